What follows belongs to an exercise in optimizing a design on an open flow for small area; a production flow would make more cautious choices. RTL that was checked went through simulation tests only; none was proved equivalent to the original. The runs stand in the order in which they began. Some may have run side by side, so a run need not build on the results above it, and the first need not be the original design. Some runs may be left out. An edit can pass the tests and still lose a function that they never use. For runs 3, 21 and 22, only the layout was checked, not whether the RTL still works. Power is estimated from default activity; no workload was simulated.

$ cat flow/design.v
module cic3
    #(parameter DECIMATION_FACTOR = 256,  
    parameter CLOCK_WIDTH = $clog2(DECIMATION_FACTOR),
    parameter NUMBITS = 3*CLOCK_WIDTH+1)
    (output logic [NUMBITS-1:0] out,  
    input logic in,  
    input logic clk,  
    input logic reset_n);  
logic [NUMBITS-1:0] in_coded;  
logic [NUMBITS-1:0] acc1;
logic [NUMBITS-1:0] acc2;
logic [NUMBITS-1:0] acc3;
logic [NUMBITS-1:0] acc3_next;
logic [NUMBITS-1:0] acc3_d;
logic [NUMBITS-1:0] diff1;
logic [NUMBITS-1:0] diff2;
logic [NUMBITS-1:0] diff3;
logic [NUMBITS-1:0] diff1_d;
logic [NUMBITS-1:0] diff2_d;
logic [CLOCK_WIDTH-1:0] clock_counter;  
logic diff_en;  
logic out_en;  
always_comb begin : coder
    if (in) 
        in_coded = 1;
    else
        in_coded = 0;
end  
always_comb begin : clock_assign
    diff_en = (clock_counter == {CLOCK_WIDTH{1'b1}});
    out_en = (clock_counter == {1'b0, {(CLOCK_WIDTH-1){1'b1}}});
    acc3_next = acc3 + acc2;
end  
always_ff @ (posedge clk or negedge reset_n) begin : integrators 
    if (!reset_n) begin 
        acc1 <= 'b0; 
        acc2 <= 'b0; 
        acc3 <= 'b0; 
    end 
    else begin
        acc1 <= acc1 + in_coded; 
        acc2 <= acc2 + acc1; 
        acc3 <= acc3_next;  
    end
end  
always_ff @ (posedge clk or negedge reset_n) begin : clk_divider
    if (!reset_n)
        clock_counter <= 'b0; 
    else 
        clock_counter <= clock_counter + 1'b1;
end  
always_ff @ (posedge clk or negedge reset_n) begin: differentiators
    if(!reset_n) begin
        acc3_d <= 'b0; 
        diff1_d <= 'b0; 
        diff2_d <= 'b0; 
        diff1 <= 'b0; 
        diff2 <= 'b0; 
        diff3 <= 'b0;
    end 
    else if (diff_en) begin 
        diff1 <= acc3_next - acc3_d; 
        diff2 <= diff1 - diff1_d; 
        diff3 <= diff2 - diff2_d; 
        acc3_d <= acc3_next; 
        diff1_d <= diff1; 
        diff2_d <= diff2; 
    end
end  
always_ff @ (posedge clk)  
    if (out_en)
        out <= diff3;
endmodule
$ cat flow/run.sh
#!/bin/bash
# synth_recipe.tcl (not shown) runs the flow's synth.tcl, then flattens the netlist and writes it again
# the make line also repeats each setting of config.mk as NAME=value (left out here)
make -C /OpenROAD-flow-scripts/flow DESIGN_CONFIG=/design/flow/config.mk WORK_HOME=/design/flow/orfs CLKGATE_MAP_FILE= SYNTH_SCRIPT=/design/flow/synth_recipe.tcl finish
$ cat flow/config.mk
export PLATFORM = sky130hd
export DESIGN_NAME = cic3
export DESIGN_NICKNAME = cic3
export VERILOG_FILES = /design/flow/design.v
export SDC_FILE = /design/flow/constraint.sdc
export NUM_CORES = 4
export LEC_CHECK = 0
export CAP_MARGIN = 20
export CORE_MARGIN = 2
export CORE_UTILIZATION = 40
export SLEW_MARGIN = 20
$ cat flow/constraint.sdc
create_clock -name core_clock -period 5.0 [get_ports {clk}]
set_input_delay 1.0000 -clock core_clock [delete_from_list [all_inputs] [get_ports {clk}]]
set_output_delay 1.0000 -clock core_clock [all_outputs]
set_load 0.01 [all_outputs]
==> results.txt, run 1 <==
* Max-cap viol count at 0
* Mapped Area at 14690 µm²
* Worst reg2reg endpoint: diff1[24]
* Die ar. at 38270 µm²
* Core Footprint at 36350 µm²
* Cells on Worst Hold Path at 0
* Commonest non-fill, non-tap cell in the layout: dfrtp_1
* Clock Tree Root: clkbuf_16
* GRT Overall Usage at 0.1324
* Critical path type: flop to flop
* CTS resizes at 0
* Vias in the first global route at 9533
* Dominant synthesized flop cell: dfrtp_1
* Worst R2R Setup Slack at 0.55 ns
* Critical path cell sequence: ha_1 -> a21o_1 -> a21oi_1 -> nand2b_1 -> a21oi_1 -> a21o_1 -> a21o_1 -> a21oi_1 -> xnor2_1 -> ha_1 -> a21oi_1 -> o21ai_0 -> a21oi_1 -> o21ai_1 -> a21oi_1 -> o21ai_1 -> a221oi_1 -> o21bai_1 -> xor3_1 -> o21ai_1
* Register area at 6581 µm²
* Drt pass-1 iters at 4
* GP Congestion at 0.7708
* Hold-fix buffers, CTS at 0
* Sequential-to-total area share from yosys stat at 0.4481
* Ant. Diodes at 0
* Crit-path most repeated cell: a21oi_1
* Worst r2r src: acc2[1]
* Critical Path Start Type: flop
* # setup viols final at 0
* CTS buffer count at 29
* 1st-iter DRT viols at 343
* H-tree lvl count at 1
* P per Cell Area at 562.8 nW/µm²
* IO Pins at 28
* Most Crowded Layer GR: met2
* Largest net degree at the start of global routing at 236
* Worst Hold Class: flop to flop
* Worst skew pair latency at 0.55 ns
* Worst-path clk slew at 0.06 ns
* Critical path data arrival time at 4.84 ns
* Dpl hpwl at 17.53 mm
* Synthesized instance count at 1430
* Initial Utilization at 0.4041
* Synth unique cells at 74
* Fin. max-slew vios at 0
* RSZ-0062 raised after global routing: false
* Actual slew at the worst max-slew pin at 1.138 ns
* CP bufs+invs at 0
* Die outline height at 195.6 µm
* Peak supply drop at 0.4205 mV
* Slowest stage delay, CP at 0.40 ns
* Max Freq at 224.8 MHz
* Final Hold Violating Endpoints at 0
* Critical path origin: acc2[1]
* Fraction of registers with async set/reset at 0.9031
* Syn Nets at 1561
* Fillcell total at 3452
* CP max-delay cell: dfrtp_1
* Relative slew slack at 0.2413
* Clk sinks at 258
* Port buffer count at 27
* Crit-path max FO at 8
* DIE WIDTH at 195.6 µm
* Met1 Use GR at 0.1813
* TNS Setup at 0 ns
* Number of synthesized flops with an enable pin at 25
* Per-cell routed wire length at 12.56 µm
* Via/cell ratio at 4.919
* Overflow after GRT at 0
* Initial antenna violation count at 0
* CP Capture Type: flop
* Number of cell rows at 70
* Final core occ at 0.4522
* ANT nets after route at 0
* Crit path max-delay family: compound AO/OA/AOI/OAI gates
* Final min period at 4.449 ns
* Layout area overhead at 11.91%
* Met3 usage at 0.01658
* Hold Startpoint: diff3[9]
* Final period utilization at 0.8898
* Multi-input gate area at 7562 µm²
* Detailed-route via count at 9588
* Clk_skew at 0.01014 ns
* # DRC at 0
* WHS Endpoint: out[9]
* Most frequent cells in the layout: dfrtp_1 (233), nand2_1 (141), ha_1 (123)
* Synth warn at 1
* Lkg Pwr at 7.731 nW
* First-pass GRT wire length at 43.58 mm
* Ratio of cells with drive above 1 in the final layout at 0.1006
* CP required at 5.39 ns
* Max clock buf depth at 3
* CTS tree: built
* Drt total wl at 24.48 mm
* Syn_area_per_cell at 10.27 µm²
* Run status: no timing/DRC/antenna violations
* Synth Register Bits at 258
* Setup Buffers After CTS at 0
* Final #Nets at 1590
* GR Util met2 at 0.2221
* R2R depth at 20
==> report_power, final <==
group	switching (mW)	internal, mW	leakage (nW)	total, mW
combinational	2.67	2.01	3.94	4.68
sequential	0.124	2.33	3.31	2.46
clock	0.829	1.29	0.478	2.11
==> worst reg2reg max path: stages, from the launching register on <==
cell	delay, ns
dfrtp_1	0.40
ha_1	0.30
a21o_1	0.18
a21oi_1	0.25
nand2b_1	0.17
a21oi_1	0.07
a21o_1	0.20
a21o_1	0.18
a21oi_1	0.17
xnor2_1	0.19
ha_1	0.35
a21oi_1	0.22
o21ai_0	0.12
a21oi_1	0.16
o21ai_1	0.09
a21oi_1	0.38
o21ai_1	0.20
a221oi_1	0.33
o21bai_1	0.10
xor3_1	0.19
o21ai_1	0.06
==> how the worst max path moves through the flow <==
stage                      to  slack (ns)  cells after the start
finish              diff1[24]        0.55                     20
floorplan           diff1[24]        1.20                     20
CTS                 diff1[24]        0.63                     20
global placement    diff1[24]        0.72                     20
global route        diff1[24]        0.32                     20
detailed placement  diff1[24]        0.65                     20
==> cell usage after synthesis, types with 3 or more instances <==
master	number	area [µm²]
a2111oi_0	3	26.28
a211o_1	5	43.79
a211oi_1	6	45.04
a21boi_0	3	22.52
a21o_1	65	488.0
a21oi_1	86	430.4
a221o_1	4	40.04
a221oi_2	4	60.06
a31oi_1	10	62.56
and2_1	5	31.28
and3_1	18	112.6
clkbuf_1	34	127.6
dfrtp_1	233	5831
edfxtp_1	25	750.7
fa_1	5	100.1
ha_1	123	1539
inv_1	111	416.7
mux2_2	70	788.3
mux2i_1	4	40.04
nand2_1	141	529.3
nand2b_1	16	100.1
nand3_1	29	145.1
nand4_1	16	100.1
nor2_1	47	176.4
nor2b_1	11	68.82
nor3_1	17	85.08
nor3b_1	7	52.55
o211ai_1	6	45.04
o21a_1	7	52.55
o21ai_0	109	545.5
o21ai_1	10	50.05
o21bai_1	7	52.55
o31ai_1	8	60.06
or2_2	6	37.54
xnor2_1	81	709.4
xor2_1	53	464.2
==> cell families after synthesis <==
logic type | Yosys count | synth area share
AO/OA/AOI/OAI | 362 | 0.1590
XOR/XNOR | 136 | 0.08263
adder cells (fa/ha/maj) | 128 | 0.1116
buffers and inverters | 146 | 0.03740
flip-flops | 258 | 0.4481
multiplexers | 74 | 0.05639
AND/OR/NAND/NOR | 326 | 0.1049
==> stage by stage <==
step / power [mW] / setup slack [ns] / area [µm²] / hold WS (ns) / cells
floorplan: 6.272 / 1.198 / 14690 / 0.4248 / 1430
global placement: 7.087 / 0.7202 / 15480 / 0.4315 / 1896
detailed placement: 7.140 / 0.6520 / 15480 / 0.4297 / 1896
CTS: 9.320 / 0.6288 / 16440 / 0.4383 / 1949
global route: 10.04 / 0.3193 / 16440 / 0.4467 / 1949
finish: 9.251 / 0.5509 / 16440 / 0.4407 / 1949
==> cell type report <==
cell class / instances / share of cell area
sequential: 258 / 0.4004
clock inverter: 14 / 0.008830
tap: 468 / 0.03562
timing repair buffer: 33 / 0.02025
multi-input combinational: 1026 / 0.4601
clock buffer: 39 / 0.04948
inverter: 111 / 0.02535
==> routing by layer <==
metal  vias to the layer above  wire [µm]  part of all wire
li1                       5115          -                 -
met1                      4326      12410              0.51
met2                       104      10830              0.44
met3                        43        578             0.024
met4                         0        662             0.027
met5                         -          0                 0
==> run 2, diff against run 1 <==
==> flow/design.v (replaced) <==
module cic3
    #(parameter DECIMATION_FACTOR = 256,  
    parameter CLOCK_WIDTH = $clog2(DECIMATION_FACTOR),
    parameter NUMBITS = 3*CLOCK_WIDTH+1)
    (output logic [NUMBITS-1:0] out,  
    input logic in,  
    input logic clk,  
    input logic reset_n);  
localparam int W = 25;    
localparam int L = 141;   
localparam int PB = 26;   
localparam int PC = 52;   
localparam int PO = 119;  
logic [7:0] cnt;           
logic [1:0] age;           
logic [W-1:0] acc1, acc2, acc3;
logic [L-1:0] ring;
logic cy1, cy2;            
logic blk_start, ser_first, ser_act, out_load;
logic sa, sb, sc, s1, s2, c1i, c2i;
always_comb begin
    blk_start = (cnt == 8'd0);
    ser_first = (cnt == 8'd1);
    ser_act   = (cnt >= 8'd1) && (cnt <= 8'd25);
    out_load  = (cnt == 8'd127) && age[1];
    sa  = ring[0]  & (age != 2'd0);
    sb  = ring[PB-1] & age[1] & !ser_first;
    sc  = ring[PC] & (age == 2'd3);
    c1i = ser_first ? 1'b0 : cy1;
    c2i = ser_first ? 1'b1 : cy2;
    s1  = sa ^ sc ^ c1i;
    s2  = s1 ^ ~sb ^ c2i;
end
always_ff @(posedge clk or negedge reset_n) begin
    if (!reset_n) begin
        cnt  <= '0;
        age  <= '0;
        acc1 <= '0;
        acc2 <= '0;
    end else begin
        cnt  <= cnt + 1'b1;
        if (cnt == 8'd255 && age != 2'd3) age <= age + 1'b1;
        acc1 <= acc1 + in;
        acc2 <= acc2 + acc1;
    end
end
always_ff @(posedge clk) begin
    acc3 <= (blk_start ? '0 : acc3) + acc2;
    cy1  <= (sa & sc) | (sa & c1i) | (sc & c1i);
    cy2  <= (s1 & ~sb) | (s1 & c2i) | (~sb & c2i);
    for (int i = 0; i < L; i++) begin
        if (i < W && blk_start)
            ring[i] <= acc3[i];
        else if (i == PC-1 && ser_act)
            ring[i] <= s2;
        else
            ring[i] <= ring[(i+1) % L];
    end
end
always_ff @(posedge clk or negedge reset_n) begin
    if (!reset_n)
        out <= '0;
    else if (out_load)
        for (int b = 0; b < W; b++)
            out[b] <= ring[(PO+b) % L];
end
endmodule
==> run 2 against run 1 <==
Net effect:
- clock skew shrank 0.0023 ns
- cell count shrank 41%
- non-clock buffer count shrank 3
- combinational power shrank 75%
- sequential power shrank 7%
- largest cell class is now registers
==> results.txt, run 2 <==
* Die outline height at 157.2 µm
* Synth top area share at 0.3581
* R2R depth at 14
* Top post-synthesis cells by area: dfxtp_1 (36%), dfrtp_1 (23%), ha_1 (7.3%)
* Clk sinks at 253
* Per-cell routed wire length at 13.15 µm
* Ant. Diodes at 0
* Critical path cell sequence: or3_1 -> nor2b_1 -> nand2_1 -> buf_4 -> and2_1 -> ha_1 -> a211oi_2 -> o211a_1 -> nor2_1 -> or3_1 -> a221oi_2 -> o31a_2 -> o21ai_0 -> and3_1
* DIE WIDTH at 157.2 µm
* CP max-delay cell: dfrtp_1
* Number of synthesized flops with an enable pin at 0
* Dominant synthesized flop cell: dfxtp_1
* Worst Hold Class: flop to flop
* CTS buffer count at 25
* CP Capture Type: flop
* WHS Endpoint: ring[43]
* Max Freq at 270.1 MHz
* Synthesized instance count at 777
* Fillcell total at 2121
* ANT nets after route at 0
* Die ar. at 24720 µm²
* Cells on Worst Hold Path at 0
* Synth unique cells at 53
* CTS tree: built
* Ratio of cells with drive above 1 in the final layout at 0.1310
* Synth top cells by count: dfxtp_1 (168), dfrtp_1 (85), ha_1 (55)
* Initial Utilization at 0.4038
* Hold Worst Slack at 0.3222 ns
* Most frequent cell after synthesis: dfxtp_1
* Initial antenna violation count at 0
* Drt pass-1 iters at 4
* Dominant cell type by area after synthesis: dfxtp_1
* Largest register FFs at 141
* Pre-CTS setup slack at 1.293 ns
* Crit-path most repeated cell: or3_1
* Final #Nets at 875
* Crit-path max FO at 48
* CP bufs+invs at 1
* Clock Tree Root: clkbuf_16
* Worst R2R Setup Slack at 1.30 ns
* Top reg by flops: ring
* TNS Setup at 0 ns
* Synth Register Bits at 253
* Worst-path clk slew at 0.06 ns
* IO Pins at 28
* 1st-iter DRT viols at 121
* Fin. max-slew vios at 0
* Relative slew slack at 0.5679
* Vias in the first global route at 5448
* Pwr Total at 5.270 mW
* First-pass GRT wire length at 26.01 mm
* Core Footprint at 23260 µm²
* Sequential-to-total area share from yosys stat at 0.5845
* RSZ-0062 raised after global routing: false
* Detailed-route via count at 5367
* GP Congestion at 0.8023
* Dpl hpwl at 10.17 mm
* Critical path type: flop to flop
* Final min period at 3.702 ns
* Syn_area_per_cell at 12.09 µm²
* # DRC at 0
* Via/cell ratio at 4.663
* Critical Path Start Type: flop
* Max clock buf depth at 3
* Max-cap viol count at 0
* Overflow after GRT at 0
* Crit path max-delay family: simple AND/OR/NAND/NOR gates
* Peak supply drop at 0.2362 mV
* Most frequent cells in the layout: dfxtp_1 (168), dfrtp_1 (85), ha_1 (55)
* CP required at 5.42 ns
* Drt total wl at 15.14 mm
* Mapped Area at 9393 µm²
* Worst reg2reg endpoint: acc3[24]
* Hold Startpoint: ring[44]
* Fraction of registers with async set/reset at 0.3360
* Final period utilization at 0.7404
* Worst setup margin at 1.298 ns
* Port buffer count at 27
* Run status: no timing/DRC/antenna violations
* Setup Buffers After CTS at 0
* Worst r2r src: cnt[6]
* Lkg Pwr at 5.029 nW
* Synth warn at 117
* Worst skew pair latency at 0.53 ns
* Slowest stage delay, CP at 0.41 ns
* Number of cell rows at 56
* Critical path data arrival time at 4.12 ns
* GRT Overall Usage at 0.1283
* Largest net degree at the start of global routing at 49
* # setup viols final at 0
* Commonest non-fill, non-tap cell in the layout: dfxtp_1
* Actual slew at the worst max-slew pin at 0.6481 ns
* Clk_skew at 0.007872 ns
* P per Cell Area at 486.5 nW/µm²
* Final Hold Violating Endpoints at 0
* Layout area overhead at 15.35%
* CTS resizes at 0
* Hold-fix buffers, CTS at 0
* H-tree lvl count at 1
* Syn Nets at 839
-- run 2: stage by stage --
stage            util  cell area (µm²)  cells
2_1_floorplan       -             9393    777
3_3_place_gp   0.4301            10010   1105
3_5_place_dp   0.4301            10010   1105
4_1_cts        0.4657            10830   1151
5_1_grt        0.4657            10830   1151
6_report       0.4657            10830   1151
-- run 2: cell families (layout without fill, tap and decap cells) --
family	after synthesis	after routing	share of synthesized area
flops	253	253	0.5845
simple gates	165	165	0.09111
compound gates	135	135	0.09605
xor+xnor	74	74	0.06900
fa+ha+maj	59	59	0.08179
mux	51	51	0.06114
buf+inv	40	95	0.01638
-- run 2: final cells by class --
cell class	instances	area, µm²	area share
Inverter	19	71.32	0.006583
Timing Repair Buffer	30	290.3	0.02679
Clock buffer	32	711.9	0.06571
Clock inverter	14	116.4	0.01074
Sequential cell	253	5490	0.5068
Tap cell	319	399.1	0.03684
Multi-Input combinational cell	484	3755	0.3466
-- run 2: how the worst max path moves through the flow --
stage               slack (ns)  cells past startpoint       end   start
finish                    1.30                     14  acc3[24]  cnt[6]
global route              1.05                     14  acc3[24]  cnt[6]
CTS                       1.26                     14  acc3[24]  cnt[6]
detailed placement        1.29                     14  acc3[24]  cnt[6]
global placement          1.31                     14  acc3[24]  cnt[6]
floorplan                 1.22                     16  acc3[24]  cnt[6]
-- run 2: routing by layer --
metal | GRT usage | routed length (µm) | vias up
li1 | - | - | 2780
met1 | 0.1772 | 7671 | 2496
met5 | 0 | 0 | -
met4 | 0.04675 | 439 | 0
met2 | 0.2021 | 6583 | 64
met3 | 0.02258 | 440 | 27
-- run 2: report_power, final --
group          internal (mW)  leakage (nW)  switching, mW
clock network           1.07         0.420          0.776
registers               2.18          2.50         0.0981
logic                  0.533          2.11          0.615
==> run 3, diff against run 2 <==
--- a/flow/design.v
+++ b/flow/design.v
@@ -18,2 +18,4 @@
 logic cy1, cy2;            
+logic [W-1:0] sum1, sum2, sum3, acc3g;
+logic [W:0] cr1, cr2, cr3;
 logic blk_start, ser_first, ser_act, out_load;
@@ -33,2 +35,16 @@
 end
+always_comb begin
+    acc3g = blk_start ? '0 : acc3;
+    cr1[0] = in;
+    cr2[0] = 1'b0;
+    cr3[0] = 1'b0;
+    for (int i = 0; i < W; i++) begin
+        sum1[i]  = acc1[i] ^ cr1[i];
+        cr1[i+1] = acc1[i] & cr1[i];
+        sum2[i]  = acc2[i] ^ acc1[i] ^ cr2[i];
+        cr2[i+1] = (acc2[i] & acc1[i]) | (acc2[i] & cr2[i]) | (acc1[i] & cr2[i]);
+        sum3[i]  = acc3g[i] ^ acc2[i] ^ cr3[i];
+        cr3[i+1] = (acc3g[i] & acc2[i]) | (acc3g[i] & cr3[i]) | (acc2[i] & cr3[i]);
+    end
+end
 always_ff @(posedge clk or negedge reset_n) begin
@@ -42,4 +58,4 @@
         if (cnt == 8'd255 && age != 2'd3) age <= age + 1'b1;
-        acc1 <= acc1 + in;
-        acc2 <= acc2 + acc1;
+        acc1 <= sum1;
+        acc2 <= sum2;
     end
@@ -47,3 +63,3 @@
 always_ff @(posedge clk) begin
-    acc3 <= (blk_start ? '0 : acc3) + acc2;
+    acc3 <= sum3;
     cy1  <= (sa & sc) | (sa & c1i) | (sc & c1i);
==> run 3 against run 2 <==
Net effect:
- sequential share of layout area up 4.6 points
- first-iteration DRC count down 4.1%
- largest power group unchanged
- highest routed layer unchanged
- count of clock-buffer cells in the layout up 3
- die area down 15%
- via count down 35%
- now fails the layout checks on negative setup slack
- cell count down 28%
- worst hold slack better by 0.0021 ns
- largest cell class unchanged
- clock skew up 0.0051 ns
- global-route usage down 1.5 points
- register-to-register slack worse by 5.7 ns
==> results.txt, run 3 <==
* Max clock buf depth at 3
* IO Pins at 28
* Ratio of cells with drive above 1 in the final layout at 0.3857
* Syn Nets at 543
* Initial antenna violation count at 0
* P per Cell Area at 467.5 nW/µm²
* Most frequent cells in the layout: dfxtp_1 (168), dfrtp_1 (83), mux2_2 (51)
* Detailed-route via count at 3510
* Die ar. at 20960 µm²
* Dominant cell type by area after synthesis: dfxtp_1
* Final Hold Violating Endpoints at 0
* Number of cell rows at 51
* Peak supply drop at 0.2512 mV
* Fin. max-slew vios at 0
* Largest net degree at the start of global routing at 52
* Worst Hold Class: flop to flop
* Mapped Area at 7928 µm²
* H-tree lvl count at 1
* Final min period at 9.430 ns
* Top post-synthesis cells by area: dfxtp_1 (42%), dfrtp_1 (27%), fa_1 (12%)
* R2R depth at 30
* Worst r2r src: cnt[0]
* Relative slew slack at 0.5570
* Worst setup margin at -4.430 ns
* TNS Setup at -59.20 ns
* RSZ-0062 raised after global routing: true
* CP max-delay cell: dfrtp_1
* Core Footprint at 19460 µm²
* Clock Tree Root: clkbuf_16
* 1st-iter DRT viols at 116
* # DRC at 0
* Top reg by flops: ring
* Synth top area share at 0.4242
* Fraction of registers with async set/reset at 0.3360
* # setup viols final at 26
* Critical path type: flop to flop
* Via/cell ratio at 4.255
* Cells on Worst Hold Path at 0
* WHS Endpoint: ring[72]
* Vias in the first global route at 3887
* CTS tree: built
* Layout area overhead at 25.46%
* DIE WIDTH at 144.8 µm
* Register area at 5493 µm²
* GR Util met2 at 0.1792
* Critical path data arrival time at 9.83 ns
* Per-cell routed wire length at 12.97 µm
* GRT Overall Usage at 0.1134
* Met3 usage at 0.02270
* Clk_skew at 0.01298 ns
* First-pass GRT wire length at 18.89 mm
* Die outline height at 144.8 µm
* Fillcell total at 1616
* Worst skew pair latency at 0.51 ns
* Dominant synthesized flop cell: dfxtp_1
* Crit-path max FO at 3
* Most frequent cell after synthesis: dfxtp_1
* Max-cap viol count at 0
* Dpl hpwl at 6.912 mm
* Most Crowded Layer GR: met2
* Final #Nets at 623
* Multi-input gate area at 2723 µm²
* Layout check faults: negative setup slack
* Ant. Diodes at 0
* Max Freq at 106.0 MHz
* Worst-path clk slew at 0.06 ns
* DP Area at 9012 µm²
* Synth Register Bits at 253
* Overflow after GRT at 0
* Syn_area_per_cell at 17.23 µm²
* Number of synthesized flops with an enable pin at 0
* Largest register FFs at 141
* Initial Utilization at 0.4073
* Drt total wl at 10.70 mm
* Crit-path most repeated cell: fa_2
* Run status: finished with violations
* Final Instance Area at 9946 µm²
* Port buffer count at 27
* CTS buffer count at 26
* Sequential-to-total area share from yosys stat at 0.6926
* Pre-CTS setup slack at -4.489 ns
* Slowest stage delay, CP at 0.39 ns
* ANT nets after route at 0
* Actual slew at the worst max-slew pin at 0.6644 ns
* Final period utilization at 1.886
* Synthesized instance count at 460
* Critical Path Start Type: flop
* Hold Startpoint: ring[73]
* Worst R2R Setup Slack at -4.43 ns
* Commonest non-fill, non-tap cell in the layout: dfxtp_1
* Drt pass-1 iters at 4
* Lkg Pwr at 4.302 nW
* Synth warn at 117
* Met1 Use GR at 0.1537
* CP Capture Type: flop
* CP required at 5.40 ns
* Worst reg2reg endpoint: acc3[24]
* Clk sinks at 253
* Synth top cells by count: dfxtp_1 (168), dfrtp_1 (85), mux2_2 (51)
* Synth unique cells at 25
* GP Congestion at 0.7433
[run 3: changes by cell type in the layout (fill, tap and decap cells not counted), moves of 13 or more]
cell	change
ha_1	-50
a21oi_1	-46
fa_2	+46
xnor2_1	-45
nand2_1	-33
buf_4	+29
a21o_1	-28
nor2_1	-25
xor2_1	-19
o21ai_0	-18
nand3_1	-15
ha_2	+14
ha_4	+13
inv_1	-13
[run 3: layout make-up]
type | instances | area share
clock buffers | 35 | 0.07825
clock inverters | 13 | 0.008429
inverters | 8 | 0.003019
multi-input cells | 192 | 0.2737
flip-flops and latches | 253 | 0.5523
well taps | 265 | 0.03334
repair buffers | 59 | 0.05095
[run 3: metal layers]
metal	wire length, µm	part of all wire
met1	5014	0.47
met2	5021	0.47
met3	306	0.029
met4	361	0.034
met5	0	0
[run 3: metrics by stage]
| stage | hold slack [ns] | util | power, mW | std cells |
|---|---|---|---|---|
| 2_1_floorplan | 0.3096 | - | 2.649 | 460 |
| 3_3_place_gp | 0.3109 | 0.4631 | 2.785 | 775 |
| 3_5_place_dp | 0.3121 | 0.4631 | 2.842 | 775 |
| 4_1_cts | 0.3239 | 0.5087 | 4.743 | 825 |
| 5_1_grt | 0.3319 | 0.5110 | 4.934 | 825 |
| 6_report | 0.3244 | 0.5110 | 4.649 | 825 |
[run 3: power by group]
part	switching, mW	leakage (nW)	internal, mW	total (mW)
clock	0.774	0.428	1.10	1.87
sequential	0.119	2.49	2.19	2.30
combinational	0.207	1.38	0.264	0.470
total	1.10	4.30	3.55	4.65
[run 3: critical path: cells and delay by family, from the launching register on]
kind                       cells  cell delay (ns)
DFF                            1             0.39
xor gates and xnor gates       2             0.26
buffers and inverters          1             0.07
and+or+nand+nor                2             0.27
adders and majority gates     25             8.32
[run 3: worst max path at each step]
stage | cells past startpoint | end | slack, ns | from
finish | 30 | acc3[24] | -4.43 | cnt[0]
floorplan | 30 | acc3[24] | -4.42 | cnt[4]
CTS | 29 | acc3[24] | -4.50 | cnt[6]
global placement | 29 | acc3[24] | -4.34 | cnt[6]
global route | 29 | acc3[24] | -4.70 | cnt[7]
detailed placement | 30 | acc3[24] | -4.49 | cnt[1]
[run 3: logic make-up after synthesis]
group | Yosys count | share of synthesized area
flip-flops | 253 | 0.6926
adder cells (fa/ha/maj) | 80 | 0.1717
multiplexers | 52 | 0.07386
AND/OR/NAND/NOR | 45 | 0.03598
buffers and inverters | 15 | 0.009469
XOR/XNOR | 12 | 0.01326
AO/OA/AOI/OAI | 3 | 0.003157
[run 3: repair_timing]
action	CTS	global route
hold buffers	0	0
gates resized for setup	6	6
pin swaps	0	2
setup buffers	2	0
endpoints found under the setup margin	29	28
==> run 4, diff against run 3 <==
--- a/flow/design.v
+++ b/flow/design.v
@@ -13,2 +13,10 @@
 localparam int PO = 119;  
+localparam int NSEG = 3;
+localparam int B1 = 9;    
+localparam int B2 = 17;   
+function automatic integer seg(input integer i);
+    if (i >= B2) seg = 2;
+    else if (i >= B1) seg = 1;
+    else seg = 0;
+endfunction
 logic [7:0] cnt;           
@@ -16,10 +24,34 @@
 logic [W-1:0] acc1, acc2, acc3;
+logic [NSEG-1:1] k1, k2, k3;   
 logic [L-1:0] ring;
 logic cy1, cy2;            
-logic [W-1:0] sum1, sum2, sum3, acc3g;
+logic [W-1:0] sum1, sum2, sum3, acc3g, wr;
 logic [W:0] cr1, cr2, cr3;
-logic blk_start, ser_first, ser_act, out_load;
+logic [NSEG-1:1] k1n, k2n, k3n;
+logic ser_first, ser_act, out_load;
 logic sa, sb, sc, s1, s2, c1i, c2i;
 always_comb begin
-    blk_start = (cnt == 8'd0);
+    for (int i = 0; i < W; i++) begin
+        wr[i]    = (cnt == seg(i));    
+        acc3g[i] = wr[i] ? 1'b0 : acc3[i];
+    end
+    for (int i = 0; i < W; i++) begin
+        if (i == 0) begin
+            cr1[i] = in; cr2[i] = 1'b0; cr3[i] = 1'b0;
+        end else if (i == B1) begin
+            k1n[1] = cr1[i]; k2n[1] = cr2[i]; k3n[1] = cr3[i];
+            cr1[i] = k1[1];  cr2[i] = k2[1];  cr3[i] = k3[1];
+        end else if (i == B2) begin
+            k1n[2] = cr1[i]; k2n[2] = cr2[i]; k3n[2] = cr3[i];
+            cr1[i] = k1[2];  cr2[i] = k2[2];  cr3[i] = k3[2];
+        end
+        sum1[i]  = acc1[i] ^ cr1[i];
+        cr1[i+1] = acc1[i] & cr1[i];
+        sum2[i]  = acc2[i] ^ acc1[i] ^ cr2[i];
+        cr2[i+1] = (acc2[i] & acc1[i]) | (acc2[i] & cr2[i]) | (acc1[i] & cr2[i]);
+        sum3[i]  = acc3g[i] ^ acc2[i] ^ cr3[i];
+        cr3[i+1] = (acc3g[i] & acc2[i]) | (acc3g[i] & cr3[i]) | (acc2[i] & cr3[i]);
+    end
+end
+always_comb begin
     ser_first = (cnt == 8'd1);
@@ -35,16 +67,2 @@
 end
-always_comb begin
-    acc3g = blk_start ? '0 : acc3;
-    cr1[0] = in;
-    cr2[0] = 1'b0;
-    cr3[0] = 1'b0;
-    for (int i = 0; i < W; i++) begin
-        sum1[i]  = acc1[i] ^ cr1[i];
-        cr1[i+1] = acc1[i] & cr1[i];
-        sum2[i]  = acc2[i] ^ acc1[i] ^ cr2[i];
-        cr2[i+1] = (acc2[i] & acc1[i]) | (acc2[i] & cr2[i]) | (acc1[i] & cr2[i]);
-        sum3[i]  = acc3g[i] ^ acc2[i] ^ cr3[i];
-        cr3[i+1] = (acc3g[i] & acc2[i]) | (acc3g[i] & cr3[i]) | (acc2[i] & cr3[i]);
-    end
-end
 always_ff @(posedge clk or negedge reset_n) begin
@@ -55,2 +73,4 @@
         acc2 <= '0;
+        k1   <= '0;
+        k2   <= '0;
     end else begin
@@ -60,2 +80,4 @@
         acc2 <= sum2;
+        k1   <= k1n;
+        k2   <= k2n;
     end
@@ -64,12 +86,12 @@
     acc3 <= sum3;
+    k3   <= k3n;
     cy1  <= (sa & sc) | (sa & c1i) | (sc & c1i);
     cy2  <= (s1 & ~sb) | (s1 & c2i) | (~sb & c2i);
-    for (int i = 0; i < L; i++) begin
-        if (i < W && blk_start)
-            ring[i] <= acc3[i];
-        else if (i == PC-1 && ser_act)
-            ring[i] <= s2;
-        else
-            ring[i] <= ring[(i+1) % L];
-    end
+    for (int i = 0; i < L; i++)
+        ring[i] <= ring[(i+1) % L];
+    for (int b = 0; b < W; b++)
+        if (wr[b])
+            ring[b - seg(b)] <= acc3[b];
+    if (ser_act)
+        ring[PC-1] <= s2;
 end
==> run 4 against run 3 <==
Net effect:
- design area decreased by 2.5%
- sequential share of layout area increased by 2.8 points
- the run now finishes clean
- critical endpoint is now acc3[16]
- register-to-register slack improved by 4.8 ns
- global-route usage decreased by 0.60 points
- largest cell class unchanged
==> results.txt, run 4 <==
* Run status: no timing/DRC/antenna violations
* Syn_area_per_cell at 16.47 µm²
* # setup viols final at 0
* Top post-synthesis cells by area: dfxtp_1 (41%), dfrtp_1 (27%), fa_1 (12%)
* CP bufs+invs at 3
* Dominant synthesized flop cell: dfxtp_1
* Initial Utilization at 0.4082
* Per-cell routed wire length at 12.50 µm
* Sw frac at 0.2327
* CTS tree: built
* GRT Overall Usage at 0.1074
* Syn Nets at 586
* DP Area at 8853 µm²
* Max clock buf depth at 3
* CP required at 5.46 ns
* Final period utilization at 0.9201
* Critical Path Start Type: flop
* ANT nets after route at 0
* Worst skew pair latency at 0.52 ns
* IO Pins at 28
* Final min period at 4.601 ns
* Most frequent cells in the layout: dfxtp_1 (170), dfrtp_1 (89), fa_1 (48)
* Synth Register Bits at 259
* CTS buffer count at 25
* Largest register FFs at 141
* GP Congestion at 0.7008
* Mapped Area at 8285 µm²
* Number of cell rows at 52
* Die ar. at 21880 µm²
* Dominant cell type by area after synthesis: dfxtp_1
* Layout area overhead at 17.03%
* Fin. max-slew vios at 0
* Crit-path most repeated cell: fa_1
* Clock Tree Root: clkbuf_16
* Max-cap viol count at 0
* Worst-path clk slew at 0.06 ns
* DIE WIDTH at 147.9 µm
* Synth warn at 1
* Clock share of power at 0.404
* CP max-delay cell: dfrtp_1
* Most frequent cell after synthesis: dfxtp_1
* Synth top area share at 0.4108
* First-pass GRT wire length at 19.26 mm
* Critical path data arrival time at 5.06 ns
* Setup Buffers After CTS at 0
* Overflow after GRT at 0
* Detailed-route via count at 3615
* P per Cell Area at 473.9 nW/µm²
* # DRC at 0
* Vias in the first global route at 4043
* Clk_skew at 0.01149 ns
* CTS resizes at 0
* Final Instance Area at 9697 µm²
* Synth top cells by count: dfxtp_1 (170), dfrtp_1 (89), fa_1 (48)
* Synthesized instance count at 503
* RSZ-0062 raised after global routing: false
* Critical path cell sequence: nor3_2 -> buf_4 -> nand3_2 -> and2_1 -> fa_1 -> fa_1 -> fa_1 -> fa_1 -> fa_1 -> fa_1 -> fa_1 -> inv_1 -> fa_1 -> inv_1
* Logic pwr share at 0.087
* Drt total wl at 10.54 mm
* Final Hold Violating Endpoints at 0
* Internal power at 3.526 mW
* Hold Worst Slack at 0.3241 ns
* Top reg by flops: ring
* Crit path max-delay family: adder cells
* Worst setup margin at 0.3993 ns
* 1st-iter DRT viols at 97
* Psw at 1.069 mW
* Sequential-to-total area share from yosys stat at 0.6796
* Synth unique cells at 35
* Ant. Diodes at 0
* Dpl hpwl at 6.976 mm
* Worst Hold Class: flop to flop
* Slowest stage delay, CP at 0.45 ns
* TNS Setup at 0 ns
* Lkg Pwr at 4.485 nW
* Initial antenna violation count at 0
* H-tree lvl count at 1
* Crit-path max FO at 11
* Drt pass-1 iters at 4
* Critical path type: flop to flop
* CP Capture Type: flop
* Relative slew slack at 0.5338
* Die outline height at 147.9 µm
* Largest net degree at the start of global routing at 55
* Hold-fix buffers, CTS at 0
* Seq pwr share at 0.510
* Peak supply drop at 0.2746 mV
* Core Footprint at 20300 µm²
* Commonest non-fill, non-tap cell in the layout: dfxtp_1
* Pre-CTS setup slack at 0.4069 ns
* Number of synthesized flops with an enable pin at 0
* Via/cell ratio at 4.288
* Ratio of cells with drive above 1 in the final layout at 0.1728
* Port buffer count at 27
* Max Freq at 217.4 MHz
* Clk sinks at 259
* Final #Nets at 637
* Fraction of registers with async set/reset at 0.3436
* Actual slew at the worst max-slew pin at 0.6993 ns
==> run 4: changes by cell type in the layout (fill, tap and decap cells not counted), sizes merged, moves of 3 or more <==
| cell | before | now |
|---|---|---|
| nand2 | 4 | 8 |
| buf | 33 | 7 |
| o211ai | 0 | 4 |
| mux2 | 52 | 47 |
| clkinv | 9 | 6 |
| inv | 10 | 38 |
| dfrtp | 85 | 89 |
==> run 4: power groups by stage <==
stage | combinational [mW] | sequential [mW] | clock [mW]
floorplan | 0.302 | 2.36 | 0
global placement | 0.367 | 2.39 | 0
detailed placement | 0.417 | 2.39 | 0
CTS | 0.419 | 2.35 | 1.91
global route | 0.515 | 2.37 | 2.00
finish | 0.399 | 2.34 | 1.85
==> run 4: through the flow <==
step	total power, mW	std cells	util
after global placement	2.754	797	0.4361
after detailed placement	2.808	797	0.4361
final	4.595	843	0.4777
after CTS	4.680	843	0.4777
after global routing	4.886	843	0.4777
after floorplan	2.662	503	-
==> run 4: routing by layer <==
layer  wire length (µm)  share of wire  GRT usage  up-vias
li1                   -              -          -     1723
met1               4989           0.47     0.1464     1825
met2               4840           0.46     0.1700       44
met3                452          0.043    0.02623       23
met4                256          0.024    0.03619        0
met5                  0              0          0        -
==> run 4: layout make-up <==
cell class	count	area (µm²)
Tap cell	270	337.8
Timing Repair Buffer	33	312.8
Sequential cell	259	5630
Clock inverter	11	108.9
Multi-Input combinational cell	201	2445
Clock buffer	35	734.5
Fill cell	1785	10600
Inverter	34	127.6
==> run 4: path summary, 6_finish.rpt <==
kind / startpoint / endpoint / slack, ns / cells after the start
max in group asynchronous: reset_n / acc1[23] / 3.52 / 2
worst max register to register: cnt[7] / acc3[16] / 0.40 / 14
worst min-delay path: ring[36] / ring[35] / 0.32 / 0
min in group asynchronous: reset_n / acc1[16] / 0.53 / 1
worst min register to register: ring[36] / ring[35] / 0.32 / 0
worst max-delay path: cnt[7] / acc3[16] / 0.40 / 14
==> run 4: logic make-up after synthesis <==
kind of cell,count (synthesis),share of synthesized area
XOR/XNOR,12,0.01268
multiplexers,47,0.06569
AND/OR/NAND/NOR,51,0.04168
buffers and inverters,43,0.02537
adder cells (fa/ha/maj),80,0.1643
flip-flops,259,0.6796
AO/OA/AOI/OAI,11,0.01072
==> run 5, diff against run 4 <==
--- a/flow/config.mk
+++ b/flow/config.mk
@@ -10,2 +10,3 @@
 export CORE_UTILIZATION = 40
+export CTS_BUF_LIST = sky130_fd_sc_hd__clkbuf_4
 export SLEW_MARGIN = 20
==> run 5 against run 4 <==
Net effect:
- first-iteration DRC count down 21%
- routed wire length up 3.7%
- critical endpoint is now acc3[8]
- area after synthesis unchanged
- sequential share of layout area up 0.20 points
- largest cell class unchanged
- design area down 0.34%
- cell count up 8.1%
- critical path type unchanged
- non-clock buffer count unchanged
==> results.txt, run 5 <==
* CP Capture Type: flop
* Critical Path Start Type: flop
* Final Instance Area at 9664 µm²
* GP Congestion at 0.7008
* Register area at 5630 µm²
* Clk sinks at 259
* Mapped Area at 8285 µm²
* Clk_skew at 0.05961 ns
* RSZ-0062 raised after global routing: false
* IO Pins at 28
* Cells on Worst Hold Path at 0
* Peak supply drop at 0.2099 mV
* Slowest stage delay, CP at 0.41 ns
* Synth warn at 1
* Actual slew at the worst max-slew pin at 0.6915 ns
* Most frequent cells in the layout: dfxtp_1 (170), clkbuf_4 (91), dfrtp_1 (89)
* 1st-iter DRT viols at 77
* Syn Nets at 586
* GRT Overall Usage at 0.1131
* DIE WIDTH at 147.9 µm
* Ratio of cells with drive above 1 in the final layout at 0.2387
* Ant. Diodes at 0
* Via/cell ratio at 4.210
* Critical path cell sequence: inv_1 -> ha_1 -> nand3_4 -> and2_1 -> ha_1 -> fa_1 -> fa_1 -> fa_1 -> fa_1 -> fa_1 -> fa_1 -> fa_1 -> inv_1 -> fa_1 -> inv_1
* CTS buffer count at 61
* Most frequent cell after synthesis: dfxtp_1
* ANT nets after route at 0
* Relative slew slack at 0.5390
* Hold-fix buffers, CTS at 0
* Final period utilization at 0.9269
* Commonest non-fill, non-tap cell in the layout: dfxtp_1
* Drt total wl at 10.92 mm
* Max clock buf depth at 3
* Top reg by flops: ring
* Largest net degree at the start of global routing at 55
* Fraction of registers with async set/reset at 0.3436
* Die ar. at 21880 µm²
* Overflow after GRT at 0
* Clock Tree Root: clkbuf_4
* Final Hold Violating Endpoints at 0
* Dpl hpwl at 6.976 mm
* Final #Nets at 673
* Sequential-to-total area share from yosys stat at 0.6796
* Worst Hold Class: flop to flop
* Setup Buffers After CTS at 0
* Critical path data arrival time at 5.20 ns
* TNS Setup at 0 ns
* CP max-delay cell: dfrtp_1
* R2R depth at 15
* Multi-input gate area at 2445 µm²
* DP Area at 8853 µm²
* First-pass GRT wire length at 20.15 mm
* Number of cell rows at 52
* Worst-path clk slew at 0.07 ns
* Die outline height at 147.9 µm
* Initial Utilization at 0.4082
* Max Freq at 215.8 MHz
* Dominant synthesized flop cell: dfxtp_1
* Fin. max-slew vios at 0
* Detailed-route via count at 3835
* Synth Register Bits at 259
* Synth unique cells at 35
* Worst skew pair latency at 0.68 ns
* CTS tree: built
* Synth top area share at 0.4108
* Critical path type: flop to flop
* Vias in the first global route at 4373
* Layout area overhead at 16.64%
* # setup viols final at 0
* Run status: no timing/DRC/antenna violations
* Synth top cells by count: dfxtp_1 (170), dfrtp_1 (89), fa_1 (48)
* Drt pass-1 iters at 4
* P per Cell Area at 456.2 nW/µm²
* Syn_area_per_cell at 16.47 µm²
* CTS resizes at 0
* CP bufs+invs at 3
* Per-cell routed wire length at 11.99 µm
* Core Footprint at 20300 µm²
* Largest register FFs at 141
* Port buffer count at 27
* Dominant cell type by area after synthesis: dfxtp_1
* CP required at 5.57 ns
* Crit path max-delay family: adder cells
* H-tree lvl count at 2
* Hold Worst Slack at 0.2846 ns
* Number of synthesized flops with an enable pin at 0
* Crit-path max FO at 5
* Synthesized instance count at 503
* WP depth at 15
* Final min period at 4.635 ns
* Lkg Pwr at 4.541 nW
* # DRC at 0
* Max-cap viol count at 0
* Crit-path most repeated cell: fa_1
* Top post-synthesis cells by area: dfxtp_1 (41%), dfrtp_1 (27%), fa_1 (12%)
* Initial antenna violation count at 0
* Fillcell total at 1820
-- run 5: routing by layer --
metal	GRT usage	share of wire	up-vias
met4	0.05714	0.020	0
met2	0.1735	0.47	68
met3	0.03673	0.050	20
met1	0.1449	0.47	1906
met5	0	0	-
li1	-	-	1841
-- run 5: power by group --
group / total [mW] / internal, mW / switching [mW]
clock network: 1.67 / 0.892 / 0.780
logic: 0.395 / 0.193 / 0.202
registers: 2.34 / 2.24 / 0.102
-- run 5: final timing paths --
kind | slack, ns | startpoint | to
max | 0.37 | cnt[0] | acc3[8]
min reg2reg | 0.28 | ring[46] | ring[45]
min | 0.28 | ring[46] | ring[45]
max in group asynchronous | 3.65 | reset_n | cnt[5]
min in group asynchronous | 0.37 | reset_n | out[7]
max reg2reg | 0.37 | cnt[0] | acc3[8]
-- run 5: cell type report --
class	count	area share
Clock buffer	91	0.07069
Clock inverter	23	0.01321
Inverter	34	0.01321
Multi-Input combinational cell	201	0.2530
Sequential cell	259	0.5826
Tap cell	270	0.03496
Timing Repair Buffer	33	0.03237
-- run 5: stage by stage --
stage	utilization	setup WS (ns)	cells	power, mW
2_1_floorplan	-	0.2679	503	2.662
3_3_place_gp	0.4361	0.5038	797	2.754
3_5_place_dp	0.4361	0.4069	797	2.808
4_1_cts	0.4761	0.3280	911	4.516
5_1_grt	0.4761	0.1378	911	4.745
6_report	0.4761	0.3654	911	4.408
-- run 5: kinds of logic (layout without fill, tap and decap cells) --
kind of cell | Yosys count | after routing | synth area share
compound gates | 11 | 11 | 0.01072
fa+ha+maj | 80 | 80 | 0.1643
mux | 47 | 47 | 0.06569
flops | 259 | 259 | 0.6796
simple gates | 51 | 51 | 0.04168
xor+xnor | 12 | 12 | 0.01268
buf+inv | 43 | 181 | 0.02537
==> run 6, diff against run 5 <==
--- a/flow/config.mk
+++ b/flow/config.mk
@@ -10,3 +10,4 @@
 export CORE_UTILIZATION = 40
-export CTS_BUF_LIST = sky130_fd_sc_hd__clkbuf_4
+export CTS_BUF_LIST = sky130_fd_sc_hd__clkbuf_2
+export CTS_CLUSTER_SIZE = 10
 export SLEW_MARGIN = 20
==> run 6 against run 5 <==
Net effect:
- still clean on timing, DRC and antenna
- global-route usage fell by 0.13 points
- cell count is the same
- sequential share of layout area is 1.5 points higher
- design area fell by 2.6%
- count of clock-buffer cells in the layout grew 4
- largest power group unchanged
- highest routed layer unchanged
==> results.txt, run 6 <==
* Clk_skew at 0.07449 ns
* Vias in the first global route at 4388
* Worst skew pair latency at 0.81 ns
* Syn Nets at 586
* DP Area at 8853 µm²
* Synth unique cells at 35
* Overflow after GRT at 0
* Number of cell rows at 52
* Drt total wl at 10.95 mm
* Actual slew at the worst max-slew pin at 0.7004 ns
* Relative slew slack at 0.5331
* WP depth at 15
* Drt pass-1 iters at 4
* Synthesized instance count at 503
* CTS tree: built
* CP Capture Type: flop
* ANT nets after route at 0
* Peak supply drop at 0.1692 mV
* Fraction of registers with async set/reset at 0.3436
* Core Footprint at 20300 µm²
* Most frequent cells in the layout: dfxtp_1 (170), clkbuf_2 (95), dfrtp_1 (89)
* Synth top cells by count: dfxtp_1 (170), dfrtp_1 (89), fa_1 (48)
* Port buffer count at 27
* First-pass GRT wire length at 19.95 mm
* Max Freq at 215.1 MHz
* Per-cell routed wire length at 12.02 µm
* Ratio of cells with drive above 1 in the final layout at 0.2453
* 1st-iter DRT viols at 102
* CTS buffer count at 60
* Dominant cell type by area after synthesis: dfxtp_1
* Slowest stage delay, CP at 0.42 ns
* R2R depth at 15
* Setup Buffers After CTS at 0
* Lkg Pwr at 4.495 nW
* Synth warn at 1
* Top post-synthesis cells by area: dfxtp_1 (41%), dfrtp_1 (27%), fa_1 (12%)
* Synth Register Bits at 259
* Critical path type: flop to flop
* Final period utilization at 0.9300
* Final core occ at 0.4639
* # DRC at 0
* Clock Tree Root: clkbuf_2
* TNS Setup at 0 ns
* Die outline height at 147.9 µm
* Dominant synthesized flop cell: dfxtp_1
* Most frequent cell after synthesis: dfxtp_1
* DIE WIDTH at 147.9 µm
* Crit path max-delay family: adder cells
* Mapped Area at 8285 µm²
* Detailed-route via count at 3817
* IO Pins at 28
* P per Cell Area at 426.6 nW/µm²
* Final #Nets at 672
* Max-cap viol count at 0
* Pwr Total at 4.018 mW
* Fillcell total at 1853
* Sequential-to-total area share from yosys stat at 0.6796
* Layout area overhead at 13.67%
* Commonest non-fill, non-tap cell in the layout: dfxtp_1
* Seq pwr share at 0.582
* Crit-path max FO at 5
* GP Congestion at 0.7008
* CTS resizes at 0
* Via/cell ratio at 4.190
* Largest net degree at the start of global routing at 55
* Number of synthesized flops with an enable pin at 0
* Worst-path clk slew at 0.12 ns
* Synth top area share at 0.4108
* Largest register FFs at 141
* Initial antenna violation count at 1
* Psw at 1.076 mW
* Critical path data arrival time at 5.34 ns
* Final Hold Violating Endpoints at 0
* CP required at 5.70 ns
* H-tree lvl count at 2
* Clock share of power at 0.319
* Clk sinks at 259
* Die ar. at 21880 µm²
* Dpl hpwl at 6.976 mm
* Fin. max-slew vios at 0
* Final Instance Area at 9418 µm²
* CP max-delay cell: dfrtp_1
* GRT Overall Usage at 0.1119
* Internal power at 2.942 mW
* # setup viols final at 0
* Top reg by flops: ring
* Final min period at 4.650 ns
* Worst Hold Class: input pin to asynchronous set/reset pin
* Sw frac at 0.2677
* Critical path cell sequence: inv_1 -> ha_1 -> nand3_4 -> and2_1 -> ha_1 -> fa_1 -> fa_1 -> fa_1 -> fa_1 -> fa_1 -> fa_1 -> fa_1 -> inv_1 -> fa_1 -> inv_1
* Critical Path Start Type: flop
* RSZ-0062 raised after global routing: false
* Hold-fix buffers, CTS at 0
* Max clock buf depth at 3
* Crit-path most repeated cell: fa_1
* Logic pwr share at 0.099
* CP bufs+invs at 3
* Syn_area_per_cell at 16.47 µm²
* Run status: no timing/DRC/antenna violations
* Initial Utilization at 0.4082
## run 6: cell count changes in the layout (fill, tap and decap cells not counted), sizes merged
cell / previous run / this run
clkbuf: 91 / 95
diode: 0 / 1
bufinv: 1 / 0
clkinv: 21 / 16
clkinvlp: 0 / 1
## run 6: logic make-up (layout without fill, tap and decap cells)
kind of cell	after synthesis	in the layout	synth area share
xor gates and xnor gates	12	12	0.01268
adders and majority gates	80	80	0.1643
AOI/OAI and AO/OA	11	11	0.01072
muxes	47	47	0.06569
and+or+nand+nor	51	51	0.04168
DFF	259	259	0.6796
buffers and inverters	43	180	0.02537
other	0	1	0
## run 6: cell type report
class                   count  area, µm²  share of cell area
flip-flops and latches    259       5630              0.5978
clock buffers              95      475.5             0.05048
multi-input cells         201       2445              0.2596
clock inverters            18      86.33            0.009167
repair buffers             33      312.8             0.03321
inverters                  34      127.6             0.01355
well taps                 270      337.8             0.03587
diodes                      1      2.502           0.0002657
## run 6: power groups by stage
stage | clock [mW] | combinational (mW) | sequential, mW
after detailed placement | 0 | 0.417 | 2.39
after global placement | 0 | 0.367 | 2.39
after floorplan | 0 | 0.302 | 2.36
final | 1.28 | 0.397 | 2.34
after CTS | 1.35 | 0.419 | 2.35
after global routing | 1.46 | 0.518 | 2.37
## run 6: worst paths after layout
check                      startpoint        to  slack (ns)
max                            cnt[0]   acc3[8]        0.35
min                           reset_n    out[4]        0.23
max reg2reg                    cnt[0]   acc3[8]        0.35
min reg2reg                  ring[46]  ring[45]        0.27
max in group asynchronous     reset_n  acc2[16]        3.76
min in group core_clock      ring[46]  ring[45]        0.27
## run 6: metrics by stage
step	hold WS [ns]	instances	setup WS (ns)
3_3_place_gp	0.3098	797	0.5038
6_report	0.2260	911	0.3502
3_5_place_dp	0.3121	797	0.4069
4_1_cts	0.1639	910	0.2814
2_1_floorplan	0.3096	503	0.2679
5_1_grt	0.1818	911	0.1069
## run 6: per-layer routing
| layer | up-vias | track usage | part of all wire |
|---|---|---|---|
| li1 | 1837 | - | - |
| met1 | 1907 | 0.1457 | 0.47 |
| met2 | 55 | 0.1716 | 0.47 |
| met3 | 18 | 0.03704 | 0.041 |
| met4 | 0 | 0.04952 | 0.017 |
| met5 | - | 0 | 0 |
==> run 7, diff against run 6 <==
--- a/flow/config.mk
+++ b/flow/config.mk
@@ -9,5 +9,6 @@
 export CORE_MARGIN = 2
-export CORE_UTILIZATION = 40
-export CTS_BUF_LIST = sky130_fd_sc_hd__clkbuf_2
-export CTS_CLUSTER_SIZE = 10
+export CORE_UTILIZATION = 60
+export CTS_BUF_LIST = sky130_fd_sc_hd__clkbuf_16
+export CTS_CLUSTER_DIAMETER = 100
+export CTS_CLUSTER_SIZE = 35
 export SLEW_MARGIN = 20
==> run 7 against run 6 <==
Net effect:
- still clean
- sequential cell count unchanged
- global-route usage up 3.9 points
- sequential share of layout area up 2.4 points
- worst hold slack better by 0.10 ns
- die area down 33%
- synthesized cell count unchanged
- largest cell class unchanged
==> results.txt, run 7 <==
* Run status: no timing/DRC/antenna violations
* RSZ-0062 raised after global routing: false
* Logic pwr share at 0.104
* P per Cell Area at 411.9 nW/µm²
* Worst r2r src: cnt[7]
* Per-cell routed wire length at 13.78 µm
* Most frequent cells in the layout: dfxtp_1 (170), dfrtp_1 (89), fa_1 (48)
* Worst-path clk slew at 0.12 ns
* Initial Utilization at 0.6207
* Fraction of registers with async set/reset at 0.3436
* CTS buffer count at 11
* Final min period at 4.534 ns
* # setup viols final at 0
* Critical path type: flop to flop
* Ant. Diodes at 0
* Seq pwr share at 0.627
* H-tree lvl count at 1
* Crit-path max FO at 14
* WHS Endpoint: ring[94]
* Fillcell total at 958
* Max-cap viol count at 0
* Syn_area_per_cell at 16.47 µm²
* TNS Setup at 0 ns
* Top reg by flops: ring
* Fin. max-slew vios at 0
* Drt pass-1 iters at 4
* Lkg Pwr at 4.236 nW
* Ratio of cells with drive above 1 in the final layout at 0.1268
* Worst setup margin at 0.4659 ns
* Pwr Total at 3.732 mW
* CTS resizes at 0
* Area share of fa/ha/maj cells after synthesis at 0.1643
* Sequential-to-total area share from yosys stat at 0.6796
* Largest family of logic cells by synthesized area: adder cells
* First-pass GRT wire length at 17.83 mm
* Max Freq at 220.6 MHz
* Layout area overhead at 9.348%
* Worst Hold Class: flop to flop
* Relative slew slack at 0.5440
* ANT nets after route at 0
* Dominant cell type by area after synthesis: dfxtp_1
* Largest register FFs at 141
* Synth Area in XOR/XNOR at 0.01268
* Detailed-route via count at 3415
* Vias in the first global route at 3652
* Clock share of power at 0.269
* CP max-delay cell: dfrtp_1
* DP Area at 8736 µm²
* Pre-CTS setup slack at 0.4567 ns
* Simple-gate share of the synthesized area at 0.04168
* # DRC at 0
* Cells on Worst Hold Path at 0
* Crit-path most repeated cell: fa_1
* Worst R2R Setup Slack at 0.47 ns
* Synth unique cells at 35
* Number of cell rows at 42
* Worst skew pair latency at 0.46 ns
* Top post-synthesis cells by area: dfxtp_1 (41%), dfrtp_1 (27%), fa_1 (12%)
* Critical path cell sequence: nor3_2 -> buf_4 -> nand3_4 -> and2_1 -> fa_1 -> fa_1 -> fa_1 -> fa_1 -> fa_1 -> fa_1 -> fa_1 -> xnor2_1 -> xnor2_1
* Actual slew at the worst max-slew pin at 0.6840 ns
* Final core occ at 0.6788
* GRT Overall Usage at 0.1504
* GP Congestion at 0.7516
* Syn Nets at 586
* Initial antenna violation count at 0
* Number of synthesized flops with an enable pin at 0
* Overflow after GRT at 0
* 1st-iter DRT viols at 174
* Clk sinks at 259
* Peak supply drop at 0.2640 mV
* Final Hold Violating Endpoints at 0
* Setup Buffers After CTS at 0
* Synth top area share at 0.4108
* Internal power at 2.845 mW
* Psw at 0.8866 mW
* Final Instance Area at 9060 µm²
* Sw frac at 0.2376
* Synth warn at 1
* Die ar. at 14760 µm²
* CP required at 5.36 ns
* Critical path data arrival time at 4.89 ns
* Dpl cells at 703
* Hold-fix buffers, CTS at 0
* CTS tree: built
* Slowest stage delay, CP at 0.46 ns
* Hold Worst Slack at 0.3281 ns
* IO Pins at 28
* CP Capture Type: flop
* Multiplexer share of the synthesized area at 0.06569
* Synth Register Bits at 259
* Drt total wl at 9.923 mm
* Mapped Area at 8285 µm²
* Port buffer count at 27
* Via/cell ratio at 4.743
* Synthesized instance count at 503
* Dpl hpwl at 6.726 mm
* Most frequent cell after synthesis: dfxtp_1
* Hold Startpoint: ring[95]
* Final #Nets at 623
* Largest net degree at the start of global routing at 58
* Worst reg2reg endpoint: acc3[24]
* Max clock buf depth at 3
* R2R depth at 13
* Synth top cells by count: dfxtp_1 (170), dfrtp_1 (89), fa_1 (48)
* Final period utilization at 0.9068
* Die outline height at 121.5 µm
* Dominant synthesized flop cell: dfxtp_1
* Core Footprint at 13350 µm²
* Critical Path Start Type: flop
* Clock Tree Root: clkbuf_16
* Cell Count, Final, Fillers Out at 720
* Compound-Gate Fraction of Synth Area at 0.01072
* Clk_skew at 0.02366 ns
* Commonest non-fill, non-tap cell in the layout: dfxtp_1
* DIE WIDTH at 121.5 µm
[run 7: how the worst max path moves through the flow]
stage,startpoint,to,slack (ns)
after floorplan,cnt[4],acc3[8],0.27
after global placement,cnt[7],acc3[16],0.52
after detailed placement,cnt[0],acc3[8],0.46
after CTS,cnt[0],acc3[8],0.43
after global routing,cnt[0],acc3[8],0.22
final,cnt[7],acc3[24],0.47
[run 7: area by class of cell]
type,count,area (µm²),share of cell area
multi-input cells,201,2445,0.2699
clock inverters,6,48.80,0.005386
inverters,34,127.6,0.01409
well taps,176,220.2,0.02431
flip-flops and latches,259,5630,0.6215
clock buffers,11,275.3,0.03038
repair buffers,33,312.8,0.03453
[run 7: worst max-delay path, delay by kind of cell, from the launching register on]
family,cells,cell delay [ns]
adders and majority gates,7,2.75
DFF,1,0.46
xor gates and xnor gates,2,0.26
and+or+nand+nor,3,0.71
buffers and inverters,1,0.24
[run 7: logic make-up after synthesis]
group           count (synthesis)
compound gates                 11
simple gates                   51
buf+inv                        43
fa+ha+maj                      80
flops                         259
mux                            47
xor+xnor                       12
[run 7: per-layer routing]
metal	track usage	vias up	wire length [µm]
met5	0	-	0
met3	0.02444	11	250
met1	0.2409	1694	5264
met4	0.03520	0	165
li1	-	1674	-
met2	0.2184	36	4243
[run 7: power groups by stage]
stage                     Sequential, mW  Combinational (mW)  Clock, mW
final                               2.34               0.388       1.00
after floorplan                     2.36               0.302          0
after CTS                           2.34               0.413       1.05
after global routing                2.36               0.490       1.12
after detailed placement            2.39               0.412          0
after global placement              2.39               0.366          0
==> run 8, diff against run 7 <==
--- a/flow/config.mk
+++ b/flow/config.mk
@@ -10,5 +10,5 @@
 export CORE_UTILIZATION = 60
-export CTS_BUF_LIST = sky130_fd_sc_hd__clkbuf_16
-export CTS_CLUSTER_DIAMETER = 100
-export CTS_CLUSTER_SIZE = 35
+export CTS_BUF_LIST = sky130_fd_sc_hd__clkbuf_8
+export CTS_CLUSTER_DIAMETER = 60
+export CTS_CLUSTER_SIZE = 20
 export SLEW_MARGIN = 20
==> run 8 against run 7 <==
Net effect:
- die area unchanged
- setup slack got worse by 0.018 ns
- fmax fell by 0.39%
- first-iteration DRC count up 11%
- global-route usage rose by 0.49 points
- non-clock buffer count stayed put
- design area is 0.54% lower
- clock skew decreased by 0.0028 ns
- power is 2.6% lower
- sequential share of layout area up 0.34 points
- clock power is 9.5% lower
- synthesized cell count did not move
- largest power group unchanged
==> results.txt, run 8 <==
* Fin. max-slew vios at 0
* Initial antenna violation count at 0
* Max-cap viol count at 0
* Register area at 5630 µm²
* CTS resizes at 0
* TNS Setup at 0 ns
* ANT nets after route at 0
* Relative slew slack at 0.5411
* Overflow after GRT at 0
* Hold-fix buffers, CTS at 0
* GRT Overall Usage at 0.1553
* Most frequent cell after synthesis: dfxtp_1
* Peak supply drop at 0.3122 mV
* Final Instance Area at 9011 µm²
* Largest net degree at the start of global routing at 58
* Clock Tree Root: clkbuf_8
* Largest register FFs at 141
* Final Hold Violating Endpoints at 0
* Pwr Total at 3.634 mW
* DIE WIDTH at 121.5 µm
* CP required at 5.45 ns
* Run status: no timing/DRC/antenna violations
* # DRC at 0
* Mapped Area at 8285 µm²
* Commonest non-fill, non-tap cell in the layout: dfxtp_1
* Port buffer count at 27
* Multi-input gate area at 2445 µm²
* Synth Register Bits at 259
* Lkg Pwr at 4.243 nW
* DP Area at 8736 µm²
* Worst Hold Class: flop to flop
* Dominant synthesized flop cell: dfxtp_1
* RSZ-0062 raised after global routing: false
* Synthesized instance count at 503
* 1st-iter DRT viols at 194
* Worst reg2reg endpoint: acc3[8]
* Worst skew pair latency at 0.51 ns
* Worst R2R Setup Slack at 0.45 ns
* Number of synthesized flops with an enable pin at 0
* Die ar. at 14760 µm²
* Final min period at 4.552 ns
* Drt pass-1 iters at 4
* Ant. Diodes at 0
* Crit-path max FO at 4
* Sequential-to-total area share from yosys stat at 0.6796
* Actual slew at the worst max-slew pin at 0.6884 ns
* Top reg by flops: ring
* P per Cell Area at 403.3 nW/µm²
* Max clock buf depth at 3
* Fillcell total at 948
* Setup Buffers After CTS at 0
* Synth top cells by count: dfxtp_1 (170), dfrtp_1 (89), fa_1 (48)
* Most frequent cells in the layout: dfxtp_1 (170), dfrtp_1 (89), fa_1 (48)
* Synth unique cells at 35
* First-pass GRT wire length at 18.26 mm
* Final #Nets at 628
* Critical Path Start Type: flop
* Syn_area_per_cell at 16.47 µm²
* Max Freq at 219.7 MHz
* Per-cell routed wire length at 13.80 µm
* Fraction of registers with async set/reset at 0.3436
* Clk_skew at 0.02084 ns
* GP Congestion at 0.7516
* R2R depth at 15
* CP Capture Type: flop
* # setup viols final at 0
* Vias in the first global route at 3755
* Dominant cell type by area after synthesis: dfxtp_1
* Syn Nets at 586
* Synth warn at 1
* Critical path data arrival time at 5.01 ns
* CTS tree: built
* Clk sinks at 259
* Via/cell ratio at 4.722
* Die outline height at 121.5 µm
* Initial Utilization at 0.6207
* H-tree lvl count at 1
* Synth top area share at 0.4108
* Layout area overhead at 8.759%
* IO Pins at 28
* Number of cell rows at 42
* Final period utilization at 0.9104
* Dpl hpwl at 6.726 mm
* Worst-path clk slew at 0.12 ns
* CTS buffer count at 16
* Ratio of cells with drive above 1 in the final layout at 0.1333
* Drt total wl at 10.09 mm
* Critical Path Sink: acc3[8]
* Worst r2r src: cnt[0]
* Core Footprint at 13350 µm²
* Detailed-route via count at 3452
* Critical path type: flop to flop
* Critical path origin: cnt[0]
* Top post-synthesis cells by area: dfxtp_1 (41%), dfrtp_1 (27%), fa_1 (12%)
-- run 8: cell counts after synthesis --
Identical to the previous run, type by type.
-- run 8: how the worst min path moves through the flow --
stage | from | to | cells past startpoint
6_report | ring[39] | ring[38] | 0
5_1_grt | ring[100] | ring[99] | 0
3_5_place_dp | ring[36] | ring[35] | 0
3_3_place_gp | ring[89] | ring[88] | 0
2_1_floorplan | ring[101] | ring[100] | 0
4_1_cts | ring[39] | ring[38] | 0
-- run 8: layout make-up --
type / instances / share of cell area
inverters: 34 / 0.01416
well taps: 176 / 0.02444
repair buffers: 33 / 0.03471
clock inverters: 11 / 0.004582
flip-flops and latches: 259 / 0.6248
multi-input cells: 201 / 0.2713
clock buffers: 17 / 0.02596
-- run 8: critical path, cell delays in order (launching register included) --
cell     delay [ns]
dfrtp_1        0.44
inv_1          0.10
ha_1           0.27
nand3_4        0.11
and2_1         0.18
ha_1           0.19
fa_1           0.39
fa_1           0.40
fa_1           0.38
fa_1           0.38
fa_1           0.39
fa_1           0.39
fa_1           0.37
inv_1          0.07
fa_1           0.40
inv_1          0.06
-- run 8: stage by stage --
step                      hold slack (ns)  setup WS, ns    util  instances
after global routing               0.3290        0.2115  0.6751        731
final                              0.3226        0.4481  0.6751        731
after floorplan                    0.3096        0.2679       -        503
after global placement             0.3097        0.5250  0.6545        703
after CTS                          0.3244        0.4094  0.6751        731
after detailed placement           0.3121        0.4567  0.6545        703
-- run 8: where the power goes --
part           internal [mW]  switching [mW]
sequential              2.24           0.101
combinational          0.191           0.200
clock                  0.320           0.585
-- run 8: cells by family (layout without fill, tap and decap cells) --
kind of cell / after synthesis / after routing / share of synthesized area
AND/OR/NAND/NOR: 51 / 51 / 0.04168
multiplexers: 47 / 47 / 0.06569
adder cells (fa/ha/maj): 80 / 80 / 0.1643
flip-flops: 259 / 259 / 0.6796
XOR/XNOR: 12 / 12 / 0.01268
AO/OA/AOI/OAI: 11 / 11 / 0.01072
buffers and inverters: 43 / 95 / 0.02537
-- run 8: metal layers --
metal | part of all wire | vias to the layer above | global-route usage
met5 | 0 | - | 0
met4 | 0.021 | 0 | 0.04167
met3 | 0.035 | 14 | 0.03383
met2 | 0.42 | 44 | 0.2226
met1 | 0.52 | 1704 | 0.2430
li1 | - | 1690 | -
==> run 9, diff against run 8 <==
--- a/flow/config.mk
+++ b/flow/config.mk
@@ -10,5 +10,5 @@
 export CORE_UTILIZATION = 60
-export CTS_BUF_LIST = sky130_fd_sc_hd__clkbuf_8
-export CTS_CLUSTER_DIAMETER = 60
-export CTS_CLUSTER_SIZE = 20
+export CTS_BUF_LIST = sky130_fd_sc_hd__clkbuf_16
+export CTS_CLUSTER_DIAMETER = 80
+export CTS_CLUSTER_SIZE = 30
 export SLEW_MARGIN = 20
==> run 9 against run 8 <==
Net effect:
- still clean on timing, DRC and antenna
- sequential share of layout area down 0.58 points
- worst hold slack gained 0.0067 ns
- die area unchanged
- register-to-register slack got worse by 0.02 ns
- critical path type unchanged
- largest power group unchanged
==> results.txt, run 9 <==
* Peak supply drop at 0.2786 mV
* Lkg Pwr at 4.261 nW
* Number of cell rows at 42
* Simple-gate share of the synthesized area at 0.04168
* Pre-CTS setup slack at 0.4567 ns
* Clk_skew at 0.01865 ns
* Syn Nets at 586
* Actual slew at the worst max-slew pin at 0.6827 ns
* Final period utilization at 0.9142
* Compound-Gate Fraction of Synth Area at 0.01072
* Drt pass-1 iters at 4
* Core Footprint at 13350 µm²
* Ant. Diodes at 0
* Synth warn at 1
* Max clock buf depth at 3
* Ratio of cells with drive above 1 in the final layout at 0.1298
* Drt total wl at 10.00 mm
* Synthesized instance count at 503
* Die ar. at 14760 µm²
* Initial Utilization at 0.6207
* Multi-input gate area at 2445 µm²
* Dominant synthesized flop cell: dfxtp_1
* Crit-path max FO at 14
* CP Capture Type: flop
* Commonest non-fill, non-tap cell in the layout: dfxtp_1
* P per Cell Area at 418.1 nW/µm²
* Relative slew slack at 0.5449
* # DRC at 0
* Most frequent cell after synthesis: dfxtp_1
* DIE WIDTH at 121.5 µm
* 1st-iter DRT viols at 183
* Worst reg2reg endpoint: acc3[24]
* Final #Nets at 624
* First-pass GRT wire length at 17.84 mm
* CTS resizes at 0
* Synth top cells by count: dfxtp_1 (170), dfrtp_1 (89), fa_1 (48)
* GP Congestion at 0.7516
* Number of synthesized flops with an enable pin at 0
* Worst R2R Setup Slack at 0.43 ns
* Hold Startpoint: ring[79]
* Final Hold Violating Endpoints at 0
* Fin. max-slew vios at 0
* Synth Area in XOR/XNOR at 0.01268
* Per-cell routed wire length at 13.83 µm
* Syn_area_per_cell at 16.47 µm²
* Most frequent cells in the layout: dfxtp_1 (170), dfrtp_1 (89), fa_1 (48)
* Setup Buffers After CTS at 0
* Largest net degree at the start of global routing at 58
* Cells on Worst Hold Path at 0
* H-tree lvl count at 1
* Detailed-route via count at 3443
* RSZ-0062 raised after global routing: false
* Initial antenna violation count at 0
* Max Freq at 218.8 MHz
* Worst skew pair latency at 0.47 ns
* Clk sinks at 259
* Layout area overhead at 9.770%
* Top reg by flops: ring
* Overflow after GRT at 0
* # setup viols final at 0
* Die outline height at 121.5 µm
* Cell Count, Final, Fillers Out at 723
* Fraction of registers with async set/reset at 0.3436
* Run status: no timing/DRC/antenna violations
* R2R depth at 13
* Worst setup margin at 0.4290 ns
* CP required at 5.35 ns
* Vias in the first global route at 3675
* Dominant cell type by area after synthesis: dfxtp_1
* CTS tree: built
* Worst r2r src: cnt[7]
* Register area at 5630 µm²
* Final core occ at 0.6814
* Worst Hold Class: flop to flop
* Worst-path clk slew at 0.11 ns
* CTS buffer count at 12
* Top post-synthesis cells by area: dfxtp_1 (41%), dfrtp_1 (27%), fa_1 (12%)
* Clock Tree Root: clkbuf_16
* Dpl hpwl at 6.726 mm
* IO Pins at 28
* Critical path data arrival time at 4.92 ns
* Critical Path Start Type: flop
* Final min period at 4.571 ns
* Fillcell total at 951
* ANT nets after route at 0
* Largest family of logic cells by synthesized area: adder cells
* Critical path type: flop to flop
* Largest register FFs at 141
* Port buffer count at 27
* Multiplexer share of the synthesized area at 0.06569
* TNS Setup at 0 ns
* Max-cap viol count at 0
* GRT Overall Usage at 0.1509
* Mapped Area at 8285 µm²
* Hold-fix buffers, CTS at 0
* Synth Register Bits at 259
* WHS Endpoint: ring[78]
* Dpl cells at 703
* Synth unique cells at 35
* Synth top area share at 0.4108
* Via/cell ratio at 4.762
* Sequential-to-total area share from yosys stat at 0.6796
* Area share of fa/ha/maj cells after synthesis at 0.1643
[run 9: worst max-delay path by stage]
stage	to	start	depth (start not counted)
floorplan	acc3[8]	cnt[4]	16
global placement	acc3[16]	cnt[7]	14
detailed placement	acc3[8]	cnt[0]	15
CTS	acc3[16]	cnt[7]	14
global route	acc3[8]	cnt[0]	15
finish	acc3[24]	cnt[7]	13
[run 9: critical path, cell delays in order (launching register included)]
cell     delay [ns]
dfrtp_1        0.46
nor3_2         0.30
buf_4          0.24
nand3_4        0.18
and2_1         0.24
fa_1           0.39
fa_1           0.40
fa_1           0.39
fa_1           0.39
fa_1           0.41
fa_1           0.40
fa_1           0.39
xnor2_1        0.14
xnor2_1        0.12
[run 9: final cells by class]
class                      instances  share of cell area
inverter                          34             0.01403
clock inverter                     7            0.003714
sequential                       259              0.6191
timing repair buffer              33             0.03439
multi-input combinational        201              0.2688
tap                              176             0.02421
clock buffer                      13             0.03577
[run 9: logic make-up after synthesis]
logic type	Yosys count
buffers and inverters	43
adders and majority gates	80
muxes	47
AOI/OAI and AO/OA	11
DFF	259
xor gates and xnor gates	12
and+or+nand+nor	51
[run 9: where the power goes]
part | switching, mW | internal [mW]
Sequential | 0.102 | 2.24
Clock | 0.594 | 0.480
Combinational | 0.200 | 0.190
Total | 0.896 | 2.91
[run 9: metrics by stage]
step                power, mW  cell area [µm²]  hold WS (ns)
finish                  3.803             9095        0.3293
global route            4.033             9095        0.3415
CTS                     3.868             9095        0.3362
detailed placement      2.802             8736        0.3121
global placement        2.754             8736        0.3097
floorplan               2.662             8285        0.3096
[run 9: metal layers]
layer / track usage / vias up / part of all wire
met1: 0.2380 / 1715 / 0.53
met2: 0.2216 / 33 / 0.43
met5: 0 / - / 0
li1: - / 1682 / -
met4: 0.04023 / 0 / 0.021
met3: 0.02350 / 13 / 0.022
==> run 10, diff against run 9 <==
--- a/flow/config.mk
+++ b/flow/config.mk
@@ -9,6 +9,6 @@
 export CORE_MARGIN = 2
-export CORE_UTILIZATION = 60
-export CTS_BUF_LIST = sky130_fd_sc_hd__clkbuf_16
-export CTS_CLUSTER_DIAMETER = 80
-export CTS_CLUSTER_SIZE = 30
+export CORE_UTILIZATION = 70
+export CTS_BUF_LIST = sky130_fd_sc_hd__clkbuf_8
+export CTS_CLUSTER_DIAMETER = 50
+export CTS_CLUSTER_SIZE = 16
 export SLEW_MARGIN = 20
==> run 10 against run 9 <==
Net effect:
- sequential power hardly changed
- sequential cell count stayed put
- design area is 0.54% lower
- largest cell class unchanged
- register-to-register slack worse by 0.12 ns
- clock skew is 0.0013 ns lower
==> results.txt, run 10 <==
* Layout area overhead at 9.182%
* Fillcell total at 636
* Synthesized instance count at 503
* Worst-path clk slew at 0.10 ns
* Crit-path max FO at 17
* Number of synthesized flops with an enable pin at 0
* CP max-delay cell: dfrtp_1
* Vias in the first global route at 3776
* Lkg Pwr at 4.286 nW
* Max Freq at 213.4 MHz
* Critical Path Start Type: flop
* Detailed-route via count at 3472
* Commonest non-fill, non-tap cell in the layout: dfxtp_1
* Synth warn at 1
* Critical path cell sequence: inv_1 -> ha_1 -> nand3_4 -> and2_1 -> ha_1 -> fa_1 -> fa_1 -> fa_1 -> fa_1 -> fa_1 -> fa_1 -> fa_1 -> inv_1 -> fa_1 -> inv_1
* Final min period at 4.687 ns
* Per-cell routed wire length at 14.41 µm
* CTS buffer count at 20
* CTS tree: built
* GP Congestion at 0.7181
* Largest register FFs at 141
* Actual slew at the worst max-slew pin at 0.5704 ns
* Psw at 0.9068 mW
* Critical path type: flop to flop
* Dpl hpwl at 6.924 mm
* Seq pwr share at 0.624
* Final Instance Area at 9046 µm²
* Syn_area_per_cell at 16.47 µm²
* P per Cell Area at 413.8 nW/µm²
* Max-cap viol count at 0
* Initial Utilization at 0.7225
* Crit path max-delay family: adder cells
* Synth top area share at 0.4108
* Run status: no timing/DRC/antenna violations
* Core Footprint at 11470 µm²
* WP depth at 15
* Internal power at 2.837 mW
* Clk sinks at 259
* Drt total wl at 10.15 mm
* Top reg by flops: ring
* DIE WIDTH at 112.8 µm
* Clk_skew at 0.01736 ns
* DP Area at 8687 µm²
* Worst Hold Class: flop to flop
* GRT Overall Usage at 0.1777
* Max clock buf depth at 3
* Overflow after GRT at 0
* Initial antenna violation count at 0
* Ratio of cells with drive above 1 in the final layout at 0.1408
* Hold Startpoint: ring[32]
* # DRC at 0
* Sw frac at 0.2422
* Dominant cell type by area after synthesis: dfxtp_1
* Crit-path most repeated cell: fa_1
* Drt pass-1 iters at 4
* ANT nets after route at 0
* IO Pins at 28
* Synth Register Bits at 259
* Peak supply drop at 0.3976 mV
* Syn Nets at 586
* Clock Tree Root: clkbuf_8
* CP required at 5.46 ns
* Die ar. at 12720 µm²
* Fraction of registers with async set/reset at 0.3436
* Number of cell rows at 39
* Relative slew slack at 0.6197
* Cells on Worst Hold Path at 0
* Synth top cells by count: dfxtp_1 (170), dfrtp_1 (89), fa_1 (48)
* Final #Nets at 631
* Die outline height at 112.8 µm
* Top post-synthesis cells by area: dfxtp_1 (41%), dfrtp_1 (27%), fa_1 (12%)
* Most frequent cells in the layout: dfxtp_1 (170), dfrtp_1 (89), fa_1 (48)
* Critical path origin: cnt[0]
* Hold-fix buffers, CTS at 0
* CP Capture Type: flop
* First-pass GRT wire length at 18.04 mm
* Clock share of power at 0.271
* Port buffer count at 27
* Via/cell ratio at 4.932
* CTS resizes at 0
* # setup viols final at 0
* Worst skew pair latency at 0.51 ns
* Ant. Diodes at 0
* RSZ-0062 raised after global routing: false
* Final period utilization at 0.9374
* TNS Setup at 0 ns
* Slowest stage delay, CP at 0.42 ns
* R2R depth at 15
* Logic pwr share at 0.105
* Most frequent cell after synthesis: dfxtp_1
* Largest net degree at the start of global routing at 47
* Critical path data arrival time at 5.15 ns
* Mapped Area at 8285 µm²
* CP bufs+invs at 3
* Sequential-to-total area share from yosys stat at 0.6796
* H-tree lvl count at 1
* Fin. max-slew vios at 0
* Dominant synthesized flop cell: dfxtp_1
* Synth unique cells at 35
* Final Hold Violating Endpoints at 0
* Worst r2r src: cnt[0]
* 1st-iter DRT viols at 201
* Setup Buffers After CTS at 0
-- run 10: cell counts after synthesis --
No cell type changed its count.
-- run 10: final cells by class --
class                   instances  area [µm²]  share of cell area
flip-flops and latches        259        5630              0.6224
multi-input cells             201        2445              0.2703
repair buffers                 32       305.3             0.03375
clock buffers                  22       302.8             0.03347
well taps                     143       178.9             0.01978
inverters                      34       127.6             0.01411
clock inverters                13       56.30            0.006224
-- run 10: final timing paths --
path	endpoint	slack, ns
setup / recovery	acc3[8]	0.31
hold / removal	ring[31]	0.33
setup reg to reg	acc3[8]	0.31
hold reg to reg	ring[31]	0.33
max in group asynchronous	out[21]	3.53
min in group asynchronous	acc2[21]	0.49
-- run 10: cells by family (layout without fill, tap and decap cells) --
kind of cell               Yosys count  after routing  synth area share
buffers and inverters               43            101           0.02537
xor gates and xnor gates            12             12           0.01268
AOI/OAI and AO/OA                   11             11           0.01072
muxes                               47             47           0.06569
and+or+nand+nor                     51             51           0.04168
adders and majority gates           80             80            0.1643
DFF                                259            259            0.6796
-- run 10: metal layers --
metal | GRT usage | wire length, µm | up-vias
met1 | 0.2621 | 4936 | 1693
li1 | - | - | 1710
met5 | 0 | 0 | -
met2 | 0.2703 | 4575 | 47
met3 | 0.03535 | 324 | 22
met4 | 0.06260 | 309 | 0
-- run 10: worst register-to-register path, stage by stage (launching register included) --
cell and delay [ns]:
dfrtp_1 0.42, inv_1 0.10, ha_1 0.27, nand3_4 0.22
and2_1 0.23, ha_1 0.18, fa_1 0.38, fa_1 0.38
fa_1 0.39, fa_1 0.39, fa_1 0.39, fa_1 0.38
fa_1 0.36, inv_1 0.08, fa_1 0.40, inv_1 0.06
-- run 10: power by group through the flow --
stage	Combinational, mW	Sequential [mW]	Clock [mW]
after floorplan	0.302	2.36	0
after global placement	0.364	2.39	0
after detailed placement	0.402	2.39	0
after CTS	0.406	2.34	1.05
after global routing	0.490	2.36	1.13
final	0.392	2.34	1.02
-- run 10: through the flow --
step	utilization	std cells	setup WS (ns)	hold slack [ns]	power, mW
global placement	0.7576	669	0.3857	0.3096	2.749
detailed placement	0.7576	669	0.3256	0.3121	2.792
global route	0.7889	704	0.05672	0.3389	3.986
finish	0.7889	704	0.3131	0.3282	3.744
CTS	0.7889	704	0.3056	0.3335	3.801
floorplan	-	503	0.2679	0.3096	2.662
==> run 11, diff against run 10 <==
--- a/flow/design.v
+++ b/flow/design.v
@@ -22,3 +22,3 @@
 logic [7:0] cnt;           
-logic [1:0] age;           
+logic first;              
 logic [W-1:0] acc1, acc2, acc3;
@@ -58,6 +58,6 @@
     ser_act   = (cnt >= 8'd1) && (cnt <= 8'd25);
-    out_load  = (cnt == 8'd127) && age[1];
-    sa  = ring[0]  & (age != 2'd0);
-    sb  = ring[PB-1] & age[1] & !ser_first;
-    sc  = ring[PC] & (age == 2'd3);
+    out_load  = (cnt == 8'd127);
+    sa  = ring[0];
+    sb  = ring[PB-1] & !ser_first;
+    sc  = ring[PC];
     c1i = ser_first ? 1'b0 : cy1;
@@ -70,3 +70,3 @@
         cnt  <= '0;
-        age  <= '0;
+        first <= 1'b1;
         acc1 <= '0;
@@ -77,3 +77,3 @@
         cnt  <= cnt + 1'b1;
-        if (cnt == 8'd255 && age != 2'd3) age <= age + 1'b1;
+        if (cnt == 8'd255) first <= 1'b0;
         acc1 <= sum1;
@@ -94,9 +94,9 @@
             ring[b - seg(b)] <= acc3[b];
-    if (ser_act)
+    if (first)
+        ring[PC-1] <= 1'b0;
+    else if (ser_act)
         ring[PC-1] <= s2;
 end
-always_ff @(posedge clk or negedge reset_n) begin
-    if (!reset_n)
-        out <= '0;
-    else if (out_load)
+always_ff @(posedge clk) begin
+    if (out_load)
         for (int b = 0; b < W; b++)
==> run 11 against run 10 <==
Net effect:
- still clean on timing, DRC and antenna
- clock skew is 0.0082 ns lower
- core utilization is 1.5 points higher
- design area is 2.9% lower
- sequential power hardly changed
- setup slack worse by 0.097 ns
- non-clock buffer count stayed put
- power is 4.0% higher
- area after synthesis is 4.5% lower
- first-iteration DRC count is 52% lower
- worst hold slack worse by 0.0027 ns
- largest cell class unchanged
- largest power group unchanged
==> results.txt, run 11 <==
* Run status: no timing/DRC/antenna violations
* Per-cell routed wire length at 14.30 µm
* Synth Register Bits at 258
* Synth top area share at 0.4299
* CP required at 5.47 ns
* Hold-fix buffers, CTS at 0
* Number of cell rows at 38
* Top reg by flops: ring
* Final Hold Violating Endpoints at 0
* Core Footprint at 10940 µm²
* Worst setup margin at 0.2159 ns
* TNS Setup at 0 ns
* Hold Startpoint: ring[95]
* Worst r2r src: cnt[6]
* Fraction of registers with async set/reset at 0.2442
* Relative slew slack at 0.4884
* Critical path type: flop to flop
* Max clock buf depth at 3
* First-pass GRT wire length at 16.13 mm
* Setup Buffers After CTS at 0
* Synth warn at 1
* CTS tree: built
* DIE WIDTH at 110.3 µm
* Fin. max-slew vios at 0
* Ratio of cells with drive above 1 in the final layout at 0.1126
* Clock Tree Root: clkbuf_8
* Initial Utilization at 0.7239
* Final #Nets at 594
* Dominant synthesized flop cell: dfxtp_1
* Worst reg2reg endpoint: acc3[8]
* Synth unique cells at 31
* CTS buffer count at 20
* Worst-path clk slew at 0.10 ns
* Drt pass-1 iters at 4
* Most frequent cell after synthesis: dfxtp_1
* R2R depth at 15
* CTS resizes at 0
* Pre-CTS setup slack at 0.2378 ns
* Actual slew at the worst max-slew pin at 0.7674 ns
* Initial antenna violation count at 0
* Worst R2R Setup Slack at 0.22 ns
* Synth top cells by count: dfxtp_1 (170), dfrtp_1 (62), fa_1 (48)
* Synthesized instance count at 463
* Syn Nets at 544
* 1st-iter DRT viols at 96
* Max-cap viol count at 0
* Layout area overhead at 10.98%
* Mapped Area at 7916 µm²
* Fillcell total at 600
* Die ar. at 12180 µm²
* CP Capture Type: flop
* Via/cell ratio at 4.857
* Crit-path max FO at 17
* Vias in the first global route at 3405
* Overflow after GRT at 0
* Critical path data arrival time at 5.25 ns
* IO Pins at 28
* H-tree lvl count at 1
* Largest net degree at the start of global routing at 64
* Dominant cell type by area after synthesis: dfxtp_1
* Syn_area_per_cell at 17.10 µm²
* Final min period at 4.784 ns
* Number of synthesized flops with an enable pin at 25
* Largest register FFs at 141
* Ant. Diodes at 0
* Worst skew pair latency at 0.51 ns
* Final period utilization at 0.9568
* Die outline height at 110.3 µm
* Peak supply drop at 0.4012 mV
* Dpl cells at 631
* P per Cell Area at 443.3 nW/µm²
* Max Freq at 209.0 MHz
* Most frequent cells in the layout: dfxtp_1 (170), dfrtp_1 (62), fa_1 (48)
* WHS Endpoint: ring[94]
* ANT nets after route at 0
* GRT Overall Usage at 0.1738
* GP Congestion at 0.7416
* Clk sinks at 258
* Commonest non-fill, non-tap cell in the layout: dfxtp_1
* # setup viols final at 0
* Cell Count, Final, Fillers Out at 664
* RSZ-0062 raised after global routing: false
* Dpl hpwl at 6.310 mm
* Cells on Worst Hold Path at 0
* Clk_skew at 0.009191 ns
* Worst Hold Class: flop to flop
* # DRC at 0
* Critical Path Start Type: flop
* Multi-input gate area at 2037 µm²
* Drt total wl at 9.493 mm
* Port buffer count at 27
* Register area at 5732 µm²
* Detailed-route via count at 3225
* Lkg Pwr at 4.023 nW
* Sequential-to-total area share from yosys stat at 0.7240
* Top post-synthesis cells by area: dfxtp_1 (43%), dfrtp_1 (20%), fa_1 (12%)
## run 11: cell count changes in the layout (fill, tap and decap cells not counted), moves of 4 or more
cell	before	now
mux2_2	38	20
mux2_1	5	0
edfxtp_1	0	25
dfrtp_1	89	62
o211ai_1	4	0
inv_1	46	41
## run 11: worst max-delay path: stages, from the launching register on
cell,delay (ns)
dfrtp_1,0.44
nor3_2,0.28
and2_1,0.24
nand2_4,0.15
and2_1,0.20
ha_1,0.18
fa_1,0.37
fa_1,0.39
fa_1,0.39
fa_1,0.39
fa_1,0.39
fa_1,0.39
fa_1,0.38
inv_1,0.08
fa_1,0.41
inv_1,0.06
## run 11: worst max-delay path by stage
stage,startpoint,to,slack (ns),cells past startpoint
3_5_place_dp,cnt[6],acc3[8],0.24,15
2_1_floorplan,cnt[6],acc3[8],0.34,17
3_3_place_gp,cnt[6],acc3[8],0.31,15
6_report,cnt[6],acc3[8],0.22,15
4_1_cts,cnt[6],acc3[8],0.20,15
5_1_grt,cnt[6],acc3[8],0.01,15
## run 11: where the power goes
part,switching (mW),internal [mW],total [mW]
registers,0.102,2.25,2.35
clock network,0.617,0.527,1.14
logic,0.202,0.194,0.396
## run 11: layout make-up
class / instances / share of cell area
sequential: 258 / 0.6524
multi-input combinational: 167 / 0.2318
clock buffer: 23 / 0.03603
timing repair buffer: 32 / 0.03446
tap: 140 / 0.01994
inverter: 34 / 0.01453
clock inverter: 10 / 0.01082
## run 11: cells by family (layout without fill, tap and decap cells)
group | after synthesis | in the layout | synth area share
compound gates | 11 | 11 | 0.01059
mux | 21 | 21 | 0.03035
fa+ha+maj | 78 | 78 | 0.1688
buf+inv | 38 | 99 | 0.02023
flops | 258 | 258 | 0.7240
simple gates | 46 | 46 | 0.03383
xor+xnor | 11 | 11 | 0.01217
## run 11: layer usage
layer  vias up  global-route usage  share of wire
met1      1575              0.2535           0.49
met4         0             0.06161          0.024
li1       1587                   -              -
met5         -                   0              0
met2        45              0.2682           0.45
met3        18             0.03116          0.034
## run 11: stage by stage
stage,power (mW),utilization,hold slack (ns),cell area (µm²)
global route,4.121,0.8034,0.3344,8786
global placement,2.754,0.7652,0.3130,8368
finish,3.895,0.8034,0.3254,8786
CTS,3.949,0.8029,0.3301,8780
detailed placement,2.817,0.7652,0.3121,8368
floorplan,2.680,-,0.3096,7916
==> run 12, diff against run 11 <==
==> flow/flow/run.sh (new file) <==
#!/bin/bash
export BUFFER_PORTS_ARGS="-buffer_cell sky130_fd_sc_hd__buf_1"
bash standard.sh > standard.log 2>&1
==> flow/standard.sh (new file) <==
#!/bin/bash
# synth_recipe.tcl (not shown) runs the flow's synth.tcl, then flattens the netlist and writes it again
# the make line also repeats each setting of config.mk as NAME=value (left out here)
make -C /OpenROAD-flow-scripts/flow DESIGN_CONFIG=/design/flow/config.mk WORK_HOME=/design/flow/orfs CLKGATE_MAP_FILE= SYNTH_SCRIPT=/design/flow/synth_recipe.tcl "${@:-finish}"
removed: flow/run.sh
==> run 12 against run 11 <==
Net effect:
- still clean on timing, DRC and antenna
- synthesized cell count is the same
- global-route usage shrank 0.26 points
- die area is the same
- register-to-register slack gained 0.05 ns
- sequential cell count is the same
- fmax grew 1.0%
- power shrank 3.9%
- via count grew 0.99%
- non-clock buffer count grew 1
- routed wire length shrank 1.9%
- critical path type unchanged
- critical endpoint unchanged
==> results.txt, run 12 <==
* Multiplexer share of the synthesized area at 0.03035
* CTS buffer count at 20
* Internal power at 2.831 mW
* Compound-Gate Fraction of Synth Area at 0.01059
* Largest net degree at the start of global routing at 64
* Per-cell routed wire length at 14.01 µm
* Pwr Total at 3.745 mW
* Max Freq at 211.2 MHz
* Largest register FFs at 141
* Synthesized instance count at 463
* Worst r2r src: cnt[5]
* Critical Path Start Type: flop
* DIE WIDTH at 110.3 µm
* Actual slew at the worst max-slew pin at 0.7633 ns
* Worst-path clk slew at 0.10 ns
* Dominant cell type by area after synthesis: dfxtp_1
* H-tree lvl count at 1
* Initial Utilization at 0.7239
* Clk sinks at 258
* Synth top area share at 0.4299
* Max clock buf depth at 3
* GP Congestion at 0.7435
* Number of synthesized flops with an enable pin at 25
* Relative slew slack at 0.4911
* Worst reg2reg endpoint: acc3[8]
* Worst Hold Class: flop to flop
* Final period utilization at 0.9472
* Logic pwr share at 0.107
* R2R depth at 15
* Drt total wl at 9.314 mm
* Mapped Area at 7916 µm²
* Lkg Pwr at 3.939 nW
* Area share of fa/ha/maj cells after synthesis at 0.1688
* DR WL met2 at 4.398 mm
* Number of cell rows at 38
* Crit-path max FO at 17
* Die outline height at 110.3 µm
* Simple-gate share of the synthesized area at 0.03382
* Hold Startpoint: ring[51]
* Overflow after GRT at 0
* Hold-fix buffers, CTS at 0
* Final min period at 4.736 ns
* Cells on Worst Hold Path at 0
* Ant. Diodes at 0
* Via/cell ratio at 4.898
* Initial antenna violation count at 0
* Critical path type: flop to flop
* Ratio of cells with drive above 1 in the final layout at 0.1143
* Commonest non-fill, non-tap cell in the layout: dfxtp_1
* Seq pwr share at 0.629
* Fraction of registers with async set/reset at 0.2442
* ANT nets after route at 0
* Most frequent cells in the layout: dfxtp_1 (170), dfrtp_1 (61), fa_1 (48)
* Vias in the first global route at 3407
* Final #Nets at 595
* Multi-input gate area at 2046 µm²
* Worst skew pair latency at 0.51 ns
* Largest family of logic cells by synthesized area: adder cells
* Drt pass-1 iters at 4
* Final Hold Violating Endpoints at 0
* Peak supply drop at 0.3686 mV
* Dominant synthesized flop cell: dfxtp_1
* Layout area overhead at 8.219%
* Core Footprint at 10940 µm²
* Top reg by flops: ring
* Register area at 5733 µm²
* WHS Endpoint: ring[50]
* Clock Tree Root: clkbuf_8
* # DRC at 0
* Synth top cells by count: dfxtp_1 (170), dfrtp_1 (62), fa_1 (48)
* Final core occ at 0.7834
* Critical path data arrival time at 5.20 ns
* Sw frac at 0.2440
* Synth unique cells at 31
* Syn_area_per_cell at 17.10 µm²
* Clk_skew at 0.01611 ns
* Top Metal Used: met4
* Detailed-route via count at 3257
* CTS tree: built
* IO Pins at 28
* CP Capture Type: flop
* # setup viols final at 0
* Psw at 0.9137 mW
* Synth warn at 1
* First-pass GRT wire length at 15.99 mm
* Top post-synthesis cells by area: dfxtp_1 (43%), dfrtp_1 (20%), fa_1 (12%)
* Clock share of power at 0.263
* Fillcell total at 642
* 1st-iter DRT viols at 147
* P per Cell Area at 437.1 nW/µm²
* Dpl hpwl at 6.274 mm
* Port buffer count at 27
* Sequential-to-total area share from yosys stat at 0.7240
* Run status: no timing/DRC/antenna violations
* Fin. max-slew vios at 0
* Die ar. at 12180 µm²
* Metal3 WL at 295 µm
* GRT Overall Usage at 0.1712
* Synth Register Bits at 258
* CP required at 5.46 ns
* Post-Route M1 WL at 4.410 mm
* Max-cap viol count at 0
* Most frequent cell after synthesis: dfxtp_1
* Synth Area in XOR/XNOR at 0.01217
* Worst R2R Setup Slack at 0.26 ns
* Syn Nets at 544
[run 12: cell count changes in the layout (fill, tap and decap cells not counted), sizes merged]
cell	before	now
clkbuf	23	21
buf	6	32
clkinv	0	2
bufinv	2	0
inv	42	45
clkdlybuf4s50	26	0
[run 12: kinds of logic after synthesis]
group | after synthesis
and+or+nand+nor | 46
DFF | 258
buffers and inverters | 38
adders and majority gates | 78
xor gates and xnor gates | 11
AOI/OAI and AO/OA | 11
muxes | 21
[run 12: metal layers]
layer	vias to the layer above	global-route usage
met4	0	0.05268
li1	1585	-
met2	42	0.2695
met1	1612	0.2472
met5	-	0
met3	18	0.03233
[run 12: stage by stage]
| step | TNS (ns) | hold WS, ns | cell area, µm² | worst slack, ns | std cells |
|---|---|---|---|---|---|
| 2_1_floorplan | 0 | 0.3096 | 7916 | 0.3439 | 463 |
| 6_report | 0 | 0.3298 | 8567 | 0.2641 | 665 |
| 3_3_place_gp | 0 | 0.3129 | 8205 | 0.3115 | 631 |
| 4_1_cts | 0 | 0.3290 | 8543 | 0.1474 | 664 |
| 3_5_place_dp | 0 | 0.3121 | 8205 | 0.1906 | 631 |
| 5_1_grt | -0.008831 | 0.3371 | 8567 | -0.008831 | 665 |
[run 12: power groups by stage]
stage | logic, mW | clock network [mW] | registers, mW
floorplan | 0.302 | 0 | 2.38
global placement | 0.353 | 0 | 2.40
detailed placement | 0.417 | 0 | 2.41
CTS | 0.423 | 1.01 | 2.36
global route | 0.513 | 1.09 | 2.38
finish | 0.402 | 0.985 | 2.36
[run 12: final cells by class]
class,count,share of cell area
Clock buffer,20,0.03213
Clock inverter,13,0.007302
Inverter,34,0.01490
Multi-Input combinational cell,167,0.2388
Sequential cell,258,0.6692
Tap cell,140,0.02045
Timing Repair Buffer,33,0.01723
[run 12: worst max-delay path, cell delays in order (launching register included)]
cell and delay (ns):
dfrtp_2 0.46, nor3_4 0.25, and2_4 0.20, nand2_4 0.13, and2_1 0.21, ha_1 0.19
fa_1 0.38, fa_1 0.39, fa_1 0.39, fa_1 0.39, fa_1 0.39, fa_1 0.38
fa_1 0.37, inv_1 0.08, fa_1 0.41, inv_1 0.06
[run 12: worst max path at each step]
stage	startpoint	to	slack (ns)	depth (start not counted)
2_1_floorplan	cnt[6]	acc3[8]	0.34	17
3_3_place_gp	cnt[6]	acc3[8]	0.31	15
3_5_place_dp	cnt[6]	acc3[8]	0.19	15
4_1_cts	cnt[6]	acc3[8]	0.15	15
5_1_grt	cnt[5]	acc3[8]	-0.009	15
6_report	cnt[5]	acc3[8]	0.26	15
[run 12: what timing repair did]
item / CTS / global route
setup buffers: 0 / 1
resized for setup: 0 / 4
endpoints found under the setup margin: 0 / 1
==> run 13, diff against run 12 <==
==> flow/flow/run.sh (replaced) <==
#!/bin/bash
export BUFFER_PORTS_ARGS="-buffer_cell sky130_fd_sc_hd__buf_1"
export CTS_ARGS="-sink_clustering_enable -repair_clock_nets -sink_clustering_size 24 -sink_clustering_max_diameter 60 -buf_list sky130_fd_sc_hd__clkbuf_16 -root_buf sky130_fd_sc_hd__clkbuf_16 -dont_use_dummy_load"
bash standard.sh > standard.log 2>&1
==> run 13 against run 12 <==
Net effect:
- worst hold slack better by 0.0021 ns
- clock power increased by 13%
- non-clock buffer count is the same
- sequential share of layout area decreased by 0.29 points
- critical path depth unchanged
- core utilization increased by 0.34 points
- first-iteration DRC count fell by 12%
- cell count is 2.7% lower
==> results.txt, run 13 <==
* Run status: no timing/DRC/antenna violations
* Port buffer count at 27
* P per Cell Area at 450.1 nW/µm²
* Drt total wl at 9.716 mm
* Max-cap viol count at 0
* Commonest non-fill, non-tap cell in the layout: dfxtp_1
* Critical path origin: cnt[3]
* RSZ-0062 raised after global routing: false
* Most frequent cells in the layout: dfxtp_1 (170), dfrtp_1 (61), fa_1 (48)
* Lkg Pwr at 3.914 nW
* 1st-iter DRT viols at 130
* Actual slew at the worst max-slew pin at 0.7687 ns
* Ant. Diodes at 0
* CTS tree: built
* Critical path type: flop to flop
* Via/cell ratio at 4.986
* Clk sinks at 258
* Initial antenna violation count at 0
* Dpl hpwl at 6.274 mm
* Top post-synthesis cells by area: dfxtp_1 (43%), dfrtp_1 (20%), fa_1 (12%)
* Dominant synthesized flop cell: dfxtp_1
* Critical Path Sink: acc3[8]
* # DRC at 0
* Largest net degree at the start of global routing at 64
* Mapped Area at 7916 µm²
* First-pass GRT wire length at 16.64 mm
* Largest register FFs at 141
* Synth top cells by count: dfxtp_1 (170), dfrtp_1 (62), fa_1 (48)
* Layout area overhead at 8.693%
* GRT Overall Usage at 0.1802
* Die ar. at 12180 µm²
* Final Hold Violating Endpoints at 0
* Most frequent cell after synthesis: dfxtp_1
* Initial Utilization at 0.7239
* CP Capture Type: flop
* Max clock buf depth at 3
* Top reg by flops: ring
* ANT nets after route at 0
* Syn_area_per_cell at 17.10 µm²
* Synth top area share at 0.4299
* Per-cell routed wire length at 15.02 µm
* Core Footprint at 10940 µm²
* Final #Nets at 590
* Syn Nets at 544
* DIE WIDTH at 110.3 µm
* # setup viols final at 0
* Peak supply drop at 0.4556 mV
* H-tree lvl count at 1
* Detailed-route via count at 3226
* Fin. max-slew vios at 0
* Clk_skew at 0.05854 ns
* Worst r2r src: cnt[3]
* GP Congestion at 0.7435
* Overflow after GRT at 0
* Worst skew pair latency at 0.47 ns
* GR Util met2 at 0.2932
* Clock Tree Root: clkbuf_16
* Max Freq at 210.8 MHz
* Crit-path max FO at 17
* Number of cell rows at 38
* Vias in the first global route at 3456
* Final core occ at 0.7868
* Sequential-to-total area share from yosys stat at 0.7240
* Critical Path Start Type: flop
* Critical path data arrival time at 5.15 ns
* Synth warn at 1
* Worst reg2reg endpoint: acc3[8]
* Worst-path clk slew at 0.09 ns
* TNS Setup at 0 ns
* Die outline height at 110.3 µm
* Most Crowded Layer GR: met2
* Fraction of registers with async set/reset at 0.2442
* CTS buffer count at 15
* Ratio of cells with drive above 1 in the final layout at 0.1006
* Dominant cell type by area after synthesis: dfxtp_1
* Synthesized instance count at 463
* Drt pass-1 iters at 4
* IO Pins at 28
* Met1 Use GR at 0.2552
* Final period utilization at 0.9489
* Final min period at 4.744 ns
* Met3 usage at 0.02881
* Hold Startpoint: ring[66]
* CP required at 5.40 ns
* Number of synthesized flops with an enable pin at 25
* R2R depth at 15
* Synth Register Bits at 258
* Worst Hold Class: flop to flop
* Synth unique cells at 31
* Worst R2R Setup Slack at 0.26 ns
* Relative slew slack at 0.4876
-- run 13: timing repair --
item | CTS | global route
endpoints found under the hold margin | 0 | 0
hold buffers | 0 | 0
buffers inserted | 0 | 1
endpoints found under the setup margin | 0 | 1
resized for setup | 0 | 4
-- run 13: worst min-delay path by stage --
stage	endpoint	slack (ns)	cells past startpoint
floorplan	ring[100]	0.31	0
global placement	ring[113]	0.31	0
detailed placement	ring[116]	0.31	0
CTS	ring[116]	0.33	0
global route	ring[65]	0.34	0
finish	ring[65]	0.33	0
-- run 13: worst max-delay path, cell delays in order (launching register included) --
cell and delay [ns]:
dfrtp_2 0.47, nor3_4 0.24, and2_4 0.19, nand2_4 0.13, and2_1 0.21, ha_1 0.19
fa_1 0.38, fa_1 0.39, fa_1 0.39, fa_1 0.39, fa_1 0.39, fa_1 0.38
fa_1 0.37, inv_1 0.08, fa_1 0.41, inv_1 0.06
-- run 13: cell families (layout without fill, tap and decap cells) --
| logic type | after synthesis | in the layout | synth area share |
|---|---|---|---|
| flip-flops | 258 | 258 | 0.7240 |
| multiplexers | 21 | 21 | 0.03035 |
| buffers and inverters | 38 | 82 | 0.02023 |
| adder cells (fa/ha/maj) | 78 | 78 | 0.1688 |
| AO/OA/AOI/OAI | 11 | 11 | 0.01059 |
| XOR/XNOR | 11 | 11 | 0.01217 |
| AND/OR/NAND/NOR | 46 | 46 | 0.03383 |
-- run 13: metrics by stage --
stage | area, µm² | hold WS, ns | power [mW] | std cells | setup WS [ns]
after floorplan | 7916 | 0.3096 | 2.680 | 463 | 0.3439
after global placement | 8205 | 0.3129 | 2.753 | 631 | 0.3115
after detailed placement | 8205 | 0.3121 | 2.827 | 631 | 0.1906
after CTS | 8581 | 0.3321 | 3.928 | 646 | 0.1055
after global routing | 8605 | 0.3397 | 4.110 | 647 | 0.01203
final | 8605 | 0.3320 | 3.873 | 647 | 0.2555
-- run 13: routing by layer --
layer	part of all wire	vias up	wire length, µm
met1	0.46	1605	4512
met4	0.025	0	243
li1	-	1565	-
met2	0.48	40	4696
met5	0	-	0
met3	0.027	16	264
-- run 13: where the power goes --
part           internal [mW]  leakage, nW  switching [mW]  total, mW
combinational          0.197         1.23           0.207      0.404
sequential              2.25         2.49           0.103       2.36
clock                  0.536        0.185           0.578       1.11
-- run 13: cell type report --
| type | instances | area, µm² |
|---|---|---|
| Tap cell | 140 | 175.2 |
| Fill cell | 626 | 2331 |
| Inverter | 34 | 127.6 |
| Timing Repair Buffer | 33 | 147.6 |
| Sequential cell | 258 | 5733 |
| Multi-Input combinational cell | 167 | 2046 |
| Clock buffer | 15 | 375.4 |
==> run 14, diff against run 13 <==
==> flow/flow/run.sh (replaced) <==
#!/bin/bash
export BUFFER_PORTS_ARGS="-buffer_cell sky130_fd_sc_hd__buf_1"
export CTS_ARGS="-sink_clustering_enable -repair_clock_nets -sink_clustering_size 16 -sink_clustering_max_diameter 50 -buf_list sky130_fd_sc_hd__clkbuf_8 -root_buf sky130_fd_sc_hd__clkbuf_8 -dont_use_dummy_load"
bash standard.sh > standard.log 2>&1
==> run 14 against run 13 <==
Net effect:
- critical endpoint unchanged
- count of clock-buffer cells in the layout grew 5
- largest power group unchanged
- still clean
- largest cell class unchanged
- sequential share of layout area grew 0.73 points
- routed wire length shrank 5.3%
- critical path depth is the same
==> results.txt, run 14 <==
* # DRC at 0
* Max Freq at 211.4 MHz
* Cells on Worst Hold Path at 0
* Critical path cell sequence: nor3_4 -> and2_4 -> nand2_4 -> and2_1 -> ha_1 -> fa_1 -> fa_1 -> fa_1 -> fa_1 -> fa_1 -> fa_1 -> fa_1 -> inv_1 -> fa_1 -> inv_1
* Fillcell total at 649
* Dpl cells at 631
* Lkg Pwr at 3.877 nW
* IO Pins at 28
* Die ar. at 12180 µm²
* Peak supply drop at 0.3859 mV
* Clock Tree Root: clkbuf_8
* Final period utilization at 0.9459
* Largest register FFs at 141
* Commonest non-fill, non-tap cell in the layout: dfxtp_1
* H-tree lvl count at 1
* Crit path max-delay family: adder cells
* Per-cell routed wire length at 14.09 µm
* GRT Overall Usage at 0.1693
* RSZ-0062 raised after global routing: false
* CP Capture Type: flop
* Ant. Diodes at 0
* Worst setup margin at 0.2706 ns
* First-pass GRT wire length at 15.81 mm
* Sw frac at 0.2359
* Fin. max-slew vios at 0
* Pre-CTS setup slack at 0.1906 ns
* DIE WIDTH at 110.3 µm
* Dominant cell type by area after synthesis: dfxtp_1
* Fraction of registers with async set/reset at 0.2442
* CP bufs+invs at 2
* R2R depth at 15
* Final Hold Violating Endpoints at 0
* Max clock buf depth at 3
* Dpl hpwl at 6.274 mm
* Most frequent cell after synthesis: dfxtp_1
* Final #Nets at 596
* Critical path type: flop to flop
* Run status: no timing/DRC/antenna violations
* Seq pwr share at 0.641
* Drt total wl at 9.198 mm
* Top post-synthesis cells by area: dfxtp_1 (43%), dfrtp_1 (20%), fa_1 (12%)
* Worst skew pair latency at 0.50 ns
* Final min period at 4.729 ns
* Number of cell rows at 38
* Layout area overhead at 7.555%
* CTS tree: built
* Detailed-route via count at 3234
* Relative slew slack at 0.4889
* # setup viols final at 0
* Max-cap viol count at 0
* Logic pwr share at 0.109
* Via/cell ratio at 4.953
* Cell Count, Final, Fillers Out at 653
* Crit-path most repeated cell: fa_1
* TNS Setup at 0 ns
* 1st-iter DRT viols at 131
* Internal power at 2.808 mW
* Synth unique cells at 31
* Initial Utilization at 0.7239
* Clk sinks at 258
* CP required at 5.43 ns
* Synthesized instance count at 463
* WP depth at 15
* Synth top cells by count: dfxtp_1 (170), dfrtp_1 (62), fa_1 (48)
* Psw at 0.8670 mW
* GP Congestion at 0.7435
* Largest net degree at the start of global routing at 64
* Die outline height at 110.3 µm
* Mapped Area at 7916 µm²
* Worst Hold Class: flop to flop
* Core Footprint at 10940 µm²
* Top reg by flops: ring
* Critical path data arrival time at 5.16 ns
* Actual slew at the worst max-slew pin at 0.7667 ns
* Synth top area share at 0.4299
* Crit-path max FO at 17
* Critical Path Start Type: flop
* ANT nets after route at 0
* Vias in the first global route at 3410
* Hold-fix buffers, CTS at 0
* Worst-path clk slew at 0.09 ns
* Synth Register Bits at 258
* P per Cell Area at 431.6 nW/µm²
* Slowest stage delay, CP at 0.46 ns
* Port buffer count at 27
* Dominant synthesized flop cell: dfxtp_1
* Syn_area_per_cell at 17.10 µm²
* Clk_skew at 0.04269 ns
* Clock share of power at 0.250
* CP max-delay cell: dfrtp_2
* Overflow after GRT at 0
* Most frequent cells in the layout: dfxtp_1 (170), dfrtp_1 (59), fa_1 (48)
* Ratio of cells with drive above 1 in the final layout at 0.1150
* Number of synthesized flops with an enable pin at 25
* CTS buffer count at 20
* Synth warn at 1
* Syn Nets at 544
* Initial antenna violation count at 0
* Drt pass-1 iters at 4
* Sequential-to-total area share from yosys stat at 0.7240
run 14: cell count changes in the layout (fill, tap and decap cells not counted):
cell	change
clkbuf_16	-15
dfrtp_2	+2
dfrtp_1	-2
buf_4	+1
clkbuf_8	+20
run 14: stage by stage:
step | util | cell area, µm² | hold slack [ns] | total power [mW]
after global routing | 0.7786 | 8514 | 0.3371 | 3.912
after detailed placement | 0.7503 | 8205 | 0.3121 | 2.827
after CTS | 0.7755 | 8481 | 0.3302 | 3.729
after global placement | 0.7503 | 8205 | 0.3129 | 2.753
final | 0.7786 | 8514 | 0.3307 | 3.675
after floorplan | - | 7916 | 0.3096 | 2.680
run 14: worst register-to-register path, delay by kind of cell, from the launching register on:
family / cells / cell delay [ns]
DFF: 1 / 0.46
buffers and inverters: 2 / 0.14
adders and majority gates: 9 / 3.28
and+or+nand+nor: 4 / 0.76
run 14: logic make-up (layout without fill, tap and decap cells):
kind of cell | after synthesis | count (layout) | synth area share
flip-flops | 258 | 258 | 0.7240
adder cells (fa/ha/maj) | 78 | 78 | 0.1688
AND/OR/NAND/NOR | 46 | 46 | 0.03383
buffers and inverters | 38 | 88 | 0.02023
multiplexers | 21 | 21 | 0.03035
AO/OA/AOI/OAI | 11 | 11 | 0.01059
XOR/XNOR | 11 | 11 | 0.01217
run 14: what timing repair did:
action / CTS / global route
setup endpoints to repair: 0 / 1
buffers inserted: 0 / 2
gates resized for setup: 0 / 6
run 14: area by class of cell:
cell class                 instances  area, µm²  area share
timing repair buffer              34      155.1     0.01822
inverter                          34      127.6     0.01499
sequential                       258       5736      0.6736
multi-input combinational        167       2046      0.2403
tap                              140      175.2     0.02057
clock buffer                      20      275.3     0.03233
run 14: routing by layer:
metal  vias up  track usage  part of all wire
li1       1572            -                 -
met2        40       0.2673              0.47
met1      1599       0.2445              0.47
met4         0      0.05089             0.025
met5         -            0                 0
met3        23      0.03175             0.033
run 14: worst paths after layout:
kind | start | slack [ns] | to
max | cnt[5] | 0.27 | acc3[8]
min | ring[36] | 0.33 | ring[35]
max reg2reg | cnt[5] | 0.27 | acc3[8]
min reg2reg | ring[36] | 0.33 | ring[35]
max in group asynchronous | reset_n | 3.80 | cnt[7]
min in group asynchronous | reset_n | 0.67 | cnt[6]
run 14: power by group through the flow:
stage          Combinational, mW  Clock (mW)  Sequential (mW)
4_1_cts                    0.420       0.946             2.36
5_1_grt                    0.512        1.02             2.38
3_5_place_dp               0.417           0             2.41
6_report                   0.399       0.919             2.36
3_3_place_gp               0.353           0             2.40
2_1_floorplan              0.302           0             2.38
==> run 15, diff against run 14 <==
==> flow/flow/run.sh (replaced) <==
#!/bin/bash
export BUFFER_PORTS_ARGS="-buffer_cell sky130_fd_sc_hd__buf_1"
export CTS_ARGS="-sink_clustering_enable -repair_clock_nets -sink_clustering_size 12 -sink_clustering_max_diameter 40 -buf_list sky130_fd_sc_hd__clkbuf_4 -root_buf sky130_fd_sc_hd__clkbuf_8 -dont_use_dummy_load"
bash standard.sh > standard.log 2>&1
==> run 15 against run 14 <==
Net effect:
- still clean on timing, DRC and antenna
- core utilization decreased by 0.34 points
- fmax about the same
- non-clock buffer count unchanged
- clock power decreased by 7.5%
- register-to-register slack about the same
- clock skew increased by 0.015 ns
- global-route usage increased by 0.15 points
- power decreased by 1.9%
- design area decreased by 0.44%
- critical path depth unchanged
- critical endpoint unchanged
==> results.txt, run 15 <==
* Run status: no timing/DRC/antenna violations
* # setup viols final at 0
* Port buffer count at 27
* # DRC at 0
* Worst R2R Setup Slack at 0.27 ns
* Fin. max-slew vios at 0
* Synth top cells by count: dfxtp_1 (170), dfrtp_1 (62), fa_1 (48)
* Worst Hold Class: flop to flop
* Pre-CTS setup slack at 0.1906 ns
* Max clock buf depth at 3
* Critical Path Start Type: flop
* Actual slew at the worst max-slew pin at 0.7638 ns
* Final min period at 4.728 ns
* DIE WIDTH at 110.3 µm
* Synth top area share at 0.4299
* Ratio of cells with drive above 1 in the final layout at 0.1322
* Final Hold Violating Endpoints at 0
* ANT nets after route at 0
* Overflow after GRT at 0
* CTS tree: built
* Critical path data arrival time at 5.17 ns
* Dominant cell type by area after synthesis: dfxtp_1
* Cell Count, Final, Fillers Out at 662
* Top reg by flops: ring
* H-tree lvl count at 1
* Max-cap viol count at 0
* Detailed-route via count at 3283
* Dpl hpwl at 6.274 mm
* Most frequent cell after synthesis: dfxtp_1
* Ant. Diodes at 0
* Largest register FFs at 141
* Lkg Pwr at 3.871 nW
* Synth warn at 1
* GP Congestion at 0.7435
* RSZ-0062 raised after global routing: false
* Hold Worst Slack at 0.3286 ns
* Number of cell rows at 38
* Via/cell ratio at 4.959
* Layout area overhead at 7.081%
* CP Capture Type: flop
* First-pass GRT wire length at 15.97 mm
* Peak supply drop at 0.3276 mV
* Worst setup margin at 0.2723 ns
* 1st-iter DRT viols at 120
* Initial Utilization at 0.7239
* Final period utilization at 0.9455
* Drt pass-1 iters at 4
* Synth Register Bits at 258
* Worst skew pair latency at 0.52 ns
* Vias in the first global route at 3498
* Largest net degree at the start of global routing at 64
* Die outline height at 110.3 µm
* Per-cell routed wire length at 13.98 µm
* Clk_skew at 0.05761 ns
* R2R depth at 15
* Fraction of registers with async set/reset at 0.2442
* Dpl cells at 631
* P per Cell Area at 425.1 nW/µm²
* Core Footprint at 10940 µm²
* Critical path origin: cnt[7]
* Hold-fix buffers, CTS at 0
* TNS Setup at 0 ns
* CTS buffer count at 29
* Clk sinks at 258
* Fillcell total at 662
* GRT Overall Usage at 0.1708
* Syn_area_per_cell at 17.10 µm²
* Initial antenna violation count at 0
* IO Pins at 28
* Syn Nets at 544
* Commonest non-fill, non-tap cell in the layout: dfxtp_1
* Max Freq at 211.5 MHz
* Synthesized instance count at 463
* Final #Nets at 605
* Critical path type: flop to flop
* Synth unique cells at 31
* Worst r2r src: cnt[7]
* Number of synthesized flops with an enable pin at 25
* Critical Path Sink: acc3[8]
* Die ar. at 12180 µm²
* Relative slew slack at 0.4908
* Drt total wl at 9.253 mm
* Most frequent cells in the layout: dfxtp_1 (170), dfrtp_1 (58), fa_1 (48)
* CP required at 5.45 ns
* Top post-synthesis cells by area: dfxtp_1 (43%), dfrtp_1 (20%), fa_1 (12%)
* Mapped Area at 7916 µm²
* Clock Tree Root: clkbuf_8
* Worst-path clk slew at 0.12 ns
* Sequential-to-total area share from yosys stat at 0.7240
* Crit-path max FO at 17
* Worst reg2reg endpoint: acc3[8]
* Dominant synthesized flop cell: dfxtp_1
-- run 15: cell counts after synthesis --
No cell type changed its count.
-- run 15: cells by family (layout without fill, tap and decap cells) --
family,count (synthesis),count (layout),synth area share
adder cells (fa/ha/maj),78,78,0.1688
AO/OA/AOI/OAI,11,11,0.01059
buffers and inverters,38,97,0.02023
XOR/XNOR,11,11,0.01217
multiplexers,21,21,0.03035
AND/OR/NAND/NOR,46,46,0.03383
flip-flops,258,258,0.7240
-- run 15: worst max-delay path, stage by stage, from the launching register on --
cell and delay, ns:
dfrtp_2 0.47, nor3_4 0.23, and2_4 0.19, nand2_4 0.13, and2_1 0.20, ha_1 0.19
fa_1 0.38, fa_1 0.39, fa_1 0.39, fa_1 0.39, fa_1 0.39, fa_1 0.38
fa_1 0.37, inv_1 0.08, fa_1 0.40, inv_1 0.06
-- run 15: what timing repair did --
item                       4_1_cts  5_1_grt
setup endpoints to repair        0        1
resized for setup                0        7
setup buffers                    0        2
-- run 15: through the flow --
stage | cell area, µm² | power, mW | util
global route | 8477 | 3.860 | 0.7752
global placement | 8205 | 2.753 | 0.7503
floorplan | 7916 | 2.680 | -
detailed placement | 8205 | 2.827 | 0.7503
CTS | 8442 | 3.670 | 0.7720
finish | 8477 | 3.604 | 0.7752
-- run 15: cell type report --
cell class | instances | area [µm²] | share of cell area
Inverter | 34 | 127.6 | 0.01506
Sequential cell | 258 | 5737 | 0.6768
Timing Repair Buffer | 34 | 155.1 | 0.01830
Clock buffer | 29 | 236.5 | 0.02790
Tap cell | 140 | 175.2 | 0.02066
Multi-Input combinational cell | 167 | 2046 | 0.2413
-- run 15: worst min-delay path by stage --
| stage | startpoint | end | slack, ns | cells past startpoint |
|---|---|---|---|---|
| final | ring[103] | ring[102] | 0.33 | 0 |
| after global routing | ring[51] | ring[50] | 0.32 | 0 |
| after CTS | ring[51] | ring[50] | 0.33 | 0 |
| after detailed placement | ring[117] | ring[116] | 0.31 | 0 |
| after global placement | ring[114] | ring[113] | 0.31 | 0 |
| after floorplan | ring[101] | ring[100] | 0.31 | 0 |
-- run 15: layer usage --
metal | routed length (µm) | part of all wire | vias to the layer above | GRT usage
li1 | - | - | 1596 | -
met1 | 4377 | 0.47 | 1622 | 0.2444
met2 | 4421 | 0.48 | 46 | 0.2634
met3 | 267 | 0.029 | 19 | 0.03116
met4 | 187 | 0.020 | 0 | 0.07054
met5 | 0 | 0 | - | 0
-- run 15: power by group --
group	total (mW)	leakage, nW	internal [mW]	switching (mW)
clock	0.850	0.141	0.296	0.554
combinational	0.397	1.24	0.194	0.203
sequential	2.36	2.49	2.25	0.103
total	3.60	3.87	2.74	0.860
==> run 16, diff against run 15 <==
==> flow/flow/run.sh (replaced) <==
#!/bin/bash
export BUFFER_PORTS_ARGS="-buffer_cell sky130_fd_sc_hd__buf_1"
export CTS_ARGS="-sink_clustering_enable -repair_clock_nets -sink_clustering_size 10 -sink_clustering_max_diameter 35 -buf_list sky130_fd_sc_hd__clkbuf_4 -root_buf sky130_fd_sc_hd__clkbuf_8 -dont_use_dummy_load"
bash standard.sh > standard.log 2>&1
==> run 16 against run 15 <==
Net effect:
- still clean
- core utilization is 0.49 points higher
- worst hold slack got worse by 0.022 ns
- global-route usage up 0.62 points
- sequential share of layout area decreased by 0.47 points
- cell count grew 0.91%
- clock skew is 0.0073 ns higher
- power increased by 2.7%
- combinational power about the same
- critical path type unchanged
- largest cell class unchanged
- highest routed layer unchanged
==> results.txt, run 16 <==
* Run status: no timing/DRC/antenna violations
* Most frequent cell after synthesis: dfxtp_1
* Commonest non-fill, non-tap cell in the layout: dfxtp_1
* Synthesized instance count at 463
* Drt total wl at 9.459 mm
* P per Cell Area at 434.0 nW/µm²
* Largest register FFs at 141
* First-pass GRT wire length at 16.17 mm
* Worst-path clk slew at 0.10 ns
* # setup viols final at 0
* Syn Nets at 544
* Synth Area in XOR/XNOR at 0.01217
* Sw frac at 0.2389
* CP required at 5.42 ns
* Synth top cells by count: dfxtp_1 (170), dfrtp_1 (62), fa_1 (48)
* R2R depth at 15
* Dominant synthesized flop cell: dfxtp_1
* Cells on Worst Hold Path at 0
* Final min period at 4.726 ns
* Pre-CTS setup slack at 0.1906 ns
* Drt pass-1 iters at 4
* Largest net degree at the start of global routing at 64
* Fraction of registers with async set/reset at 0.2442
* DIE WIDTH at 110.3 µm
* Initial Utilization at 0.7239
* Crit-path max FO at 17
* Compound-Gate Fraction of Synth Area at 0.01059
* Layout area overhead at 7.760%
* Final Hold Violating Endpoints at 0
* Peak supply drop at 0.3836 mV
* GRT Overall Usage at 0.1770
* Sequential-to-total area share from yosys stat at 0.7240
* CP Capture Type: flop
* Core Footprint at 10940 µm²
* GP Congestion at 0.7435
* Critical Path Start Type: flop
* Clk_skew at 0.06489 ns
* Initial antenna violation count at 0
* Final period utilization at 0.9451
* Hold Startpoint: ring[36]
* Most frequent cells in the layout: dfxtp_1 (170), dfrtp_1 (61), fa_1 (48)
* Worst R2R Setup Slack at 0.27 ns
* Max Freq at 211.6 MHz
* Relative slew slack at 0.4884
* CTS buffer count at 35
* Final Instance Area at 8531 µm²
* Detailed-route via count at 3301
* Simple-gate share of the synthesized area at 0.03382
* Overflow after GRT at 0
* H-tree lvl count at 2
* Final core occ at 0.7801
* Vias in the first global route at 3547
* Number of synthesized flops with an enable pin at 25
* # DRC at 0
* Max clock buf depth at 3
* Synth top area share at 0.4299
* Port buffer count at 27
* Critical path type: flop to flop
* Dominant cell type by area after synthesis: dfxtp_1
* WHS Endpoint: ring[35]
* Die ar. at 12180 µm²
* CTS tree: built
* Clk sinks at 258
* Cell Count, Final, Fillers Out at 668
* Critical path data arrival time at 5.14 ns
* Ratio of cells with drive above 1 in the final layout at 0.1364
* Hold-fix buffers, CTS at 0
* Clock share of power at 0.256
* Top post-synthesis cells by area: dfxtp_1 (43%), dfrtp_1 (20%), fa_1 (12%)
* Logic pwr share at 0.107
* Clock Tree Root: clkbuf_8
* Multiplexer share of the synthesized area at 0.03035
* Number of cell rows at 38
* Max-cap viol count at 0
* Pwr Total at 3.702 mW
* Per-cell routed wire length at 14.16 µm
* Area share of fa/ha/maj cells after synthesis at 0.1688
* Synth unique cells at 31
* Via/cell ratio at 4.942
* Worst Hold Class: flop to flop
* Dpl cells at 631
* Fin. max-slew vios at 0
* Top reg by flops: ring
* Worst setup margin at 0.2745 ns
* DP Area at 8205 µm²
* Dpl hpwl at 6.274 mm
* Synth Register Bits at 258
* Synth warn at 1
* Final #Nets at 611
* TNS Setup at 0 ns
* Seq pwr share at 0.636
* Syn_area_per_cell at 17.10 µm²
* Actual slew at the worst max-slew pin at 0.7674 ns
* Mapped Area at 7916 µm²
* Worst r2r src: cnt[5]
* Worst skew pair latency at 0.51 ns
* Largest family of logic cells by synthesized area: adder cells
* Worst reg2reg endpoint: acc3[8]
* Die outline height at 110.3 µm
* Hold Worst Slack at 0.3068 ns
* ANT nets after route at 0
* Internal power at 2.818 mW
* 1st-iter DRT viols at 126
* Psw at 0.8844 mW
* Lkg Pwr at 3.910 nW
* Ant. Diodes at 0
* IO Pins at 28
[run 16: changes by cell type in the layout (fill, tap and decap cells not counted)]
cell      before  now
clkbuf_4      26   30
dfrtp_1       58   61
dfrtp_2        4    1
clkbuf_8       3    5
[run 16: worst max-delay path by stage]
stage           start       to  slack [ns]  cells past startpoint
3_3_place_gp   cnt[6]  acc3[8]        0.31                     15
5_1_grt        cnt[5]  acc3[8]       -0.01                     15
4_1_cts        cnt[6]  acc3[8]        0.13                     15
6_report       cnt[5]  acc3[8]        0.27                     15
2_1_floorplan  cnt[6]  acc3[8]        0.34                     17
3_5_place_dp   cnt[6]  acc3[8]        0.19                     15
[run 16: power by group through the flow]
stage                     combinational, mW  sequential, mW  clock (mW)
after floorplan                       0.302            2.38           0
after global placement                0.353            2.40           0
after CTS                             0.419            2.36       0.989
after detailed placement              0.417            2.41           0
final                                 0.398            2.36       0.949
after global routing                  0.512            2.38        1.07
[run 16: repair_timing]
item | CTS | global route
gates resized for setup | 0 | 4
buffers inserted | 0 | 2
hold endpoints to repair | 0 | 0
endpoints found under the setup margin | 0 | 1
[run 16: cells by family (layout without fill, tap and decap cells)]
family / after synthesis / after routing
buffers and inverters: 38 / 103
and+or+nand+nor: 46 / 46
adders and majority gates: 78 / 78
AOI/OAI and AO/OA: 11 / 11
xor gates and xnor gates: 11 / 11
DFF: 258 / 258
muxes: 21 / 21
[run 16: per-layer routing]
| layer | up-vias | global-route usage | share of wire |
|---|---|---|---|
| met5 | - | 0 | 0 |
| met4 | 0 | 0.08214 | 0.023 |
| met3 | 17 | 0.04703 | 0.040 |
| met2 | 52 | 0.2660 | 0.47 |
| met1 | 1621 | 0.2453 | 0.47 |
| li1 | 1611 | - | - |
[run 16: final cells by class]
class	count	area, µm²
flip-flops and latches	258	5733
fillers	651	2405
multi-input cells	167	2046
clock buffers	35	294.0
well taps	140	175.2
repair buffers	34	155.1
inverters	34	127.6
[run 16: critical path, stage by stage, from the launching register on]
cell and delay [ns]:
dfrtp_2 0.46, nor3_4 0.23, and2_4 0.19, nand2_4 0.13, and2_1 0.21, ha_1 0.19, fa_1 0.38, fa_1 0.39
fa_1 0.39, fa_1 0.39, fa_1 0.39, fa_1 0.38, fa_1 0.37, inv_1 0.08, fa_1 0.40, inv_1 0.06
==> run 17, diff against run 16 <==
==> flow/flow/run.sh (replaced) <==
#!/bin/bash
export BUFFER_PORTS_ARGS="-buffer_cell sky130_fd_sc_hd__buf_1"
export CTS_ARGS="-sink_clustering_enable -repair_clock_nets -sink_clustering_size 20 -sink_clustering_max_diameter 55 -buf_list sky130_fd_sc_hd__clkbuf_8 -root_buf sky130_fd_sc_hd__clkbuf_8 -dont_use_dummy_load"
bash standard.sh > standard.log 2>&1
==> run 17 against run 16 <==
Net effect:
- largest cell class unchanged
- highest routed layer unchanged
- first-iteration DRC count shrank 4.8%
- setup slack worse by 0.0096 ns
- design area decreased by 0.78%
- clock skew is 0.021 ns lower
- critical endpoint unchanged
- clock power is 9.7% lower
- fmax fell by 0.20%
==> results.txt, run 17 <==
* Synth Register Bits at 258
* CP Capture Type: flop
* Per-cell routed wire length at 14.02 µm
* Ratio of cells with drive above 1 in the final layout at 0.1061
* Die ar. at 12180 µm²
* Pwr Total at 3.610 mW
* TNS Setup at 0 ns
* Overflow after GRT at 0
* Final min period at 4.735 ns
* Port buffer count at 27
* Dpl hpwl at 6.274 mm
* 1st-iter DRT viols at 120
* Peak supply drop at 0.3504 mV
* Fin. max-slew vios at 0
* Die outline height at 110.3 µm
* Core Footprint at 10940 µm²
* Max clock buf depth at 3
* # DRC at 0
* Vias in the first global route at 3360
* Critical path data arrival time at 5.18 ns
* Critical path type: flop to flop
* Most frequent cells in the layout: dfxtp_1 (170), dfrtp_1 (60), fa_1 (48)
* Final Hold Violating Endpoints at 0
* Syn_area_per_cell at 17.10 µm²
* Mapped Area at 7916 µm²
* DIE WIDTH at 110.3 µm
* Critical Path Start Type: flop
* Clk_skew at 0.04357 ns
* Drt pass-1 iters at 4
* Critical path origin: cnt[5]
* Number of cell rows at 38
* Most Crowded Layer GR: met2
* Max-cap viol count at 0
* First-pass GRT wire length at 15.62 mm
* Largest register FFs at 141
* Final period utilization at 0.9470
* H-tree lvl count at 1
* Lkg Pwr at 3.851 nW
* Number of synthesized flops with an enable pin at 25
* Met1 Use GR at 0.2426
* Crit-path max FO at 17
* Commonest non-fill, non-tap cell in the layout: dfxtp_1
* Dominant cell type by area after synthesis: dfxtp_1
* Met3 usage at 0.03116
* Ant. Diodes at 0
* Max Freq at 211.2 MHz
* Synth top cells by count: dfxtp_1 (170), dfrtp_1 (62), fa_1 (48)
* Worst r2r src: cnt[5]
* Dominant synthesized flop cell: dfxtp_1
* Layout area overhead at 6.923%
* Worst Hold Class: flop to flop
* Drt total wl at 9.097 mm
* Top reg by flops: ring
* P per Cell Area at 426.5 nW/µm²
* Initial antenna violation count at 0
* Sequential-to-total area share from yosys stat at 0.7240
* GP Congestion at 0.7435
* Actual slew at the worst max-slew pin at 0.7577 ns
* Clock Tree Root: clkbuf_8
* Largest net degree at the start of global routing at 64
* CP required at 5.45 ns
* Fillcell total at 653
* CTS buffer count at 17
* GRT Overall Usage at 0.1670
* Synthesized instance count at 463
* Final #Nets at 592
* Worst skew pair latency at 0.49 ns
* Synth top area share at 0.4299
* Synth unique cells at 31
* Hold Startpoint: ring[62]
* Relative slew slack at 0.4949
* Most frequent cell after synthesis: dfxtp_1
* ANT nets after route at 0
* Synth warn at 1
* Top post-synthesis cells by area: dfxtp_1 (43%), dfrtp_1 (20%), fa_1 (12%)
* GR Util met2 at 0.2612
* Via/cell ratio at 4.980
* Final core occ at 0.7740
* Syn Nets at 544
* # setup viols final at 0
* Worst-path clk slew at 0.11 ns
* Initial Utilization at 0.7239
* IO Pins at 28
* CTS tree: built
* Run status: no timing/DRC/antenna violations
* Detailed-route via count at 3232
* Fraction of registers with async set/reset at 0.2442
* Clk sinks at 258
-- run 17: cell counts after synthesis --
No cell type changed its count.
-- run 17: final timing paths --
path	slack (ns)	to	cells after the start
max in group asynchronous	3.81	cnt[6]	2
setup reg to reg	0.26	acc3[8]	15
hold / removal	0.33	ring[61]	0
setup / recovery	0.26	acc3[8]	15
hold reg to reg	0.33	ring[61]	0
min in group asynchronous	0.66	acc1[11]	2
-- run 17: routing by layer --
metal | vias up | part of all wire
met4 | 0 | 0.027
met3 | 25 | 0.034
met5 | - | 0
met2 | 44 | 0.47
li1 | 1567 | -
met1 | 1596 | 0.47
-- run 17: cell type report --
cell class              instances  area, µm²  area share
clock buffers                  17      234.0     0.02764
inverters                      34      127.6     0.01508
multi-input cells             167       2046      0.2417
flip-flops and latches        258       5734      0.6775
well taps                     140      175.2     0.02069
repair buffers                 33      147.6     0.01744
-- run 17: timing repair --
| action | 4_1_cts | 5_1_grt |
|---|---|---|
| hold buffers | 0 | 0 |
| buffers inserted | 0 | 1 |
| setup endpoints to repair | 0 | 1 |
| gates resized for setup | 0 | 5 |
-- run 17: critical path, stage by stage (launching register included) --
cell	delay, ns
dfrtp_2	0.47
nor3_4	0.25
and2_4	0.20
nand2_4	0.13
and2_1	0.20
ha_1	0.19
fa_1	0.38
fa_1	0.39
fa_1	0.39
fa_1	0.39
fa_1	0.39
fa_1	0.38
fa_1	0.37
inv_1	0.08
fa_1	0.41
inv_1	0.06
-- run 17: power by group --
part	total, mW	internal [mW]	leakage, nW	switching (mW)
Sequential	2.36	2.25	2.49	0.103
Combinational	0.397	0.194	1.23	0.203
Clock	0.857	0.309	0.122	0.548
-- run 17: cells by family after synthesis --
family          after synthesis  synth area share
mux                          21           0.03035
simple gates                 46           0.03383
compound gates               11           0.01059
buf+inv                      38           0.02023
fa+ha+maj                    78            0.1688
flops                       258            0.7240
xor+xnor                     11           0.01217
-- run 17: stage by stage --
stage | hold WS, ns | worst slack, ns | std cells | cell area (µm²)
2_1_floorplan | 0.3096 | 0.3439 | 463 | 7916
3_3_place_gp | 0.3129 | 0.3115 | 631 | 8205
3_5_place_dp | 0.3121 | 0.1906 | 631 | 8205
4_1_cts | 0.3352 | 0.1363 | 648 | 8439
5_1_grt | 0.3415 | -0.01896 | 649 | 8464
6_report | 0.3344 | 0.2648 | 649 | 8464
==> run 18, diff against run 17 <==
--- a/flow/design.v
+++ b/flow/design.v
@@ -16,2 +16,3 @@
 localparam int B2 = 17;   
+localparam int WI = 24;   
 function automatic integer seg(input integer i);
@@ -23,3 +24,3 @@
 logic first;              
-logic [W-1:0] acc1, acc2, acc3;
+logic [WI-1:0] acc1, acc2, acc3;
 logic [NSEG-1:1] k1, k2, k3;   
@@ -27,9 +28,10 @@
 logic cy1, cy2;            
-logic [W-1:0] sum1, sum2, sum3, acc3g, wr;
-logic [W:0] cr1, cr2, cr3;
+logic zf;                  
+logic [WI-1:0] sum1, sum2, sum3, acc3g, wr;
+logic [WI:0] cr1, cr2, cr3;
 logic [NSEG-1:1] k1n, k2n, k3n;
-logic ser_first, ser_act, out_load;
+logic ser_first, ser_act, ser_last, out_load, flag_wr;
 logic sa, sb, sc, s1, s2, c1i, c2i;
 always_comb begin
-    for (int i = 0; i < W; i++) begin
+    for (int i = 0; i < WI; i++) begin
         wr[i]    = (cnt == seg(i));    
@@ -37,3 +39,3 @@
     end
-    for (int i = 0; i < W; i++) begin
+    for (int i = 0; i < WI; i++) begin
         if (i == 0) begin
@@ -58,2 +60,4 @@
     ser_act   = (cnt >= 8'd1) && (cnt <= 8'd25);
+    ser_last  = (cnt == 8'd25);
+    flag_wr   = (cnt == 8'd253);
     out_load  = (cnt == 8'd127);
@@ -65,3 +69,3 @@
     s1  = sa ^ sc ^ c1i;
-    s2  = s1 ^ ~sb ^ c2i;
+    s2  = ser_last ? (zf & sa) : (s1 ^ ~sb ^ c2i);
 end
@@ -89,7 +93,10 @@
     cy2  <= (s1 & ~sb) | (s1 & c2i) | (~sb & c2i);
+    zf   <= (ser_first | zf) & ~s2;
     for (int i = 0; i < L; i++)
         ring[i] <= ring[(i+1) % L];
-    for (int b = 0; b < W; b++)
+    for (int b = 0; b < WI; b++)
         if (wr[b])
             ring[b - seg(b)] <= acc3[b];
+    if (flag_wr)
+        ring[W-1+3] <= in;
     if (first)
--- a/flow/config.mk
+++ b/flow/config.mk
@@ -9,6 +9,3 @@
 export CORE_MARGIN = 2
-export CORE_UTILIZATION = 70
-export CTS_BUF_LIST = sky130_fd_sc_hd__clkbuf_8
-export CTS_CLUSTER_DIAMETER = 50
-export CTS_CLUSTER_SIZE = 16
+export CORE_UTILIZATION = 85
 export SLEW_MARGIN = 20
==> run 18 against run 17 <==
Net effect:
- sequential share of layout area increased by 0.47 points
- non-clock buffer count decreased by 2
- global-route usage increased by 17 points
- highest routed layer unchanged
- core utilization increased by 14 points
==> results.txt, run 18 <==
* Final period utilization at 0.9594
* CP Capture Type: flop
* P per Cell Area at 452.8 nW/µm²
* Overflow after GRT at 0
* IO Pins at 28
* CTS resizes at 0
* Syn_area_per_cell at 16.88 µm²
* Detailed-route via count at 3593
* Clock Tree Root: clkbuf_8
* Clock share of power at 0.233
* CTS buffer count at 16
* Worst Hold Class: flop to flop
* Setup Buffers After CTS at 0
* Synthesized instance count at 466
* DIE WIDTH at 100.2 µm
* Max clock buf depth at 3
* Mapped Area at 7865 µm²
* Die outline height at 100.2 µm
* Final core occ at 0.9144
* Crit-path max FO at 17
* Actual slew at the worst max-slew pin at 0.7685 ns
* CTS tree: built
* Drt pass-1 iters at 4
* Critical Path Start Type: flop
* WHS Endpoint: ring[114]
* Most frequent cells in the layout: dfxtp_1 (170), dfrtp_1 (60), fa_1 (46)
* CP max-delay cell: dfrtp_1
* Initial Utilization at 0.8635
* Crit-path most repeated cell: fa_1
* TNS Setup at 0 ns
* # setup viols final at 0
* Pre-CTS setup slack at 0.3255 ns
* Top post-synthesis cells by area: dfxtp_1 (43%), dfrtp_1 (19%), fa_1 (12%)
* Critical path type: flop to flop
* Dpl hpwl at 9.096 mm
* Ant. Diodes at 0
* Layout area overhead at 5.902%
* Drt total wl at 15.49 mm
* Logic pwr share at 0.140
* Fin. max-slew vios at 0
* Worst reg2reg endpoint: acc3[8]
* GRT Overall Usage at 0.3402
* Internal power at 2.771 mW
* Clk_skew at 0.03217 ns
* Per-cell routed wire length at 25.03 µm
* Worst R2R Setup Slack at 0.20 ns
* Peak supply drop at 0.3383 mV
* Final Hold Violating Endpoints at 0
* Worst skew pair latency at 0.50 ns
* Top Registers: ring: 141 flops, out: 25 flops
* Max Freq at 208.5 MHz
* Syn Nets at 545
* Hold Worst Slack at 0.3319 ns
* Lkg Pwr at 3.724 nW
* Dominant cell type by area after synthesis: dfxtp_1
* Most frequent cell after synthesis: dfxtp_1
* Hold Startpoint: ring[115]
* First-pass GRT wire length at 24.16 mm
* # DRC at 0
* Clk sinks at 256
* RSZ-0062 raised after global routing: false
* Largest net degree at the start of global routing at 62
* Sw frac at 0.2652
* Synth Register Bits at 256
* Ratio of cells with drive above 1 in the final layout at 0.09843
* Psw at 1.000 mW
* Hold-fix buffers, CTS at 0
* Fraction of registers with async set/reset at 0.2383
* Synth top area share at 0.4327
* Number of cell rows at 35
* Largest register FFs at 141
* Worst setup margin at 0.2029 ns
* Worst r2r src: cnt[7]
* H-tree lvl count at 1
* Final #Nets at 589
* R2R depth at 14
* Core Footprint at 9109 µm²
* ANT nets after route at 0
* Relative slew slack at 0.4877
* Cells on Worst Hold Path at 0
* Crit path max-delay family: adder cells
* Initial antenna violation count at 0
* Synth top cells by count: dfxtp_1 (170), dfrtp_1 (60), fa_1 (46)
* Slowest stage delay, CP at 0.49 ns
* Die ar. at 10040 µm²
* Seq pwr share at 0.627
* Port buffer count at 27
* Final min period at 4.797 ns
* Sequential-to-total area share from yosys stat at 0.7224
* Max-cap viol count at 0
* Run status: no timing/DRC/antenna violations
* Worst-path clk slew at 0.12 ns
* GP Congestion at 0.7601
* Commonest non-fill, non-tap cell in the layout: dfxtp_1
* Top reg by flops: ring
* Number of synthesized flops with an enable pin at 25
* CP bufs+invs at 3
* Via/cell ratio at 5.805
* Vias in the first global route at 4113
* Critical path data arrival time at 5.26 ns
* CP required at 5.46 ns
* Synth warn at 1
* 1st-iter DRT viols at 262
* Critical path cell sequence: nor3_4 -> nand3_2 -> buf_4 -> and2_1 -> fa_1 -> fa_1 -> fa_1 -> fa_1 -> fa_1 -> fa_1 -> fa_1 -> inv_1 -> fa_1 -> inv_1
* Dominant synthesized flop cell: dfxtp_1
* Synth unique cells at 33
## run 18: worst max-delay path by stage
stage / startpoint / end / slack, ns / cells past startpoint
2_1_floorplan: cnt[5] / acc3[8] / 0.41 / 15
4_1_cts: cnt[4] / acc3[8] / 0.18 / 14
3_5_place_dp: cnt[7] / acc3[8] / 0.33 / 14
3_3_place_gp: cnt[7] / acc3[8] / 0.52 / 14
6_report: cnt[7] / acc3[8] / 0.20 / 14
5_1_grt: cnt[3] / acc3[8] / 0.09 / 14
## run 18: area by class of cell
cell class,count,area (µm²)
timing repair buffer,31,132.6
fill,263,779.5
multi-input combinational,170,2024
sequential,256,5682
tap,111,138.9
clock buffer,16,220.2
inverter,35,131.4
## run 18: cell families after synthesis
| logic type | after synthesis | share of synthesized area |
|---|---|---|
| AOI/OAI and AO/OA | 7 | 0.006044 |
| xor gates and xnor gates | 11 | 0.01225 |
| adders and majority gates | 76 | 0.1648 |
| buffers and inverters | 40 | 0.02084 |
| DFF | 256 | 0.7224 |
| muxes | 24 | 0.03436 |
| and+or+nand+nor | 52 | 0.03930 |
## run 18: worst reg2reg max path, stage by stage, from the launching register on
cell and delay [ns]:
dfrtp_1 0.49, nor3_4 0.33, nand3_2 0.16, buf_4 0.23, and2_1 0.19, fa_1 0.41
fa_1 0.39, fa_1 0.38, fa_1 0.40, fa_1 0.42, fa_1 0.39, fa_1 0.38
inv_1 0.09, fa_1 0.42, inv_1 0.07
## run 18: power groups by stage
| stage | Clock [mW] | Sequential (mW) | Combinational (mW) |
|---|---|---|---|
| final | 0.879 | 2.36 | 0.528 |
| after global routing | 0.936 | 2.38 | 0.575 |
| after CTS | 0.875 | 2.37 | 0.527 |
| after detailed placement | 0 | 2.39 | 0.450 |
| after global placement | 0 | 2.38 | 0.359 |
| after floorplan | 0 | 2.36 | 0.298 |
## run 18: through the flow
| step | std cells | instance area (µm²) | power [mW] |
|---|---|---|---|
| global route | 619 | 8329 | 3.895 |
| floorplan | 466 | 7865 | 2.659 |
| detailed placement | 603 | 8109 | 2.845 |
| CTS | 619 | 8329 | 3.768 |
| global placement | 603 | 8109 | 2.741 |
| finish | 619 | 8329 | 3.771 |
## run 18: layer usage
| metal | part of all wire | GRT usage | vias to the layer above |
|---|---|---|---|
| li1 | - | - | 1556 |
| met1 | 0.36 | 0.3955 | 1848 |
| met2 | 0.57 | 0.6453 | 134 |
| met3 | 0.033 | 0.04039 | 55 |
| met4 | 0.044 | 0.1296 | 0 |
| met5 | 0 | 0 | - |
==> run 19, diff against run 18 <==
--- a/flow/config.mk
+++ b/flow/config.mk
@@ -9,3 +9,6 @@
 export CORE_MARGIN = 2
-export CORE_UTILIZATION = 85
+export CORE_UTILIZATION = 70
+export CTS_BUF_LIST = sky130_fd_sc_hd__clkbuf_8
+export CTS_CLUSTER_DIAMETER = 50
+export CTS_CLUSTER_SIZE = 16
 export SLEW_MARGIN = 20
==> run 19 against run 18 <==
Net effect:
- still clean on timing, DRC and antenna
- core utilization is 14 points lower
- register-to-register slack better by 0.28 ns
- design area is 0.69% higher
- sequential power hardly changed
- synthesized cell count stayed put
- fmax is 6.2% higher
- global-route usage is 17 points lower
- critical path type unchanged
- critical endpoint unchanged
- largest cell class unchanged
- largest power group unchanged
- highest routed layer unchanged
==> results.txt, run 19 <==
* Critical path data arrival time at 4.96 ns
* Final core occ at 0.7703
* Worst setup margin at 0.4825 ns
* Cell Count, Final, Fillers Out at 650
* Synthesized instance count at 466
* Fin. max-slew vios at 0
* Setup Buffers After CTS at 0
* Clock Tree Root: clkbuf_8
* TNS Setup at 0 ns
* Final #Nets at 591
* Worst-path clk slew at 0.11 ns
* Critical path type: flop to flop
* Ratio of cells with drive above 1 in the final layout at 0.1020
* 1st-iter DRT viols at 179
* Largest net degree at the start of global routing at 62
* Synth unique cells at 33
* Top post-synthesis cells by area: dfxtp_1 (43%), dfrtp_1 (19%), fa_1 (12%)
* CTS buffer count at 17
* Number of synthesized flops with an enable pin at 25
* Syn_area_per_cell at 16.88 µm²
* Via/cell ratio at 4.983
* Core Footprint at 10890 µm²
* IO Pins at 28
* First-pass GRT wire length at 15.77 mm
* Vias in the first global route at 3400
* DIE WIDTH at 110 µm
* CTS resizes at 0
* Clk_skew at 0.03681 ns
* Final Instance Area at 8387 µm²
* Psw at 0.8569 mW
* Critical Path Start Type: flop
* Peak supply drop at 0.3596 mV
* Syn Nets at 545
* ANT nets after route at 0
* GP Congestion at 0.7396
* Logic pwr share at 0.112
* CP required at 5.45 ns
* GRT Overall Usage at 0.1704
* Seq pwr share at 0.650
* Overflow after GRT at 0
* Pre-CTS setup slack at 0.4589 ns
* Clk sinks at 256
* Worst skew pair latency at 0.49 ns
* Sw frac at 0.2380
* Clock share of power at 0.238
* Internal power at 2.743 mW
* Top Registers: ring: 141 flops, out: 25 flops
* Ant. Diodes at 0
* CTS tree: built
* Mapped Area at 7865 µm²
* Crit-path max FO at 8
* # setup viols final at 0
* Fraction of registers with async set/reset at 0.2383
* Run status: no timing/DRC/antenna violations
* Relative slew slack at 0.5000
* Synth top area share at 0.4327
* CP Capture Type: flop
* Synth warn at 1
* Dpl cells at 633
* Dpl hpwl at 6.441 mm
* Max Freq at 221.4 MHz
* Fillcell total at 631
* Final min period at 4.518 ns
* Final Hold Violating Endpoints at 0
* Drt total wl at 9.407 mm
* Largest register FFs at 141
* Actual slew at the worst max-slew pin at 0.7500 ns
* Dominant synthesized flop cell: dfxtp_1
* Hold-fix buffers, CTS at 0
* Die outline height at 110 µm
* Detailed-route via count at 3239
* Per-cell routed wire length at 14.47 µm
* Synth top cells by count: dfxtp_1 (170), dfrtp_1 (60), fa_1 (46)
* Sequential-to-total area share from yosys stat at 0.7224
* Number of cell rows at 38
* Final period utilization at 0.9035
* DP Area at 8153 µm²
* Dominant cell type by area after synthesis: dfxtp_1
* Max clock buf depth at 3
* # DRC at 0
* Initial Utilization at 0.7224
* Initial antenna violation count at 0
* Commonest non-fill, non-tap cell in the layout: dfxtp_1
* Top reg by flops: ring
* Lkg Pwr at 3.735 nW
* Worst Hold Class: flop to flop
* Most frequent cell after synthesis: dfxtp_1
* Synth Register Bits at 256
* Drt pass-1 iters at 4
* Die ar. at 12100 µm²
* RSZ-0062 raised after global routing: false
* P per Cell Area at 429.3 nW/µm²
* Port buffer count at 27
* H-tree lvl count at 1
* Layout area overhead at 6.634%
* Most frequent cells in the layout: dfxtp_1 (170), dfrtp_1 (60), fa_1 (46)
* Max-cap viol count at 0
==> run 19: path summary, 6_finish.rpt <==
kind	startpoint	to	slack, ns	cells after the start
hold reg to reg	ring[51]	ring[50]	0.32	0
setup reg to reg	cnt[4]	acc3[8]	0.48	14
min in group asynchronous	reset_n	cnt[5]	0.66	2
max in group asynchronous	reset_n	acc1[13]	3.82	2
setup / recovery	cnt[4]	acc3[8]	0.48	14
hold / removal	ring[51]	ring[50]	0.32	0
==> run 19: power by group through the flow <==
stage	clock network (mW)	registers [mW]	logic, mW
after floorplan	0	2.36	0.298
after global placement	0	2.39	0.363
after detailed placement	0	2.39	0.427
after CTS	0.890	2.35	0.426
after global routing	0.954	2.37	0.481
final	0.858	2.34	0.402
==> run 19: cell type report <==
cell class | count | area, µm² | area share
multi-input cells | 170 | 2024 | 0.2414
flip-flops and latches | 256 | 5682 | 0.6775
clock buffers | 17 | 234.0 | 0.02790
well taps | 140 | 175.2 | 0.02089
inverters | 35 | 131.4 | 0.01566
repair buffers | 32 | 140.1 | 0.01671
==> run 19: kinds of logic after synthesis <==
family,after synthesis,share of synthesized area
DFF,256,0.7224
and+or+nand+nor,52,0.03930
AOI/OAI and AO/OA,7,0.006044
adders and majority gates,76,0.1648
buffers and inverters,40,0.02084
muxes,24,0.03436
xor gates and xnor gates,11,0.01225
==> run 19: per-stage QoR <==
step                      power [mW]  hold slack [ns]
final                          3.600           0.3174
after global routing           3.801           0.3344
after CTS                      3.661           0.3200
after detailed placement       2.815           0.3121
after global placement         2.752           0.3114
after floorplan                2.659           0.3096
==> run 19: per-layer routing <==
metal  GRT usage  up-vias  wire (µm)
met5           0        -          0
met4     0.05606        0        246
met3     0.03116       21        315
met2      0.2765       44       4509
met1      0.2368     1614       4336
li1            -     1560          -
==> run 19: worst max-delay path: stages, from the launching register on <==
cell	delay (ns)
dfrtp_1	0.48
nor3_4	0.29
nand3_2	0.12
buf_4	0.18
and2_1	0.17
fa_1	0.40
fa_1	0.40
fa_1	0.39
fa_1	0.39
fa_1	0.38
fa_1	0.38
fa_1	0.36
inv_1	0.07
fa_1	0.40
inv_1	0.06
==> run 20, diff against run 19 <==
==> flow/config.mk (replaced) <==
export PLATFORM = sky130hd
export DESIGN_NAME = cic3
export DESIGN_NICKNAME = cic3
export VERILOG_FILES = /design/flow/design.v
export SDC_FILE = /design/flow/constraint.sdc
export NUM_CORES = 4
export LEC_CHECK = 0
export CAP_MARGIN = 0
export CORE_MARGIN = 2
export CORE_UTILIZATION = 70
export SLEW_MARGIN = 0
==> run 20 against run 19 <==
Net effect:
- still clean
- critical path depth unchanged
- worst hold slack stayed put
- sequential cell count is the same
- global-route usage is the same
- synthesized cell count unchanged
- clock skew is the same
- cell count is the same
- register-to-register slack barely moved
- setup slack did not move
- clock power is essentially flat
- fmax stayed put
- area after synthesis unchanged
==> results.txt, run 20 <==
* IO Pins at 28
* Final #Nets at 591
* Max clock buf depth at 3
* Hold Worst Slack at 0.3174 ns
* Die ar. at 12100 µm²
* GP Congestion at 0.7396
* Ant. Diodes at 0
* Largest register FFs at 141
* H-tree lvl count at 1
* Multi-input gate area at 2024 µm²
* Critical path data arrival time at 4.96 ns
* Mapped Area at 7865 µm²
* Commonest non-fill, non-tap cell in the layout: dfxtp_1
* Number of cell rows at 38
* Synth unique cells at 33
* Critical Path Start Type: flop
* Synth top cells by count: dfxtp_1 (170), dfrtp_1 (60), fa_1 (46)
* Top post-synthesis cells by area: dfxtp_1 (43%), dfrtp_1 (19%), fa_1 (12%)
* Max Freq at 221.4 MHz
* 1st-iter DRT viols at 179
* # DRC at 0
* Final core occ at 0.7703
* Synthesized instance count at 466
* Port buffer count at 27
* Top reg by flops: ring
* Most frequent cells in the layout: dfxtp_1 (170), dfrtp_1 (60), fa_1 (46)
* CP bufs+invs at 3
* CP Capture Type: flop
* CTS buffer count at 17
* Crit path max-delay family: adder cells
* Initial Utilization at 0.7224
* Final period utilization at 0.9035
* Fraction of registers with async set/reset at 0.2383
* Lkg Pwr at 3.735 nW
* Number of synthesized flops with an enable pin at 25
* Ratio of cells with drive above 1 in the final layout at 0.1020
* ANT nets after route at 0
* Syn Nets at 545
* Dpl hpwl at 6.441 mm
* Max-cap viol count at 0
* Dpl cells at 633
* CTS resizes at 0
* WP depth at 14
* Actual slew at the worst max-slew pin at 0.7500 ns
* Hold-fix buffers, CTS at 0
* Worst skew pair latency at 0.49 ns
* # setup viols final at 0
* Clk_skew at 0.03681 ns
* CTS tree: built
* DIE WIDTH at 110 µm
* Fillcell total at 631
* Sequential-to-total area share from yosys stat at 0.7224
* Largest net degree at the start of global routing at 62
* Clock Tree Root: clkbuf_8
* Slowest stage delay, CP at 0.48 ns
* TNS Setup at 0 ns
* RSZ-0062 raised after global routing: false
* Core Footprint at 10890 µm²
* First-pass GRT wire length at 15.77 mm
* Layout area overhead at 6.634%
* Cells on Worst Hold Path at 0
* P per Cell Area at 429.3 nW/µm²
* Die outline height at 110 µm
* Pwr Total at 3.600 mW
* Drt total wl at 9.407 mm
* Top Registers: ring: 141 flops, out: 25 flops
* CP required at 5.45 ns
* Clk sinks at 256
* GRT Overall Usage at 0.1704
* Overflow after GRT at 0
* Synth top area share at 0.4327
* Fin. max-slew vios at 0
* Final Hold Violating Endpoints at 0
* Critical path cell sequence: nor3_4 -> nand3_2 -> buf_4 -> and2_1 -> fa_1 -> fa_1 -> fa_1 -> fa_1 -> fa_1 -> fa_1 -> fa_1 -> inv_1 -> fa_1 -> inv_1
* Detailed-route via count at 3239
* Drt pass-1 iters at 4
* Most frequent cell after synthesis: dfxtp_1
* Syn_area_per_cell at 16.88 µm²
* Initial antenna violation count at 0
* Vias in the first global route at 3400
* Peak supply drop at 0.3596 mV
* Dominant cell type by area after synthesis: dfxtp_1
* Worst Hold Class: flop to flop
* Final min period at 4.518 ns
* CP max-delay cell: dfrtp_1
* Synth Register Bits at 256
* Cell Count, Final, Fillers Out at 650
* Crit-path most repeated cell: fa_1
* Per-cell routed wire length at 14.47 µm
* Register area at 5682 µm²
* Crit-path max FO at 8
* Dominant synthesized flop cell: dfxtp_1
* Via/cell ratio at 4.983
* Relative slew slack at 0.5000
* Run status: no timing/DRC/antenna violations
* Worst-path clk slew at 0.11 ns
* Synth warn at 1
* Setup Buffers After CTS at 0
* R2R depth at 14
* Critical path type: flop to flop
run 20: logic make-up (layout without fill, tap and decap cells):
family / Yosys count / after routing / share of synthesized area
adders and majority gates: 76 / 76 / 0.1648
DFF: 256 / 256 / 0.7224
buffers and inverters: 40 / 84 / 0.02084
muxes: 24 / 24 / 0.03436
xor gates and xnor gates: 11 / 11 / 0.01225
AOI/OAI and AO/OA: 7 / 7 / 0.006044
and+or+nand+nor: 52 / 52 / 0.03930
run 20: worst paths after layout:
path / startpoint / end / slack [ns]
setup / recovery: cnt[4] / acc3[8] / 0.48
max in group asynchronous: reset_n / acc1[13] / 3.82
hold reg to reg: ring[51] / ring[50] / 0.32
setup reg to reg: cnt[4] / acc3[8] / 0.48
min in group asynchronous: reset_n / cnt[5] / 0.66
hold / removal: ring[51] / ring[50] / 0.32
run 20: layer usage:
layer	share of wire	wire [µm]	global-route usage	up-vias
met5	0	0	0	-
met1	0.46	4336	0.2368	1614
met4	0.026	246	0.05606	0
met2	0.48	4509	0.2765	44
met3	0.033	315	0.03116	21
li1	-	-	-	1560
run 20: report_power, final:
group | total, mW | switching, mW | internal, mW
clock network | 0.858 | 0.549 | 0.309
registers | 2.34 | 0.103 | 2.24
logic | 0.402 | 0.205 | 0.197
total | 3.60 | 0.857 | 2.74
run 20: area by class of cell:
class,count,share of cell area
Timing Repair Buffer,32,0.01671
Clock buffer,17,0.02790
Tap cell,140,0.02089
Sequential cell,256,0.6775
Multi-Input combinational cell,170,0.2414
Inverter,35,0.01566
run 20: worst reg2reg max path, cell delays in order (launching register included):
cell	delay, ns
dfrtp_1	0.48
nor3_4	0.29
nand3_2	0.12
buf_4	0.18
and2_1	0.17
fa_1	0.40
fa_1	0.40
fa_1	0.39
fa_1	0.39
fa_1	0.38
fa_1	0.38
fa_1	0.36
inv_1	0.07
fa_1	0.40
inv_1	0.06
run 20: stage by stage:
step | cell area [µm²] | setup slack [ns]
3_3_place_gp | 8153 | 0.5361
3_5_place_dp | 8153 | 0.4589
6_report | 8387 | 0.4825
4_1_cts | 8387 | 0.4390
2_1_floorplan | 7865 | 0.4090
5_1_grt | 8387 | 0.2973
==> run 21, diff against run 20 <==
--- a/flow/design.v
+++ b/flow/design.v
@@ -43,7 +43,7 @@
         end else if (i == B1) begin
-            k1n[1] = cr1[i]; k2n[1] = cr2[i]; k3n[1] = cr3[i];
-            cr1[i] = k1[1];  cr2[i] = k2[1];  cr3[i] = k3[1];
+            k1n[1] = ~cr1[i]; k2n[1] = ~cr2[i]; k3n[1] = ~cr3[i];
+            cr1[i] = ~k1[1];  cr2[i] = ~k2[1];  cr3[i] = ~k3[1];
         end else if (i == B2) begin
-            k1n[2] = cr1[i]; k2n[2] = cr2[i]; k3n[2] = cr3[i];
-            cr1[i] = k1[2];  cr2[i] = k2[2];  cr3[i] = k3[2];
+            k1n[2] = ~cr1[i]; k2n[2] = ~cr2[i]; k3n[2] = ~cr3[i];
+            cr1[i] = ~k1[2];  cr2[i] = ~k2[2];  cr3[i] = ~k3[2];
         end
@@ -77,4 +77,4 @@
         acc2 <= '0;
-        k1   <= '0;
-        k2   <= '0;
+        k1   <= '1;
+        k2   <= '1;
     end else begin
--- a/flow/config.mk
+++ b/flow/config.mk
@@ -7,5 +7,8 @@
 export LEC_CHECK = 0
-export CAP_MARGIN = 0
+export CAP_MARGIN = 20
 export CORE_MARGIN = 2
 export CORE_UTILIZATION = 70
-export SLEW_MARGIN = 0
+export CTS_BUF_LIST = sky130_fd_sc_hd__clkbuf_8
+export CTS_CLUSTER_DIAMETER = 50
+export CTS_CLUSTER_SIZE = 16
+export SLEW_MARGIN = 20
==> run 21 against run 20 <==
Net effect:
- first-iteration DRC count down 23%
- core utilization down 0.13 points
- power up 2.0%
- global-route usage down 0.97 points
- clock skew down 0.0024 ns
- largest cell class unchanged
- largest power group unchanged
- highest routed layer unchanged
==> results.txt, run 21 <==
* Clock Tree Root: clkbuf_8
* Critical path type: flop to flop
* Die outline height at 109.8 µm
* ANT nets after route at 0
* Hold-fix buffers, CTS at 0
* Synth Register Bits at 256
* Clk sinks at 256
* Syn Nets at 524
* Top post-synthesis cells by area: dfxtp_1 (43%), dfrtp_1 (18%), fa_1 (12%)
* Relative slew slack at 0.4786
* Die ar. at 12070 µm²
* Worst Hold Class: flop to flop
* RSZ-0062 raised after global routing: false
* Largest register FFs at 141
* IO Pins at 28
* Final core occ at 0.7690
* Via/cell ratio at 4.941
* Sequential-to-total area share from yosys stat at 0.7251
* Synth top area share at 0.4340
* Worst-path clk slew at 0.11 ns
* Ratio of cells with drive above 1 in the final layout at 0.1141
* Ant. Diodes at 0
* Final Hold Violating Endpoints at 0
* Largest net degree at the start of global routing at 62
* Synth top cells by count: dfxtp_1 (170), dfrtp_1 (56), fa_1 (46)
* Dpl hpwl at 5.951 mm
* Vias in the first global route at 3182
* Critical path data arrival time at 4.97 ns
* # setup viols final at 0
* Final #Nets at 572
* Final period utilization at 0.9169
* Overflow after GRT at 0
* Run status: no timing/DRC/antenna violations
* Number of cell rows at 38
* CP Capture Type: flop
* GP Congestion at 0.7415
* Top reg by flops: ring
* Per-cell routed wire length at 13.94 µm
* Final min period at 4.585 ns
* Max Freq at 218.1 MHz
* Mapped Area at 7843 µm²
* Dominant synthesized flop cell: dfxtp_1
* Port buffer count at 27
* Fin. max-slew vios at 0
* Critical Path Start Type: flop
* Syn_area_per_cell at 17.62 µm²
* Fraction of registers with async set/reset at 0.2383
* Setup Buffers After CTS at 0
* Most frequent cells in the layout: dfxtp_1 (170), dfrtp_1 (56), fa_1 (46)
* Lkg Pwr at 3.688 nW
* # DRC at 0
* Worst skew pair latency at 0.49 ns
* CP required at 5.39 ns
* CTS buffer count at 17
* Actual slew at the worst max-slew pin at 0.7820 ns
* Commonest non-fill, non-tap cell in the layout: dfxtp_1
* P per Cell Area at 438.7 nW/µm²
* Layout area overhead at 6.765%
* Initial antenna violation count at 0
* Max-cap viol count at 0
* Max clock buf depth at 3
* H-tree lvl count at 1
* DIE WIDTH at 109.8 µm
* Top Registers: ring: 141 flops, out: 25 flops
* 1st-iter DRT viols at 138
* Number of synthesized flops with an enable pin at 25
* Drt total wl at 8.799 mm
* Core Footprint at 10890 µm²
* CTS resizes at 0
* Drt pass-1 iters at 4
* CTS tree: built
* Most frequent cell after synthesis: dfxtp_1
* Synthesized instance count at 445
* Detailed-route via count at 3118
* Synth unique cells at 33
* Crit-path max FO at 11
* First-pass GRT wire length at 14.94 mm
* Initial Utilization at 0.7203
* Clk_skew at 0.03440 ns
* Peak supply drop at 0.3791 mV
* Synth warn at 1
* GRT Overall Usage at 0.1606
* Dominant cell type by area after synthesis: dfxtp_1
* TNS Setup at 0 ns
run 21: layer usage:
| metal | up-vias | global-route usage | part of all wire |
|---|---|---|---|
| met5 | - | 0 | 0 |
| met3 | 18 | 0.02905 | 0.031 |
| li1 | 1527 | - | - |
| met2 | 39 | 0.2393 | 0.45 |
| met4 | 0 | 0.05063 | 0.028 |
| met1 | 1534 | 0.2441 | 0.49 |
run 21: worst max-delay path, cell delays in order, from the launching register on:
cell and delay [ns]:
dfrtp_1 0.47, nor4_4 0.35, nand3_4 0.15, buf_4 0.20, and2_1 0.18, fa_1 0.40
fa_1 0.39, fa_1 0.39, fa_1 0.39, fa_1 0.38, fa_1 0.38, fa_1 0.38
fa_1 0.42
run 21: cells by family after synthesis:
| group | Yosys count | share of synthesized area |
|---|---|---|
| AND/OR/NAND/NOR | 48 | 0.04148 |
| multiplexers | 24 | 0.03685 |
| XOR/XNOR | 11 | 0.01229 |
| flip-flops | 256 | 0.7251 |
| buffers and inverters | 23 | 0.01308 |
| AO/OA/AOI/OAI | 7 | 0.005904 |
| adder cells (fa/ha/maj) | 76 | 0.1653 |
run 21: area by class of cell:
| type | count | area (µm²) |
|---|---|---|
| fill | 642 | 2515 |
| multi-input combinational | 166 | 2058 |
| clock buffer | 17 | 234.0 |
| sequential | 256 | 5687 |
| inverter | 19 | 71.32 |
| timing repair buffer | 33 | 147.6 |
| tap | 140 | 175.2 |
run 21: per-stage QoR:
step	area (µm²)	hold WS, ns	total power [mW]	std cells	setup slack, ns
4_1_cts	8373	0.3328	3.735	631	0.3835
2_1_floorplan	7843	0.3096	2.745	445	0.2296
6_report	8373	0.3307	3.673	631	0.4153
3_5_place_dp	8139	0.3121	2.905	614	0.3893
5_1_grt	8373	0.3431	3.915	631	0.2326
3_3_place_gp	8139	0.3120	2.851	614	0.4343
run 21: worst paths after layout:
path	from	endpoint	slack, ns	cells after the start
setup / recovery	cnt[2]	acc3[8]	0.42	12
hold / removal	ring[48]	ring[47]	0.33	0
setup reg to reg	cnt[2]	acc3[8]	0.42	12
hold reg to reg	ring[48]	ring[47]	0.33	0
max in group asynchronous	reset_n	acc2[0]	3.79	2
min in group asynchronous	reset_n	acc1[8]	0.65	2
run 21: report_power, final:
| part | switching, mW | internal [mW] | leakage [nW] | total (mW) |
|---|---|---|---|---|
| sequential | 0.121 | 2.27 | 2.38 | 2.39 |
| combinational | 0.212 | 0.218 | 1.18 | 0.430 |
| clock | 0.545 | 0.309 | 0.122 | 0.854 |
| total | 0.878 | 2.80 | 3.69 | 3.67 |
==> run 22, diff against run 21 <==
--- a/flow/design.v
+++ b/flow/design.v
@@ -14,4 +14,4 @@
 localparam int NSEG = 3;
-localparam int B1 = 9;    
-localparam int B2 = 17;   
+localparam int B1 = 12;    
+localparam int B2 = 24;   
 localparam int WI = 24;   
@@ -39,2 +39,3 @@
     end
+    k1n = '0; k2n = '0; k3n = '0;
     for (int i = 0; i < WI; i++) begin
@@ -43,7 +44,7 @@
         end else if (i == B1) begin
-            k1n[1] = ~cr1[i]; k2n[1] = ~cr2[i]; k3n[1] = ~cr3[i];
-            cr1[i] = ~k1[1];  cr2[i] = ~k2[1];  cr3[i] = ~k3[1];
+            k1n[1] = cr1[i]; k2n[1] = cr2[i]; k3n[1] = cr3[i];
+            cr1[i] = k1[1];  cr2[i] = k2[1];  cr3[i] = k3[1];
         end else if (i == B2) begin
-            k1n[2] = ~cr1[i]; k2n[2] = ~cr2[i]; k3n[2] = ~cr3[i];
-            cr1[i] = ~k1[2];  cr2[i] = ~k2[2];  cr3[i] = ~k3[2];
+            k1n[2] = cr1[i]; k2n[2] = cr2[i]; k3n[2] = cr3[i];
+            cr1[i] = k1[2];  cr2[i] = k2[2];  cr3[i] = k3[2];
         end
@@ -77,4 +78,4 @@
         acc2 <= '0;
-        k1   <= '1;
-        k2   <= '1;
+        k1   <= '0;
+        k2   <= '0;
     end else begin
==> run 22 against run 21 <==
Net effect:
- now fails the layout checks on negative setup slack
- count of clock-buffer cells in the layout did not move
- clock skew rose by 0.0093 ns
- register-to-register slack got worse by 0.58 ns
- critical endpoint is now acc3[11]
==> results.txt, run 22 <==
* Ratio of cells with drive above 1 in the final layout at 0.2249
* Core Footprint at 10790 µm²
* Synthesized instance count at 446
* Critical Path Start Type: flop
* Commonest non-fill, non-tap cell in the layout: dfxtp_1
* Logic pwr share at 0.130
* ANT nets after route at 0
* Critical path cell sequence: nor3_4 -> nand3_2 -> and2_4 -> ha_4 -> fa_2 -> fa_2 -> fa_2 -> fa_2 -> fa_2 -> fa_2 -> fa_2 -> fa_2 -> fa_2 -> fa_2 -> inv_2 -> fa_1 -> inv_1
* Synth Register Bits at 253
* Relative slew slack at 0.5138
* Worst reg2reg endpoint: acc3[11]
* Cell Count, Final, Fillers Out at 647
* GRT Overall Usage at 0.1771
* Worst setup margin at -0.1642 ns
* Drt total wl at 9.314 mm
* Die ar. at 11850 µm²
* Top reg by flops: ring
* WHS Endpoint: ring[106]
* Worst Hold Class: flop to flop
* Die outline height at 108.8 µm
* Seq pwr share at 0.636
* # setup viols final at 2
* Per-cell routed wire length at 14.40 µm
* Hold-fix buffers, CTS at 0
* Critical path type: flop to flop
* Detailed-route via count at 3202
* Sequential-to-total area share from yosys stat at 0.7294
* Largest register FFs at 141
* Fin. max-slew vios at 0
* Vias in the first global route at 3374
* Worst skew pair latency at 0.49 ns
* Initial Utilization at 0.7128
* First-pass GRT wire length at 16.35 mm
* GP Congestion at 0.8099
* Max-cap viol count at 0
* Top Registers: ring: 141 flops, out: 25 flops
* Port buffer count at 27
* CP required at 5.43 ns
* Cells on Worst Hold Path at 0
* RSZ-0062 raised after global routing: true
* Top post-synthesis cells by area: dfxtp_1 (44%), dfrtp_1 (19%), fa_1 (12%)
* Number of cell rows at 38
* Clock Tree Root: clkbuf_8
* Synth top cells by count: dfxtp_1 (169), dfrtp_1 (58), fa_1 (46)
* P per Cell Area at 427.8 nW/µm²
* Max clock buf depth at 3
* Run status: finished with violations
* Final min period at 5.164 ns
* Max Freq at 193.6 MHz
* CP Capture Type: flop
* Ant. Diodes at 0
* Clk_skew at 0.04371 ns
* Multi-input gate area at 2146 µm²
* Worst r2r src: cnt[2]
* Mapped Area at 7694 µm²
* Drt pass-1 iters at 4
* Psw at 0.8708 mW
* Number of synthesized flops with an enable pin at 25
* Final core occ at 0.7884
* Register area at 5612 µm²
* Worst-path clk slew at 0.11 ns
* Overflow after GRT at 0
* Most frequent cells in the layout: dfxtp_1 (169), dfrtp_1 (58), fa_2 (34)
* Dominant synthesized flop cell: dfxtp_1
* Layout check faults: negative setup slack
* Clk sinks at 253
* IO Pins at 28
* Hold Worst Slack at 0.3317 ns
* Syn_area_per_cell at 17.25 µm²
* Critical path origin: cnt[2]
* Internal power at 2.769 mW
* Most frequent cell after synthesis: dfxtp_1
* CTS tree: built
* Syn Nets at 524
* CTS buffer count at 17
* Synth top area share at 0.4397
* Synth unique cells at 29
* Dominant cell type by area after synthesis: dfxtp_1
* Sw frac at 0.2392
* Largest net degree at the start of global routing at 60
* # DRC at 0
* Final #Nets at 587
* Dpl hpwl at 6.316 mm
* Fillcell total at 617
* Dpl cells at 627
* Lkg Pwr at 3.786 nW
* Hold Startpoint: ring[107]
* Actual slew at the worst max-slew pin at 0.7294 ns
* Final Hold Violating Endpoints at 0
* Critical path data arrival time at 5.59 ns
* H-tree lvl count at 1
* Via/cell ratio at 4.949
* Initial antenna violation count at 0
* Final period utilization at 1.033
* Layout area overhead at 10.60%
* Worst R2R Setup Slack at -0.16 ns
* Peak supply drop at 0.3309 mV
* Clock share of power at 0.233
* Crit-path max FO at 4
* R2R depth at 17
* Synth warn at 1
* Pre-CTS setup slack at -0.2169 ns
* Slowest stage delay, CP at 0.42 ns
* Fraction of registers with async set/reset at 0.2332
* CP max-delay cell: dfrtp_1
* 1st-iter DRT viols at 124
* DIE WIDTH at 108.8 µm
* Crit-path most repeated cell: fa_2
## run 22: cell types whose count changed after synthesis, moves of 3 or more
cell,change
mux2_4,-6
nand2_1,+4
mux2_2,+8
buf_2,+3
dfstp_2,-4
nor3_1,+5
## run 22: worst max-delay path, delay by kind of cell, from the launching register on
kind | cells | cell delay (ns)
buf+inv | 2 | 0.11
flops | 1 | 0.42
simple gates | 3 | 0.59
fa+ha+maj | 12 | 3.97
## run 22: cell families after synthesis
family	Yosys count	synth area share
xor gates and xnor gates	11	0.01252
buffers and inverters	24	0.01220
and+or+nand+nor	51	0.03659
muxes	24	0.03497
adders and majority gates	75	0.1669
DFF	253	0.7294
AOI/OAI and AO/OA	8	0.007482
## run 22: area by class of cell
| cell class | count | area share |
|---|---|---|
| inverter | 18 | 0.007940 |
| sequential | 253 | 0.6595 |
| multi-input combinational | 169 | 0.2522 |
| timing repair buffer | 50 | 0.03235 |
| clock buffer | 17 | 0.02750 |
| tap | 140 | 0.02059 |
## run 22: power by group through the flow
stage	Clock [mW]	Combinational, mW	Sequential (mW)
after CTS	0.875	0.490	2.32
after global routing	0.949	0.576	2.34
after floorplan	0	0.313	2.33
after detailed placement	0	0.475	2.36
final	0.850	0.474	2.32
after global placement	0	0.400	2.35
## run 22: worst max path at each step
stage | to | slack, ns
floorplan | acc3[23] | -0.34
global placement | acc3[11] | -0.13
detailed placement | acc3[11] | -0.22
CTS | acc3[11] | -0.18
global route | acc3[23] | -0.34
finish | acc3[11] | -0.16
## run 22: layer usage
layer	vias up	GRT usage	share of wire
met1	1597	0.2611	0.48
met4	0	0.04670	0.021
li1	1549	-	-
met5	-	0	0
met3	14	0.03646	0.031
met2	42	0.2750	0.46
## run 22: repair_timing
item	CTS	global route
resized for setup	9	9
setup endpoints to repair	6	6
buffers inserted	0	3
pin swaps	2	1
## run 22: per-stage QoR
stage          setup TNS [ns]  instance area, µm²  total power [mW]
2_1_floorplan         -0.8448                7811             2.647
3_3_place_gp          -0.3414                8189             2.752
3_5_place_dp          -0.6092                8189             2.834
4_1_cts               -0.3838                8462             3.683
5_1_grt               -0.8548                8509             3.864
6_report              -0.3107                8509             3.640
==> run 23, diff against run 22 <==
--- a/flow/design.v
+++ b/flow/design.v
@@ -14,4 +14,4 @@
 localparam int NSEG = 3;
-localparam int B1 = 12;    
-localparam int B2 = 24;   
+localparam int B1 = 9;    
+localparam int B2 = 17;   
 localparam int WI = 24;   
@@ -39,3 +39,2 @@
     end
-    k1n = '0; k2n = '0; k3n = '0;
     for (int i = 0; i < WI; i++) begin
==> flow/run.sh (new file) <==
#!/bin/bash
# synth_recipe.tcl (not shown) runs the flow's synth.tcl, then flattens the netlist and writes it again
# the make line also repeats each setting of config.mk as NAME=value (left out here)
make -C /OpenROAD-flow-scripts/flow DESIGN_CONFIG=/design/flow/config.mk WORK_HOME=/design/flow/orfs CLKGATE_MAP_FILE= SYNTH_SCRIPT=/design/flow/synth_recipe.tcl finish
removed: flow/flow/run.sh
removed: flow/standard.sh
==> run 23 against run 22 <==
Net effect:
- the run now finishes clean
- register-to-register slack better by 0.60 ns
- largest power group unchanged
- design area up 2.1%
- count of clock-buffer cells in the layout up 4
- clock power up 24%
- critical endpoint is now acc3[8]
==> results.txt, run 23 <==
* Fin. max-slew vios at 0
* Slowest stage delay, CP at 0.44 ns
* Top reg by flops: ring
* GRT Overall Usage at 0.1798
* Max-cap viol count at 0
* Setup Buffers After CTS at 0
* First-pass GRT wire length at 16.61 mm
* Drt pass-1 iters at 5
* Actual slew at the worst max-slew pin at 0.7578 ns
* 1st-iter DRT viols at 107
* Peak supply drop at 0.3744 mV
* Final min period at 4.561 ns
* Final core occ at 0.7976
* # setup viols final at 0
* Critical Path Start Type: flop
* Mapped Area at 7865 µm²
* Syn_area_per_cell at 16.88 µm²
* Most frequent cell after synthesis: dfxtp_1
* Initial antenna violation count at 0
* Critical path cell sequence: nor3_4 -> nand3_2 -> and2_1 -> ha_1 -> fa_1 -> fa_1 -> fa_1 -> fa_1 -> fa_1 -> fa_1 -> fa_1 -> inv_1 -> fa_1 -> inv_1
* Synth top cells by count: dfxtp_1 (170), dfrtp_1 (60), fa_1 (46)
* Cell Count, Final, Fillers Out at 668
* Synth top area share at 0.4327
* CTS buffer count at 20
* Most frequent cells in the layout: dfxtp_1 (170), dfrtp_1 (60), fa_1 (46)
* Crit-path max FO at 5
* WHS Endpoint: ring[106]
* Cells on Worst Hold Path at 0
* Worst r2r src: cnt[5]
* Fraction of registers with async set/reset at 0.2383
* Per-cell routed wire length at 14.62 µm
* Die outline height at 110 µm
* CP Capture Type: flop
* ANT nets after route at 0
* Syn Nets at 545
* Number of synthesized flops with an enable pin at 25
* Pwr Total at 3.795 mW
* Critical path type: flop to flop
* Worst-path clk slew at 0.10 ns
* Clock Tree Root: clkbuf_8
* CTS resizes at 0
* Commonest non-fill, non-tap cell in the layout: dfxtp_1
* Synthesized instance count at 466
* Final #Nets at 593
* Hold Startpoint: ring[107]
* Vias in the first global route at 3564
* Dpl hpwl at 6.504 mm
* Drt total wl at 9.768 mm
* Worst R2R Setup Slack at 0.44 ns
* Worst reg2reg endpoint: acc3[8]
* Max Freq at 219.3 MHz
* H-tree lvl count at 1
* CP max-delay cell: dfrtp_1
* Largest net degree at the start of global routing at 62
* Run status: no timing/DRC/antenna violations
* CTS tree: built
* # DRC at 0
* Dominant cell type by area after synthesis: dfxtp_1
* Die ar. at 12100 µm²
* Critical path data arrival time at 5.02 ns
* Worst skew pair latency at 0.50 ns
* GP Congestion at 0.7054
* Top Registers: ring: 141 flops, out: 25 flops
* Sequential-to-total area share from yosys stat at 0.7224
* Number of cell rows at 38
* Layout area overhead at 10.42%
* IO Pins at 28
* Detailed-route via count at 3243
* DIE WIDTH at 110 µm
* Dominant synthesized flop cell: dfxtp_1
* Final Hold Violating Endpoints at 0
* Clk_skew at 0.01134 ns
* Ant. Diodes at 0
* Synth Register Bits at 256
* Top post-synthesis cells by area: dfxtp_1 (43%), dfrtp_1 (19%), fa_1 (12%)
* Initial Utilization at 0.7224
* Synth unique cells at 33
* Overflow after GRT at 0
* Relative slew slack at 0.4948
* Dpl cells at 632
* Hold-fix buffers, CTS at 0
* Lkg Pwr at 3.927 nW
* Ratio of cells with drive above 1 in the final layout at 0.1136
* RSZ-0062 raised after global routing: false
* CP required at 5.46 ns
* TNS Setup at 0 ns
* P per Cell Area at 437.0 nW/µm²
* Synth warn at 1
* Clk sinks at 256
* Max clock buf depth at 3
* Core Footprint at 10890 µm²
* R2R depth at 14
* Worst Hold Class: flop to flop
* Largest register FFs at 141
* Final period utilization at 0.9122
* Crit-path most repeated cell: fa_1
* Via/cell ratio at 4.855
* Port buffer count at 27
[run 23: stage by stage]
step           worst slack [ns]  hold WS (ns)  cell area, µm²
6_report                 0.4392        0.3206            8685
4_1_cts                  0.3847        0.3283            8685
3_3_place_gp             0.5110        0.3121            8308
5_1_grt                  0.2435        0.3332            8685
3_5_place_dp             0.3977        0.3135            8308
2_1_floorplan            0.4090        0.3096            7865
[run 23: worst max-delay path by stage]
stage,startpoint,slack [ns],end
6_report,cnt[5],0.44,acc3[8]
2_1_floorplan,cnt[5],0.41,acc3[8]
4_1_cts,cnt[5],0.38,acc3[8]
3_5_place_dp,cnt[7],0.40,acc3[8]
5_1_grt,cnt[5],0.24,acc3[8]
3_3_place_gp,cnt[7],0.51,acc3[8]
[run 23: where the power goes]
part	total [mW]	switching (mW)	internal, mW
Combinational	0.404	0.205	0.198
Sequential	2.34	0.107	2.24
Clock	1.05	0.601	0.447
Total	3.80	0.913	2.88
[run 23: logic make-up after synthesis]
| group | count (synthesis) | synth area share |
|---|---|---|
| mux | 24 | 0.03436 |
| flops | 256 | 0.7224 |
| simple gates | 52 | 0.03930 |
| xor+xnor | 11 | 0.01225 |
| fa+ha+maj | 76 | 0.1648 |
| compound gates | 7 | 0.006044 |
| buf+inv | 40 | 0.02084 |
[run 23: critical path, delay by kind of cell (launching register included)]
| kind | cells | cell delay, ns |
|---|---|---|
| buffers and inverters | 2 | 0.13 |
| flip-flops | 1 | 0.44 |
| AND/OR/NAND/NOR | 3 | 0.66 |
| adder cells (fa/ha/maj) | 9 | 3.28 |
[run 23: metal layers]
| metal | global-route usage | part of all wire | routed length (µm) | up-vias |
|---|---|---|---|---|
| met1 | 0.2461 | 0.45 | 4404 | 1596 |
| met2 | 0.2975 | 0.49 | 4799 | 44 |
| met3 | 0.03175 | 0.033 | 319 | 23 |
| li1 | - | - | - | 1580 |
| met4 | 0.05877 | 0.025 | 244 | 0 |
| met5 | 0 | 0 | 0 | - |
[run 23: cell type report]
| type | instances | area (µm²) |
|---|---|---|
| Fill cell | 604 | 2203 |
| Sequential cell | 256 | 5682 |
| Tap cell | 140 | 175.2 |
| Timing Repair Buffer | 31 | 295.3 |
| Clock inverter | 15 | 87.58 |
| Inverter | 35 | 131.4 |
| Clock buffer | 21 | 289.0 |
| Multi-Input combinational cell | 170 | 2024 |

what the ideal ports hide:
No port has a modelled driver above. Below, the same layouts with a new extraction and two added sets of constraints.
Step 1 (the two cells are an assumption about what drives the block):
set clk [get_ports {clk}]
set_driving_cell -lib_cell sky130_fd_sc_hd__clkbuf_16 $clk
set_driving_cell -lib_cell sky130_fd_sc_hd__buf_2 [delete_from_list [all_inputs] $clk]
Step 2 adds t to the input delays and takes it off the output delays; t is the mean of the earliest and latest rising clock arrival at the registers after step 1. Input paths then give back, and output paths get back, about the clock's delay inside the block.
Slacks: no drivers / after step 1 / after step 2; pairs: no drivers / after step 1.
run	shift t [ns]	setup WS [ns]	worst register clock-pin slew, ns	cell pins on the clock port's net
run 1	0.595	0.551 / 0.551 / 0.551	0.06 / 0.06	1
run 2	0.570	1.298 / 1.298 / 1.298	0.06 / 0.06	1
run 3	0.548	-4.430 / -4.430 / -4.430	0.06 / 0.06	1
run 4	0.555	0.399 / 0.399 / 0.399	0.06 / 0.06	1
run 5	0.682	0.365 / 0.365 / 0.365	0.07 / 0.07	1
run 6	0.809	0.350 / 0.350 / 0.350	0.12 / 0.12	1
run 7	0.490	0.466 / 0.466 / 0.466	0.12 / 0.12	1
run 8	0.536	0.448 / 0.448 / 0.448	0.12 / 0.12	1
run 9	0.500	0.429 / 0.429 / 0.429	0.11 / 0.11	1
run 10	0.538	0.313 / 0.313 / 0.313	0.10 / 0.10	1
run 11	0.544	0.216 / 0.216 / 0.216	0.10 / 0.10	1
run 12	0.532	0.264 / 0.264 / 0.264	0.10 / 0.10	1
run 13	0.485	0.256 / 0.256 / 0.256	0.09 / 0.09	1
run 14	0.510	0.271 / 0.271 / 0.271	0.09 / 0.09	1
run 15	0.522	0.272 / 0.272 / 0.272	0.12 / 0.12	1
run 16	0.514	0.274 / 0.274 / 0.274	0.11 / 0.11	1
run 17	0.508	0.265 / 0.265 / 0.265	0.11 / 0.11	1
run 18	0.518	0.203 / 0.203 / 0.203	0.12 / 0.12	1
run 19	0.510	0.482 / 0.482 / 0.482	0.11 / 0.11	1
run 20	0.510	0.482 / 0.482 / 0.482	0.11 / 0.11	1
run 21	0.508	0.415 / 0.415 / 0.415	0.11 / 0.11	1
run 22	0.500	-0.164 / -0.164 / -0.164	0.11 / 0.11	1
run 23	0.534	0.439 / 0.439 / 0.439	0.10 / 0.10	1
